This design comes from an exercise in tuning for small area on the open sky130 flow, not from production work. Where RTL was checked, it was by simulation tests only, not by an equivalence proof against the original. Order is by start time. A run may have started before the one above it ended, and the first run may already hold edits. Some runs may be left out. An edit can pass the tests and still lose a function that they never use. Function not checked in runs 2, 6 and 7: the RTL went through the layout flow alone.

===== flow/design.v =====
`timescale 10 ns/1 ns
module div(
  input clk,
  input ld_b,            
  input start,           
  input busy,
  input [4:0] step,
  input low,
  input [19:0] mc,
  input [27:0] fhigh,
  output reg [31:0] dec
);
localparam [27:0] FREQ_NUM = 28'd500_000;
reg mode_low;
reg [18:0] rem;        
reg [19:0] dvs;        
wire abit = FREQ_NUM[5'd27 - step];
wire [19:0] r = {rem, abit};
wire qb = r > dvs;
wire [19:0] diff = r - dvs;
wire bit_in = mode_low ? qb : rem[18];
always @(posedge clk) begin
    if (start) begin
        mode_low <= low;
        if (low)
            rem <= 0;
        else begin
            rem <= fhigh[27:9];
            dvs[19:11] <= fhigh[8:0];
        end
    end
    else if (ld_b)
        dvs <= mc;
    else if (busy) begin
        if (mode_low)
            rem <= qb ? diff[18:0] : r[18:0];
        else begin
            rem <= {rem[17:0], dvs[19]};
            dvs <= {dvs[18:0], 1'b0};
        end
    end
end
reg [31:0] adj;
integer i;
always @(*) begin
    for (i = 0; i < 8; i = i + 1)
        adj[4*i +: 4] = (dec[4*i +: 4] > 4'd4) ? dec[4*i +: 4] + 4'd3 : dec[4*i +: 4];
end
always @(posedge clk) begin
    if (start)
        dec <= 0;
    else if (busy)
        dec <= {adj[30:0], bit_in};
end
endmodule
`timescale 10 ns/1 ns
module frequency
(
  input clk, rst,
  input sig,             
  input rise,            
  input clk_1Hz,
  input gate_pulse,
  output reg [27:0] fhigh,
  output reg [19:0] mc,
  output reg low,
  output reg [6:0] duty
);
reg [31:0] counter;
always @(posedge clk or negedge rst) begin
    if (!rst) begin
        counter <= 0;
        mc <= 0;
    end
    else if (rise) begin
        mc <= {|counter[31:19], counter[18:0]};
        counter <= 0;
    end
    else
        counter <= counter + 1;
end
reg last_1Hz;
reg [27:0] freq_count;
always @(posedge clk or negedge rst) begin
    if (!rst) begin
        freq_count <= 0;
        last_1Hz <= 0;
        fhigh <= 0;
    end
    else if (rise) begin
        if (!last_1Hz & clk_1Hz) begin
            fhigh <= freq_count;
            freq_count <= 0;
        end
        else
            freq_count <= freq_count + 1;
        last_1Hz <= clk_1Hz;
    end
end
reg low_ok;
wire high_ok = (fhigh <= 28'd1000);
always @(posedge clk or negedge rst) begin
    if (!rst) begin
        low_ok <= 0;
        low <= 1;
    end
    else begin
        low_ok <= (mc >= 20'd500);
        low <= low ? low_ok : high_ok;
    end
end
reg [12:0] cnt;
reg [6:0] quo;
wire [6:0] quo_inc = quo + 1;
reg [12:0] lim;    
always @(*) begin
    casez (quo)
        7'b??????0: lim = 13'd4999;
        7'b?????01: lim = 13'd5000;
        7'b????011: lim = 13'd5002;
        7'b???0111: lim = 13'd5006;
        7'b??01111: lim = 13'd5014;
        7'b?011111: lim = 13'd5030;
        default:    lim = 13'd5062;
    endcase
end
always @(posedge clk or negedge rst) begin
    if (!rst) begin
        cnt <= 0;
        quo <= 0;
        duty <= 0;
    end
    else if (gate_pulse) begin
        duty <= quo;
        cnt <= 0;
        quo <= 0;
    end
    else if (sig) begin
        if (cnt == lim) begin
            cnt <= lim - 13'd4998;
            quo <= quo_inc;
        end
        else
            cnt <= cnt + 1;
    end
end
endmodule
`timescale 10 ns/1 ns
module bin2dec(
    input [6:0] bin,
    output reg [7:0] number
);
always @(*) begin
    case (bin)
        7'd0: number = 8'h00;
        7'd1: number = 8'h01;
        7'd2: number = 8'h02;
        7'd3: number = 8'h03;
        7'd4: number = 8'h04;
        7'd5: number = 8'h05;
        7'd6: number = 8'h06;
        7'd7: number = 8'h07;
        7'd8: number = 8'h08;
        7'd9: number = 8'h09;
        7'd10: number = 8'h10;
        7'd11: number = 8'h11;
        7'd12: number = 8'h12;
        7'd13: number = 8'h13;
        7'd14: number = 8'h14;
        7'd15: number = 8'h15;
        7'd16: number = 8'h16;
        7'd17: number = 8'h17;
        7'd18: number = 8'h18;
        7'd19: number = 8'h19;
        7'd20: number = 8'h20;
        7'd21: number = 8'h21;
        7'd22: number = 8'h22;
        7'd23: number = 8'h23;
        7'd24: number = 8'h24;
        7'd25: number = 8'h25;
        7'd26: number = 8'h26;
        7'd27: number = 8'h27;
        7'd28: number = 8'h28;
        7'd29: number = 8'h29;
        7'd30: number = 8'h30;
        7'd31: number = 8'h31;
        7'd32: number = 8'h32;
        7'd33: number = 8'h33;
        7'd34: number = 8'h34;
        7'd35: number = 8'h35;
        7'd36: number = 8'h36;
        7'd37: number = 8'h37;
        7'd38: number = 8'h38;
        7'd39: number = 8'h39;
        7'd40: number = 8'h40;
        7'd41: number = 8'h41;
        7'd42: number = 8'h42;
        7'd43: number = 8'h43;
        7'd44: number = 8'h44;
        7'd45: number = 8'h45;
        7'd46: number = 8'h46;
        7'd47: number = 8'h47;
        7'd48: number = 8'h48;
        7'd49: number = 8'h49;
        7'd50: number = 8'h50;
        7'd51: number = 8'h51;
        7'd52: number = 8'h52;
        7'd53: number = 8'h53;
        7'd54: number = 8'h54;
        7'd55: number = 8'h55;
        7'd56: number = 8'h56;
        7'd57: number = 8'h57;
        7'd58: number = 8'h58;
        7'd59: number = 8'h59;
        7'd60: number = 8'h60;
        7'd61: number = 8'h61;
        7'd62: number = 8'h62;
        7'd63: number = 8'h63;
        7'd64: number = 8'h64;
        7'd65: number = 8'h65;
        7'd66: number = 8'h66;
        7'd67: number = 8'h67;
        7'd68: number = 8'h68;
        7'd69: number = 8'h69;
        7'd70: number = 8'h70;
        7'd71: number = 8'h71;
        7'd72: number = 8'h72;
        7'd73: number = 8'h73;
        7'd74: number = 8'h74;
        7'd75: number = 8'h75;
        7'd76: number = 8'h76;
        7'd77: number = 8'h77;
        7'd78: number = 8'h78;
        7'd79: number = 8'h79;
        7'd80: number = 8'h80;
        7'd81: number = 8'h81;
        7'd82: number = 8'h82;
        7'd83: number = 8'h83;
        7'd84: number = 8'h84;
        7'd85: number = 8'h85;
        7'd86: number = 8'h86;
        7'd87: number = 8'h87;
        7'd88: number = 8'h88;
        7'd89: number = 8'h89;
        7'd90: number = 8'h90;
        7'd91: number = 8'h91;
        7'd92: number = 8'h92;
        7'd93: number = 8'h93;
        7'd94: number = 8'h94;
        7'd95: number = 8'h95;
        7'd96: number = 8'h96;
        7'd97: number = 8'h97;
        7'd98: number = 8'h98;
        7'd99: number = 8'h99;
        7'd100: number = 8'h00;
        7'd101: number = 8'h01;
        7'd102: number = 8'h02;
        7'd103: number = 8'h03;
        7'd104: number = 8'h04;
        7'd105: number = 8'h05;
        7'd106: number = 8'h06;
        7'd107: number = 8'h07;
        7'd108: number = 8'h08;
        7'd109: number = 8'h09;
        7'd110: number = 8'h10;
        7'd111: number = 8'h11;
        7'd112: number = 8'h12;
        7'd113: number = 8'h13;
        7'd114: number = 8'h14;
        7'd115: number = 8'h15;
        7'd116: number = 8'h16;
        7'd117: number = 8'h17;
        7'd118: number = 8'h18;
        7'd119: number = 8'h19;
        7'd120: number = 8'h20;
        7'd121: number = 8'h21;
        7'd122: number = 8'h22;
        7'd123: number = 8'h23;
        7'd124: number = 8'h24;
        7'd125: number = 8'h25;
        7'd126: number = 8'h26;
        7'd127: number = 8'h27;
    endcase
end
endmodule
`timescale 10 ns/1 ns
module time_difference(
    input clk,
    input rst,
    input rise0,
    input rise1,
    output reg [31:0] differ
);
reg count_en, last_en;
always @(posedge clk or negedge rst) begin
    if (!rst) begin
        count_en <= 0;
        last_en <= 0;
    end
    else begin
        if (rise0)
            count_en <= 1;
        else if (rise1)
            count_en <= 0;
        last_en <= count_en;
    end
end
reg [32:0] counter;
wire wrap = (counter == 33'h1_3421_7727);
reg [32:0] inc;
reg c;
integer i;
always @(*) begin
    c = 1;
    for (i = 0; i < 8; i = i + 1) begin
        if (c) begin
            if (counter[4*i +: 4] == 4'd9)
                inc[4*i +: 4] = 0;
            else begin
                inc[4*i +: 4] = counter[4*i +: 4] + 1;
                c = 0;
            end
        end
        else
            inc[4*i +: 4] = counter[4*i +: 4];
    end
    inc[32] = counter[32] ^ c;
end
always @(posedge clk or negedge rst) begin
    if (!rst) begin
        differ <= 0;
        counter <= 0;
    end
    else if (last_en && !count_en) begin
        differ <= counter[31:0];
        counter <= 0;
    end
    else if (count_en)
        counter <= wrap ? 33'd0 : inc;
end
endmodule
`timescale 10 ns/1 ns
module RAM_set(
    input [4:0] code,
    input [2:0] col,
    input [2:0] line,
    output pix
);
reg [7:0] bits;
always @(*) begin
    case ({code, col})
        {5'd0, 3'd1}: bits = 8'b00111110;   
        {5'd0, 3'd2}: bits = 8'b01010001;   
        {5'd0, 3'd3}: bits = 8'b01001001;   
        {5'd0, 3'd4}: bits = 8'b01000101;   
        {5'd0, 3'd5}: bits = 8'b00111110;   
        {5'd1, 3'd2}: bits = 8'b01000010;   
        {5'd1, 3'd3}: bits = 8'b01111111;   
        {5'd1, 3'd4}: bits = 8'b01000000;   
        {5'd2, 3'd1}: bits = 8'b01000010;   
        {5'd2, 3'd2}: bits = 8'b01100001;   
        {5'd2, 3'd3}: bits = 8'b01010001;   
        {5'd2, 3'd4}: bits = 8'b01001001;   
        {5'd2, 3'd5}: bits = 8'b01000110;   
        {5'd3, 3'd1}: bits = 8'b00100010;   
        {5'd3, 3'd2}: bits = 8'b01000001;   
        {5'd3, 3'd3}: bits = 8'b01001001;   
        {5'd3, 3'd4}: bits = 8'b01001001;   
        {5'd3, 3'd5}: bits = 8'b00110110;   
        {5'd4, 3'd1}: bits = 8'b00011000;   
        {5'd4, 3'd2}: bits = 8'b00010100;   
        {5'd4, 3'd3}: bits = 8'b00010010;   
        {5'd4, 3'd4}: bits = 8'b01111111;   
        {5'd4, 3'd5}: bits = 8'b00010000;   
        {5'd5, 3'd1}: bits = 8'b00100111;   
        {5'd5, 3'd2}: bits = 8'b01000101;   
        {5'd5, 3'd3}: bits = 8'b01000101;   
        {5'd5, 3'd4}: bits = 8'b01000101;   
        {5'd5, 3'd5}: bits = 8'b00111001;   
        {5'd6, 3'd1}: bits = 8'b00111110;   
        {5'd6, 3'd2}: bits = 8'b01001001;   
        {5'd6, 3'd3}: bits = 8'b01001001;   
        {5'd6, 3'd4}: bits = 8'b01001001;   
        {5'd6, 3'd5}: bits = 8'b00110010;   
        {5'd7, 3'd1}: bits = 8'b01100001;   
        {5'd7, 3'd2}: bits = 8'b00010001;   
        {5'd7, 3'd3}: bits = 8'b00001001;   
        {5'd7, 3'd4}: bits = 8'b00000101;   
        {5'd7, 3'd5}: bits = 8'b00000011;   
        {5'd8, 3'd1}: bits = 8'b00110110;   
        {5'd8, 3'd2}: bits = 8'b01001001;   
        {5'd8, 3'd3}: bits = 8'b01001001;   
        {5'd8, 3'd4}: bits = 8'b01001001;   
        {5'd8, 3'd5}: bits = 8'b00110110;   
        {5'd9, 3'd1}: bits = 8'b00100110;   
        {5'd9, 3'd2}: bits = 8'b01001001;   
        {5'd9, 3'd3}: bits = 8'b01001001;   
        {5'd9, 3'd4}: bits = 8'b01001001;   
        {5'd9, 3'd5}: bits = 8'b00111110;   
        {5'd10, 3'd1}: bits = 8'b01111111;   
        {5'd10, 3'd2}: bits = 8'b00001001;   
        {5'd10, 3'd3}: bits = 8'b00001001;   
        {5'd10, 3'd4}: bits = 8'b00001001;   
        {5'd10, 3'd5}: bits = 8'b00000001;   
        {5'd11, 3'd2}: bits = 8'b00110110;   
        {5'd11, 3'd3}: bits = 8'b00110110;   
        {5'd12, 3'd1}: bits = 8'b01111111;   
        {5'd12, 3'd2}: bits = 8'b00001000;   
        {5'd12, 3'd3}: bits = 8'b00001000;   
        {5'd12, 3'd4}: bits = 8'b00001000;   
        {5'd12, 3'd5}: bits = 8'b01111111;   
        {5'd13, 3'd1}: bits = 8'b01100001;   
        {5'd13, 3'd2}: bits = 8'b01010001;   
        {5'd13, 3'd3}: bits = 8'b01001001;   
        {5'd13, 3'd4}: bits = 8'b01000101;   
        {5'd13, 3'd5}: bits = 8'b01000011;   
        {5'd14, 3'd1}: bits = 8'b01111111;   
        {5'd14, 3'd2}: bits = 8'b01000001;   
        {5'd14, 3'd3}: bits = 8'b01000001;   
        {5'd14, 3'd4}: bits = 8'b01000001;   
        {5'd14, 3'd5}: bits = 8'b00111110;   
        {5'd15, 3'd1}: bits = 8'b00111111;   
        {5'd15, 3'd2}: bits = 8'b01000000;   
        {5'd15, 3'd3}: bits = 8'b01000000;   
        {5'd15, 3'd4}: bits = 8'b01000000;   
        {5'd15, 3'd5}: bits = 8'b00111111;   
        {5'd16, 3'd1}: bits = 8'b00000001;   
        {5'd16, 3'd2}: bits = 8'b00000001;   
        {5'd16, 3'd3}: bits = 8'b01111111;   
        {5'd16, 3'd4}: bits = 8'b00000001;   
        {5'd16, 3'd5}: bits = 8'b00000001;   
        {5'd17, 3'd1}: bits = 8'b00000011;   
        {5'd17, 3'd2}: bits = 8'b00000100;   
        {5'd17, 3'd3}: bits = 8'b01111000;   
        {5'd17, 3'd4}: bits = 8'b00000100;   
        {5'd17, 3'd5}: bits = 8'b00000011;   
        {5'd18, 3'd1}: bits = 8'b01111111;   
        {5'd18, 3'd2}: bits = 8'b01000000;   
        {5'd18, 3'd3}: bits = 8'b01000000;   
        {5'd18, 3'd4}: bits = 8'b01000000;   
        {5'd18, 3'd5}: bits = 8'b01000000;   
        {5'd19, 3'd1}: bits = 8'b00100110;   
        {5'd19, 3'd2}: bits = 8'b01001001;   
        {5'd19, 3'd3}: bits = 8'b01001001;   
        {5'd19, 3'd4}: bits = 8'b01001001;   
        {5'd19, 3'd5}: bits = 8'b00110010;   
        default: bits = 8'b0;
    endcase
end
assign pix = bits[line];
endmodule
`timescale 10 ns/1 ns
module vga_char_display(
    input clk,
    input rst,
    input [31:0] f_0,
    input [6:0] duty_0,
    input [31:0] f_1,
    input [6:0] duty_1,
    input [31:0] differ,
    output st_a,
    output st_b,
    output st_c,
    output [3:0] r,
    output [3:0] g,
    output [3:0] b,
    output reg hs,
    output reg vs
);
reg [1:0] ph;
always @(posedge clk or negedge rst) begin
    if (!rst)
        ph <= 0;
    else
        ph <= ph + 1;
end
wire ce_25M = (ph == 2'd0);
reg [6:0] hg;
reg [2:0] hc;
reg [5:0] vg;
reg [3:0] vl;
wire h_sync = (hg < 7'd14) | ((hg == 7'd14) & (hc <= 3'd2));    
wire h_last = (hg == 7'd114) & (hc == 3'd6);                    
wire h_first = (hg == 7'd0) & (hc == 3'd5);                     
wire v_sync = (vg == 6'd0) & (vl <= 4'd4);                      
wire v_last = (vg == 6'd58) & (vl == 4'd5);                     
always @(posedge clk or negedge rst) begin
    if (!rst) begin
        hg <= 0;
        hc <= 3'd5;
        hs <= 0;
    end
    else if (ce_25M) begin
        if (h_last) begin
            hg <= 0;
            hc <= 3'd5;
        end
        else begin
            hs <= ~h_sync;
            if (hc == 3'd6) begin
                hc <= 0;
                hg <= hg + 1;
            end
            else
                hc <= hc + 1;
        end
    end
end
wire hs_fall = ce_25M & hs & h_sync;
always @(posedge clk or negedge rst) begin
    if (!rst) begin
        vg <= 0;
        vl <= 4'd3;
        vs <= 0;
    end
    else if (hs_fall) begin
        if (v_last) begin
            vg <= 0;
            vl <= 4'd3;
        end
        else begin
            vs <= ~v_sync;
            if (vl == 4'd8) begin
                vl <= 0;
                vg <= vg + 1;
            end
            else
                vl <= vl + 1;
        end
    end
end
wire at_wrap = h_first & hs & v_last;      
assign st_a = ce_25M & h_last & v_last;
assign st_b = at_wrap & (ph == 2'd1);
assign st_c = at_wrap & (ph == 2'd3);
reg shown;
reg [6:0] duty_0_s, duty_1_s;
reg [31:0] differ_s;
always @(posedge clk or negedge rst) begin
    if (!rst)
        shown <= 0;
    else if (st_b)
        shown <= 1;
end
always @(posedge clk) begin
    if (st_b) begin
        duty_0_s <= duty_0;
        duty_1_s <= duty_1;
    end
    if (st_c)
        differ_s <= differ;
end
wire [2:0] row = vg[2:0] - 3'd6;           
wire in_row = (vg >= 6'd30) & (vg <= 6'd34) & (vl != 4'd8);
wire [6:0] ci7 = hg - 7'd66;
wire [3:0] ci = ci7[3:0];
wire in_col = (hg >= 7'd66) & (hg <= 7'd77);
wire [7:0] duty_dec;
bin2dec B2D(
    .bin(row[1] ? duty_1_s : duty_0_s),
    .number(duty_dec)
);
reg [31:0] num;
always @(*) begin
    case (row)
        3'd0: num = f_0;
        3'd2: num = f_1;
        default: num = differ_s;
    endcase
end
wire [3:0] digit_v = num[4*(4'd9 - ci) +: 4];
wire [3:0] digit = shown ? digit_v : 4'd0;
wire [3:0] ddigit = shown ? (ci[0] ? duty_dec[7:4] : duty_dec[3:0]) : 4'd0;
reg [4:0] code;
always @(*) begin
    code = 5'd31;
    if (row[0]) begin    
        case (ci)
            4'd0: code = 5'd14;
            4'd1: code = 5'd15;
            4'd2: code = 5'd16;
            4'd3: code = 5'd17;
            4'd4: code = 5'd11;
            4'd5: code = {1'b0, ddigit};
            4'd6: code = {1'b0, ddigit};
            default: code = 5'd31;
        endcase
    end
    else begin           
        case (ci)
            4'd0: code = row[2] ? 5'd14 : 5'd10;
            4'd1: code = 5'd11;
            4'd10: code = row[2] ? 5'd18 : 5'd12;
            4'd11: code = row[2] ? 5'd19 : 5'd13;
            default: code = {1'b0, digit};
        endcase
    end
end
wire pix;
RAM_set CG(
    .code(code),
    .col(hc),
    .line(vl[2:0]),
    .pix(pix)
);
reg lit;
always @(posedge clk or negedge rst) begin
    if (!rst)
        lit <= 0;
    else if (ce_25M)
        lit <= pix & in_row & in_col;
end
assign r = {4{lit}};
assign g = {4{lit}};
assign b = {4{lit}};
endmodule
`timescale 10 ns/1 ns
module main
(
  input clk_100M,
  input rst,
  input sign_in_0,
  input sign_in_1,
  output [3:0] r,
  output [3:0] g,
  output [3:0] b,
  output hs,
  output vs
);
reg [17:0] clk_count;
reg clk_1Hz;
always @(posedge clk_100M or negedge rst) begin
    if (!rst) begin
        clk_count <= 0;
        clk_1Hz <= 1;
    end
    else if (clk_count == 18'd249_999) begin
        clk_count <= 0;
        clk_1Hz <= ~clk_1Hz;
    end
    else
        clk_count <= clk_count + 1;
end
wire gate_pulse = clk_1Hz & (clk_count == 18'd1);
reg s0_d1, s0_d2, s1_d1, s1_d2;
always @(posedge clk_100M or negedge rst) begin
    if (!rst) begin
        s0_d1 <= 0;
        s0_d2 <= 1;
        s1_d1 <= 0;
        s1_d2 <= 1;
    end
    else begin
        s0_d1 <= sign_in_0;
        s0_d2 <= s0_d1;
        s1_d1 <= sign_in_1;
        s1_d2 <= s1_d1;
    end
end
wire rise_0 = s0_d1 & ~s0_d2;
wire rise_1 = s1_d1 & ~s1_d2;
wire st_a, st_b, st_c;
wire [27:0] fhigh_0, fhigh_1;
wire [19:0] mc_0, mc_1;
wire low_0, low_1;
wire [6:0] duty_0, duty_1;
frequency FreQ_0(
    .clk(clk_100M),
    .rst(rst),
    .sig(s0_d1),
    .rise(rise_0),
    .clk_1Hz(clk_1Hz),
    .gate_pulse(gate_pulse),
    .fhigh(fhigh_0),
    .mc(mc_0),
    .low(low_0),
    .duty(duty_0)
);
frequency FreQ_1(
    .clk(clk_100M),
    .rst(rst),
    .sig(s1_d1),
    .rise(rise_1),
    .clk_1Hz(clk_1Hz),
    .gate_pulse(gate_pulse),
    .fhigh(fhigh_1),
    .mc(mc_1),
    .low(low_1),
    .duty(duty_1)
);
wire [31:0] differ;
time_difference P_D(
    .clk(clk_100M),
    .rst(rst),
    .rise0(rise_0),
    .rise1(rise_1),
    .differ(differ)
);
reg [4:0] step;
wire busy = ~(step[4] & step[3] & step[2]);
always @(posedge clk_100M or negedge rst) begin
    if (!rst)
        step <= 5'd28;
    else if (st_b)
        step <= 0;
    else if (busy)
        step <= step + 1;
end
wire [31:0] f_0_s, f_1_s;
div CV_0(
    .clk(clk_100M),
    .ld_b(st_a),
    .start(st_b),
    .busy(busy),
    .step(step),
    .low(low_0),
    .mc(mc_0),
    .fhigh(fhigh_0),
    .dec(f_0_s)
);
div CV_1(
    .clk(clk_100M),
    .ld_b(st_a),
    .start(st_b),
    .busy(busy),
    .step(step),
    .low(low_1),
    .mc(mc_1),
    .fhigh(fhigh_1),
    .dec(f_1_s)
);
vga_char_display VGA(
    .clk(clk_100M),
    .rst(rst),
    .f_0(f_0_s),
    .duty_0(duty_0),
    .f_1(f_1_s),
    .duty_1(duty_1),
    .differ(differ),
    .st_a(st_a),
    .st_b(st_b),
    .st_c(st_c),
    .r(r),
    .g(g),
    .b(b),
    .hs(hs),
    .vs(vs)
);
endmodule

===== flow/run.sh =====
#!/bin/bash
# synth_recipe.tcl (not shown) runs the flow's synth.tcl, then flattens the netlist and writes it again
# the make line also repeats each setting of config.mk as NAME=value (left out here)
make -C /OpenROAD-flow-scripts/flow DESIGN_CONFIG=/design/flow/config.mk WORK_HOME=/design/flow/orfs CLKGATE_MAP_FILE= SYNTH_SCRIPT=/design/flow/synth_recipe.tcl finish

===== flow/config.mk =====
export PLATFORM = sky130hd
export DESIGN_NAME = main
export DESIGN_NICKNAME = main
export VERILOG_FILES = /design/flow/design.v
export SDC_FILE = /design/flow/constraint.sdc
export NUM_CORES = 8
export LEC_CHECK = 0
export ABC_AREA = 1
export CAP_MARGIN = 20
export CORE_MARGIN = 2
export CORE_UTILIZATION = 40
export SLEW_MARGIN = 20

===== flow/constraint.sdc =====
create_clock -name core_clock -period 150.0 [get_ports {clk_100M}]
set_input_delay 30.0000 -clock core_clock [delete_from_list [all_inputs] [get_ports {clk_100M}]]
set_output_delay 30.0000 -clock core_clock [all_outputs]
set_load 0.01 [all_outputs]

==> impl_results.md, run 1 <==
* Synthesized area per cell at 7.87 µm²
* Met2 wire len at 36.5 mm
* Final Hold Fails at 0
* Final Cell Area at 37100 µm²
* Reg clk slew, reported paths at 0.06 ns
* Most used DFF post-synth: dfrtp_1
* Vias at 28100
* Num CTS Buffers at 73
* Clk sink count at 587
* Flop-to-flop setup slack at 144.77 ns
* Cell variety after synth at 72
* Compound-Gate Fraction of Synth Area at 14.8%
* Synth Register Bits at 587
* H-tree depth at 3
* Hpwl dp at 58.2 mm
* Global route total overflow at 0
* CP Launch Type: flip-flop
* Largest net degree at the start of global routing at 157
* GRT Total Usage at 19.4%
* Horiz. Die Dim at 293 µm
* DR DRC count at 0
* Site Rows at 106
* Layout cells sized above 1 at 6.27%
* Unrepaired setup endpoints after global routing: no
* Worst endpoint required time at 120.00 ns
* Critical path's largest stage delay at 0.61 ns
* WL final at 83.0 mm
* Least-Margin Pin Slew at 0.977 ns
* Synthesized cell area at 33500 µm²
* Crit Path Max Fanout at 13
* Syn nets at 4399
* Wire length on met1 at 40.8 mm
* DRT Pass-1 Iters at 5
* Die height at 293 µm
* # diodes at 0
* Post-placement cell area at 34700 µm²
* Clock root cell: clkbuf_16
* Crit path kind: reg -> out
* Worst path depth at 1
* Core Area at 83300 µm²
* Drt wl/cell at 15.4 µm
* Reg2reg path depth at 21
* Setup Buffers After CTS at 0
* Most common cell after layout, fill and taps aside: nand2_1
* Clk_skew at 0.0268 ns
* Max clock buf depth at 3
* Number of antenna violations at the first check in global routing at 1
* Worst skew pair latency at 0.63 ns
* # setup viols final at 0
* Area contributors post-synth: dfrtp_1, edfxtp_1, nand2_1, inv_1, o21ai_0
* CP top delay family: buffers and inverters
* Post-synthesis mux area share at 0.0336%
* Yosys top cell by area: dfrtp_1
* Post-Route Setup TNS at 0 ns
* DR WL met3 at 3.95 mm
* Yosys warns at 7
* Simple logic cell fraction of the synthesized area at 23.4%
* Slew Viols, Final at 0
* CP endpoint kind: primary output
* Initial DRC Count at 2062
* Fmax achieved at 0.0315 GHz
* Worst slew margin at 34.6%
* First-pass GRT wire length at 139 mm
* Crit path time final at 31.76 ns
* CTS resizes at 0
* Antenna-violating nets left at 0
* Asr flop ratio synth at 67.6%
* Number of flops mapped to enable cells by yosys at 126
* Synth Area in XOR/XNOR at 2.43%
* Hold WC Path Type: reg -> reg
* Starting Density at 40.2%
* IO Pins at 18
* CP max stage cell: clkdlybuf4s50_1
* Max Used Layer: met4
* Core Util, Final at 44.6%
* Post-synthesis adder-cell area fraction at 5.20%
* Number of global-route vias before repair at 26900
* TritonCTS clock tree: yes
* Final GP Congestion at 0.867
* Arr. time, crit path at 1.76 ns
* Final period util at 21.2%
* Most frequent cells in the layout: nand2_1, inv_1, o21ai_0
* Crit path to: g[0]
* Die area at 86100 µm²
* Via/cell ratio at 5.21
* Hold buffer count at CTS at 0
* Area grow syn2layout at 10.9%
* Buf/Inv on CP at 1
* Syn Inst Count at 4257
* Port bufs at 17
* Top cell type's share of synthesized area at 28.8%
* Final Net Count at 4391
* Reg2reg end: VGA.lit
* Maxcap violations at 0
* Status: timing/DRC/antenna clean
* Sequential-to-total area share from yosys stat at 44.8%
* Reg-to-reg critical path startpoint: VGA.vg[1]
* Critical Path Source: VGA.lit
* Cell Chain, Critical Path: clkdlybuf4s50_1
* Largest family of logic cells by synthesized area: simple AND/OR/NAND/NOR gates
==> per-stage QoR <==
| step | cells | hold WS [ns] | setup slack (ns) |
|---|---|---|---|
| after detailed placement | 5253 | 0.429 | 118.28 |
| after global placement | 5253 | 0.431 | 118.30 |
| after global routing | 5388 | 0.453 | 118.13 |
| after floorplan | 4257 | 0.393 | 119.34 |
| after CTS | 5387 | 0.439 | 118.19 |
| final | 5388 | 0.435 | 118.24 |
==> worst min-delay path by stage <==
stage / from / to / slack, ns / depth (start not counted)
6_report: s1_d1 / s1_d2 / 0.44 / 0
2_1_floorplan: s1_d1 / s1_d2 / 0.39 / 0
3_5_place_dp: s0_d1 / s0_d2 / 0.43 / 0
5_1_grt: s1_d1 / s1_d2 / 0.45 / 0
3_3_place_gp: P_D.differ[20] / VGA.differ_s[20] / 0.43 / 0
4_1_cts: P_D.differ[16] / VGA.differ_s[16] / 0.44 / 0
==> registers in the layout, indices dropped and copies added (netlist names), 20 cells and up <==
name,flops
FreQ_0.mc,20
FreQ_0.freq_count,28
FreQ_1.fhigh,28
CV_0.dec,32
CV_1.dec,32
FreQ_1.mc,20
FreQ_0.fhigh,28
VGA.differ_s,32
P_D.differ,32
P_D.counter,33
FreQ_1.counter,32
FreQ_0.counter,32
CV_0.dvs,20
CV_1.dvs,20
FreQ_1.freq_count,28
==> cells in the mapped netlist (17+ instances only) <==
master,n
xor2_1,81
o21ai_1,17
o21ai_0,413
o211ai_1,59
inv_1,638
a21oi_1,201
a211oi_1,18
ha_1,136
buf_2,18
nor2_1,338
nor3_1,114
nor4_1,47
clkbuf_1,84
nand4_1,64
dfrtp_1,385
nand3_1,246
edfxtp_1,126
nand2_2,19
nand2_1,872
buf_4,19
dfxtp_1,64
o22ai_1,48
a31oi_1,24
o221ai_1,30
==> area by class of cell <==
type,count,area (µm²)
fill,8356,46100
multi-input combinational,2879,15400
sequential,587,15000
inverter,663,2500
clock buffer,91,1980
tap,1080,1350
clock inverter,43,475
timing repair buffer,45,410
==> layer usage <==
layer | vias up | GRT usage [%]
li1 | 14200 | -
met1 | 13200 | 28.0
met2 | 616 | 30.4
met3 | 120 | 2.47
met4 | 0 | 5.90
met5 | - | 0
==> kinds of logic (layout without fill, tap and decap cells) <==
group | Yosys count | after routing
AOI/OAI and AO/OA | 869 | 869
buffers and inverters | 791 | 842
xor gates and xnor gates | 93 | 93
adders and majority gates | 138 | 138
and+or+nand+nor | 1778 | 1778
muxes | 1 | 1
DFF | 587 | 587
Power of run 1 is not shown: the default activity estimate is doubtful for this run.
==> run 2, diff against run 1 <==
==> flow/design.v (replaced) <==
`timescale 10 ns/1 ns
module div(
  input clk,
  input start,           
  input busy,
  input [4:0] step,
  input low,
  input [19:0] mc,
  input [27:0] fhigh,
  output reg [31:0] dec
);
localparam [27:0] FREQ_NUM = 28'd500_000;
reg mode_low;
reg [18:0] rem;        
reg [19:0] dvs;        
wire abit = FREQ_NUM[5'd27 - step];
wire [19:0] r = {rem, abit};
reg [19:0] diff;
reg nb;
integer k;
always @(*) begin
    nb = 1'b1;
    for (k = 0; k < 20; k = k + 1) begin
        diff[k] = r[k] ^ ~dvs[k] ^ nb;
        nb = (r[k] & ~dvs[k]) | (r[k] & nb) | (~dvs[k] & nb);
    end
end
wire qb = nb & (|diff);
wire bit_in = mode_low ? qb : rem[18];
always @(posedge clk) begin
    if (start)
        mode_low <= low;
    if (start)
        rem <= low ? 19'd0 : fhigh[27:9];
    else if (mode_low)
        rem <= qb ? diff[18:0] : r[18:0];
    else
        rem <= {rem[17:0], dvs[19]};
    if (start)
        dvs[19:11] <= low ? mc[19:11] : fhigh[8:0];
    else if (!mode_low)
        dvs[19:11] <= {dvs[18:11], 1'b0};
    if (start)
        dvs[10:0] <= mc[10:0];
end
reg [31:0] adj;
integer i;
always @(*) begin
    for (i = 0; i < 8; i = i + 1)
        adj[4*i +: 4] = (dec[4*i +: 4] > 4'd4) ? dec[4*i +: 4] + 4'd3 : dec[4*i +: 4];
end
always @(posedge clk) begin
    if (start)
        dec <= 0;
    else if (busy)
        dec <= {adj[30:0], bit_in};
end
endmodule
`timescale 10 ns/1 ns
module frequency
(
  input clk, rst,
  input sig,             
  input rise,            
  input clk_1Hz,
  input gate_pulse,
  output [27:0] fhigh_nx,      
  output reg [19:0] mc,
  output low_nx,               
  output [6:0] duty_nx         
);
function [31:0] inc(input [31:0] x, input ci);
    integer i;
    reg c;
    begin
        c = ci;
        for (i = 0; i < 32; i = i + 1) begin
            inc[i] = x[i] ^ c;
            c = c & x[i];
        end
    end
endfunction
reg [31:0] counter;
wire [31:0] counter_inc = inc(counter, 1'b1);
always @(posedge clk or negedge rst) begin
    if (!rst)
        counter <= 0;
    else
        counter <= rise ? 32'd0 : counter_inc;
end
always @(posedge clk or negedge rst) begin
    if (!rst)
        mc <= 0;
    else if (rise)
        mc <= {|counter[31:19], counter[18:0]};
end
reg last_1Hz;
reg [27:0] freq_count;
wire gate_edge = rise & ~last_1Hz & clk_1Hz;
wire [27:0] freq_count_inc = inc({4'd0, freq_count}, rise);
always @(posedge clk or negedge rst) begin
    if (!rst) begin
        freq_count <= 0;
        last_1Hz <= 0;
    end
    else begin
        freq_count <= gate_edge ? 28'd0 : freq_count_inc;
        if (rise)
            last_1Hz <= clk_1Hz;
    end
end
reg [27:0] fhigh;
assign fhigh_nx = gate_edge ? freq_count : fhigh;
always @(posedge clk or negedge rst) begin
    if (!rst)
        fhigh <= 0;
    else
        fhigh <= fhigh_nx;
end
reg low_ok;
reg low;
wire mc_ge_500 = (|mc[19:9]) | (&mc[8:4] & (mc[3] | mc[2]));
wire fh_le_1000 = ~(|fhigh[27:10]) &
                  ~(&fhigh[9:5] & (fhigh[4] | fhigh[3] & (|fhigh[2:0])));
assign low_nx = low ? low_ok : fh_le_1000;
always @(posedge clk or negedge rst) begin
    if (!rst) begin
        low_ok <= 0;
        low <= 1;
    end
    else begin
        low_ok <= mc_ge_500;
        low <= low_nx;
    end
end
reg [12:0] cnt;
reg [6:0] quo;
reg [12:0] lim;    
reg [6:0] base;    
always @(*) begin
    casez (quo)
        7'b??????0: begin base = 7'd1;  lim = 13'd4999; end
        7'b?????01: begin base = 7'd2;  lim = 13'd5000; end
        7'b????011: begin base = 7'd4;  lim = 13'd5002; end
        7'b???0111: begin base = 7'd8;  lim = 13'd5006; end
        7'b??01111: begin base = 7'd16; lim = 13'd5014; end
        7'b?011111: begin base = 7'd32; lim = 13'd5030; end
        default:    begin base = 7'd64; lim = 13'd5062; end
    endcase
end
wire hit = sig & (cnt == lim);
wire [12:0] cnt_inc = inc({19'd0, cnt}, sig);
wire [6:0] quo_inc = inc({25'd0, quo}, hit);
reg [6:0] duty;
assign duty_nx = gate_pulse ? quo : duty;
always @(posedge clk) begin
    duty <= duty_nx;
    cnt <= gate_pulse ? 13'd0 : hit ? {6'd0, base} : cnt_inc;
    quo <= gate_pulse ? 7'd0 : quo_inc;
end
endmodule
`timescale 10 ns/1 ns
module bin2dec(
    input [6:0] bin,
    output [7:0] number
);
reg [18:0] t;
integer i;
always @(*) begin
    t = {12'd0, bin};
    for (i = 0; i < 7; i = i + 1) begin
        if (t[10:7] > 4'd4)
            t[10:7] = t[10:7] + 4'd3;
        if (t[14:11] > 4'd4)
            t[14:11] = t[14:11] + 4'd3;
        t = t << 1;
    end
end
assign number = t[14:7];
endmodule
`timescale 10 ns/1 ns
module time_difference(
    input clk,
    input rst,
    input rise0,
    input rise1,
    output reg [31:0] differ
);
reg count_en, last_en;
always @(posedge clk or negedge rst) begin
    if (!rst) begin
        count_en <= 0;
        last_en <= 0;
    end
    else begin
        if (rise0)
            count_en <= 1;
        else if (rise1)
            count_en <= 0;
        last_en <= count_en;
    end
end
reg [32:0] counter;
wire wrap = (counter == 33'h1_3421_7727);
reg [32:0] inc;
reg c;
integer i;
always @(*) begin
    c = count_en;
    for (i = 0; i < 8; i = i + 1) begin
        inc[4*i]   = counter[4*i] ^ c;
        inc[4*i+1] = counter[4*i+1] ^ (c & counter[4*i]);
        inc[4*i+2] = counter[4*i+2] ^ (c & counter[4*i] & counter[4*i+1]);
        inc[4*i+3] = counter[4*i+3] ^ (c & counter[4*i] & counter[4*i+1] & counter[4*i+2]);
        if (c & counter[4*i] & counter[4*i+3]) begin    
            inc[4*i +: 4] = 4'd0;
            c = 1'b1;
        end
        else
            c = 1'b0;
    end
    inc[32] = counter[32] ^ c;
end
wire capture = last_en & ~count_en;
always @(posedge clk or negedge rst) begin
    if (!rst)
        counter <= 0;
    else
        counter <= (capture | (count_en & wrap)) ? 33'd0 : inc;
end
always @(posedge clk or negedge rst) begin
    if (!rst)
        differ <= 0;
    else if (capture)
        differ <= counter[31:0];
end
endmodule
`timescale 10 ns/1 ns
module RAM_set(
    input [4:0] code,
    input [2:0] col,
    input [2:0] line,
    output pix
);
reg [7:0] bits;
always @(*) begin
    case ({code, col})
        {5'd0, 3'd1}: bits = 8'b00111110;   
        {5'd0, 3'd2}: bits = 8'b01010001;   
        {5'd0, 3'd3}: bits = 8'b01001001;   
        {5'd0, 3'd4}: bits = 8'b01000101;   
        {5'd0, 3'd5}: bits = 8'b00111110;   
        {5'd1, 3'd2}: bits = 8'b01000010;   
        {5'd1, 3'd3}: bits = 8'b01111111;   
        {5'd1, 3'd4}: bits = 8'b01000000;   
        {5'd2, 3'd1}: bits = 8'b01000010;   
        {5'd2, 3'd2}: bits = 8'b01100001;   
        {5'd2, 3'd3}: bits = 8'b01010001;   
        {5'd2, 3'd4}: bits = 8'b01001001;   
        {5'd2, 3'd5}: bits = 8'b01000110;   
        {5'd3, 3'd1}: bits = 8'b00100010;   
        {5'd3, 3'd2}: bits = 8'b01000001;   
        {5'd3, 3'd3}: bits = 8'b01001001;   
        {5'd3, 3'd4}: bits = 8'b01001001;   
        {5'd3, 3'd5}: bits = 8'b00110110;   
        {5'd4, 3'd1}: bits = 8'b00011000;   
        {5'd4, 3'd2}: bits = 8'b00010100;   
        {5'd4, 3'd3}: bits = 8'b00010010;   
        {5'd4, 3'd4}: bits = 8'b01111111;   
        {5'd4, 3'd5}: bits = 8'b00010000;   
        {5'd5, 3'd1}: bits = 8'b00100111;   
        {5'd5, 3'd2}: bits = 8'b01000101;   
        {5'd5, 3'd3}: bits = 8'b01000101;   
        {5'd5, 3'd4}: bits = 8'b01000101;   
        {5'd5, 3'd5}: bits = 8'b00111001;   
        {5'd6, 3'd1}: bits = 8'b00111110;   
        {5'd6, 3'd2}: bits = 8'b01001001;   
        {5'd6, 3'd3}: bits = 8'b01001001;   
        {5'd6, 3'd4}: bits = 8'b01001001;   
        {5'd6, 3'd5}: bits = 8'b00110010;   
        {5'd7, 3'd1}: bits = 8'b01100001;   
        {5'd7, 3'd2}: bits = 8'b00010001;   
        {5'd7, 3'd3}: bits = 8'b00001001;   
        {5'd7, 3'd4}: bits = 8'b00000101;   
        {5'd7, 3'd5}: bits = 8'b00000011;   
        {5'd8, 3'd1}: bits = 8'b00110110;   
        {5'd8, 3'd2}: bits = 8'b01001001;   
        {5'd8, 3'd3}: bits = 8'b01001001;   
        {5'd8, 3'd4}: bits = 8'b01001001;   
        {5'd8, 3'd5}: bits = 8'b00110110;   
        {5'd9, 3'd1}: bits = 8'b00100110;   
        {5'd9, 3'd2}: bits = 8'b01001001;   
        {5'd9, 3'd3}: bits = 8'b01001001;   
        {5'd9, 3'd4}: bits = 8'b01001001;   
        {5'd9, 3'd5}: bits = 8'b00111110;   
        {5'd10, 3'd1}: bits = 8'b01111111;   
        {5'd10, 3'd2}: bits = 8'b00001001;   
        {5'd10, 3'd3}: bits = 8'b00001001;   
        {5'd10, 3'd4}: bits = 8'b00001001;   
        {5'd10, 3'd5}: bits = 8'b00000001;   
        {5'd11, 3'd2}: bits = 8'b00110110;   
        {5'd11, 3'd3}: bits = 8'b00110110;   
        {5'd12, 3'd1}: bits = 8'b01111111;   
        {5'd12, 3'd2}: bits = 8'b00001000;   
        {5'd12, 3'd3}: bits = 8'b00001000;   
        {5'd12, 3'd4}: bits = 8'b00001000;   
        {5'd12, 3'd5}: bits = 8'b01111111;   
        {5'd13, 3'd1}: bits = 8'b01100001;   
        {5'd13, 3'd2}: bits = 8'b01010001;   
        {5'd13, 3'd3}: bits = 8'b01001001;   
        {5'd13, 3'd4}: bits = 8'b01000101;   
        {5'd13, 3'd5}: bits = 8'b01000011;   
        {5'd14, 3'd1}: bits = 8'b01111111;   
        {5'd14, 3'd2}: bits = 8'b01000001;   
        {5'd14, 3'd3}: bits = 8'b01000001;   
        {5'd14, 3'd4}: bits = 8'b01000001;   
        {5'd14, 3'd5}: bits = 8'b00111110;   
        {5'd15, 3'd1}: bits = 8'b00111111;   
        {5'd15, 3'd2}: bits = 8'b01000000;   
        {5'd15, 3'd3}: bits = 8'b01000000;   
        {5'd15, 3'd4}: bits = 8'b01000000;   
        {5'd15, 3'd5}: bits = 8'b00111111;   
        {5'd16, 3'd1}: bits = 8'b00000001;   
        {5'd16, 3'd2}: bits = 8'b00000001;   
        {5'd16, 3'd3}: bits = 8'b01111111;   
        {5'd16, 3'd4}: bits = 8'b00000001;   
        {5'd16, 3'd5}: bits = 8'b00000001;   
        {5'd17, 3'd1}: bits = 8'b00000011;   
        {5'd17, 3'd2}: bits = 8'b00000100;   
        {5'd17, 3'd3}: bits = 8'b01111000;   
        {5'd17, 3'd4}: bits = 8'b00000100;   
        {5'd17, 3'd5}: bits = 8'b00000011;   
        {5'd18, 3'd1}: bits = 8'b01111111;   
        {5'd18, 3'd2}: bits = 8'b01000000;   
        {5'd18, 3'd3}: bits = 8'b01000000;   
        {5'd18, 3'd4}: bits = 8'b01000000;   
        {5'd18, 3'd5}: bits = 8'b01000000;   
        {5'd19, 3'd1}: bits = 8'b00100110;   
        {5'd19, 3'd2}: bits = 8'b01001001;   
        {5'd19, 3'd3}: bits = 8'b01001001;   
        {5'd19, 3'd4}: bits = 8'b01001001;   
        {5'd19, 3'd5}: bits = 8'b00110010;   
        default: bits = 8'b0;
    endcase
end
assign pix = bits[line];
endmodule
`timescale 10 ns/1 ns
module vga_char_display(
    input clk,
    input rst,
    input [31:0] f_0,
    input [6:0] duty_0,
    input [31:0] f_1,
    input [6:0] duty_1,
    input [31:0] differ,
    output st_a,
    output st_c,
    output [3:0] r,
    output [3:0] g,
    output [3:0] b,
    output reg hs,
    output reg vs
);
function [7:0] inc8(input [7:0] x);
    integer i;
    reg c;
    begin
        c = 1'b1;
        for (i = 0; i < 8; i = i + 1) begin
            inc8[i] = x[i] ^ c;
            c = c & x[i];
        end
    end
endfunction
reg [1:0] ph;
always @(posedge clk or negedge rst) begin
    if (!rst)
        ph <= 0;
    else
        ph <= {ph[1] ^ ph[0], ~ph[0]};
end
wire ce_25M = (ph == 2'd0);
reg [6:0] hg;
reg [2:0] hc;
reg [5:0] vg;
reg [3:0] vl;
wire h_sync = (hg >= 7'd126) | (hg < 7'd12) | ((hg == 7'd12) & (hc <= 3'd2));  
wire h_last = (hg == 7'd112) & (hc == 3'd6);                    
wire h_first = (hg == 7'd126) & (hc == 3'd5);                   
wire v_sync = (vg == 6'd2) & (vl <= 4'd4);                      
wire v_last = (vg == 6'd60) & (vl == 4'd5);                     
always @(posedge clk or negedge rst) begin
    if (!rst) begin
        hg <= 7'd126;
        hc <= 3'd5;
        hs <= 0;
    end
    else if (ce_25M) begin
        if (h_last) begin
            hg <= 7'd126;
            hc <= 3'd5;
        end
        else begin
            hs <= ~h_sync;
            if (hc == 3'd6) begin
                hc <= 0;
                hg <= inc8({1'b0, hg});
            end
            else
                hc <= inc8({5'd0, hc});
        end
    end
end
wire hs_fall = ce_25M & hs & h_sync;
always @(posedge clk or negedge rst) begin
    if (!rst) begin
        vg <= 6'd2;
        vl <= 4'd3;
        vs <= 0;
    end
    else if (hs_fall) begin
        if (v_last) begin
            vg <= 6'd2;
            vl <= 4'd3;
        end
        else begin
            vs <= ~v_sync;
            if (vl == 4'd8) begin
                vl <= 0;
                vg <= inc8({2'b0, vg});
            end
            else
                vl <= inc8({4'd0, vl});
        end
    end
end
wire at_wrap = h_first & hs & v_last;      
assign st_a = ce_25M & h_last & v_last;
assign st_c = at_wrap & (ph == 2'd3);
reg shown;
reg [6:0] duty_0_s, duty_1_s;
reg [31:0] differ_s;
always @(posedge clk or negedge rst) begin
    if (!rst)
        shown <= 0;
    else if (st_a)
        shown <= 1;
end
always @(posedge clk) begin
    if (st_a) begin
        duty_0_s <= duty_0;
        duty_1_s <= duty_1;
    end
    if (st_c)
        differ_s <= differ;
end
wire [2:0] row = vg[2:0];
wire in_row = (vg[5:3] == 3'b100) & (vg[2:0] <= 3'd4) & (vl != 4'd8);
wire [3:0] ci = hg[3:0];
wire in_col = (hg[6:4] == 3'b100) & (hg[3:0] <= 4'd11);
wire [7:0] duty_dec;
bin2dec B2D(
    .bin(row[1] ? duty_1_s : duty_0_s),
    .number(duty_dec)
);
reg [31:0] num;
always @(*) begin
    case (row)
        3'd0: num = f_0;
        3'd2: num = f_1;
        default: num = differ_s;
    endcase
end
reg [3:0] digit_v;
always @(*) begin
    case (ci)
        4'd2: digit_v = num[31:28];
        4'd3: digit_v = num[27:24];
        4'd4: digit_v = num[23:20];
        4'd5: digit_v = num[19:16];
        4'd6: digit_v = num[15:12];
        4'd7: digit_v = num[11:8];
        4'd8: digit_v = num[7:4];
        default: digit_v = num[3:0];
    endcase
end
wire [3:0] digit = shown ? digit_v : 4'd0;
wire [3:0] ddigit = shown ? (ci[0] ? duty_dec[7:4] : duty_dec[3:0]) : 4'd0;
reg [4:0] code;
always @(*) begin
    code = 5'd31;
    if (row[0]) begin    
        case (ci)
            4'd0: code = 5'd14;
            4'd1: code = 5'd15;
            4'd2: code = 5'd16;
            4'd3: code = 5'd17;
            4'd4: code = 5'd11;
            4'd5: code = {1'b0, ddigit};
            4'd6: code = {1'b0, ddigit};
            default: code = 5'd31;
        endcase
    end
    else begin           
        case (ci)
            4'd0: code = row[2] ? 5'd14 : 5'd10;
            4'd1: code = 5'd11;
            4'd10: code = row[2] ? 5'd18 : 5'd12;
            4'd11: code = row[2] ? 5'd19 : 5'd13;
            default: code = {1'b0, digit};
        endcase
    end
end
wire pix;
RAM_set CG(
    .code(code),
    .col(hc),
    .line(vl[2:0]),
    .pix(pix)
);
reg lit;
always @(posedge clk or negedge rst) begin
    if (!rst)
        lit <= 0;
    else if (ce_25M)
        lit <= pix & in_row & in_col;
end
assign r = {4{lit}};
assign g = {4{lit}};
assign b = {4{lit}};
endmodule
`timescale 10 ns/1 ns
module main
(
  input clk_100M,
  input rst,
  input sign_in_0,
  input sign_in_1,
  output [3:0] r,
  output [3:0] g,
  output [3:0] b,
  output hs,
  output vs
);
function [31:0] inc(input [31:0] x, input ci);
    integer i;
    reg c;
    begin
        c = ci;
        for (i = 0; i < 32; i = i + 1) begin
            inc[i] = x[i] ^ c;
            c = c & x[i];
        end
    end
endfunction
reg [17:0] clk_count;
reg clk_1Hz;
wire gate_end = (clk_count == 18'd159_553);
always @(posedge clk_100M or negedge rst) begin
    if (!rst) begin
        clk_count <= 0;
        clk_1Hz <= 1;
    end
    else begin
        clk_count <= gate_end ? 18'd0 : {clk_count[16:0], ~(clk_count[17] ^ clk_count[10])};
        if (gate_end)
            clk_1Hz <= ~clk_1Hz;
    end
end
wire gate_pulse = clk_1Hz & (clk_count == 18'd1);
reg s0_d1, s0_d2, s1_d1, s1_d2;
always @(posedge clk_100M or negedge rst) begin
    if (!rst) begin
        s0_d1 <= 0;
        s0_d2 <= 1;
        s1_d1 <= 0;
        s1_d2 <= 1;
    end
    else begin
        s0_d1 <= sign_in_0;
        s0_d2 <= s0_d1;
        s1_d1 <= sign_in_1;
        s1_d2 <= s1_d1;
    end
end
wire rise_0 = s0_d1 & ~s0_d2;
wire rise_1 = s1_d1 & ~s1_d2;
wire st_a, st_c;
wire [27:0] fhigh_0, fhigh_1;
wire [19:0] mc_0, mc_1;
wire low_0, low_1;
wire [6:0] duty_0, duty_1;    
frequency FreQ_0(
    .clk(clk_100M),
    .rst(rst),
    .sig(s0_d1),
    .rise(rise_0),
    .clk_1Hz(clk_1Hz),
    .gate_pulse(gate_pulse),
    .fhigh_nx(fhigh_0),
    .mc(mc_0),
    .low_nx(low_0),
    .duty_nx(duty_0)
);
frequency FreQ_1(
    .clk(clk_100M),
    .rst(rst),
    .sig(s1_d1),
    .rise(rise_1),
    .clk_1Hz(clk_1Hz),
    .gate_pulse(gate_pulse),
    .fhigh_nx(fhigh_1),
    .mc(mc_1),
    .low_nx(low_1),
    .duty_nx(duty_1)
);
wire [31:0] differ;
time_difference P_D(
    .clk(clk_100M),
    .rst(rst),
    .rise0(rise_0),
    .rise1(rise_1),
    .differ(differ)
);
reg [4:0] step;
wire busy = ~(step[4] & step[3] & step[2]);
wire [4:0] step_inc = inc({27'd0, step}, busy);
always @(posedge clk_100M or negedge rst) begin
    if (!rst)
        step <= 5'd28;
    else
        step <= st_a ? 5'd0 : step_inc;
end
wire [31:0] f_0_s, f_1_s;
div CV_0(
    .clk(clk_100M),
    .start(st_a),
    .busy(busy),
    .step(step),
    .low(low_0),
    .mc(mc_0),
    .fhigh(fhigh_0),
    .dec(f_0_s)
);
div CV_1(
    .clk(clk_100M),
    .start(st_a),
    .busy(busy),
    .step(step),
    .low(low_1),
    .mc(mc_1),
    .fhigh(fhigh_1),
    .dec(f_1_s)
);
vga_char_display VGA(
    .clk(clk_100M),
    .rst(rst),
    .f_0(f_0_s),
    .duty_0(duty_0),
    .f_1(f_1_s),
    .duty_1(duty_1),
    .differ(differ),
    .st_a(st_a),
    .st_c(st_c),
    .r(r),
    .g(g),
    .b(b),
    .hs(hs),
    .vs(vs)
);
endmodule
==> flow/flow/run.sh (new file) <==
#!/bin/bash
# Layout flow: the standard flow (standard.sh), with one change: the
# synthesis maps the logic with an area-oriented ABC script (abc_area.script
# here) in place of ORFS's, which buffers and upsizes for speed. Everything
# else, including the registers the synthesis makes, is the standard flow's.
set -euo pipefail
here=$(pwd)
rm -rf "$here/scripts_own"
mkdir -p "$here/scripts_own"
cp -r "$FLOW_HOME/scripts/." "$here/scripts_own/"
cp "$here/flow/abc_area.script" "$here/scripts_own/abc_area.script"
export SCRIPTS_DIR="$here/scripts_own"
bash standard.sh synth > "$here/synth.log" 2>&1
bash standard.sh > "$here/layout.log" 2>&1
==> flow/flow/abc_area.script (new file) <==
strash
dch -f
amap
==> flow/standard.sh (new file) <==
#!/bin/bash
# synth_recipe.tcl (not shown) runs the flow's synth.tcl, then flattens the netlist and writes it again
# the make line also repeats each setting of config.mk as NAME=value (left out here)
make -C /OpenROAD-flow-scripts/flow DESIGN_CONFIG=/design/flow/config.mk WORK_HOME=/design/flow/orfs CLKGATE_MAP_FILE= SYNTH_SCRIPT=/design/flow/synth_recipe.tcl "${@:-finish}"
--- a/flow/config.mk
+++ b/flow/config.mk
@@ -10,3 +10,6 @@
 export CORE_MARGIN = 2
 export CORE_UTILIZATION = 40
+export CTS_BUF_LIST = sky130_fd_sc_hd__clkbuf_8
+export CTS_CLUSTER_DIAMETER = 80
+export CTS_CLUSTER_SIZE = 16
 export SLEW_MARGIN = 20
removed: flow/run.sh
==> run 2 against run 1 <==
- routed wire length fell by 30%
- setup slack got worse by 0.069 ns
- first-iteration DRC count fell by 28%
- sequential cell count did not move
- fmax fell by 0.22%
- clock skew fell by 0.0013 ns
- cell count fell by 34%
==> impl_results.md, run 2 <==
* Flop-to-flop setup slack at 137.58 ns (-7.19 ns)
* Drt wl/cell at 16.4 µm (+6.2%)
* Port bufs at 17 (unchanged)
* Worst Hold Path EP: clk_count[5]
* Synthesized cell area at 27400 µm² (-18%)
* Reg clk slew, reported paths at 0.11 ns (+0.05 ns)
* H-tree depth at 2 (-1)
* Post-synthesis adder-cell area fraction at 13.9% (+8.7 points)
* GRT Total Usage at 16.8% (-2.6 points)
* Synthesized area per cell at 10.7 µm² (+36%)
* HP Start: clk_count[4]
* Largest register FFs at 33 (unchanged)
* Number of antenna violations at the first check in global routing at 1 (unchanged)
* Final Non-Filler Cells at 3557 (-34%)
* Max clock buf depth at 3 (unchanged)
* Die height at 266 µm (-9.4%)
* Most frequent cells in the layout: dfrtp_1, clkinv_1, nor2_1
* Crit path kind: reg -> out
* Reg2reg path depth at 34 (+62%)
* Arr. time, crit path at 1.83 ns (+0.07 ns)
* Worst skew pair latency at 0.66 ns (+0.03 ns)
* Most numerous cell in the Yosys netlist: dfrtp_1
* Largest net degree at the start of global routing at 184 (+17%)
* Worst slew margin at 36.4% (+1.8 points)
* Post-synthesis mux area share at 0% (-0.034 points)
* Top cell type's share of synthesized area at 29.6% (+0.79 points)
* Vias at 19500 (-31%)
* Clk_skew at 0.0255 ns (-0.00129 ns)
* Die area at 70700 µm² (-18%)
* Crit path time final at 31.83 ns (+0.0690 ns)
* Yosys warns at 7 (unchanged)
* Syn nets at 2854 (-35%)
* Least-Margin Pin Slew at 0.953 ns (-0.0231 ns)
* Fmax achieved at 0.0314 GHz (-0.22%)
* Sequential-to-total area share from yosys stat at 52.4% (+7.6 points)
* Reg2reg end: CV_0.rem[11]
* Global route total overflow at 0 (unchanged)
* Critical path's largest stage delay at 0.61 ns (about the same)
* Synth Area in XOR/XNOR at 0.0958% (-2.3 points)
* FILL cells at 6393 (-23%)
* Reg-to-reg critical path startpoint: step[2]
* Setup Buffers After CTS at 0 (unchanged)
* Status: timing/DRC/antenna clean
* Final Hold Fails at 0 (unchanged)
* Asr flop ratio synth at 58.4% (-9.2 points)
* Num CTS Buffers at 43 (-41%)
* Biggest register: P_D.counter
* CP Launch Type: flip-flop
* Final period util at 21.2% (+0.046 points)
* Cell variety after synth at 49 (-32%)
* Starting Density at 40.2% (about the same)
* # setup viols final at 0 (unchanged)
* Hold buffer count at CTS at 0 (unchanged)
* Area contributors post-synth: dfrtp_1, dfxtp_1, ha_1, edfxtp_1, clkinv_1
* Number of flops mapped to enable cells by yosys at 88 (-30%)
* Crit Path Max Fanout at 13 (unchanged)
* Most used DFF post-synth: dfrtp_1
* Post-Route Setup TNS at 0 ns (unchanged)
* Horiz. Die Dim at 266 µm (-9.4%)
* Final GP Congestion at 0.888 (+2.4%)
* Via/cell ratio at 5.47 (+5.1%)
* Unrepaired setup endpoints after global routing: no
* Buf/Inv on CP at 1 (unchanged)
* Synth Register Bits at 587 (unchanged)
* Largest family of logic cells by synthesized area: compound AO/OA/AOI/OAI gates
* Hold depth at 0 (unchanged)
* Compound-Gate Fraction of Synth Area at 16.6% (+1.8 points)
* Hold WC Path Type: reg -> reg
* Cell Chain, Critical Path: clkdlybuf4s50_1
* Core Area at 68200 µm² (-18%)
* WHS at 0.378 ns (-0.0577 ns)
* Hpwl dp at 40.7 mm (-30%)
* Slew Viols, Final at 0 (unchanged)
* CP endpoint kind: primary output
* Simple logic cell fraction of the synthesized area at 12.1% (-11 points)
* Yosys top cell by area: dfrtp_1
* Area grow syn2layout at 8.39%
* WL final at 58.2 mm (-30%)
* IO Pins at 18 (unchanged)
* CP max stage cell: clkdlybuf4s50_1
* Antenna-violating nets left at 0 (unchanged)
* Worst endpoint required time at 120.00 ns (about the same)
* DR DRC count at 0 (unchanged)
* DRT Pass-1 Iters at 7 (+2)
* First-pass GRT wire length at 98.9 mm (-29%)
* Most common cell after layout, fill and taps aside: dfrtp_1
* Syn Inst Count at 2567 (-40%)
* Clock root cell: clkbuf_8
* Final Net Count at 2926 (-33%)
* CTS resizes at 0 (unchanged)
* Number of global-route vias before repair at 19400 (-28%)
* Initial DRC Count at 1486 (-28%)
* Layout cells sized above 1 at 4.34% (-1.9 points)
* Clk sink count at 587 (unchanged)
* Site Rows at 96 (-9.4%)
* Maxcap violations at 0 (unchanged)
* CP top delay family: buffers and inverters
* TritonCTS clock tree: yes
* Cell count after placement at 3475 (-34%)
* Post-synth top cells: dfrtp_1, clkinv_1, nor2_1, ha_1, o22ai_1
## run 2: cell type report
class / instances / area, µm² / area share [%]
clock inverter: 34 / 173 / 0.581
tap: 882 / 1100 / 3.71
sequential: 587 / 14400 / 48.3
antenna: 1 / 2.50 / 0.00842
timing repair buffer: 48 / 444 / 1.49
clock buffer: 46 / 633 / 2.13
inverter: 322 / 1210 / 4.07
multi-input combinational: 1637 / 11800 / 39.7
## run 2: routing by layer
metal / wire length, µm / global-route usage (%) / vias to the layer above / share of wire [%]
li1: - / - / 9493 / -
met1: 27300 / 23.4 / 9472 / 47
met2: 27300 / 27.8 / 409 / 47
met3: 2380 / 2.13 / 90 / 4.1
met4: 1300 / 4.31 / 0 / 2.2
met5: 0 / 0 / - / 0
## run 2: cell families after synthesis
group,count (synthesis)
flops,587
xor+xnor,3
simple gates,682
compound gates,669
buf+inv,343
fa+ha+maj,283
## run 2: how the worst max path moves through the flow
stage               cells after the start              end  slack, ns     from
floorplan                               1             b[0]     119.34  VGA.lit
global placement                        3  P_D.counter[11]     117.79      rst
detailed placement                      3   P_D.differ[10]     117.73      rst
CTS                                     1             r[2]     118.09  VGA.lit
global route                            1             r[2]     118.03  VGA.lit
finish                                  1             r[2]     118.17  VGA.lit
## run 2: per-stage QoR
stage                     utilization, %  worst slack [ns]  cell area (µm²)
final                               43.6            118.17            29700
after global routing                43.6            118.03            29700
after CTS                           43.5            118.09            29700
after floorplan                        -            119.34            27400
after detailed placement            42.4            117.73            28900
after global placement              42.3            117.79            28900
Power of run 2 is not shown: the default activity estimate is doubtful for this run.
==> run 3, diff against run 2 <==
--- a/flow/design.v
+++ b/flow/design.v
@@ -2,16 +2,61 @@
 module div(
   input clk,
-  input start,           
-  input busy,
-  input [4:0] step,
-  input low,
-  input [19:0] mc,
-  input [27:0] fhigh,
+  input rst,
+  input st_a,
+  input st_c,
+  input low_0,             
+  input low_1,
+  input [19:0] mc_0,       
+  input [19:0] mc_1,
+  input [27:0] fh_0,       
+  input [27:0] fh_1,
+  input [6:0] duty_0,      
+  input [6:0] duty_1,
+  input [26:0] differ,     
+  input conv,              
+  input [2:0] row,         
+  input shown,             
   output reg [31:0] dec
 );
 localparam [27:0] FREQ_NUM = 28'd500_000;
-reg mode_low;
-reg [18:0] rem;        
-reg [19:0] dvs;        
+function [31:0] inc(input [31:0] x, input ci);
+    integer i;
+    reg c;
+    begin
+        c = ci;
+        for (i = 0; i < 32; i = i + 1) begin
+            inc[i] = x[i] ^ c;
+            c = c & x[i];
+        end
+    end
+endfunction
+reg [4:0] step;
+wire last = (step == 5'd27);
+always @(posedge clk or negedge rst) begin
+    if (!rst)
+        step <= 0;
+    else
+        step <= (st_a | last) ? 5'd0 : inc({27'd0, step}, 1'b1);
+end
+reg [1:0] dstate;
+reg mode_0, mode_1;
+always @(posedge clk or negedge rst) begin
+    if (!rst)
+        dstate <= 2'd2;
+    else if (st_a)
+        dstate <= 2'd0;
+    else if (last & ~dstate[1])
+        dstate <= {dstate[0], ~dstate[0]};
+end
+always @(posedge clk) begin
+    if (st_a) begin
+        mode_0 <= low_0;
+        mode_1 <= low_1;
+    end
+end
+wire div_0 = (dstate == 2'd0) & mode_0;
+wire div_1 = (dstate == 2'd1) & mode_1;
+reg [18:0] rem;
+reg [19:0] dvs;
 wire abit = FREQ_NUM[5'd27 - step];
 wire [19:0] r = {rem, abit};
@@ -26,22 +71,38 @@
     end
 end
-wire qb = nb & (|diff);
-wire bit_in = mode_low ? qb : rem[18];
+wire qb = (div_0 | div_1) & nb & (|diff);
+reg [27:0] s0, s1, s2;
+reg [6:0] s3, s4;
+wire next_div = last & (dstate == 2'd0);
 always @(posedge clk) begin
-    if (start)
-        mode_low <= low;
-    if (start)
-        rem <= low ? 19'd0 : fhigh[27:9];
-    else if (mode_low)
-        rem <= qb ? diff[18:0] : r[18:0];
-    else
-        rem <= {rem[17:0], dvs[19]};
-    if (start)
-        dvs[19:11] <= low ? mc[19:11] : fhigh[8:0];
-    else if (!mode_low)
-        dvs[19:11] <= {dvs[18:11], 1'b0};
-    if (start)
-        dvs[10:0] <= mc[10:0];
+    rem <= (st_a | next_div) ? 19'd0 : qb ? diff[18:0] : r[18:0];
+    if (st_a)
+        dvs <= mc_0;
+    else if (next_div)
+        dvs <= {s1[18:0], s1[27]};       
+    s0 <= st_a ? fh_0 : {s0[26:0], div_0 ? qb : s0[27]};
+    s1 <= st_a ? (low_1 ? {8'd0, mc_1} : fh_1) : {s1[26:0], div_1 ? qb : s1[27]};
+    s2 <= st_c ? {differ[24:0], 1'b0, differ[26:25]} : {s2[26:0], s2[27]};
+    s3 <= st_a ? duty_0 : {s3[5:0], s3[6]};
+    s4 <= st_a ? duty_1 : {s4[5:0], s4[6]};
 end
+reg cbusy;
+always @(posedge clk or negedge rst) begin
+    if (!rst)
+        cbusy <= 0;
+    else if (last)
+        cbusy <= conv;
+end
+reg src;
+always @(*) begin
+    case (row)
+        3'd0: src = s0[27];
+        3'd1: src = (step >= 5'd21) & s3[6];
+        3'd2: src = s1[27];
+        3'd3: src = (step >= 5'd21) & s4[6];
+        default: src = s2[27];
+    endcase
+end
+wire bit_in = shown & src;
 reg [31:0] adj;
 integer i;
@@ -51,8 +112,6 @@
 end
 always @(posedge clk) begin
-    if (start)
-        dec <= 0;
-    else if (busy)
-        dec <= {adj[30:0], bit_in};
+    if (cbusy)
+        dec <= (step == 5'd0) ? {31'd0, bit_in} : {adj[30:0], bit_in};
 end
 endmodule
@@ -161,22 +220,4 @@
 endmodule
 `timescale 10 ns/1 ns
-module bin2dec(
-    input [6:0] bin,
-    output [7:0] number
-);
-reg [18:0] t;
-integer i;
-always @(*) begin
-    t = {12'd0, bin};
-    for (i = 0; i < 7; i = i + 1) begin
-        if (t[10:7] > 4'd4)
-            t[10:7] = t[10:7] + 4'd3;
-        if (t[14:11] > 4'd4)
-            t[14:11] = t[14:11] + 4'd3;
-        t = t << 1;
-    end
-end
-assign number = t[14:7];
-endmodule
 `timescale 10 ns/1 ns
 module time_difference(
@@ -185,5 +226,5 @@
     input rise0,
     input rise1,
-    output reg [31:0] differ
+    output reg [26:0] differ
 );
 reg count_en, last_en;
@@ -201,24 +242,14 @@
     end
 end
-reg [32:0] counter;
-wire wrap = (counter == 33'h1_3421_7727);
-reg [32:0] inc;
+reg [26:0] counter;
+reg [26:0] inc;
 reg c;
 integer i;
 always @(*) begin
     c = count_en;
-    for (i = 0; i < 8; i = i + 1) begin
-        inc[4*i]   = counter[4*i] ^ c;
-        inc[4*i+1] = counter[4*i+1] ^ (c & counter[4*i]);
-        inc[4*i+2] = counter[4*i+2] ^ (c & counter[4*i] & counter[4*i+1]);
-        inc[4*i+3] = counter[4*i+3] ^ (c & counter[4*i] & counter[4*i+1] & counter[4*i+2]);
-        if (c & counter[4*i] & counter[4*i+3]) begin    
-            inc[4*i +: 4] = 4'd0;
-            c = 1'b1;
-        end
-        else
-            c = 1'b0;
+    for (i = 0; i < 27; i = i + 1) begin
+        inc[i] = counter[i] ^ c;
+        c = c & counter[i];
     end
-    inc[32] = counter[32] ^ c;
 end
 wire capture = last_en & ~count_en;
@@ -227,5 +258,5 @@
         counter <= 0;
     else
-        counter <= (capture | (count_en & wrap)) ? 33'd0 : inc;
+        counter <= capture ? 27'd0 : inc;
 end
 always @(posedge clk or negedge rst) begin
@@ -233,5 +264,5 @@
         differ <= 0;
     else if (capture)
-        differ <= counter[31:0];
+        differ <= counter;
 end
 endmodule
@@ -350,11 +381,10 @@
     input clk,
     input rst,
-    input [31:0] f_0,
-    input [6:0] duty_0,
-    input [31:0] f_1,
-    input [6:0] duty_1,
-    input [31:0] differ,
+    input [31:0] dec,      
     output st_a,
     output st_c,
+    output reg shown,      
+    output conv,           
+    output [2:0] row,      
     output [3:0] r,
     output [3:0] g,
@@ -439,7 +469,4 @@
 assign st_a = ce_25M & h_last & v_last;
 assign st_c = at_wrap & (ph == 2'd3);
-reg shown;
-reg [6:0] duty_0_s, duty_1_s;
-reg [31:0] differ_s;
 always @(posedge clk or negedge rst) begin
     if (!rst)
@@ -448,44 +475,22 @@
         shown <= 1;
 end
-always @(posedge clk) begin
-    if (st_a) begin
-        duty_0_s <= duty_0;
-        duty_1_s <= duty_1;
-    end
-    if (st_c)
-        differ_s <= differ;
-end
-wire [2:0] row = vg[2:0];
+assign conv = ~hg[6] & ~hg[5];             
+assign row = vg[2:0];
 wire in_row = (vg[5:3] == 3'b100) & (vg[2:0] <= 3'd4) & (vl != 4'd8);
 wire [3:0] ci = hg[3:0];
 wire in_col = (hg[6:4] == 3'b100) & (hg[3:0] <= 4'd11);
-wire [7:0] duty_dec;
-bin2dec B2D(
-    .bin(row[1] ? duty_1_s : duty_0_s),
-    .number(duty_dec)
-);
-reg [31:0] num;
-always @(*) begin
-    case (row)
-        3'd0: num = f_0;
-        3'd2: num = f_1;
-        default: num = differ_s;
-    endcase
-end
-reg [3:0] digit_v;
+reg [3:0] digit;
 always @(*) begin
     case (ci)
-        4'd2: digit_v = num[31:28];
-        4'd3: digit_v = num[27:24];
-        4'd4: digit_v = num[23:20];
-        4'd5: digit_v = num[19:16];
-        4'd6: digit_v = num[15:12];
-        4'd7: digit_v = num[11:8];
-        4'd8: digit_v = num[7:4];
-        default: digit_v = num[3:0];
+        4'd2: digit = dec[31:28];
+        4'd3: digit = dec[27:24];
+        4'd4: digit = dec[23:20];
+        4'd5: digit = row[0] ? dec[7:4] : dec[19:16];
+        4'd6: digit = row[0] ? dec[3:0] : dec[15:12];
+        4'd7: digit = dec[11:8];
+        4'd8: digit = dec[7:4];
+        default: digit = dec[3:0];
     endcase
 end
-wire [3:0] digit = shown ? digit_v : 4'd0;
-wire [3:0] ddigit = shown ? (ci[0] ? duty_dec[7:4] : duty_dec[3:0]) : 4'd0;
 reg [4:0] code;
 always @(*) begin
@@ -498,6 +503,6 @@
             4'd3: code = 5'd17;
             4'd4: code = 5'd11;
-            4'd5: code = {1'b0, ddigit};
-            4'd6: code = {1'b0, ddigit};
+            4'd5: code = {1'b0, digit};
+            4'd6: code = {1'b0, digit};
             default: code = 5'd31;
         endcase
@@ -544,15 +549,4 @@
   output vs
 );
-function [31:0] inc(input [31:0] x, input ci);
-    integer i;
-    reg c;
-    begin
-        c = ci;
-        for (i = 0; i < 32; i = i + 1) begin
-            inc[i] = x[i] ^ c;
-            c = c & x[i];
-        end
-    end
-endfunction
 reg [17:0] clk_count;
 reg clk_1Hz;
@@ -587,9 +581,8 @@
 wire rise_0 = s0_d1 & ~s0_d2;
 wire rise_1 = s1_d1 & ~s1_d2;
-wire st_a, st_c;
 wire [27:0] fhigh_0, fhigh_1;
 wire [19:0] mc_0, mc_1;
 wire low_0, low_1;
-wire [6:0] duty_0, duty_1;    
+wire [6:0] duty_0, duty_1;
 frequency FreQ_0(
     .clk(clk_100M),
@@ -616,5 +609,5 @@
     .duty_nx(duty_1)
 );
-wire [31:0] differ;
+wire [26:0] differ;
 time_difference P_D(
     .clk(clk_100M),
@@ -624,44 +617,35 @@
     .differ(differ)
 );
-reg [4:0] step;
-wire busy = ~(step[4] & step[3] & step[2]);
-wire [4:0] step_inc = inc({27'd0, step}, busy);
-always @(posedge clk_100M or negedge rst) begin
-    if (!rst)
-        step <= 5'd28;
-    else
-        step <= st_a ? 5'd0 : step_inc;
-end
-wire [31:0] f_0_s, f_1_s;
-div CV_0(
-    .clk(clk_100M),
-    .start(st_a),
-    .busy(busy),
-    .step(step),
-    .low(low_0),
-    .mc(mc_0),
-    .fhigh(fhigh_0),
-    .dec(f_0_s)
-);
-div CV_1(
-    .clk(clk_100M),
-    .start(st_a),
-    .busy(busy),
-    .step(step),
-    .low(low_1),
-    .mc(mc_1),
-    .fhigh(fhigh_1),
-    .dec(f_1_s)
-);
-vga_char_display VGA(
+wire st_a, st_c, shown, conv;
+wire [2:0] row;
+wire [31:0] dec;
+div CV(
     .clk(clk_100M),
     .rst(rst),
-    .f_0(f_0_s),
+    .st_a(st_a),
+    .st_c(st_c),
+    .low_0(low_0),
+    .low_1(low_1),
+    .mc_0(mc_0),
+    .mc_1(mc_1),
+    .fh_0(fhigh_0),
+    .fh_1(fhigh_1),
     .duty_0(duty_0),
-    .f_1(f_1_s),
     .duty_1(duty_1),
     .differ(differ),
+    .conv(conv),
+    .row(row),
+    .shown(shown),
+    .dec(dec)
+);
+vga_char_display VGA(
+    .clk(clk_100M),
+    .rst(rst),
+    .dec(dec),
     .st_a(st_a),
     .st_c(st_c),
+    .shown(shown),
+    .conv(conv),
+    .row(row),
     .r(r),
     .g(g),
==> run 3 against run 2 <==
- still clean
- die area fell by 11%
- critical path depth stayed put
- routed wire length shrank 19%
- worst hold slack gained 0.0052 ns
- critical path type unchanged
- largest cell class unchanged
==> impl_results.md, run 3 <==
* Reg2reg path depth at 31 (-8.8%)
* Hpwl dp at 32.0 mm (-21%)
* CTS resizes at 0 (unchanged)
* H-tree depth at 2 (unchanged)
* Reg-to-reg critical path startpoint: CV.step[2]
* Arr. time, crit path at 1.77 ns (-0.06 ns)
* DRT Pass-1 Iters at 5 (-2)
* # diodes at 0 (-1)
* Hold depth at 0 (unchanged)
* Fmax achieved at 0.0315 GHz (+0.19%)
* Maxcap violations at 0 (unchanged)
* DR DRC count at 0 (unchanged)
* Area grow syn2layout at 8.38% (about the same)
* Sequential-to-total area share from yosys stat at 55.3% (+2.9 points)
* Syn Inst Count at 2174 (-15%)
* Global route total overflow at 0 (unchanged)
* Asr flop ratio synth at 59.8% (+1.4 points)
* Initial DRC Count at 865 (-42%)
* Multi-input gate area at 10100 µm² (-15%)
* Largest net degree at the start of global routing at 129 (-30%)
* Number of antenna violations at the first check in global routing at 0 (-1)
* Final Hold Fails at 0 (unchanged)
* Num CTS Buffers at 41 (-4.7%)
* Clk sink count at 560 (-4.6%)
* Clk_skew at 0.0564 ns (+0.0309 ns)
* Post-Route Setup TNS at 0 ns (unchanged)
* WL final at 46.9 mm (-19%)
* Area contributors post-synth: dfrtp_1, dfxtp_1, ha_1, edfxtp_1, o22a_1
* FILL cells at 5609 (-12%)
* Final Net Count at 2491 (-15%)
* CP Launch Type: flip-flop
* HP Start: clk_count[4]
* Port bufs at 17 (unchanged)
* Worst slew margin at 31.1% (-5.4 points)
* Max clock buf depth at 3 (unchanged)
* Most used DFF post-synth: dfrtp_1
* Crit path time final at 31.77 ns (-0.0620 ns)
* Least-Margin Pin Slew at 1.03 ns (+0.0779 ns)
* CP endpoint kind: primary output
* Top Registers: CV.dec x32, FreQ_0.counter x32, FreQ_1.counter x32
* Reg area at 13400 µm² (-6.4%)
* CP max stage cell: clkdlybuf4s50_1
* First-pass GRT wire length at 80.5 mm (-19%)
* Layout cells sized above 1 at 4.32% (-0.019 points)
* CP top delay family: buffers and inverters
* Core Area at 60200 µm² (-12%)
* Final GP Congestion at 0.835 (-6.0%)
* Hold buffer count at CTS at 0 (unchanged)
* Reg2reg end: CV.rem[13]
* Critical path's largest stage delay at 0.61 ns (about the same)
* Worst skew pair latency at 0.65 ns (about the same)
* Number of global-route vias before repair at 16300 (-16%)
* Antenna-violating nets left at 0 (unchanged)
* # setup viols final at 0 (unchanged)
* Crit path kind: reg -> out
* GRT Total Usage at 15.2% (-1.6 points)
* Unrepaired setup endpoints after global routing: no
* Drt wl/cell at 15.4 µm (-6.0%)
* Synthesized area per cell at 11.2 µm² (+4.8%)
* TritonCTS clock tree: yes
* Via/cell ratio at 5.29 (-3.3%)
* Clock root cell: clkbuf_8
* Die area at 62800 µm² (-11%)
* Yosys top cell by area: dfrtp_1
* Crit Path Max Fanout at 13 (unchanged)
* Number of flops mapped to enable cells by yosys at 54 (-39%)
* Buf/Inv on CP at 1 (unchanged)
* Cell count after placement at 2974 (-14%)
* Cell Chain, Critical Path: clkdlybuf4s50_1
* Synthesized cell area at 24300 µm² (-11%)
* Final Non-Filler Cells at 3051 (-14%)
* Status: timing/DRC/antenna clean
* Die height at 251 µm (-5.7%)
* WHS at 0.383 ns (+0.00522 ns)
* Post-synth top cells: dfrtp_1, ha_1, clkinv_1, nor2_1, dfxtp_1
* Site Rows at 90 (-6.3%)
* Most common cell after layout, fill and taps aside: dfrtp_1
* Hold WC Path Type: reg -> reg
* IO Pins at 18 (unchanged)
* Top cell type's share of synthesized area at 32.7% (+3.1 points)
* Final period util at 21.2% (-0.041 points)
* Flop-to-flop setup slack at 137.96 ns (+0.38 ns)
* Most numerous cell in the Yosys netlist: dfrtp_1
* Yosys warns at 6 (-1)
* Reg clk slew, reported paths at 0.10 ns (about the same)
* Most frequent cells in the layout: dfrtp_1, ha_1, clkinv_1
* Starting Density at 40.4% (+0.19 points)
* Setup Buffers After CTS at 0 (unchanged)
* Critical Path Source: VGA.lit
* Cell variety after synth at 55 (+12%)
* Horiz. Die Dim at 251 µm (-5.7%)
* Synth Register Bits at 560 (-4.6%)
* Slew Viols, Final at 0 (unchanged)
* Vias at 16100 (-17%)
* Syn nets at 2428 (-15%)
* Worst endpoint required time at 120.00 ns (about the same)
* Worst Hold Path EP: clk_count[5]
[run 3: kinds of logic after synthesis]
logic type	synth area share, %
buffers and inverters	3.59
adders and majority gates	13.4
DFF	55.3
AOI/OAI and AO/OA	15.0
xor gates and xnor gates	0.0720
and+or+nand+nor	12.7
[run 3: worst max path at each step]
stage                           end  slack (ns)  cells after the start
finish                         g[2]      118.23                      1
global route                   b[2]      118.11                      1
CTS                 FreQ_0.fhigh[1]      118.16                      3
detailed placement  P_D.counter[13]      117.47                      3
global placement     P_D.differ[12]      117.54                      3
floorplan                      b[0]      119.34                      1
[run 3: layer usage]
layer	routed length [µm]	up-vias	GRT usage (%)
li1	-	7970	-
met1	21800	7888	20.3
met2	22800	219	26.3
met3	1360	70	1.89
met4	984	0	4.04
met5	0	-	0
[run 3: layout make-up]
cell class	instances	area share (%)
Clock buffer	43	2.24
Clock inverter	32	0.555
Inverter	200	2.85
Multi-Input combinational cell	1393	38.2
Sequential cell	560	51.0
Tap cell	782	3.71
Timing Repair Buffer	41	1.50
[run 3: per-stage QoR]
step           utilization (%)  instance area, µm²  setup WS [ns]
5_1_grt                   43.8               26400         118.11
4_1_cts                   43.7               26300         118.16
3_3_place_gp              42.5               25600         117.54
3_5_place_dp              42.5               25600         117.47
2_1_floorplan                -               24300         119.34
6_report                  43.8               26400         118.23
Power of run 3 is not shown: the default activity estimate is doubtful for this run.
==> run 4, diff against run 3 <==
--- a/flow/design.v
+++ b/flow/design.v
@@ -33,10 +33,6 @@
 reg [4:0] step;
 wire last = (step == 5'd27);
-always @(posedge clk or negedge rst) begin
-    if (!rst)
-        step <= 0;
-    else
-        step <= (st_a | last) ? 5'd0 : inc({27'd0, step}, 1'b1);
-end
+always @(posedge clk)
+    step <= (st_a | last | ~rst) ? 5'd0 : inc({27'd0, step}, 1'b1);
 reg [1:0] dstate;
 reg mode_0, mode_1;
@@ -142,10 +138,6 @@
 reg [31:0] counter;
 wire [31:0] counter_inc = inc(counter, 1'b1);
-always @(posedge clk or negedge rst) begin
-    if (!rst)
-        counter <= 0;
-    else
-        counter <= rise ? 32'd0 : counter_inc;
-end
+always @(posedge clk)
+    counter <= (rise | ~rst) ? 32'd0 : counter_inc;
 always @(posedge clk or negedge rst) begin
     if (!rst)
@@ -158,14 +150,11 @@
 wire gate_edge = rise & ~last_1Hz & clk_1Hz;
 wire [27:0] freq_count_inc = inc({4'd0, freq_count}, rise);
+always @(posedge clk)
+    freq_count <= (gate_edge | ~rst) ? 28'd0 : freq_count_inc;
 always @(posedge clk or negedge rst) begin
-    if (!rst) begin
-        freq_count <= 0;
+    if (!rst)
         last_1Hz <= 0;
-    end
-    else begin
-        freq_count <= gate_edge ? 28'd0 : freq_count_inc;
-        if (rise)
-            last_1Hz <= clk_1Hz;
-    end
+    else if (rise)
+        last_1Hz <= clk_1Hz;
 end
 reg [27:0] fhigh;
@@ -247,5 +236,5 @@
 integer i;
 always @(*) begin
-    c = count_en;
+    c = 1'b1;
     for (i = 0; i < 27; i = i + 1) begin
         inc[i] = counter[i] ^ c;
@@ -254,10 +243,6 @@
 end
 wire capture = last_en & ~count_en;
-always @(posedge clk or negedge rst) begin
-    if (!rst)
-        counter <= 0;
-    else
-        counter <= capture ? 27'd0 : inc;
-end
+always @(posedge clk)
+    counter <= count_en ? inc : 27'd0;
 always @(posedge clk or negedge rst) begin
     if (!rst)
@@ -552,14 +537,11 @@
 reg clk_1Hz;
 wire gate_end = (clk_count == 18'd159_553);
+always @(posedge clk_100M)
+    clk_count <= (gate_end | ~rst) ? 18'd0 : {clk_count[16:0], ~(clk_count[17] ^ clk_count[10])};
 always @(posedge clk_100M or negedge rst) begin
-    if (!rst) begin
-        clk_count <= 0;
+    if (!rst)
         clk_1Hz <= 1;
-    end
-    else begin
-        clk_count <= gate_end ? 18'd0 : {clk_count[16:0], ~(clk_count[17] ^ clk_count[10])};
-        if (gate_end)
-            clk_1Hz <= ~clk_1Hz;
-    end
+    else if (gate_end)
+        clk_1Hz <= ~clk_1Hz;
 end
 wire gate_pulse = clk_1Hz & (clk_count == 18'd1);
==> run 4 against run 3 <==
- sequential cell count is the same
- routed wire length shrank 1.0%
- critical path depth grew 3
- register-to-register slack is essentially flat
- cell count grew 0.13%
- count of clock-buffer cells in the layout grew 1
- area after synthesis shrank 3.5%
- first-iteration DRC count grew 28%
- via count grew 0.85%
- clock skew shrank 0.0067 ns
- die area shrank 3.4%
- final area shrank 3.2%
==> impl_results.md, run 4 <==
* Number of antenna violations at the first check in global routing at 0 (unchanged)
* Hold buffer count at CTS at 0 (unchanged)
* Port bufs at 17 (unchanged)
* Most used DFF post-synth: dfxtp_1
* Drt wl/cell at 15.2 µm (-1.1%)
* Post-synth top cells: dfxtp_1, ha_1, clkinv_1, nor2_1, dfrtp_1
* Reg area at 12600 µm² (-6.3%)
* Worst slew margin at 36.6% (+5.6 points)
* Clk sink count at 560 (unchanged)
* Final Hold Fails at 0 (unchanged)
* DR WL met3 at 1.53 mm (+12%)
* Max clock buf depth at 3 (unchanged)
* Cell Chain, Critical Path: buf_8 > buf_4 > buf_4 > and3_1
* IO Pins at 18 (unchanged)
* Unrepaired setup endpoints after global routing: no
* Horiz. Die Dim at 246 µm (-1.7%)
* DRT Pass-1 Iters at 5 (unchanged)
* Site Rows at 88 (-2.2%)
* Crit path to: FreQ_0.freq_count[8]
* Area grow syn2layout at 8.73%
* Arr. time, crit path at 32.39 ns (+30.62 ns)
* Multi-input gate area at 10100 µm² (about the same)
* Num CTS Buffers at 42 (+2.4%)
* Core Area at 57900 µm² (-3.9%)
* HP Start: P_D.count_en
* Maxcap violations at 0 (unchanged)
* CP top delay family: buffers and inverters
* Least-Margin Pin Slew at 0.950 ns (-0.0811 ns)
* Setup Buffers After CTS at 0 (unchanged)
* CTS resizes at 0 (unchanged)
* Top cell type's share of synthesized area at 29.1% (-3.6 points)
* Initial DRC Count at 1105 (+28%)
* # diodes at 0 (unchanged)
* TritonCTS clock tree: yes
* Fmax achieved at 0.0314 GHz (-0.23%)
* Reg2reg path depth at 33 (+6.5%)
* Asr flop ratio synth at 29.5% (-30 points)
* Post-Route Setup TNS at 0 ns (unchanged)
* Vias at 16300 (+0.85%)
* Crit-path most repeated cell: buf_4
* Clk_skew at 0.0497 ns (-0.00669 ns)
* Hpwl dp at 31.6 mm (-1.3%)
* Worst path depth at 4 (+3)
* Cell variety after synth at 53 (-3.6%)
* Sequential-to-total area share from yosys stat at 53.6% (-1.6 points)
* Max Used Layer: met4
* Final GP Congestion at 0.866 (+3.7%)
* Final period util at 21.2% (+0.049 points)
* CP endpoint kind: flip-flop
* CP Launch Type: input pin
* # setup viols final at 0 (unchanged)
* Reg-to-reg critical path startpoint: CV.step[2]
* Syn Inst Count at 2183 (+0.41%)
* Met2 wire len at 22.3 mm (-2.1%)
* DR DRC count at 0 (unchanged)
* FILL cells at 5519 (-1.6%)
* Yosys warns at 6 (unchanged)
* Buf/Inv on CP at 3 (+2)
* Number of global-route vias before repair at 16400 (+0.68%)
* Reg clk slew, reported paths at 0.10 ns (about the same)
* Starting Density at 40.6% (+0.16 points)
* Status: timing/DRC/antenna clean
* Most common cell after layout, fill and taps aside: dfxtp_1
* CP max stage cell: buf_4
* Final Net Count at 2510 (+0.76%)
* Hold WC Path Type: reg -> reg
* Syn nets at 2436 (+0.33%)
* Area contributors post-synth: dfxtp_1, dfrtp_1, ha_1, edfxtp_1, o22a_1
* Reg2reg end: CV.s0[0]
* Global route total overflow at 0 (unchanged)
* Die area at 60700 µm² (-3.4%)
* Largest net degree at the start of global routing at 148 (+15%)
* Crit path time final at 31.84 ns (+0.0740 ns)
* Top Registers: CV.dec x32, FreQ_0.counter x32, FreQ_1.counter x32
* Worst skew pair latency at 0.64 ns (about the same)
* Crit Path Max Fanout at 147 (+134)
* Synthesized cell area at 23500 µm² (-3.5%)
* Synthesized area per cell at 10.8 µm² (-3.9%)
* Critical Path Source: rst
* Slew Viols, Final at 0 (unchanged)
* Synth Register Bits at 560 (unchanged)
* H-tree depth at 2 (unchanged)
* Die height at 246 µm (-1.7%)
* Via/cell ratio at 5.33 (+0.72%)
* Yosys top cell by area: dfxtp_1
* Worst endpoint required time at 150.54 ns (+30.54 ns)
* Flop-to-flop setup slack at 137.95 ns (about the same)
* Number of flops mapped to enable cells by yosys at 54 (unchanged)
* Wire length on met1 at 21.6 mm (-1.0%)
* GRT Total Usage at 15.7% (+0.41 points)
* Clock root cell: clkbuf_8
* Most numerous cell in the Yosys netlist: dfxtp_1
* Crit path kind: in -> reg
* Most frequent cells in the layout: dfxtp_1, ha_1, clkinv_1
* WL final at 46.5 mm (-1.0%)
* Antenna-violating nets left at 0 (unchanged)
* Critical path's largest stage delay at 0.83 ns (+0.22 ns)
* First-pass GRT wire length at 79.5 mm (-1.2%)
* Layout cells sized above 1 at 4.37% (+0.048 points)
-- run 4: logic make-up after synthesis --
logic type	share of synthesized area, %
compound gates	15.6
fa+ha+maj	13.9
flops	53.6
buf+inv	3.69
xor+xnor	0.0746
simple gates	13.1
-- run 4: worst register-to-register path: cells and delay by family, from the launching register on --
kind,cells,cell delay [ns]
flops,1,0.50
buf+inv,2,0.72
simple gates,5,0.64
fa+ha+maj,21,9.44
compound gates,5,0.68
-- run 4: area by class of cell --
class | instances | share of cell area (%)
Clock inverter | 33 | 0.642
Sequential cell | 560 | 49.3
Multi-Input combinational cell | 1404 | 39.4
Inverter | 207 | 3.04
Timing Repair Buffer | 42 | 1.42
Tap cell | 765 | 3.75
Clock buffer | 44 | 2.37
-- run 4: metal layers --
metal,GRT usage [%],up-vias
met3,2.12,73
met5,0,-
met1,20.5,7818
li1,-,8145
met2,26.7,248
met4,5.01,0
-- run 4: worst min path at each step --
stage,to,slack (ns),cells after the start
finish,P_D.last_en,0.40,0
global route,P_D.last_en,0.41,0
CTS,P_D.last_en,0.40,0
detailed placement,P_D.last_en,0.37,0
global placement,P_D.last_en,0.36,0
floorplan,P_D.last_en,0.36,0
-- run 4: stage by stage --
stage | instances | area, µm² | hold WS, ns | utilization (%) | worst slack, ns
2_1_floorplan | 2183 | 23500 | 0.361 | - | 119.34
3_3_place_gp | 2978 | 24800 | 0.362 | 42.8 | 117.38
3_5_place_dp | 2978 | 24800 | 0.367 | 42.8 | 117.32
4_1_cts | 3055 | 25500 | 0.399 | 44.1 | 117.99
5_1_grt | 3055 | 25500 | 0.413 | 44.1 | 117.75
6_report | 3055 | 25500 | 0.398 | 44.1 | 118.16
Power of run 4 is not shown: the default activity estimate is doubtful for this run.
==> run 5, diff against run 4 <==
--- a/flow/design.v
+++ b/flow/design.v
@@ -16,5 +16,4 @@
   input conv,              
   input [2:0] row,         
-  input shown,             
   output reg [31:0] dec
 );
@@ -39,5 +38,5 @@
 always @(posedge clk or negedge rst) begin
     if (!rst)
-        dstate <= 2'd2;
+        dstate <= 2'd3;
     else if (st_a)
         dstate <= 2'd0;
@@ -55,5 +54,6 @@
 reg [18:0] rem;
 reg [19:0] dvs;
-wire abit = FREQ_NUM[5'd27 - step];
+localparam [27:0] NUM_REV = 28'h0485e00;
+wire abit = NUM_REV[step];
 wire [19:0] r = {rem, abit};
 reg [19:0] diff;
@@ -90,20 +90,30 @@
         cbusy <= conv;
 end
+wire late = step[4] & (step[3] | (step[2] & (step[1] | step[0])));    
 reg src;
 always @(*) begin
     case (row)
         3'd0: src = s0[27];
-        3'd1: src = (step >= 5'd21) & s3[6];
+        3'd1: src = late & s3[6];
         3'd2: src = s1[27];
-        3'd3: src = (step >= 5'd21) & s4[6];
+        3'd3: src = late & s4[6];
         default: src = s2[27];
     endcase
 end
+wire shown = ~(dstate[1] & dstate[0]);
 wire bit_in = shown & src;
+function [3:0] add3(input [3:0] d);
+    begin
+        add3[3] = d[3] | (d[2] & d[0]) | (d[2] & d[1]);
+        add3[2] = (d[3] & d[0]) | (d[2] & ~d[1] & ~d[0]);
+        add3[1] = (d[3] & ~d[0]) | (~d[2] & d[1]) | (d[1] & d[0]);
+        add3[0] = (d[3] & ~d[0]) | (~d[3] & ~d[2] & d[0]) | (d[2] & d[1] & ~d[0]);
+    end
+endfunction
 reg [31:0] adj;
 integer i;
 always @(*) begin
     for (i = 0; i < 8; i = i + 1)
-        adj[4*i +: 4] = (dec[4*i +: 4] > 4'd4) ? dec[4*i +: 4] + 4'd3 : dec[4*i +: 4];
+        adj[4*i +: 4] = add3(dec[4*i +: 4]);
 end
 always @(posedge clk) begin
@@ -369,5 +379,4 @@
     output st_a,
     output st_c,
-    output reg shown,      
     output conv,           
     output [2:0] row,      
@@ -401,13 +410,14 @@
 reg [5:0] vg;
 reg [3:0] vl;
-wire h_sync = (hg >= 7'd126) | (hg < 7'd12) | ((hg == 7'd12) & (hc <= 3'd2));  
-wire h_last = (hg == 7'd112) & (hc == 3'd6);                    
-wire h_first = (hg == 7'd126) & (hc == 3'd5);                   
-wire v_sync = (vg == 6'd2) & (vl <= 4'd4);                      
+wire h_sync = (&hg[6:1]) | (~|hg[6:4] & ~(hg[3] & hg[2])) |
+              ((hg == 7'd12) & ~hc[2] & ~hc[1]);
+wire h_last = (hg == 7'd112) & (hc == 3'd5);                    
+wire h_first = (hg == 7'd126) & (hc == 3'd4);                   
+wire v_sync = (vg == 6'd2) & ~vl[3] & ~(vl[2] & (vl[1] | vl[0]));  
 wire v_last = (vg == 6'd60) & (vl == 4'd5);                     
 always @(posedge clk or negedge rst) begin
     if (!rst) begin
         hg <= 7'd126;
-        hc <= 3'd5;
+        hc <= 3'd4;
         hs <= 0;
     end
@@ -415,5 +425,5 @@
         if (h_last) begin
             hg <= 7'd126;
-            hc <= 3'd5;
+            hc <= 3'd4;
         end
         else begin
@@ -454,15 +464,9 @@
 assign st_a = ce_25M & h_last & v_last;
 assign st_c = at_wrap & (ph == 2'd3);
-always @(posedge clk or negedge rst) begin
-    if (!rst)
-        shown <= 0;
-    else if (st_a)
-        shown <= 1;
-end
 assign conv = ~hg[6] & ~hg[5];             
 assign row = vg[2:0];
-wire in_row = (vg[5:3] == 3'b100) & (vg[2:0] <= 3'd4) & (vl != 4'd8);
+wire in_row = (vg[5:3] == 3'b100) & ~(vg[2] & (vg[1] | vg[0])) & (vl != 4'd8);
 wire [3:0] ci = hg[3:0];
-wire in_col = (hg[6:4] == 3'b100) & (hg[3:0] <= 4'd11);
+wire in_col = (hg[6:4] == 3'b100) & ~(hg[3] & hg[2]);
 reg [3:0] digit;
 always @(*) begin
@@ -510,11 +514,5 @@
     .pix(pix)
 );
-reg lit;
-always @(posedge clk or negedge rst) begin
-    if (!rst)
-        lit <= 0;
-    else if (ce_25M)
-        lit <= pix & in_row & in_col;
-end
+wire lit = pix & in_row & in_col;
 assign r = {4{lit}};
 assign g = {4{lit}};
@@ -599,5 +597,5 @@
     .differ(differ)
 );
-wire st_a, st_c, shown, conv;
+wire st_a, st_c, conv;
 wire [2:0] row;
 wire [31:0] dec;
@@ -618,5 +616,4 @@
     .conv(conv),
     .row(row),
-    .shown(shown),
     .dec(dec)
 );
@@ -627,5 +624,4 @@
     .st_a(st_a),
     .st_c(st_c),
-    .shown(shown),
     .conv(conv),
     .row(row),
==> flow/flow/run.sh (replaced) <==
#!/bin/bash
# Layout flow: the standard flow (standard.sh) with three changes:
#  - synthesis maps the logic with an area-oriented ABC script
#    (abc_area.script here) in place of ORFS's, which buffers and upsizes
#    for speed; the registers are the standard synthesis's;
#  - the port buffers are sky130_fd_sc_hd__buf_1 cells;
#  - clock tree synthesis uses clkbuf_8 cells in clusters of up to 16 sinks
#    and inserts no dummy loads.
# Each step's full output is in synth.log and layout.log here, and ORFS's
# own logs are under orfs/logs.
set -euo pipefail
here=$(pwd)
rm -rf "$here/scripts_own"
mkdir -p "$here/scripts_own"
cp -r "$FLOW_HOME/scripts/." "$here/scripts_own/"
cp "$here/flow/abc_area.script" "$here/scripts_own/abc_area.script"
export SCRIPTS_DIR="$here/scripts_own"
bash standard.sh synth > "$here/synth.log" 2>&1
bash standard.sh \
  "BUFFER_PORTS_ARGS=-buffer_cell sky130_fd_sc_hd__buf_1" \
  "CTS_ARGS=-sink_clustering_enable -repair_clock_nets -buf_list sky130_fd_sc_hd__clkbuf_8 -sink_clustering_size 16 -sink_clustering_max_diameter 80 -dont_use_dummy_load" \
  finish > "$here/layout.log" 2>&1
==> run 5 against run 4 <==
- utilization decreased by 0.72 points
- setup slack worse by 4.8 ns
- area after synthesis fell by 1.3%
- highest routed layer unchanged
- clock skew increased by 0.015 ns
- synthesized cell count down 0.87%
- global-route usage up 0.19 points
- non-clock buffer count unchanged
- final area decreased by 2.4%
- routed wire length shrank 0.20%
==> impl_results.md, run 5 <==
* Crit Path Max Fanout at 16 (-89%)
* DR DRC count at 0 (unchanged)
* Worst endpoint required time at 120.00 ns (-30.54 ns)
* # setup viols final at 0 (unchanged)
* Reg-to-reg critical path startpoint: CV.step[0]
* Syn Inst Count at 2164 (-0.87%)
* CP Launch Type: flip-flop
* Number of flops mapped to enable cells by yosys at 54 (unchanged)
* Clk_skew at 0.0651 ns (+0.0154 ns)
* Post-Route Setup TNS at 0 ns (unchanged)
* Crit path time final at 36.65 ns (+4.80 ns)
* First-pass GRT wire length at 79.9 mm (+0.40%)
* Status: timing/DRC/antenna clean
* CP top delay family: simple AND/OR/NAND/NOR gates
* Die area at 59900 µm² (-1.3%)
* Drt wl/cell at 15.5 µm (+1.6%)
* Initial DRC Count at 981 (-11%)
* Cell count after placement at 2959 (-0.64%)
* Asr flop ratio synth at 29.2% (-0.25 points)
* Site Rows at 88 (unchanged)
* Max clock buf depth at 3 (unchanged)
* Largest net degree at the start of global routing at 99 (-33%)
* Area contributors post-synth: dfxtp_1, dfrtp_1, ha_1, edfxtp_1, nor2_1
* # diodes at 0 (unchanged)
* Setup Buffers After CTS at 0 (unchanged)
* Top Registers: CV.dec x32, FreQ_0.counter x32, FreQ_1.counter x32
* Reg clk slew, reported paths at 0.10 ns (about the same)
* Clk sink count at 558 (-0.36%)
* WHS at 0.411 ns (+0.0133 ns)
* Most frequent cells in the layout: dfxtp_1, nor2_1, ha_1
* Horiz. Die Dim at 245 µm (-0.66%)
* Die height at 245 µm (-0.66%)
* Port bufs at 17 (unchanged)
* Synth Register Bits at 558 (-0.36%)
* Hpwl dp at 31.6 mm (about the same)
* CP max stage cell: nor4bb_2
* Critical path's largest stage delay at 0.72 ns (-0.11 ns)
* Synthesized cell area at 23200 µm² (-1.3%)
* IO Pins at 18 (unchanged)
* Crit path kind: reg -> out
* Clock root cell: clkbuf_8
* Most numerous cell in the Yosys netlist: dfxtp_1
* Most common cell after layout, fill and taps aside: dfxtp_1
* Cell Chain, Critical Path: clkinv_1 > ha_1 > clkinv_1 > nor2_1 > nor2_1 > nand3_1 > nor2_1 > a21oi_1 > or2_0 > a41oi_1 > buf_4 > clkinv_1 > nor2_1 > nand2_1 > a311oi_1 > a21oi_1 > o221a_1 > nor3_1 > a31oi_1 > a221o_1 > nor2b_1 > nor3b_1 > nor4bb_2 > buf_1
* Antenna-violating nets left at 0 (unchanged)
* Final Net Count at 2470 (-1.6%)
* Hold depth at 0 (unchanged)
* Fmax achieved at 0.0273 GHz (-13%)
* Hold buffer count at CTS at 0 (unchanged)
* Worst Hold Path EP: P_D.last_en
* Most used DFF post-synth: dfxtp_1
* Sequential-to-total area share from yosys stat at 54.1% (+0.51 points)
* Hold WC Path Type: reg -> reg
* HP Start: P_D.count_en
* Flop-to-flop setup slack at 138.41 ns (+0.46 ns)
* Reg2reg path depth at 28 (-15%)
* GRT Total Usage at 15.8% (+0.19 points)
* Arr. time, crit path at 6.65 ns (-25.74 ns)
* CP endpoint kind: primary output
* Num CTS Buffers at 41 (-2.4%)
* Unrepaired setup endpoints after global routing: no
* Core Area at 57500 µm² (-0.76%)
* Crit-path most repeated cell: nor2_1
* Final period util at 24.4% (+3.2 points)
* Cell variety after synth at 55 (+3.8%)
* Least-Margin Pin Slew at 1.02 ns (+0.0690 ns)
* Area grow syn2layout at 7.56%
* Final Hold Fails at 0 (unchanged)
* Maxcap violations at 0 (unchanged)
* Top cell type's share of synthesized area at 29.5% (+0.39 points)
* Global route total overflow at 0 (unchanged)
* Layout cells sized above 1 at 4.30% (-0.072 points)
* Slew Viols, Final at 0 (unchanged)
* Final Non-Filler Cells at 3000 (-1.8%)
* Worst skew pair latency at 0.64 ns (about the same)
* Via/cell ratio at 5.30 (-0.66%)
* Reg2reg end: CV.rem[15]
* Final GP Congestion at 0.843 (-2.6%)
* Syn nets at 2397 (-1.6%)
* Post-synth top cells: dfxtp_1, nor2_1, ha_1, clkinv_1, dfrtp_1
* Number of antenna violations at the first check in global routing at 0 (unchanged)
* Vias at 15900 (-2.4%)
* TritonCTS clock tree: yes
* Yosys warns at 6 (unchanged)
* Worst slew margin at 31.9% (-4.7 points)
* Number of global-route vias before repair at 16100 (-1.7%)
* Buf/Inv on CP at 5 (+2)
* Core Util, Final at 43.4% (-0.72 points)
* DRT Pass-1 Iters at 5 (unchanged)
* Starting Density at 40.3% (-0.23 points)
* WL final at 46.4 mm (-0.20%)
* H-tree depth at 2 (unchanged)
* Yosys top cell by area: dfxtp_1
* Synthesized area per cell at 10.7 µm² (-0.46%)
* CTS resizes at 0 (unchanged)
## run 5: cell count changes in the layout (fill, tap and decap cells not counted), sizes merged, moves of 16 or more
| cell | change |
|---|---|
| a21oi | +65 |
| nor2 | +34 |
| a22o | +27 |
| ha | -20 |
| clkdlybuf4s50 | -16 |
| nand2 | -37 |
| o21ai | -48 |
| o22a | -28 |
| inv | -30 |
## run 5: kinds of logic (layout without fill, tap and decap cells)
family / count (synthesis) / after routing / synth area share [%]
fa+ha+maj: 229 / 229 / 13.0
xor+xnor: 1 / 1 / 0.0378
simple gates: 641 / 641 / 13.4
buf+inv: 212 / 283 / 3.63
compound gates: 523 / 523 / 15.8
flops: 558 / 558 / 54.1
## run 5: metrics by stage
step                      setup slack, ns  cell area (µm²)
after detailed placement           114.07            24400
after global placement             114.05            24400
after floorplan                    113.77            23200
final                              113.35            24900
after global routing               112.58            24900
after CTS                          113.29            24900
## run 5: worst max-delay path by stage
stage	startpoint	to	slack, ns	cells after the start
2_1_floorplan	VGA.hg[1]	b[0]	113.77	22
3_3_place_gp	VGA.hg[1]	b[3]	114.05	24
3_5_place_dp	VGA.hg[1]	b[2]	114.07	24
4_1_cts	VGA.hg[1]	b[2]	113.29	24
5_1_grt	VGA.vg[0]	g[2]	112.58	25
6_report	VGA.hg[1]	b[2]	113.35	24
## run 5: per-layer routing
| metal | wire length [µm] | global-route usage (%) | up-vias | part of all wire (%) |
|---|---|---|---|---|
| met2 | 22300 | 26.8 | 160 | 48 |
| met3 | 1340 | 2.37 | 52 | 2.9 |
| met5 | 0 | 0 | - | 0 |
| li1 | - | - | 8028 | - |
| met4 | 780 | 3.87 | 0 | 1.7 |
| met1 | 22000 | 21.3 | 7646 | 47 |
## run 5: cell type report
class,instances,area (µm²)
multi-input combinational,1394,9850
clock buffer,41,564
fill,5546,32500
timing repair buffer,42,255
sequential,558,12500
tap,765,957
inverter,200,751
Power of run 5 is not shown: the default activity estimate is doubtful for this run.
==> run 6, diff against run 5 <==
--- a/flow/design.v
+++ b/flow/design.v
@@ -45,8 +45,6 @@
 end
 always @(posedge clk) begin
-    if (st_a) begin
-        mode_0 <= low_0;
-        mode_1 <= low_1;
-    end
+    mode_0 <= (st_a & low_0) | (~st_a & mode_0);
+    mode_1 <= (st_a & low_1) | (~st_a & mode_1);
 end
 wire div_0 = (dstate == 2'd0) & mode_0;
@@ -73,8 +71,6 @@
 always @(posedge clk) begin
     rem <= (st_a | next_div) ? 19'd0 : qb ? diff[18:0] : r[18:0];
-    if (st_a)
-        dvs <= mc_0;
-    else if (next_div)
-        dvs <= {s1[18:0], s1[27]};       
+    dvs <= ({20{st_a}} & mc_0) | ({20{next_div}} & {s1[18:0], s1[27]}) |    
+           ({20{~st_a & ~next_div}} & dvs);
     s0 <= st_a ? fh_0 : {s0[26:0], div_0 ? qb : s0[27]};
     s1 <= st_a ? (low_1 ? {8'd0, mc_1} : fh_1) : {s1[26:0], div_1 ? qb : s1[27]};
@@ -118,6 +114,6 @@
 end
 always @(posedge clk) begin
-    if (cbusy)
-        dec <= (step == 5'd0) ? {31'd0, bit_in} : {adj[30:0], bit_in};
+    dec <= ({32{cbusy & (step != 5'd0)}} & {adj[30:0], 1'b0}) | {31'd0, cbusy & bit_in} |
+           ({32{~cbusy}} & dec);
 end
 endmodule
@@ -150,10 +146,7 @@
 always @(posedge clk)
     counter <= (rise | ~rst) ? 32'd0 : counter_inc;
-always @(posedge clk or negedge rst) begin
-    if (!rst)
-        mc <= 0;
-    else if (rise)
-        mc <= {|counter[31:19], counter[18:0]};
-end
+wire hold = ~rise & rst;
+always @(posedge clk)
+    mc <= ({20{rise}} & {|counter[31:19], counter[18:0]}) | ({20{hold}} & mc);
 reg last_1Hz;
 reg [27:0] freq_count;
@@ -169,11 +162,7 @@
 end
 reg [27:0] fhigh;
-assign fhigh_nx = gate_edge ? freq_count : fhigh;
-always @(posedge clk or negedge rst) begin
-    if (!rst)
-        fhigh <= 0;
-    else
-        fhigh <= fhigh_nx;
-end
+assign fhigh_nx = ({28{gate_edge}} & freq_count) | ({28{~gate_edge & rst}} & fhigh);
+always @(posedge clk)
+    fhigh <= fhigh_nx;
 reg low_ok;
 reg low;
@@ -211,5 +200,5 @@
 wire [6:0] quo_inc = inc({25'd0, quo}, hit);
 reg [6:0] duty;
-assign duty_nx = gate_pulse ? quo : duty;
+assign duty_nx = ({7{gate_pulse}} & quo) | ({7{~gate_pulse}} & duty);
 always @(posedge clk) begin
     duty <= duty_nx;
@@ -255,10 +244,6 @@
 always @(posedge clk)
     counter <= count_en ? inc : 27'd0;
-always @(posedge clk or negedge rst) begin
-    if (!rst)
-        differ <= 0;
-    else if (capture)
-        differ <= counter;
-end
+always @(posedge clk)
+    differ <= ({27{capture}} & counter) | ({27{~capture & rst}} & differ);
 endmodule
 `timescale 10 ns/1 ns
==> run 6 against run 5 <==
- sequential cell count stayed put
- routed wire length is 3.8% lower
- register-to-register slack worse by 0.62 ns
- critical path type unchanged
==> impl_results.md, run 6 <==
* Most frequent cells in the layout: dfxtp_1, clkinv_1, nor2_1
* # setup viols final at 0 (unchanged)
* Largest net degree at the start of global routing at 108 (+9.1%)
* Syn Inst Count at 2260 (+4.4%)
* Slew Viols, Final at 0 (unchanged)
* Hpwl dp at 31.4 mm (-0.57%)
* Least-Margin Pin Slew at 0.997 ns (-0.0221 ns)
* Yosys top cell by area: dfxtp_1
* Die area at 58000 µm² (-3.1%)
* Buf/Inv on CP at 5 (unchanged)
* Fmax achieved at 0.0269 GHz (-1.3%)
* Syn nets at 2493 (+4.0%)
* Crit path time final at 37.14 ns (+0.495 ns)
* DR DRC count at 0 (unchanged)
* Number of global-route vias before repair at 15500 (-4.0%)
* Worst slew margin at 33.4% (+1.5 points)
* Clk_skew at 0.0620 ns (-0.00315 ns)
* Top Registers: FreQ_0.counter x32, FreQ_1.counter x32, CV.dec x31
* Setup Buffers After CTS at 0 (unchanged)
* Worst skew pair latency at 0.64 ns (about the same)
* Hold WC Path Type: reg -> reg
* Final period util at 24.8% (+0.33 points)
* Crit path kind: reg -> out
* Antenna-violating nets left at 0 (unchanged)
* Core Area at 55300 µm² (-3.8%)
* H-tree depth at 2 (unchanged)
* FILL cells at 5350 (-3.5%)
* Reg2reg path depth at 32 (+14%)
* Most numerous cell in the Yosys netlist: dfxtp_1
* Area grow syn2layout at 7.69%
* Crit Path Max Fanout at 15 (-1)
* Top cell type's share of synthesized area at 45.9% (+16 points)
* CP max stage cell: o22ai_1
* First-pass GRT wire length at 76.0 mm (-4.8%)
* Yosys warns at 6 (unchanged)
* Die height at 241 µm (-1.6%)
* Worst path depth at 24 (unchanged)
* WL final at 44.6 mm (-3.8%)
* Arr. time, crit path at 7.14 ns (+0.49 ns)
* Layout cells sized above 1 at 3.99% (-0.30 points)
* Max clock buf depth at 3 (unchanged)
* CP Launch Type: flip-flop
* Synth Register Bits at 558 (unchanged)
* Area contributors post-synth: dfxtp_1, ha_1, clkinv_1, nor2b_1, nor2_1
* Sequential-to-total area share from yosys stat at 50.9% (-3.3 points)
* Most common cell after layout, fill and taps aside: dfxtp_1
* Asr flop ratio synth at 7.17% (-22 points)
* Horiz. Die Dim at 241 µm (-1.6%)
* Site Rows at 86 (-2.3%)
* Status: timing/DRC/antenna clean
* Unrepaired setup endpoints after global routing: no
* Number of flops mapped to enable cells by yosys at 3 (-94%)
* Worst endpoint required time at 120.00 ns (about the same)
* Synthesized cell area at 22500 µm² (-3.1%)
* Cell variety after synth at 55 (unchanged)
* CP endpoint kind: primary output
* Cell Chain, Critical Path: clkinv_1 > ha_1 > clkinv_1 > nor2_1 > nor2_1 > nand3_1 > nor3_1 > clkinv_1 > o22ai_1 > a21oi_1 > o22ai_1 > clkinv_1 > nor2_1 > o21ai_0 > o21ai_0 > o221ai_1 > o41ai_1 > nand2_1 > o21ai_0 > nand2_1 > and2_0 > nor3b_1 > nor4b_2 > buf_1
* Number of antenna violations at the first check in global routing at 0 (unchanged)
* Post-Route Setup TNS at 0 ns (unchanged)
* DRT Pass-1 Iters at 5 (unchanged)
* Final Net Count at 2565 (+3.8%)
* Global route total overflow at 0 (unchanged)
* Port bufs at 17 (unchanged)
* IO Pins at 18 (unchanged)
* Initial DRC Count at 961 (-2.0%)
* Via/cell ratio at 5.19 (-1.9%)
* Core Util, Final at 43.7% (+0.34 points)
* CP top delay family: simple AND/OR/NAND/NOR gates
* Synthesized area per cell at 9.93 µm² (-7.2%)
* Reg clk slew, reported paths at 0.10 ns (about the same)
* Clk sink count at 558 (unchanged)
* Starting Density at 40.6% (+0.27 points)
* TritonCTS clock tree: yes
* Critical path's largest stage delay at 0.76 ns (+0.04 ns)
* Vias at 16000 (+0.64%)
* GRT Total Usage at 15.7% (-0.12 points)
* Most used DFF post-synth: dfxtp_1
* CTS resizes at 0 (unchanged)
* Final Hold Fails at 0 (unchanged)
* Maxcap violations at 0 (unchanged)
* Hold buffer count at CTS at 0 (unchanged)
* # diodes at 0 (unchanged)
* Drt wl/cell at 14.5 µm (-6.3%)
* Clock root cell: clkbuf_8
* Post-synth top cells: dfxtp_1, clkinv_1, nor2_1, ha_1, nor2b_1
* Final GP Congestion at 0.865 (+2.5%)
* Crit-path most repeated cell: clkinv_1
* Num CTS Buffers at 42 (+2.4%)
* Hold depth at 2 (+2)
==> run 6: cell count changes after synthesis, sizes merged, moves of 25 or more <==
cell | before | now
dfxtp | 341 | 515
dfrtp | 146 | 23
and3 | 124 | 14
nor2b | 53 | 159
o22a | 89 | 3
clkinv | 200 | 279
o22ai | 61 | 131
edfxtp | 54 | 3
a22o | 28 | 66
a21oi | 115 | 84
nand2 | 106 | 75
nor2 | 227 | 252
==> run 6: stage by stage <==
stage	hold WS [ns]	setup slack, ns	area [µm²]	instances
after floorplan	0.361	113.80	22500	2260
after global placement	0.365	113.71	23600	3035
after detailed placement	0.372	113.64	23600	3035
after CTS	0.382	112.91	24100	3077
after global routing	0.395	112.10	24200	3078
final	0.380	112.86	24200	3078
==> run 6: worst paths after layout <==
path,startpoint,to,slack [ns]
min reg2reg,clk_count[1],clk_count[2],0.38
min in group asynchronous,rst,s0_d1,29.56
max in group asynchronous,rst,VGA.hc[1],119.97
max reg2reg,CV.step[1],CV.s1[0],137.79
min,clk_count[1],clk_count[2],0.38
max,VGA.hg[1],g[1],112.86
==> run 6: cell type report <==
cell class	count	area, µm²	share of cell area, %
multi-input cells	1411	9930	41.1
clock buffers	42	578	2.39
flip-flops and latches	558	11400	47.2
well taps	748	936	3.87
inverters	279	1050	4.33
repair buffers	40	258	1.07
==> run 6: worst reg2reg max path, delay by kind of cell, from the launching register on <==
kind	cells	cell delay, ns
AOI/OAI and AO/OA	5	1.07
and+or+nand+nor	4	0.64
buffers and inverters	2	0.72
adders and majority gates	21	9.32
DFF	1	0.38
==> run 6: logic make-up (layout without fill, tap and decap cells) <==
| logic type | after synthesis | after routing | synth area share [%] |
|---|---|---|---|
| buf+inv | 291 | 361 | 5.07 |
| xor+xnor | 1 | 1 | 0.0390 |
| fa+ha+maj | 229 | 229 | 13.4 |
| flops | 558 | 558 | 50.9 |
| simple gates | 640 | 640 | 13.9 |
| compound gates | 541 | 541 | 16.7 |
==> run 6: routing by layer <==
layer  GRT usage, %  vias up  share of wire (%)
li1               -     8181                  -
met1           20.9     7498                 48
met2           26.6      245                 47
met3           2.09       64                3.2
met4           4.79        0                2.2
met5              0        -                  0
Power of run 6 is not shown: the default activity estimate is doubtful for this run.
==> run 7, diff against run 6 <==
--- a/flow/design.v
+++ b/flow/design.v
@@ -50,6 +50,8 @@
 wire div_0 = (dstate == 2'd0) & mode_0;
 wire div_1 = (dstate == 2'd1) & mode_1;
-reg [18:0] rem;
-reg [19:0] dvs;
+reg [6:0] rem_hi;
+wire [18:0] rem = {rem_hi, dec[31:20]};
+wire rem_sel = st_a | ~dstate[1];      
+wire [19:0] dvs = dec[19:0];
 localparam [27:0] NUM_REV = 28'h0485e00;
 wire abit = NUM_REV[step];
@@ -69,8 +71,7 @@
 reg [6:0] s3, s4;
 wire next_div = last & (dstate == 2'd0);
+wire [18:0] rem_nx = (st_a | next_div) ? 19'd0 : qb ? diff[18:0] : r[18:0];
 always @(posedge clk) begin
-    rem <= (st_a | next_div) ? 19'd0 : qb ? diff[18:0] : r[18:0];
-    dvs <= ({20{st_a}} & mc_0) | ({20{next_div}} & {s1[18:0], s1[27]}) |    
-           ({20{~st_a & ~next_div}} & dvs);
+    rem_hi <= rem_nx[18:12];
     s0 <= st_a ? fh_0 : {s0[26:0], div_0 ? qb : s0[27]};
     s1 <= st_a ? (low_1 ? {8'd0, mc_1} : fh_1) : {s1[26:0], div_1 ? qb : s1[27]};
@@ -114,6 +115,10 @@
 end
 always @(posedge clk) begin
-    dec <= ({32{cbusy & (step != 5'd0)}} & {adj[30:0], 1'b0}) | {31'd0, cbusy & bit_in} |
-           ({32{~cbusy}} & dec);
+    dec[19:0] <= ({20{cbusy & (step != 5'd0)}} & {adj[18:0], 1'b0}) | {19'd0, cbusy & bit_in} |
+                 ({20{st_a}} & mc_0) | ({20{next_div}} & {s1[18:0], s1[27]}) |  
+                 ({20{~cbusy & ~st_a & ~next_div}} & dec[19:0]);
+    dec[31:20] <= ({12{cbusy & (step != 5'd0)}} & adj[30:19]) |
+                  ({12{rem_sel}} & rem_nx[11:0]) |
+                  ({12{~cbusy & ~rem_sel}} & dec[31:20]);
 end
 endmodule
@@ -401,53 +406,39 @@
 wire v_sync = (vg == 6'd2) & ~vl[3] & ~(vl[2] & (vl[1] | vl[0]));  
 wire v_last = (vg == 6'd60) & (vl == 4'd5);                     
+wire h_en = ce_25M | ~rst;                  
+wire h_ld = h_last | ~rst;                  
+wire hc_wr = (hc == 3'd6);
+wire [6:0] hg_nx = h_ld ? 7'd126 : hc_wr ? inc8({1'b0, hg}) : hg;
+wire [2:0] hc_nx = h_ld ? 3'd4 : hc_wr ? 3'd0 : inc8({5'd0, hc});
+always @(posedge clk) begin
+    hg <= ({7{h_en}} & hg_nx) | ({7{~h_en}} & hg);
+    hc <= ({3{h_en}} & hc_nx) | ({3{~h_en}} & hc);
+end
 always @(posedge clk or negedge rst) begin
-    if (!rst) begin
-        hg <= 7'd126;
-        hc <= 3'd4;
+    if (!rst)
         hs <= 0;
-    end
-    else if (ce_25M) begin
-        if (h_last) begin
-            hg <= 7'd126;
-            hc <= 3'd4;
-        end
-        else begin
-            hs <= ~h_sync;
-            if (hc == 3'd6) begin
-                hc <= 0;
-                hg <= inc8({1'b0, hg});
-            end
-            else
-                hc <= inc8({5'd0, hc});
-        end
-    end
+    else if (ce_25M & ~h_last)
+        hs <= ~h_sync;
 end
 wire hs_fall = ce_25M & hs & h_sync;
+wire v_en = hs_fall | ~rst;
+wire v_ld = v_last | ~rst;
+wire vl_wr = (vl == 4'd8);
+wire [5:0] vg_nx = v_ld ? 6'd2 : vl_wr ? inc8({2'b0, vg}) : vg;
+wire [3:0] vl_nx = v_ld ? 4'd3 : vl_wr ? 4'd0 : inc8({4'd0, vl});
+always @(posedge clk) begin
+    vg <= ({6{v_en}} & vg_nx) | ({6{~v_en}} & vg);
+    vl <= ({4{v_en}} & vl_nx) | ({4{~v_en}} & vl);
+end
 always @(posedge clk or negedge rst) begin
-    if (!rst) begin
-        vg <= 6'd2;
-        vl <= 4'd3;
+    if (!rst)
         vs <= 0;
-    end
-    else if (hs_fall) begin
-        if (v_last) begin
-            vg <= 6'd2;
-            vl <= 4'd3;
-        end
-        else begin
-            vs <= ~v_sync;
-            if (vl == 4'd8) begin
-                vl <= 0;
-                vg <= inc8({2'b0, vg});
-            end
-            else
-                vl <= inc8({4'd0, vl});
-        end
-    end
+    else if (hs_fall & ~v_last)
+        vs <= ~v_sync;
 end
 wire at_wrap = h_first & hs & v_last;      
 assign st_a = ce_25M & h_last & v_last;
 assign st_c = at_wrap & (ph == 2'd3);
-assign conv = ~hg[6] & ~hg[5];             
+assign conv = ~hg[6] & ~hg[5] & vg[5] & ~vg[4] & ~vg[3];    
 assign row = vg[2:0];
 wire in_row = (vg[5:3] == 3'b100) & ~(vg[2] & (vg[1] | vg[0])) & (vl != 4'd8);
==> run 7 against run 6 <==
- still clean on timing, DRC and antenna
- fmax grew 0.96%
- global-route usage grew 0.67 points
- first-iteration DRC count grew 18%
- register-to-register slack gained 2.0 ns
- sequential cell count shrank 32
- final area shrank 3.5%
- die area shrank 3.3%
==> impl_results.md, run 7 <==
* Most numerous cell in the Yosys netlist: dfxtp_1
* Top Registers: CV.dec x32, FreQ_0.counter x32, FreQ_1.counter x32
* Least-Margin Pin Slew at 1.00 ns (+0.00703 ns)
* Yosys warns at 6 (unchanged)
* Reg clk slew, reported paths at 0.10 ns (about the same)
* Core Util, Final at 43.4% (-0.28 points)
* First-pass GRT wire length at 77.3 mm (+1.6%)
* Drt wl/cell at 15.8 µm (+8.8%)
* Vias at 15800 (-1.3%)
* Cell variety after synth at 51 (-7.3%)
* Post-placement cell area at 22800 µm² (-3.4%)
* Final Net Count at 2434 (-5.1%)
* Synth Register Bits at 526 (-5.7%)
* Antenna-violating nets left at 0 (unchanged)
* Setup Buffers After CTS at 0 (unchanged)
* Max clock buf depth at 3 (unchanged)
* Number of flops mapped to enable cells by yosys at 22 (+19)
* Final period util at 24.5% (-0.24 points)
* Port bufs at 17 (unchanged)
* Die height at 237 µm (-1.6%)
* Crit-path most repeated cell: nor2_1
* Synthesized cell area at 21700 µm² (-3.3%)
* IO Pins at 18 (unchanged)
* Asr flop ratio synth at 3.80% (-3.4 points)
* Maxcap violations at 0 (unchanged)
* Largest net degree at the start of global routing at 86 (-20%)
* Crit Path Max Fanout at 15 (unchanged)
* Sequential-to-total area share from yosys stat at 50.0% (-0.85 points)
* Hold WC Path Type: reg -> reg
* Worst skew pair latency at 0.62 ns (-0.02 ns)
* Post-synth top cells: dfxtp_1, nor2_1, ha_1, clkinv_1, nor2b_1
* Hold buffer count at CTS at 0 (unchanged)
* CTS resizes at 0 (unchanged)
* Site Rows at 85 (-1.2%)
* Syn nets at 2364 (-5.2%)
* Clk sink count at 526 (-5.7%)
* Starting Density at 40.4% (-0.17 points)
* CP endpoint kind: primary output
* Clk_skew at 0.0623 ns (+0.000359 ns)
* Arr. time, crit path at 6.79 ns (-0.35 ns)
* Crit path kind: reg -> out
* DR DRC count at 0 (unchanged)
* Fmax achieved at 0.0272 GHz (+0.96%)
* Unrepaired setup endpoints after global routing: no
* Reg2reg path depth at 33 (+3.1%)
* Slew Viols, Final at 0 (unchanged)
* Post-Route Setup TNS at 0 ns (unchanged)
* Crit path time final at 36.79 ns (-0.353 ns)
* Worst slew margin at 32.3% (-1.0 points)
* Num CTS Buffers at 39 (-7.1%)
* Worst endpoint required time at 120.00 ns (about the same)
* GRT Total Usage at 16.4% (+0.67 points)
* H-tree depth at 2 (unchanged)
* Status: timing/DRC/antenna clean
* Number of antenna violations at the first check in global routing at 1 (+1)
* Most frequent cells in the layout: dfxtp_1, nor2_1, ha_1
* Number of global-route vias before repair at 15400 (-0.54%)
* Global route total overflow at 0 (unchanged)
* Most common cell after layout, fill and taps aside: dfxtp_1
* Die area at 56100 µm² (-3.3%)
* Horiz. Die Dim at 237 µm (-1.6%)
* Critical path's largest stage delay at 0.73 ns (-0.03 ns)
* Initial DRC Count at 1134 (+18%)
* # setup viols final at 0 (unchanged)
* WHS at 0.392 ns (+0.0125 ns)
* WL final at 45.6 mm (+2.3%)
* Core Area at 53700 µm² (-2.9%)
* TritonCTS clock tree: yes
* Syn Inst Count at 2131 (-5.7%)
* HP Start: P_D.count_en
* Via/cell ratio at 5.45 (+4.9%)
* Final GP Congestion at 0.907 (+5.0%)
* Reg-to-reg critical path startpoint: CV.step[0]
* Most used DFF post-synth: dfxtp_1
* Worst Hold Path EP: P_D.last_en
* Reg2reg end: CV.dec[20]
* CP Launch Type: flip-flop
* Area grow syn2layout at 7.46%
* Flop-to-flop setup slack at 139.82 ns (+2.03 ns)
* Synthesized area per cell at 10.2 µm² (+2.5%)
* Clock root cell: clkbuf_8
* Final Hold Fails at 0 (unchanged)
* Yosys top cell by area: dfxtp_1
* Top cell type's share of synthesized area at 44.6% (-1.3 points)
* Hold depth at 0 (-2)
* Final Cell Area at 23300 µm² (-3.5%)
* Hpwl dp at 32.5 mm (+3.6%)
* CP max stage cell: a2111oi_0
* DRT Pass-1 Iters at 5 (unchanged)
* Layout cells sized above 1 at 3.73% (-0.26 points)
* Area contributors post-synth: dfxtp_1, ha_1, nor2b_1, nor2_1, a22o_1
-- run 7: cell types whose count changed after synthesis, sizes merged, moves of 13 or more --
cell and change:
dfxtp -31, a21oi +19, o21ai +13, o22ai -54, nand2 -26, a22o +27, a221o -14, o221ai +13
a221oi -17, nor3 -16, a22oi -32, clkinv -78, edfxtp +19, o22a +52
-- run 7: stage by stage --
stage,std cells,setup slack (ns)
after floorplan,2131,113.72
after global placement,2855,114.05
after detailed placement,2855,113.97
after CTS,2894,113.24
after global routing,2896,112.48
final,2896,113.21
-- run 7: cell families (layout without fill, tap and decap cells) --
logic type | count (synthesis) | in the layout | synth area share (%)
fa+ha+maj | 229 | 229 | 13.9
simple gates | 591 | 591 | 13.4
compound gates | 570 | 570 | 18.7
flops | 526 | 526 | 50.0
buf+inv | 213 | 281 | 3.89
xor+xnor | 2 | 2 | 0.0807
other cells | 0 | 1 | 0
-- run 7: area by class of cell --
cell class | count | area, µm²
fill | 5142 | 30400
antenna | 1 | 2.50
sequential | 526 | 10900
clock buffer | 39 | 537
timing repair buffer | 41 | 258
tap | 696 | 871
multi-input combinational | 1392 | 10000
inverter | 201 | 754
-- run 7: per-layer routing --
layer  routed length (µm)  vias up  GRT usage (%)
met1                21900     7477           22.3
met3                 1770       71           2.21
li1                     -     7913              -
met2                21000      313           27.3
met5                    0        -              0
met4                  983        0           4.41
-- run 7: worst max-delay path, delay by kind of cell, from the launching register on --
kind / cells / cell delay [ns]
AOI/OAI and AO/OA: 9 / 1.95
DFF: 1 / 0.45
and+or+nand+nor: 12 / 2.41
adders and majority gates: 1 / 0.15
buffers and inverters: 6 / 1.23
-- run 7: worst max path at each step --
| stage | end | slack [ns] | depth (start not counted) |
|---|---|---|---|
| 2_1_floorplan | b[0] | 113.72 | 26 |
| 3_3_place_gp | b[0] | 114.05 | 28 |
| 3_5_place_dp | g[0] | 113.97 | 28 |
| 4_1_cts | g[0] | 113.24 | 28 |
| 5_1_grt | g[3] | 112.48 | 28 |
| 6_report | g[2] | 113.21 | 28 |
Power of run 7 is not shown: the default activity estimate is doubtful for this run.
==> run 8, diff against run 7 <==
--- a/flow/design.v
+++ b/flow/design.v
@@ -45,6 +45,8 @@
 end
 always @(posedge clk) begin
-    mode_0 <= (st_a & low_0) | (~st_a & mode_0);
-    mode_1 <= (st_a & low_1) | (~st_a & mode_1);
+    if (st_a) begin
+        mode_0 <= low_0;
+        mode_1 <= low_1;
+    end
 end
 wire div_0 = (dstate == 2'd0) & mode_0;
@@ -412,6 +414,8 @@
 wire [2:0] hc_nx = h_ld ? 3'd4 : hc_wr ? 3'd0 : inc8({5'd0, hc});
 always @(posedge clk) begin
-    hg <= ({7{h_en}} & hg_nx) | ({7{~h_en}} & hg);
-    hc <= ({3{h_en}} & hc_nx) | ({3{~h_en}} & hc);
+    if (h_en) begin
+        hg <= hg_nx;
+        hc <= hc_nx;
+    end
 end
 always @(posedge clk or negedge rst) begin
@@ -428,6 +432,8 @@
 wire [3:0] vl_nx = v_ld ? 4'd3 : vl_wr ? 4'd0 : inc8({4'd0, vl});
 always @(posedge clk) begin
-    vg <= ({6{v_en}} & vg_nx) | ({6{~v_en}} & vg);
-    vl <= ({4{v_en}} & vl_nx) | ({4{~v_en}} & vl);
+    if (v_en) begin
+        vg <= vg_nx;
+        vl <= vl_nx;
+    end
 end
 always @(posedge clk or negedge rst) begin
==> run 8 against run 7 <==
- cell count is 0.55% higher
- first-iteration DRC count is 1.7% lower
- global-route usage is 0.085 points higher
- non-clock buffer count is 2 lower
- via count is 1.3% lower
- critical path type unchanged
- largest cell class unchanged
==> impl_results.md, run 8 <==
* Drt wl/cell at 15.8 µm (+0.29%)
* Worst slew margin at 28.2% (-4.1 points)
* Post-synthesis adder-cell area fraction at 13.9% (+0.049 points)
* Most used DFF post-synth: dfxtp_1
* Cell variety after synth at 51 (unchanged)
* Synthesized cell area at 21600 µm² (-0.35%)
* Least-Margin Pin Slew at 1.07 ns (+0.0639 ns)
* Clock root cell: clkbuf_8
* Num CTS Buffers at 40 (+2.6%)
* TritonCTS clock tree: yes
* Initial DRC Count at 1115 (-1.7%)
* Arr. time, crit path at 6.65 ns (-0.14 ns)
* Core Area at 53600 µm² (-0.20%)
* DRT Pass-1 Iters at 6 (+1)
* Final Net Count at 2450 (+0.66%)
* Horiz. Die Dim at 237 µm (-0.17%)
* Via/cell ratio at 5.35 (-1.8%)
* Clk sink count at 526 (unchanged)
* Syn nets at 2381 (+0.72%)
* Post-synth top cells: dfxtp_1, nor2_1, ha_1, clkinv_1, nor2b_1
* Post-synthesis mux area share at 0% (unchanged)
* Largest net degree at the start of global routing at 77 (-10%)
* Largest family of logic cells by synthesized area: compound AO/OA/AOI/OAI gates
* Syn Inst Count at 2148 (+0.80%)
* Final period util at 24.4% (-0.089 points)
* H-tree depth at 2 (unchanged)
* Hold WC Path Type: reg -> reg
* Clk_skew at 0.0609 ns (-0.00142 ns)
* Area grow syn2layout at 7.49% (about the same)
* Fmax achieved at 0.0273 GHz (+0.36%)
* Unrepaired setup endpoints after global routing: no
* Yosys top cell by area: dfxtp_1
* Number of flops mapped to enable cells by yosys at 22 (unchanged)
* Number of antenna violations at the first check in global routing at 1 (unchanged)
* CTS resizes at 0 (unchanged)
* Reg clk slew, reported paths at 0.10 ns (about the same)
* Yosys warns at 6 (unchanged)
* Die area at 56000 µm² (-0.35%)
* Sequential-to-total area share from yosys stat at 50.2% (+0.18 points)
* GRT Total Usage at 16.5% (+0.085 points)
* Number of global-route vias before repair at 15200 (-1.3%)
* Die height at 237 µm (-0.17%)
* Port bufs at 17 (unchanged)
* Area contributors post-synth: dfxtp_1, ha_1, nor2b_1, nor2_1, a22o_1
* Hold buffer count at CTS at 0 (unchanged)
* Global route total overflow at 0 (unchanged)
* Antenna-violating nets left at 0 (unchanged)
* Most frequent cells in the layout: dfxtp_1, nor2_1, ha_1
* Crit path time final at 36.66 ns (-0.133 ns)
* Most common cell after layout, fill and taps aside: dfxtp_1
* Crit path kind: reg -> out
* Synth Area in XOR/XNOR at 0% (-0.081 points)
* First-pass GRT wire length at 76.7 mm (-0.76%)
* DR DRC count at 0 (unchanged)
* Status: timing/DRC/antenna clean
* Top cell type's share of synthesized area at 44.8% (+0.16 points)
* Worst skew pair latency at 0.64 ns (+0.02 ns)
* Top Registers: CV.dec x32, FreQ_0.counter x32, FreQ_1.counter x32
* Synthesized area per cell at 10.1 µm² (-1.1%)
* # setup viols final at 0 (unchanged)
* Post-Route Setup TNS at 0 ns (unchanged)
* Maxcap violations at 0 (unchanged)
* IO Pins at 18 (unchanged)
* Worst endpoint required time at 120.00 ns (about the same)
* Site Rows at 85 (unchanged)
* Most numerous cell in the Yosys netlist: dfxtp_1
* Hpwl dp at 32.8 mm (+0.86%)
* Synth Register Bits at 526 (unchanged)
* Final Hold Fails at 0 (unchanged)
* Asr flop ratio synth at 3.80% (unchanged)
* Max clock buf depth at 3 (unchanged)
* Compound-Gate Fraction of Synth Area at 17.9% (-0.84 points)
* Crit Path Max Fanout at 18 (+3)
* Vias at 15600 (-1.3%)
* WL final at 46.0 mm (+0.85%)
* Setup Buffers After CTS at 0 (unchanged)
* Slew Viols, Final at 0 (unchanged)
* Simple logic cell fraction of the synthesized area at 14.2% (+0.73 points)
* CP endpoint kind: primary output
* CP Launch Type: flip-flop
* Starting Density at 40.4% (-0.062 points)
* Layout cells sized above 1 at 3.75% (+0.018 points)
* Final GP Congestion at 0.872 (-3.9%)
-- run 8: cell types whose count changed after synthesis, moves of 7 or more --
| cell | previous run | this run |
|---|---|---|
| o22ai_1 | 77 | 57 |
| o221ai_1 | 17 | 25 |
| nor2_1 | 244 | 234 |
| a222oi_1 | 14 | 5 |
| nand2_1 | 49 | 90 |
| a22o_1 | 93 | 86 |
| o21ai_0 | 83 | 109 |
-- run 8: final timing paths --
| check | cells after the start | slack (ns) | endpoint | from |
|---|---|---|---|---|
| hold reg to reg | 0 | 0.39 | P_D.last_en | P_D.count_en |
| setup / recovery | 26 | 113.35 | r[0] | VGA.hg[0] |
| setup reg to reg | 33 | 139.98 | CV.dec[24] | CV.step[0] |
| max in group asynchronous | 2 | 120.22 | s1_d1 | rst |
| hold / removal | 0 | 0.39 | P_D.last_en | P_D.count_en |
| min in group asynchronous | 2 | 29.41 | FreQ_0.last_1Hz | rst |
-- run 8: per-layer routing --
| layer | up-vias | wire length [µm] | GRT usage [%] |
|---|---|---|---|
| li1 | 7848 | - | - |
| met1 | 7346 | 22300 | 22.6 |
| met2 | 302 | 20500 | 26.6 |
| met3 | 75 | 2090 | 3.03 |
| met4 | 0 | 1080 | 4.70 |
| met5 | - | 0 | 0 |
-- run 8: worst max-delay path: stages (launching register included) --
cell	delay (ns)
edfxtp_1	0.42
clkinv_1	0.12
ha_1	0.22
clkinv_1	0.08
nor2_1	0.12
nor2_1	0.26
nand3_1	0.18
nor3_1	0.40
clkinv_1	0.22
o21ai_0	0.32
nor2_1	0.09
o32ai_2	0.21
buf_4	0.27
clkinv_1	0.35
o21ai_0	0.34
o32ai_1	0.18
o22a_1	0.19
o21ai_0	0.24
a21oi_1	0.12
o22ai_1	0.21
nand2_1	0.07
o21ai_0	0.07
nor2b_1	0.15
nor2b_1	0.07
a2111o_1	0.34
nor4_2	0.62
buf_1	0.22
-- run 8: cell families (layout without fill, tap and decap cells) --
| family | count (synthesis) | after routing |
|---|---|---|
| AOI/OAI and AO/OA | 554 | 554 |
| adders and majority gates | 229 | 229 |
| buffers and inverters | 210 | 277 |
| DFF | 526 | 526 |
| other | 0 | 1 |
| and+or+nand+nor | 629 | 629 |
-- run 8: through the flow --
stage / hold slack, ns / setup slack [ns] / instances / cell area [µm²] / util, %
after floorplan: 0.361 / 113.81 / 2148 / 21600 / -
after global placement: 0.371 / 114.11 / 2871 / 22700 / 42.3
after detailed placement: 0.370 / 113.99 / 2871 / 22700 / 42.3
after CTS: 0.393 / 113.33 / 2911 / 23200 / 43.4
after global routing: 0.415 / 112.68 / 2912 / 23300 / 43.4
final: 0.394 / 113.35 / 2912 / 23300 / 43.4
-- run 8: cell type report --
class	instances	area (µm²)
flip-flops and latches	526	10900
diodes	1	2.50
repair buffers	39	230
clock buffers	40	551
fillers	5214	30400
inverters	198	743
well taps	696	871
multi-input cells	1412	9990
Power of run 8 is not shown: the default activity estimate is doubtful for this run.
==> run 9, diff against run 8 <==
--- a/flow/flow/run.sh
+++ b/flow/flow/run.sh
@@ -5,5 +5,5 @@
 #    for speed; the registers are the standard synthesis's;
 #  - the port buffers are sky130_fd_sc_hd__buf_1 cells;
-#  - clock tree synthesis uses clkbuf_8 cells in clusters of up to 16 sinks
+#  - clock tree synthesis uses clkbuf_8 cells in clusters of up to 18 sinks
 #    and inserts no dummy loads.
 # Each step's full output is in synth.log and layout.log here, and ORFS's
@@ -19,4 +19,4 @@
 bash standard.sh \
   "BUFFER_PORTS_ARGS=-buffer_cell sky130_fd_sc_hd__buf_1" \
-  "CTS_ARGS=-sink_clustering_enable -repair_clock_nets -buf_list sky130_fd_sc_hd__clkbuf_8 -sink_clustering_size 16 -sink_clustering_max_diameter 80 -dont_use_dummy_load" \
+  "CTS_ARGS=-sink_clustering_enable -repair_clock_nets -buf_list sky130_fd_sc_hd__clkbuf_8 -sink_clustering_size 18 -sink_clustering_max_diameter 80 -dont_use_dummy_load" \
   finish > "$here/layout.log" 2>&1
--- a/flow/config.mk
+++ b/flow/config.mk
@@ -12,4 +12,4 @@
 export CTS_BUF_LIST = sky130_fd_sc_hd__clkbuf_8
 export CTS_CLUSTER_DIAMETER = 80
-export CTS_CLUSTER_SIZE = 16
+export CTS_CLUSTER_SIZE = 18
 export SLEW_MARGIN = 20
==> run 9 against run 8 <==
- via count decreased by 0.36%
- worst hold slack improved by 0.0025 ns
- setup slack improved by 0.031 ns
- final area decreased by 0.24%
- count of clock-buffer cells in the layout decreased by 4
- die area unchanged
- global-route usage about the same
- utilization decreased by 0.10 points
- cell count decreased by 0.14%
- sequential cell count unchanged
- critical endpoint unchanged
- highest routed layer unchanged
==> impl_results.md, run 9 <==
* Status: timing/DRC/antenna clean
* CP endpoint kind: primary output
* Drt wl/cell at 15.8 µm (+0.11%)
* Starting Density at 40.4% (unchanged)
* Clk sink count at 526 (unchanged)
* Flop-to-flop setup slack at 140.03 ns (+0.05 ns)
* Vias at 15500 (-0.36%)
* Critical path's largest stage delay at 0.62 ns (about the same)
* Via/cell ratio at 5.34 (-0.22%)
* GRT Total Usage at 16.5% (+0.029 points)
* CP Launch Type: flip-flop
* Most numerous cell in the Yosys netlist: dfxtp_1
* Fmax achieved at 0.0273 GHz (about the same)
* CP max stage cell: nor4_2
* Arr. time, crit path at 6.62 ns (-0.03 ns)
* Num CTS Buffers at 36 (-10%)
* Sequential-to-total area share from yosys stat at 50.2% (unchanged)
* Initial DRC Count at 1026 (-8.0%)
* Layout cells sized above 1 at 3.57% (-0.17 points)
* Multi-input gate area at 9990 µm² (unchanged)
* Slew Viols, Final at 0 (unchanged)
* Global route total overflow at 0 (unchanged)
* Worst endpoint required time at 120.00 ns (about the same)
* Max clock buf depth at 3 (unchanged)
* Horiz. Die Dim at 237 µm (unchanged)
* Top cell type's share of synthesized area at 44.8% (unchanged)
* Post-synth top cells: dfxtp_1, nor2_1, ha_1, clkinv_1, nor2b_1
* Largest net degree at the start of global routing at 77 (unchanged)
* Maxcap violations at 0 (unchanged)
* FILL cells at 5215 (+0.019%)
* Crit path kind: reg -> out
* Reg2reg end: CV.dec[24]
* Final Net Count at 2446 (-0.16%)
* IO Pins at 18 (unchanged)
* Most frequent cells in the layout: dfxtp_1, nor2_1, ha_1
* Syn Inst Count at 2148 (unchanged)
* Reg-to-reg critical path startpoint: CV.step[0]
* Crit Path Max Fanout at 18 (unchanged)
* Final GP Congestion at 0.872 (unchanged)
* CP top delay family: compound AO/OA/AOI/OAI gates
* # setup viols final at 0 (unchanged)
* Top Registers: CV.dec x32, FreQ_0.counter x32, FreQ_1.counter x32
* Least-Margin Pin Slew at 1.07 ns (+0.00115 ns)
* Antenna-violating nets left at 0 (unchanged)
* Reg area at 10900 µm² (unchanged)
* Reg clk slew, reported paths at 0.11 ns (about the same)
* Die area at 56000 µm² (unchanged)
* TritonCTS clock tree: yes
* H-tree depth at 2 (unchanged)
* Synthesized cell area at 21600 µm² (unchanged)
* Die height at 237 µm (unchanged)
* Buf/Inv on CP at 6 (unchanged)
* Cell variety after synth at 51 (unchanged)
* Critical Path Source: VGA.hg[0]
* Yosys top cell by area: dfxtp_1
* Syn nets at 2381 (unchanged)
* Most common cell after layout, fill and taps aside: dfxtp_1
* Worst slew margin at 28.2% (-0.077 points)
* Clk_skew at 0.0888 ns (+0.0279 ns)
* Number of global-route vias before repair at 15200 (+0.16%)
* DR DRC count at 0 (unchanged)
* Unrepaired setup endpoints after global routing: no
* Setup Buffers After CTS at 0 (unchanged)
* Site Rows at 85 (unchanged)
* Clock root cell: clkbuf_8
* Crit path time final at 36.62 ns (-0.0310 ns)
* Worst path depth at 26 (unchanged)
* Crit path to: r[0]
* First-pass GRT wire length at 76.8 mm (+0.21%)
* Number of flops mapped to enable cells by yosys at 22 (unchanged)
* CTS resizes at 0 (unchanged)
* Yosys warns at 6 (unchanged)
* DRT Pass-1 Iters at 6 (unchanged)
* Post-Route Setup TNS at 0 ns (unchanged)
* Reg2reg path depth at 33 (unchanged)
* Port bufs at 17 (unchanged)
* WL final at 46.0 mm (about the same)
* Synthesized area per cell at 10.1 µm² (unchanged)
* Core Area at 53600 µm² (unchanged)
* Hold buffer count at CTS at 0 (unchanged)
* Final period util at 24.4% (about the same)
* Synth Register Bits at 526 (unchanged)
* Most used DFF post-synth: dfxtp_1
* Final Hold Fails at 0 (unchanged)
* Hpwl dp at 32.8 mm (unchanged)
* Area grow syn2layout at 7.24%
* Number of antenna violations at the first check in global routing at 1 (unchanged)
* Hold WC Path Type: reg -> reg
* Area contributors post-synth: dfxtp_1, ha_1, nor2b_1, nor2_1, a22o_1
* Asr flop ratio synth at 3.80% (unchanged)
* Worst skew pair latency at 0.62 ns (-0.02 ns)
run 9: final cells by class:
class,instances,area share (%)
inverters,198,3.20
clock buffers,36,2.14
repair buffers,39,0.993
flip-flops and latches,526,46.8
multi-input cells,1412,43.1
diodes,1,0.0108
well taps,696,3.75
run 9: metal layers:
metal	GRT usage, %	wire (µm)	share of wire [%]	vias up
met5	0	0	0	-
met1	22.6	22300	49	7319
met2	26.9	20700	45	288
li1	-	-	-	7847
met3	2.48	1920	4.2	61
met4	5.22	1100	2.4	0
run 9: per-stage QoR:
stage | utilization (%) | worst slack, ns | hold slack [ns] | instances | cell area, µm²
4_1_cts | 43.3 | 113.37 | 0.397 | 2907 | 23200
2_1_floorplan | - | 113.81 | 0.361 | 2148 | 21600
3_5_place_dp | 42.3 | 113.99 | 0.370 | 2871 | 22700
5_1_grt | 43.3 | 112.73 | 0.419 | 2908 | 23200
3_3_place_gp | 42.3 | 114.11 | 0.371 | 2871 | 22700
6_report | 43.3 | 113.38 | 0.397 | 2908 | 23200
run 9: kinds of logic after synthesis:
| family | synth area share [%] |
|---|---|
| AND/OR/NAND/NOR | 14.2 |
| AO/OA/AOI/OAI | 17.9 |
| flip-flops | 50.2 |
| adder cells (fa/ha/maj) | 13.9 |
| buffers and inverters | 3.85 |
run 9: worst min path at each step:
stage / from / endpoint / slack (ns) / cells past startpoint
after floorplan: P_D.count_en / P_D.last_en / 0.36 / 0
after global placement: P_D.count_en / P_D.last_en / 0.37 / 0
after detailed placement: P_D.count_en / P_D.last_en / 0.37 / 0
after CTS: P_D.count_en / P_D.last_en / 0.40 / 0
after global routing: P_D.count_en / P_D.last_en / 0.42 / 0
final: P_D.count_en / P_D.last_en / 0.40 / 0
run 9: worst register-to-register path: cells and delay by family, from the launching register on:
family          cells  cell delay (ns)
simple gates        2             0.27
fa+ha+maj          21             7.25
compound gates      6             1.14
buf+inv             4             0.81
flops               1             0.37
Power of run 9 is not shown: the default activity estimate is doubtful for this run.

## separate check: timing with driven ports
How much do the figures lean on ideal ports? The routed layouts below were timed once more, with nothing changed but the port constraints. Step 1 sets driving cells, clkbuf_16 on the clock port and buf_2 on the other inputs (assumed; they add their load-dependent delay and slew). Step 2 times the ports against the registers' clock, not the clock port: input delays grow and output delays shrink by t, the midpoint of the rising clock arrivals with the driver on. Three values: no drivers, after step 1, after step 2; two values: the first two.
run | t, ns | setup WS [ns] | worst setup path at the end | slew at the worst register clock pin (ns)
run 1 | 0.677 | 118.237 / 118.173 / 118.312 | input, reset recovery | 0.06 / 0.06
run 2 | 0.696 | 118.168 / 118.115 / 118.431 | input, reset recovery | 0.11 / 0.11
run 3 | 0.676 | 118.230 / 118.177 / 118.270 | input, reset recovery | 0.11 / 0.11
run 4 | 0.666 | 118.156 / 118.159 / 117.492 | input to register | 0.12 / 0.12
run 5 | 0.657 | 113.354 / 113.301 / 113.959 | register to output | 0.10 / 0.10
run 6 | 0.660 | 112.859 / 112.806 / 113.466 | register to output | 0.10 / 0.10
run 7 | 0.641 | 113.212 / 113.157 / 113.799 | register to output | 0.11 / 0.11
run 8 | 0.660 | 113.345 / 113.289 / 113.950 | register to output | 0.10 / 0.10
run 9 | 0.631 | 113.376 / 113.325 / 113.956 | register to output | 0.11 / 0.11
After both steps every run listed still meets setup and hold. The setup slack of run 4, which loses most, moves by +0.003 ns with the drivers and by -0.664 ns with both steps. Setup slack includes reset recovery checks.
